Source: an optimization exercise on an open RTL-to-GDS flow (aim: small area). Production flows keep margins and buffers that such runs may drop.
Where RTL was checked, it was by simulation tests only, not by an equivalence proof against the original.
Order is by start time. A run may have started before the one above it ended, and the first run may already hold edits.
Not every run is shown, and edits may drop behaviour that the tests do not exercise.
The RTL of runs 3, 4, 10, 11, 14, 16, 18 and 23 was laid out without a check of its function.
Power and IR drop assume default switching activity.

File: design/flow/design.v
module clock_cell_dffr(
	input wire ck,
	input wire rn,
	input wire d,
	output wire out
);
reg out_reg;
assign out = out_reg;
always @(posedge ck or negedge rn)
begin
	if(!rn)
		out_reg <= 1'b0;
	else
		out_reg <= d;
end
endmodule
module clock_logic_cross_sync_0(
	input  wire clock,
	input  wire resetn,
	input  wire data_in,
	output wire data_out
);
wire data_metastable;
clock_cell_dffr clock_domain_cross_sync(
	.ck(clock),
	.rn(resetn),
	.d(data_in),
	.out(data_metastable)
);
clock_cell_dffr meta_stable_remover(
	.ck(clock),
	.rn(resetn),
	.d(data_metastable),
	.out(data_out)
);
endmodule
module clock_logic_delay_chain_0(
	input  wire clock,
	input  wire resetn,
	input  wire data_in,
	output wire data_delay_1,
	output wire data_delay_2,
	output wire data_delay_3,
	output wire data_delay_4
);
reg [4:1] delay;
assign data_delay_1 = delay[1];
assign data_delay_2 = delay[2];
assign data_delay_3 = delay[3];
assign data_delay_4 = delay[4];
always @(posedge clock or negedge resetn)
begin
	if(~resetn)
		delay <= 4'b0;
	else
		delay <= {delay[3:1], data_in};
end
endmodule
module clock_route_control_div(
	input  wire clock,
	input  wire async_resetn,
	input  wire async_enable,
	output  reg async_enable_ack,
	input  wire async_update,
	output wire async_update_ack,
	input  wire [7:0] mfi,
	input  wire [7:0] mfn,
	input  wire [7:0] mfd,
	output wire control_path_data0_or_gate,
	output wire control_path_data1_and_gate
);
wire	[7:0] podf_in_active;
reg	[7:0] ratio_samp;
reg	[7:0] count;
reg	counter_in_1;
wire	[7:0] short;
wire	[7:0] long;
reg	pre_data0_clk;
reg	data1_clk;
reg	[7:0] remainder;
reg	remainder_overflow;
wire	enable;
clock_logic_cross_sync_0  enable_sync(
	.clock(clock),
	.resetn(async_resetn),
	.data_in(async_enable),
	.data_out(enable)
);
always @(posedge clock or negedge async_resetn)
begin
	if(~async_resetn)
		async_enable_ack <= 1'b0;
	else if(counter_in_1)
		async_enable_ack <= enable;
end
wire update;
wire update_prev;
wire update_edge = ~update_prev & update;
clock_logic_cross_sync_0  update_sync(
	.clock(clock),
	.resetn(async_resetn),
	.data_in(async_update),
	.data_out(update)
);
clock_logic_delay_chain_0 update_delay(
	.clock(clock),
	.resetn(async_resetn),
	.data_in(update),
	.data_delay_1(update_prev)
);
assign async_update_ack = update_prev;
reg	[7:0] mfi_int;
reg	[7:0] mfd_int;
reg	[7:0] mfn_int;
always @(posedge clock or negedge async_resetn)
begin
	if(~async_resetn)
	begin
		mfi_int <= 8'h0;
		mfn_int <= 8'b0;
		mfd_int <= 8'b0;
	end
	else if(update_edge)
	begin
		mfi_int <= mfi;
		mfn_int <= mfn;
		mfd_int <= mfd;
	end
end
always @(posedge clock or negedge async_resetn)
begin
	if(~async_resetn)
		remainder <= 8'b0;
	else if(update_edge)
		remainder <= 8'b0;
	else if(counter_in_1)
		remainder <= (remainder + mfn_int) > mfd_int ? (remainder + mfn_int - mfd_int) : (remainder + mfn_int);
end
always @(posedge clock or negedge async_resetn)
begin
	if(~async_resetn)
		remainder_overflow <= 1'b0;
	else if(counter_in_1)
		remainder_overflow <= (remainder + mfn_int) > mfd_int ? 1 : 0;
end
assign podf_in_active = mfi_int + (remainder_overflow ? 1 : 0);
always @(posedge clock or negedge async_resetn)
begin
    if(~async_resetn)
        counter_in_1 <= 1'b1;
    else 
        counter_in_1 <= ((podf_in_active == 1) | (count == 2)) | (~async_enable_ack);
end
always @(posedge clock or negedge async_resetn)
begin
    if (~async_resetn) 
        count <= 8'b0;
    else if (podf_in_active == 1)
        count <= 8'b1;
    else if (~async_enable_ack)
        count <= 8'b0;
    else if (counter_in_1 & enable)
        count <= podf_in_active;
    else
        count <= count - 1'b1;
end
always @(posedge clock or negedge async_resetn)
begin
    if(~async_resetn)
        ratio_samp <= 8'b0;
    else if (counter_in_1)
        ratio_samp <= podf_in_active;
end
assign short = (ratio_samp) / 2;
assign long =  (ratio_samp + 1) / 2;
always @(posedge clock or negedge async_resetn)
begin
    if(~async_resetn)
        data1_clk <= 1'b0;
    else
        data1_clk <=  (count > short);
end
always @(posedge clock or negedge async_resetn)
begin
    if(~async_resetn)
        pre_data0_clk <= 1'b0;
    else
        pre_data0_clk <=  (count > long);
end
assign control_path_data0_or_gate = pre_data0_clk;
assign control_path_data1_and_gate = data1_clk;
endmodule
File: design/flow/run.sh
#!/bin/bash
# synth_recipe.tcl (not shown) runs the flow's synth.tcl, then flattens the netlist and writes it again
# the make line also repeats each setting of config.mk as NAME=value (left out here)
make -C /OpenROAD-flow-scripts/flow DESIGN_CONFIG=/design/flow/config.mk WORK_HOME=/design/flow/orfs CLKGATE_MAP_FILE= SYNTH_SCRIPT=/design/flow/synth_recipe.tcl finish
File: design/flow/config.mk
export PLATFORM = sky130hd
export DESIGN_NAME = clock_route_control_div
export DESIGN_NICKNAME = clock_route_control_div
export VERILOG_FILES = /design/flow/design.v
export SDC_FILE = /design/flow/constraint.sdc
export NUM_CORES = 4
export LEC_CHECK = 0
export CAP_MARGIN = 20
export CORE_MARGIN = 2
export CORE_UTILIZATION = 40
export SLEW_MARGIN = 20
File: design/flow/constraint.sdc
create_clock -name core_clock -period 5.0 [get_ports {clock}]
set_input_delay 1.0000 -clock core_clock [delete_from_list [all_inputs] [get_ports {clock}]]
set_output_delay 1.0000 -clock core_clock [all_outputs]
set_load 0.01 [all_outputs]
==> run notes, run 1 <==
Final min period=between 3000 and 4000 ps; worst-margin pin slew=around 750 ps; DRT iter0 DRCs=roughly 90; worst setup path class=reg2reg; Final Cycle Share=0.7027; first-pass GRT wire length=about 13000 um; die footprint=0.009757 mm2; Inserted Diodes=0; outcome=finished clean; Setup TNS Final=0 ps; Syn Std Cell Area=roughly 0.0036 mm2; Async S/R FF share, synth=1.000; Post-Layout Cell Count=508; CP max FO=13; Post-synth EDFFs=0; Std-Cell Rows=34; gr usage total=0.1672; Clock Skews=7.216 ps; crit path DAT=between 3000 and 4000 ps; Slew headroom=0.5003; drt total wl=approximately 7500 um; vias=around 2800; TritonCTS buffer count=9; global routing's busiest layer=met2; final hold violations=0; CTS tree=built; Clock Pin Slew Worst Setup and Hold Paths=about 60 ps; Slew Limit Fails=0; GPL Wtd Cong=roughly 0.83; PD cells=692.5 mW/mm2; YS warnings=3; main flop type after synthesis=dfrtp_1; initial antenna violation count=0; die extent in y=roughly 99 um; largest net degree at the start of global routing=about 60; R2R setup slack=1490 ps; fin area=around 0.0042 mm2; Max Cap Viol=0; fmax=284.6 MHz; Netlist cell types=49; vias per cell=around 5.5; DR DRC count=0; crit path from=remainder[0]$_DFFE_PN0P_; Worst setup EP type=register; PortBufs=31; WL/cell=between 10 and 15 um; cts-stage hold buffer count=0; Initial Util=0.4121; worst-case reg-to-reg path depth=11; Chip Width=98.78 um; Ports=32; leakage power=around 1.8 nW; CTS Sinks=58; Syn-to-layout area delta=16.64%; Worst Hold Class=reg2reg; worst-skew pair later-pin latency=between 300 and 400 ps; VDD IR-drop max=slightly below 0.0005 V; Syn Area/Cell=9.954 um2; #FFs+latches synth=58; WHS=350.5 ps; Design Power=2.903 mW; Detail Route Antenna Nets=0; root buffer cell=clkbuf_8; Worst R2R End=remainder[0]$_DFFE_PN0P_; unrepaired setup endpoints after global routing=false; Core Area=~0.0087 mm2; Global Route met2 Usage=0.2827; M3 GR Usage=0.04752; number of global-route vias before repair=around 2800; placed wire-length estimate=5420 um; Hold Startpoint=enable_sync.clock_domain_cross_sync.out_reg$_DFF_PN0_; count of final setup violators=0; post-place instance area=around 0.004 mm2; Detailed Routing Iterations Pass 1=4; post-CTS setup buffers=0; DP Cell Count=492; Setup crit start kind=register; H-Tree Depth=3; critical path required time=5240 ps; clk buf depth=2; nets=460; Net Count, Synth=426; cts repair resizes=0; Seq/Total Area, Yosys=0.4042; layout cells sized above 1=0.1150; Critical Path Sink=remainder[0]$_DFFE_PN0P_; FF-to-FF Start=remainder[0]$_DFFE_PN0P_; post-synthesis cell count=around 360; grt ovf=0; met1 Track Usage GR=0.1960
[placed cells by master (no fill, tap or decap), types with 9 or more instances in the layout]
master,count
inv_1,23
o21ai_0,23
ha_1,35
nand2_1,23
nand3_1,9
xor2_1,11
mux2_2,21
a211oi_1,16
clkbuf_8,12
a21oi_1,17
clkdlybuf4s50_1,30
dfrtp_1,57
nor2_1,34
xnor2_1,16
[synth_stat cells (2+ instances only)]
| master | n | share of area |
|---|---|---|
| dfrtp_1 | 57 | 0.40 |
| ha_1 | 35 | 0.12 |
| nor2_1 | 34 | 0.036 |
| inv_1 | 23 | 0.024 |
| nand2_1 | 23 | 0.024 |
| o21ai_0 | 23 | 0.032 |
| mux2_2 | 21 | 0.066 |
| a21oi_1 | 17 | 0.024 |
| a211oi_1 | 16 | 0.033 |
| xnor2_1 | 16 | 0.039 |
| xor2_1 | 11 | 0.027 |
| nand3_1 | 9 | 0.013 |
| nand4_1 | 6 | 0.010 |
| nor3_1 | 6 | 0.0084 |
| o21a_1 | 6 | 0.013 |
| clkbuf_1 | 5 | 0.0052 |
| nand2b_1 | 5 | 0.0087 |
| nor2b_1 | 4 | 0.0070 |
| a21o_1 | 3 | 0.0063 |
| buf_1 | 3 | 0.0031 |
| mux2i_1 | 3 | 0.0084 |
| o21bai_1 | 3 | 0.0063 |
| fa_1 | 2 | 0.011 |
| nor4b_1 | 2 | 0.0049 |
| o211ai_1 | 2 | 0.0042 |
| o22ai_1 | 2 | 0.0035 |
| or4_1 | 2 | 0.0042 |
[report_power, final]
part	total (mW)	switching [mW]	internal, mW
clock network	0.402	0.183	0.219
registers	0.796	0.175	0.621
logic	1.70	0.903	0.802
total	2.90	1.26	1.64
[cells by family (layout without fill, tap and decap cells)]
group | Yosys count | after routing | synth area share
AOI/OAI and AO/OA | 84 | 84 | 0.1560
and+or+nand+nor | 98 | 98 | 0.1309
muxes | 24 | 24 | 0.07417
DFF | 58 | 58 | 0.4042
buffers and inverters | 33 | 72 | 0.03586
adders and majority gates | 37 | 37 | 0.1330
xor gates and xnor gates | 27 | 27 | 0.06581
[final cells by class]
| class | instances | area (um2) |
|---|---|---|
| clock buffer | 14 | 172.7 |
| clock inverter | 2 | 10.01 |
| inverter | 23 | 86.33 |
| tap | 108 | 135.1 |
| fill | 809 | 4529 |
| timing repair buffer | 33 | 320.3 |
| sequential | 58 | 1453 |
| multi-input combinational | 270 | 2014 |
[worst max-delay path, stage by stage (launching register included)]
cell and delay (ps):
dfrtp_1 380, ha_1 240, fa_1 430, a211oi_1 330, or4b_4 200, o2111ai_2 120
ha_1 360, nand4_1 130, a211oi_1 210, o22a_2 380, mux2_2 370, a211oi_1 250
[per-stage QoR]
step,worst slack (ps),utilization
after floorplan,2022,-
after global placement,1689,0.4597
after detailed placement,1546,0.4597
after CTS,1491,0.4806
after global routing,1206,0.4806
final,1487,0.4806
[worst min-delay path by stage]
stage | slack (ps) | end | cells after the start
after floorplan | 330 | enable_sync.meta_stable_remover.out_reg$_DFF_PN0_ | 0
after global placement | 330 | update_sync.meta_stable_remover.out_reg$_DFF_PN0_ | 0
after detailed placement | 340 | update_sync.meta_stable_remover.out_reg$_DFF_PN0_ | 0
after CTS | 350 | enable_sync.meta_stable_remover.out_reg$_DFF_PN0_ | 0
after global routing | 360 | enable_sync.meta_stable_remover.out_reg$_DFF_PN0_ | 0
final | 350 | enable_sync.meta_stable_remover.out_reg$_DFF_PN0_ | 0
[layer usage]
layer	up-vias	share of wire
li1	1359	-
met1	1341	0.43
met2	49	0.51
met3	23	0.033
met4	0	0.031
met5	-	0
==> run 2: changes to the inputs <==
--- a/design/flow/config.mk
+++ b/design/flow/config.mk
@@ -8,4 +8,5 @@
 export CAP_MARGIN = 20
 export CORE_MARGIN = 2
 export CORE_UTILIZATION = 40
+export CTS_BUF_LIST = sky130_fd_sc_hd__clkbuf_4
 export SLEW_MARGIN = 20
==> run 2 against run 1 <==
Final cell count unchanged. Utilization down 0.90 points. Worst setup slack worse by 11 ps. Clock-buffer cell count down 3. Flip-flop and latch count unchanged. Via count down 1.0%. Sequential share of layout area up 0.66 points. First-iteration DRC count down 10%. Still clean. Synthesized area unchanged. Wire length up 0.13%. Non-clock buffer count unchanged. Sequential power about the same.
==> run notes, run 2 <==
WL/cell=about 15 um; TritonCTS buffer count=9; post-place instance area=0.004009 mm2; Max Cap Viol=0; sw frac=0.4485; Top delay family on crit path=compound AO/OA/AOI/OAI gates; final hold violations=0; DP Cell Count=492; area leader, netlist=dfrtp_1; DRT iter0 DRCs=80; Synth top cells by count=dfrtp_1, ha_1, nor2_1; Clock Skews=between 10 and 15 ps; nets=460; Post-synth EDFFs=0; Std-Cell Rows=34; Syn-to-layout area delta=14.45%; Worst Hold Class=reg2reg; GPL Wtd Cong=approximately 0.83; PD cells=674.0 mW/mm2; Chip Width=~99 um; worst-path cell chain=ha_1 -> fa_1 -> a211oi_1 -> or4b_4 -> o2111ai_2 -> ha_1 -> nand4_1 -> a211oi_1 -> o22a_2 -> mux2_2 -> a211oi_1; commonest cells after routing, fill and taps aside=dfrtp_1, ha_1, nor2_1; Seq/Total Area, Yosys=0.4042; Inserted Diodes=0; Slowest-stage cell, CP=fa_1; cts-stage hold buffer count=0; initial antenna violation count=0; final core utilization=0.4716; die footprint=approximately 0.0098 mm2; total number of cells along the worst setup path=11; critical path required time=between 5000 and 6000 ps; gr usage total=0.1662; number of global-route vias before repair=approximately 2800; Setup crit start kind=register; crit path DAT=approximately 3800 ps; Core Area=a little under 0.009 mm2; Logic pwr share=0.613; CTS tree=built; Int Pwr=1.529 mW; largest cells by area after synthesis=dfrtp_1, ha_1, mux2_2, xnor2_1, nor2_1; Netlist cell types=49; Syn Std Cell Area=0.003593 mm2; crit path from=remainder[0]$_DFFE_PN0P_; post-CTS setup buffers=0; Crit path largest cell delay=between 400 and 500 ps; CP Buf/Inv Count=0; layout cells sized above 1=0.1125; root buffer cell=clkbuf_4; hold path depth=0; fin area=about 0.0041 mm2; #FFs+latches synth=a little under 60; fin worst setup slack=around 1500 ps; placed wire-length estimate=between 5000 and 6000 um; leakage power=roughly 1.8 nW; H-Tree Depth=3; cts repair resizes=0; first-pass GRT wire length=~13000 um; DR DRC count=0; worst-margin pin slew=about 750 ps; Sequential Power Share=0.287; Worst R2R End=remainder[0]$_DFFE_PN0P_; DP Worst Slack=about 1500 ps; Net Count, Synth=426; Clock Pin Slew Worst Setup and Hold Paths=100 ps; Syn Area/Cell=between 9 and 10 um2; Async S/R FF share, synth=1.000; cell with the most instances after synthesis=dfrtp_1; R2R setup slack=~1500 ps; unrepaired setup endpoints after global routing=false; CP dominant cell by count=a211oi_1; post-synthesis cell count=roughly 360; worst-case reg-to-reg path depth=11; drt total wl=~7500 um; vias per cell=5.400; Clock power frac=0.100; most common cell after layout, fill and taps aside=dfrtp_1; Critical Path Sink=remainder[0]$_DFFE_PN0P_; CTS Sinks=58; fmax=between 200 and 300 MHz; vias=around 2700; clk buf depth=2; count of final setup violators=0; die extent in y=roughly 100 um; worst setup path class=reg2reg; VDD IR-drop max=slightly below 0.0005 V; main flop type after synthesis=dfrtp_1; FF-to-FF Start=remainder[0]$_DFFE_PN0P_; outcome=finished clean; Slew Limit Fails=0; Setup TNS Final=0 ps; top cell type's share of synthesized area=0.3969; Ports=32; Sw Pwr=1.243 mW; Detailed Routing Iterations Pass 1=4; Final min period=about 3500 ps; Final Cycle Share=0.7049; YS warnings=3; Slew headroom=0.5023; Initial Util=0.4121; Detail Route Antenna Nets=0; worst-skew pair later-pin latency=approximately 400 ps; Post-Layout Cell Count=508; grt ovf=0; PortBufs=31; CP max FO=13; largest net degree at the start of global routing=between 50 and 60; Worst setup EP type=register
run 2: cell counts after synthesis:
No cell type changed its count.
run 2: how the worst min path moves through the flow:
stage,start,end,slack [ps]
global placement,update_sync.clock_domain_cross_sync.out_reg$_DFF_PN0_,update_sync.meta_stable_remover.out_reg$_DFF_PN0_,330
CTS,enable_sync.clock_domain_cross_sync.out_reg$_DFF_PN0_,enable_sync.meta_stable_remover.out_reg$_DFF_PN0_,360
finish,enable_sync.clock_domain_cross_sync.out_reg$_DFF_PN0_,enable_sync.meta_stable_remover.out_reg$_DFF_PN0_,350
floorplan,enable_sync.clock_domain_cross_sync.out_reg$_DFF_PN0_,enable_sync.meta_stable_remover.out_reg$_DFF_PN0_,330
detailed placement,update_sync.clock_domain_cross_sync.out_reg$_DFF_PN0_,update_sync.meta_stable_remover.out_reg$_DFF_PN0_,340
global route,enable_sync.clock_domain_cross_sync.out_reg$_DFF_PN0_,enable_sync.meta_stable_remover.out_reg$_DFF_PN0_,350
run 2: logic make-up (layout without fill, tap and decap cells):
| group | after synthesis | after routing | share of synthesized area |
|---|---|---|---|
| flops | 58 | 58 | 0.4042 |
| simple gates | 98 | 98 | 0.1309 |
| buf+inv | 33 | 72 | 0.03586 |
| xor+xnor | 27 | 27 | 0.06581 |
| compound gates | 84 | 84 | 0.1560 |
| fa+ha+maj | 37 | 37 | 0.1330 |
| mux | 24 | 24 | 0.07417 |
run 2: final cells by class:
class	instances	area [um2]
Clock buffer	11	82.58
Clock inverter	5	21.27
Fill cell	830	4608
Inverter	23	86.33
Multi-Input combinational cell	270	2014
Sequential cell	58	1453
Tap cell	108	135.1
Timing Repair Buffer	33	320.3
run 2: power groups by stage:
stage	Clock (mW)	Sequential [mW]	Combinational [mW]
3_5_place_dp	0	0.804	1.70
3_3_place_gp	0	0.800	1.67
4_1_cts	0.293	0.796	1.71
2_1_floorplan	0	0.729	1.39
6_report	0.278	0.794	1.70
5_1_grt	0.311	0.822	1.93
run 2: through the flow:
stage	hold slack, ps	power [mW]
final	351.5	2.772
after global routing	353.3	3.067
after CTS	355.5	2.800
after detailed placement	338.7	2.501
after global placement	333.8	2.467
after floorplan	331.2	2.123
run 2: routing by layer:
| metal | part of all wire | up-vias | global-route usage | routed length, um |
|---|---|---|---|---|
| met3 | 0.026 | 13 | 0.04326 | 199 |
| met4 | 0.022 | 0 | 0.06006 | 162 |
| met2 | 0.52 | 38 | 0.2926 | 3882 |
| li1 | - | 1361 | - | - |
| met1 | 0.44 | 1331 | 0.1947 | 3279 |
| met5 | 0 | - | 0 | 0 |
==> run 3: changes to the inputs <==
==> design/flow/design.v (replaced) <==
module clock_cell_dffr(
	input wire ck,
	input wire rn,
	input wire d,
	output wire out
);
reg out_reg;
assign out = out_reg;
always @(posedge ck or negedge rn)
begin
	if(!rn)
		out_reg <= 1'b0;
	else
		out_reg <= d;
end
endmodule
module clock_logic_cross_sync_0(
	input  wire clock,
	input  wire resetn,
	input  wire data_in,
	output wire data_out
);
wire data_metastable;
clock_cell_dffr clock_domain_cross_sync(
	.ck(clock),
	.rn(resetn),
	.d(data_in),
	.out(data_metastable)
);
clock_cell_dffr meta_stable_remover(
	.ck(clock),
	.rn(resetn),
	.d(data_metastable),
	.out(data_out)
);
endmodule
module clock_logic_delay_chain_0(
	input  wire clock,
	input  wire resetn,
	input  wire data_in,
	output wire data_delay_1,
	output wire data_delay_2,
	output wire data_delay_3,
	output wire data_delay_4
);
reg [4:1] delay;
assign data_delay_1 = delay[1];
assign data_delay_2 = delay[2];
assign data_delay_3 = delay[3];
assign data_delay_4 = delay[4];
always @(posedge clock or negedge resetn)
begin
	if(~resetn)
		delay <= 4'b0;
	else
		delay <= {delay[3:1], data_in};
end
endmodule
module clock_route_control_div(
	input  wire clock,
	input  wire async_resetn,
	input  wire async_enable,
	output  reg async_enable_ack,
	input  wire async_update,
	output wire async_update_ack,
	input  wire [7:0] mfi,
	input  wire [7:0] mfn,
	input  wire [7:0] mfd,
	output wire control_path_data0_or_gate,
	output wire control_path_data1_and_gate
);
reg en_s1, enable, up_s1, update, update_prev;
reg [7:0] mfi_int, mfn_int, mfd_int;
reg [7:0] remainder;
reg remainder_overflow;
reg counter_in_1;
reg [7:0] count;
reg [7:0] ratio_samp;
reg data1_clk, pre_data0_clk;
wire update_edge = update & ~update_prev;
assign async_update_ack = update_prev;
wire [7:0] addend = mfn_int & {8{counter_in_1}};
wire [8:0] ca;
wire [7:0] sum;
assign ca[0] = 1'b0;
wire [8:0] cs;
wire [7:0] diff;
assign cs[0] = 1'b1;
genvar i;
generate for (i = 0; i < 8; i = i + 1) begin : g_acc
	assign sum[i] = remainder[i] ^ addend[i] ^ ca[i];
	assign ca[i+1] = (remainder[i] & addend[i]) | (ca[i] & (remainder[i] ^ addend[i]));
	assign diff[i] = sum[i] ^ ~mfd_int[i] ^ cs[i];
	assign cs[i+1] = (sum[i] & ~mfd_int[i]) | (cs[i] & (sum[i] ^ ~mfd_int[i]));
end endgenerate
wire gt = cs[8] & (|diff);
wire take = counter_in_1 & gt;
wire [8:0] ci;
wire [7:0] podf;
assign ci[0] = remainder_overflow;
generate for (i = 0; i < 8; i = i + 1) begin : g_podf
	assign podf[i] = mfi_int[i] ^ ci[i];
	assign ci[i+1] = mfi_int[i] & ci[i];
end endgenerate
wire podf_is_1 = (mfi_int[7:1] == 7'd0) & (mfi_int[0] ^ remainder_overflow);
wire [8:0] bd;
wire [7:0] cm1;
assign bd[0] = 1'b1;
generate for (i = 0; i < 8; i = i + 1) begin : g_dec
	assign cm1[i] = count[i] ^ bd[i];
	assign bd[i+1] = ~count[i] & bd[i];
end endgenerate
wire [7:0] shortx = {1'b0, ratio_samp[7:1]};
wire [8:0] g1, g2;
assign g1[0] = 1'b0;
assign g2[0] = 1'b0;
generate for (i = 0; i < 8; i = i + 1) begin : g_cmp
	assign g1[i+1] = (count[i] & ~shortx[i]) | (g1[i] & (count[i] | ~shortx[i]));
	assign g2[i+1] = (cm1[i] & ~shortx[i]) | (g2[i] & (cm1[i] | ~shortx[i]));
end endgenerate
wire d1_next = g1[8];
wire d0_next = ratio_samp[0] ? (g2[8] & ~bd[8]) : g1[8];
always @(posedge clock or negedge async_resetn)
begin
	if (~async_resetn) begin
		en_s1 <= 1'b0; enable <= 1'b0;
		up_s1 <= 1'b0; update <= 1'b0; update_prev <= 1'b0;
		mfi_int <= 8'd0; mfn_int <= 8'd0; mfd_int <= 8'd0;
		remainder <= 8'd0; remainder_overflow <= 1'b0;
		async_enable_ack <= 1'b0;
		counter_in_1 <= 1'b1;
		count <= 8'd0;
		ratio_samp <= 8'd0;
		data1_clk <= 1'b0; pre_data0_clk <= 1'b0;
	end else begin
		en_s1 <= async_enable; enable <= en_s1;
		up_s1 <= async_update; update <= up_s1; update_prev <= update;
		if (update_edge) begin
			mfi_int <= mfi; mfn_int <= mfn; mfd_int <= mfd;
		end
		remainder <= update_edge ? 8'd0 : (take ? diff : sum);
		if (counter_in_1) begin
			remainder_overflow <= gt;
			async_enable_ack <= enable;
			ratio_samp <= podf;
		end
		counter_in_1 <= podf_is_1 | (count == 8'd2) | ~async_enable_ack;
		if (podf_is_1) count <= 8'd1;
		else if (~async_enable_ack) count <= 8'd0;
		else if (counter_in_1 & enable) count <= podf;
		else count <= cm1;
		data1_clk <= d1_next;
		pre_data0_clk <= d0_next;
	end
end
assign control_path_data0_or_gate = pre_data0_clk;
assign control_path_data1_and_gate = data1_clk;
endmodule
--- a/design/flow/config.mk
+++ b/design/flow/config.mk
@@ -7,6 +7,8 @@
 export LEC_CHECK = 0
 export CAP_MARGIN = 20
 export CORE_MARGIN = 2
-export CORE_UTILIZATION = 40
+export CORE_UTILIZATION = 70
 export CTS_BUF_LIST = sky130_fd_sc_hd__clkbuf_4
+export CTS_CLUSTER_DIAMETER = 60
+export CTS_CLUSTER_SIZE = 20
 export SLEW_MARGIN = 20
==> run 3 against run 2 <==
Via count is 23% lower. Clock power grew about 40%. Utilization rose by 42 points. Flip-flop and latch count unchanged. Synthesized cell count is 34% lower. Clock-buffer cell count fell by 1. Wire length is 10% lower. Still clean on timing, DRC and antenna. Power fell by 0.29%. Die area fell by 51%.
==> run notes, run 3 <==
Initial Util=0.7332; final hold violations=0; count of final setup violators=0; cell with the most instances after synthesis=dfrtp_1; Std-Cell Rows=23; top cell type's share of synthesized area=0.4828; die extent in y=68.96 um; fin worst setup slack=~53 ps; outcome=finished clean; cts-stage hold buffer count=0; gr usage total=0.3012; Syn Std Cell Area=a little under 0.003 mm2; clk buf depth=2; layout cells sized above 1=0.2877; Slew Limit Fails=0; worst setup path class=reg2reg; Design Power=2.764 mW; worst-margin pin slew=717.0 ps; nets=338; grt ovf=0; final core utilization=0.8891; Final Cycle Share=0.9894; Netlist cell types=35; TritonCTS buffer count=9; post-synthesis cell count=240; number of global-route vias before repair=between 2000 and 2500; Final min period=around 5000 ps; main flop type after synthesis=dfrtp_1; Clock Pin Slew Worst Setup and Hold Paths=100 ps; PortBufs=31; Chip Width=slightly below 70 um; Seq/Total Area, Yosys=0.4917; Slew headroom=0.5220; worst-case reg-to-reg path depth=16; Worst Hold Class=reg2reg; first-pass GRT wire length=between 9000 and 10000 um; YS warnings=1; Synth top cells by count=dfrtp_1, mux2_2, inv_1, ha_1, nand2_1; Post-synth EDFFs=0; Async S/R FF share, synth=1.000; Syn Area/Cell=between 10 and 15 um2; DRT iter0 DRCs=approximately 240; Syn-to-layout area delta=21.26%; drt total wl=between 6000 and 7000 um; hold path depth=0; vias=2104; VDD IR-drop max=between 0.0005 and 0.0006 V; H-Tree Depth=3; die footprint=approximately 0.0048 mm2; initial antenna violation count=0; Worst setup EP type=register; Setup crit start kind=register; CTS tree=built; leakage power=about 1.6 nW; most common cell after layout, fill and taps aside=dfrtp_1; Net Count, Synth=around 300; PD cells=roughly 770 mW/mm2; Inserted Diodes=0; Detailed Routing Iterations Pass 1=4; Detail Route Antenna Nets=0; GPL Wtd Cong=between 0.8 and 0.9; largest net degree at the start of global routing=between 50 and 60; Core Area=0.004029 mm2; #FFs+latches synth=58; Ports=32; crit path DAT=5240 ps; placed wire-length estimate=slightly above 4000 um; largest cells by area after synthesis=dfrtp_1, mux2_2, fa_1, ha_1, a211oi_1; worst-skew pair later-pin latency=between 400 and 500 ps; DR DRC count=0; Clock Skews=roughly 14 ps; commonest cells after routing, fill and taps aside=dfrtp_1, clkdlybuf4s50_1, mux2_2; area leader, netlist=dfrtp_1; Max Cap Viol=0; CP max FO=7; critical path required time=between 5000 and 6000 ps; Post-Layout Cell Count=around 340; DP Cell Count=~320; CTS Sinks=a little under 60; vias per cell=between 6 and 7; WL/cell=roughly 20 um; Setup TNS Final=0 ps; root buffer cell=clkbuf_4; fmax=between 200 and 250 MHz; DP Worst Slack=-78.53 ps
==> run 3: path summary, 6_finish.rpt <==
kind	slack, ps	startpoint	endpoint
worst max-delay path	50	counter_in_1$_DFF_PN1_	remainder[4]$_DFF_PN0_
worst min-delay path	360	up_s1$_DFF_PN0_	update$_DFF_PN0_
worst max register to register	50	counter_in_1$_DFF_PN1_	remainder[4]$_DFF_PN0_
worst min register to register	360	up_s1$_DFF_PN0_	update$_DFF_PN0_
max in group asynchronous	3800	async_resetn	count[1]$_DFF_PN0_
min in group asynchronous	710	async_resetn	pre_data0_clk$_DFF_PN0_
==> run 3: area by class of cell <==
cell class | count | area, um2
repair buffers | 36 | 342.8
fillers | 176 | 446.7
clock buffers | 10 | 75.07
inverters | 24 | 90.09
clock inverters | 6 | 81.33
flip-flops and latches | 58 | 1453
multi-input cells | 151 | 1478
well taps | 50 | 62.56
==> run 3: where the power goes <==
group	total [mW]	switching [mW]	internal, mW	leakage (nW)
Combinational	1.63	0.853	0.782	0.773
Sequential	0.740	0.117	0.623	0.695
Clock	0.389	0.184	0.205	0.0838
==> run 3: critical path: stages (launching register included) <==
cell and delay [ps]:
dfstp_2 550, and2_1 120, ha_1 130, inv_1 50
fa_2 350, fa_2 360, fa_2 360, fa_2 470
fa_2 400, fa_2 380, fa_2 390, fa_1 570
nand4_1 80, buf_4 170, o21ai_4 210, and2_1 190
a211oi_2 50
==> run 3: cells by family (layout without fill, tap and decap cells) <==
logic type	Yosys count	after routing	synth area share
flip-flops	58	58	0.4917
AND/OR/NAND/NOR	47	47	0.07624
AO/OA/AOI/OAI	38	39	0.09530
adder cells (fa/ha/maj)	33	33	0.1715
buffers and inverters	32	76	0.04574
multiplexers	29	29	0.1105
XOR/XNOR	3	3	0.008896
==> run 3: what timing repair did <==
item | 4_1_cts | 5_1_grt
setup endpoints to repair | 9 | 9
pin swaps | 4 | 8
gates cloned | 1 | 0
setup buffers | 0 | 2
resized for setup | 13 | 14
==> run 3: metal layers <==
metal / GRT usage / wire [um]
met1: 0.3812 / 2672
met2: 0.4748 / 3425
met3: 0.08442 / 432
met4: 0.1544 / 240
met5: 0 / 0
==> run 3: per-stage QoR <==
step | hold WS, ps | cell area [um2]
floorplan | 331.2 | 2963
global placement | 336.0 | 3307
detailed placement | 341.3 | 3307
CTS | 364.1 | 3511
global route | 370.5 | 3582
finish | 363.7 | 3582
==> run 4: changes to the inputs <==
--- a/design/flow/config.mk
+++ b/design/flow/config.mk
@@ -7,7 +7,7 @@
 export LEC_CHECK = 0
 export CAP_MARGIN = 20
 export CORE_MARGIN = 2
-export CORE_UTILIZATION = 70
+export CORE_UTILIZATION = 40
 export CTS_BUF_LIST = sky130_fd_sc_hd__clkbuf_4
 export CTS_CLUSTER_DIAMETER = 60
 export CTS_CLUSTER_SIZE = 20
==> run 4 against run 3 <==
Cell area up 1.6%. Clock skew is 2.0 ps lower. Critical endpoint is now remainder[2]$_DFF_PN0_. Still clean. Synthesized area did not move. Largest power group unchanged. Critical path type unchanged.
==> run notes, run 4 <==
Inserted Diodes=0; sw frac=0.3822; cts-stage hold buffer count=0; WL/cell=between 10 and 15 um; initial antenna violation count=0; worst setup path class=reg2reg; leakage power=1.557 nW; R2R setup slack=~120 ps; M3 GR Usage=0.02934; vias=between 1500 and 2000; Final min period=about 5000 ps; H-Tree Depth=3; vias per cell=4.924; worst-margin pin slew=around 730 ps; worst-path cell chain=and2_4 -> ha_4 -> inv_2 -> fa_2 -> fa_2 -> fa_2 -> fa_2 -> fa_2 -> fa_2 -> fa_2 -> fa_1 -> nand4_1 -> o21ai_1 -> buf_4 -> and2_1 -> a211oi_2; fin worst setup slack=approximately 120 ps; Worst Hold Class=reg2reg; largest net degree at the start of global routing=between 50 and 60; Syn Std Cell Area=roughly 0.0030 mm2; Slowest-stage cell, CP=dfstp_2; Sequential Power Share=0.286; post-place instance area=0.003376 mm2; Syn Area/Cell=12.31 um2; layout cells sized above 1=0.2842; CP dominant cell by count=fa_2; Netlist cell types=35; YS warnings=1; CTS tree=built; root buffer cell=clkbuf_4; CP Buf/Inv Count=2; critical path required time=about 5300 ps; FF-to-FF Start=counter_in_1$_DFF_PN1_; unrepaired setup endpoints after global routing=true; nets=between 300 and 400; commonest cells after routing, fill and taps aside=dfrtp_1, clkdlybuf4s50_1, mux2_2; final hold violations=0; main flop type after synthesis=dfrtp_1; Logic pwr share=0.550; Clock Pin Slew Worst Setup and Hold Paths=110 ps; VDD IR-drop max=roughly 0.00024 V; worst-skew pair later-pin latency=roughly 400 ps; Hold Startpoint=en_s1$_DFF_PN0_; Global Route met2 Usage=0.2210; DR DRC count=0; Detail Route Antenna Nets=0; CP max FO=7; Ports=32; DP Cell Count=approximately 370; met1 Track Usage GR=0.2065; DP Worst Slack=-16.63 ps; Slew headroom=0.5148; Detailed Routing Iterations Pass 1=4; Max Cap Viol=0; cell with the most instances after synthesis=dfrtp_1; Clock Skews=~12 ps; global routing's busiest layer=met2; Int Pwr=1.577 mW; DRT iter0 DRCs=88; #FFs+latches synth=between 50 and 60; crit path DAT=approximately 5200 ps; fin area=around 0.0036 mm2; Crit path largest cell delay=about 560 ps; TritonCTS buffer count=9; largest cells by area after synthesis=dfrtp_1, mux2_2, fa_1, ha_1, a211oi_1; Clock power frac=0.164; area leader, netlist=dfrtp_1; gr usage total=0.1488; count of final setup violators=0; most common cell after layout, fill and taps aside=dfrtp_1; Post-Layout Cell Count=384; Setup crit start kind=register; Final Cycle Share=0.9759; Post-synth EDFFs=0; number of global-route vias before repair=1989; Net Count, Synth=slightly below 300; post-synthesis cell count=240; PD cells=approximately 700 mW/mm2; Layout fillers=~670; Initial Util=0.4095; GPL Wtd Cong=~0.8; hold path depth=0; outcome=finished clean; Std-Cell Rows=31; placed wire-length estimate=~4000 um; drt total wl=5571 um; clk buf depth=2; area of the multi-input gates=0.001449 mm2; CTS Sinks=58; Chip Width=around 90 um; final core utilization=0.5047; top cell type's share of synthesized area=0.4828; worst-case reg-to-reg path depth=16; Core Area=just over 0.007 mm2; Async S/R FF share, synth=1.000; Worst setup EP type=register; fmax=about 200 MHz; Worst R2R End=remainder[2]$_DFF_PN0_; grt ovf=0; die footprint=roughly 0.008 mm2; Top delay family on crit path=adder cells; die extent in y=~90 um; PortBufs=31; Sw Pwr=0.9753 mW; register area=between 0.001 and 0.0015 mm2; Seq/Total Area, Yosys=0.4917; first-pass GRT wire length=approximately 9500 um; Slew Limit Fails=0; Syn-to-layout area delta=23.25%; Synth top cells by count=dfrtp_1, mux2_2, inv_1, ha_1, nand2_1; Hold Path End=enable$_DFF_PN0_
[run 4: cell counts after synthesis]
Identical to the previous run, type by type.
[run 4: worst max-delay path by stage]
stage	depth (start not counted)	endpoint	startpoint
finish	16	remainder[2]$_DFF_PN0_	counter_in_1$_DFF_PN1_
floorplan	16	remainder[0]$_DFF_PN0_	counter_in_1$_DFF_PN1_
detailed placement	14	remainder[6]$_DFF_PN0_	counter_in_1$_DFF_PN1_
CTS	14	remainder[6]$_DFF_PN0_	counter_in_1$_DFF_PN1_
global placement	14	remainder[2]$_DFF_PN0_	counter_in_1$_DFF_PN1_
global route	18	remainder[6]$_DFF_PN0_	counter_in_1$_DFF_PN1_
[run 4: final cells by class]
cell class,count,area share
Timing Repair Buffer,37,0.09622
Tap cell,99,0.03402
Multi-Input combinational cell,150,0.3979
Clock inverter,7,0.02955
Clock buffer,9,0.01856
Inverter,24,0.02474
Sequential cell,58,0.3990
[run 4: metal layers]
metal  share of wire  vias up
met1            0.48      923
met2            0.46       43
met5               0        -
met3           0.044       12
li1                -      913
met4           0.023        0
[run 4: power by group through the flow]
stage | clock network (mW) | registers (mW) | logic, mW
finish | 0.418 | 0.730 | 1.40
floorplan | 0 | 0.711 | 0.931
detailed placement | 0 | 0.737 | 1.21
global placement | 0 | 0.734 | 1.19
global route | 0.450 | 0.748 | 1.59
CTS | 0.431 | 0.728 | 1.23
[run 4: worst reg2reg max path, stage by stage, from the launching register on]
cell and delay [ps]:
dfstp_2 560, and2_4 140, ha_4 120, inv_2 30
fa_2 350, fa_2 380, fa_2 510, fa_2 390
fa_2 370, fa_2 340, fa_2 350, fa_1 560
nand4_1 120, o21ai_1 170, buf_4 170, and2_1 160
a211oi_2 50
[run 4: what timing repair did]
item | in CTS | in global routing
setup endpoints to repair | 1 | 9
gates resized for setup | 1 | 25
pin swaps | 0 | 13
setup buffers | 0 | 2
[run 4: logic make-up after synthesis]
logic type	synth area share
AO/OA/AOI/OAI	0.09530
XOR/XNOR	0.008896
adder cells (fa/ha/maj)	0.1715
buffers and inverters	0.04574
flip-flops	0.4917
multiplexers	0.1105
AND/OR/NAND/NOR	0.07624
[run 4: metrics by stage]
| step | power [mW] | hold slack (ps) | setup TNS (ps) |
|---|---|---|---|
| 2_1_floorplan | 1.642 | 331.2 | 0 |
| 3_3_place_gp | 1.924 | 334.1 | 0 |
| 3_5_place_dp | 1.951 | 337.9 | -16.63 |
| 4_1_cts | 2.385 | 359.9 | 0 |
| 5_1_grt | 2.786 | 380.2 | -365.5 |
| 6_report | 2.552 | 356.5 | 0 |
==> run 5: changes to the inputs <==
--- a/design/flow/design.v
+++ b/design/flow/design.v
@@ -102,7 +102,9 @@
 	assign podf[i] = mfi_int[i] ^ ci[i];
 	assign ci[i+1] = mfi_int[i] & ci[i];
 end endgenerate
-wire podf_is_1 = (mfi_int[7:1] == 7'd0) & (mfi_int[0] ^ remainder_overflow);
+wire podf_is_1;
+wire load = podf_is_1 | (async_enable_ack & counter_in_1 & enable);
+assign podf_is_1 = (mfi_int[7:1] == 7'd0) & (mfi_int[0] ^ remainder_overflow);
 wire [8:0] bd;
 wire [7:0] cm1;
 assign bd[0] = 1'b1;
@@ -145,10 +147,7 @@
 			ratio_samp <= podf;
 		end
 		counter_in_1 <= podf_is_1 | (count == 8'd2) | ~async_enable_ack;
-		if (podf_is_1) count <= 8'd1;
-		else if (~async_enable_ack) count <= 8'd0;
-		else if (counter_in_1 & enable) count <= podf;
-		else count <= cm1;
+		count <= load ? podf : (cm1 & {8{async_enable_ack}});
 		data1_clk <= d1_next;
 		pre_data0_clk <= d0_next;
 	end
--- a/design/flow/config.mk
+++ b/design/flow/config.mk
@@ -8,7 +8,7 @@
 export CAP_MARGIN = 20
 export CORE_MARGIN = 2
 export CORE_UTILIZATION = 40
-export CTS_BUF_LIST = sky130_fd_sc_hd__clkbuf_4
-export CTS_CLUSTER_DIAMETER = 60
-export CTS_CLUSTER_SIZE = 20
+export CTS_BUF_LIST = sky130_fd_sc_hd__clkbuf_16
+export CTS_CLUSTER_DIAMETER = 500
+export CTS_CLUSTER_SIZE = 100
 export SLEW_MARGIN = 20
==> run 5 against run 4 <==
Clock power up about 40%. Via count fell by 1.6%. Global-route usage increased by 1.1 points. Synthesized cell count grew 0.42%. Cell area rose by 1.0%. Critical path depth unchanged. Combinational power down 6%. Worst setup slack better by 31 ps. Power is 3.5% higher. Utilization rose by 1.1 points. Critical endpoint is now remainder[1]$_DFF_PN0_.
==> run notes, run 5 <==
Netlist cell types=35; die extent in y=89.32 um; Worst setup EP type=register; GPL Wtd Cong=approximately 0.84; first-pass GRT wire length=9494 um; worst setup path class=reg2reg; fmax=between 200 and 250 MHz; Inserted Diodes=0; main flop type after synthesis=dfrtp_1; die footprint=0.007977 mm2; most common cell after layout, fill and taps aside=dfrtp_1; Syn-to-layout area delta=26.34%; post-CTS setup buffers=0; Net Count, Synth=roughly 300; Hold Startpoint=up_s1$_DFF_PN0_; Clock Skews=7.074 ps; FF-to-FF Start=counter_in_1$_DFF_PN1_; PortBufs=31; Chip Width=89.32 um; vias per cell=4.844; drt total wl=5560 um; CTS Sinks=58; final hold violations=0; fin area=between 0.003 and 0.004 mm2; DP Worst Slack=-34.94 ps; Slew headroom=0.5143; Hold Path End=update$_DFF_PN0_; top cell type's share of synthesized area=0.4899; worst-margin pin slew=between 700 and 800 ps; fin worst setup slack=~150 ps; number of global-route vias before repair=1915; Synth Area in Adders=0.1659; Clock Pin Slew Worst Setup and Hold Paths=50 ps; Detailed Routing Iterations Pass 1=4; Initial Util=0.4080; Max Cap Viol=0; grt ovf=0; WL/cell=about 14 um; area leader, netlist=dfrtp_1; Std-Cell Rows=31; PD cells=718.1 mW/mm2; critical path required time=about 5200 ps; Async S/R FF share, synth=1.000; Setup crit start kind=register; post-synthesis mux area share=0.1122; Design Power=roughly 2.6 mW; Ports=32; count of final setup violators=0; R2R setup slack=around 150 ps; worst-skew pair later-pin latency=roughly 330 ps; outcome=finished clean; largest family of logic cells by synthesized area=adder cells; hold path depth=0; Synth top cells by count=dfrtp_1, mux2_2, inv_1, nand2_1, ha_1; CP max FO=7; commonest cells after routing, fill and taps aside=dfrtp_1, clkdlybuf4s50_1, mux2_2; Worst Hold Class=reg2reg; DR DRC count=0; #FFs+latches synth=58; leakage power=around 1.6 nW; DRT iter0 DRCs=roughly 80; xor/xnor share of the synthesized area=0.009024; placed wire-length estimate=~3800 um; cell with the most instances after synthesis=dfrtp_1; worst-case reg-to-reg path depth=16; Worst R2R End=remainder[1]$_DFF_PN0_; Post-synth EDFFs=0; YS warnings=1; clk buf depth=2; nets=between 300 and 400; unrepaired setup endpoints after global routing=false; Detail Route Antenna Nets=0; root buffer cell=clkbuf_16; Final min period=about 4800 ps; Core Area=around 0.007 mm2; post-synthesis compound-gate area fraction=0.09411; Syn Std Cell Area=0.002912 mm2; initial antenna violation count=0; Slew Limit Fails=0; layout cells sized above 1=0.2281; Final Cycle Share=0.9697; largest cells by area after synthesis=dfrtp_1, mux2_2, fa_1, ha_1, inv_1; H-Tree Depth=3; gr usage total=0.1600; post-synthesis cell count=241; TritonCTS buffer count=9; largest net degree at the start of global routing=59; Setup TNS Final=0 ps; Synth Area in Simple Gates=0.07950; crit path DAT=roughly 5100 ps; final core utilization=0.5154; Syn Area/Cell=12.08 um2; Seq/Total Area, Yosys=0.4989; Layout fillers=between 600 and 700; vias=approximately 1900; VDD IR-drop max=0.0002444 V; post-place instance area=around 0.0033 mm2; CTS tree=built
==> run 5: changes by cell type in the layout (fill, tap and decap cells not counted), moves of 5 or more <==
cell and change:
a211oi_1 -6, clkbuf_16 +9, clkbuf_4 -9, nand2_1 +5, nor2_1 -6, o21ai_0 +6
==> run 5: worst max-delay path, cell delays in order (launching register included) <==
cell and delay (ps):
dfstp_2 540, and2_1 120, ha_1 130, inv_1 50, fa_2 330, fa_2 340, fa_2 350, fa_1 510
fa_2 390, fa_2 370, fa_1 400, fa_1 480, nand4_1 140, o21ai_1 70, buf_4 160, and2_1 160
a211oi_2 210
==> run 5: what timing repair did <==
action,4_1_cts,5_1_grt
setup endpoints to repair,8,8
gates resized for setup,5,7
hold buffers,0,0
pin swaps,0,1
==> run 5: metrics by stage <==
step | cells | hold slack (ps)
finish | 384 | 357.9
floorplan | 241 | 331.2
global route | 384 | 362.5
detailed placement | 368 | 347.1
global placement | 368 | 339.4
CTS | 384 | 358.7
==> run 5: cell type report <==
class                           count  area, um2  share of cell area
Clock inverter                      7      61.31             0.01667
Clock buffer                        9      225.2             0.06122
Timing Repair Buffer               35      335.3             0.09116
Sequential cell                    58       1453              0.3949
Multi-Input combinational cell    153       1394              0.3789
Tap cell                           99      123.9             0.03367
Inverter                           23      86.33             0.02347
==> run 5: worst max path at each step <==
stage,startpoint,to,slack [ps]
3_3_place_gp,counter_in_1$_DFF_PN1_,remainder[3]$_DFF_PN0_,120
6_report,counter_in_1$_DFF_PN1_,remainder[1]$_DFF_PN0_,150
3_5_place_dp,counter_in_1$_DFF_PN1_,remainder[2]$_DFF_PN0_,-30
5_1_grt,counter_in_1$_DFF_PN1_,remainder[1]$_DFF_PN0_,7
4_1_cts,counter_in_1$_DFF_PN1_,remainder[2]$_DFF_PN0_,20
2_1_floorplan,counter_in_1$_DFF_PN1_,remainder[1]$_DFF_PN0_,40
==> run 5: power breakdown <==
group | total (mW) | internal (mW) | switching, mW
clock | 0.587 | 0.379 | 0.207
combinational | 1.32 | 0.643 | 0.677
sequential | 0.735 | 0.624 | 0.111
==> run 5: cell families after synthesis <==
logic type / count (synthesis)
buf+inv: 30
flops: 58
mux: 29
simple gates: 48
xor+xnor: 3
compound gates: 42
fa+ha+maj: 31
==> run 5: layer usage <==
metal  up-vias  GRT usage  share of wire
met2        30     0.2337           0.46
met1       909     0.2283           0.48
met3         6    0.04340          0.040
met4         0    0.06106          0.014
li1        915          -              -
met5         -          0              0
==> run 6: changes to the inputs <==
--- a/design/flow/config.mk
+++ b/design/flow/config.mk
@@ -8,7 +8,7 @@
 export CAP_MARGIN = 20
 export CORE_MARGIN = 2
 export CORE_UTILIZATION = 40
-export CTS_BUF_LIST = sky130_fd_sc_hd__clkbuf_16
-export CTS_CLUSTER_DIAMETER = 500
-export CTS_CLUSTER_SIZE = 100
+export CTS_BUF_LIST = sky130_fd_sc_hd__clkbuf_8
+export CTS_CLUSTER_DIAMETER = 200
+export CTS_CLUSTER_SIZE = 30
 export SLEW_MARGIN = 20
==> run 6 against run 5 <==
Via count increased by 1.4%. Synthesized area unchanged. Flip-flop and latch count unchanged. Largest power group unchanged.
==> run notes, run 6 <==
outcome=finished clean; leakage power=1.545 nW; die extent in y=just under 90 um; WL/cell=14.32 um; Chip Width=between 80 and 90 um; Initial Util=0.4080; Final Cycle Share=0.9652; VDD IR-drop max=~0.00027 V; commonest cells after routing, fill and taps aside=dfrtp_1, clkdlybuf4s50_1, mux2_2; largest cells by area after synthesis=dfrtp_1, mux2_2, fa_1, ha_1, inv_1; Sw Pwr=0.9920 mW; Max Cap Viol=0; Async S/R FF share, synth=1.000; critical path required time=around 5200 ps; H-Tree Depth=3; Ports=32; top cell type's share of synthesized area=0.4899; fin worst setup slack=about 170 ps; DRT iter0 DRCs=105; worst setup path class=reg2reg; grt ovf=0; DR DRC count=0; GPL Wtd Cong=~0.84; Net Count, Synth=between 200 and 300; Worst Hold Class=reg2reg; placed wire-length estimate=3800 um; sw frac=0.3879; post-place instance area=0.003347 mm2; #FFs+latches synth=between 50 and 60; drt total wl=between 5000 and 6000 um; final core utilization=0.5075; main flop type after synthesis=dfrtp_1; Worst setup EP type=register; Netlist cell types=35; die footprint=between 0.007 and 0.008 mm2; crit path DAT=5030 ps; PD cells=706.1 mW/mm2; Slew headroom=0.5074; CTS Sinks=58; number of global-route vias before repair=about 1900; Int Pwr=1.565 mW; Synth top cells by count=dfrtp_1, mux2_2, inv_1, nand2_1, ha_1; first-pass GRT wire length=9335 um; final hold violations=0; Setup crit start kind=register; Clock power frac=0.161; Slew Limit Fails=0; gr usage total=0.1580; fmax=207.2 MHz; vias per cell=between 4 and 5; Post-Layout Cell Count=~390; Detailed Routing Iterations Pass 1=4; Post-synth EDFFs=0; largest net degree at the start of global routing=about 60; DP Cell Count=around 370; TritonCTS buffer count=9; root buffer cell=clkbuf_8; WHS=roughly 360 ps; nets=340; post-synthesis cell count=around 240; initial antenna violation count=0; clk buf depth=2; Std-Cell Rows=31; worst-skew pair later-pin latency=around 340 ps; count of final setup violators=0; area leader, netlist=dfrtp_1; Clock Skews=approximately 6.6 ps; Detail Route Antenna Nets=0; vias=~1900; Core Area=about 0.0071 mm2; fin area=roughly 0.0036 mm2; Syn-to-layout area delta=24.41%; DP Worst Slack=-34.94 ps; Syn Std Cell Area=around 0.0029 mm2; CP max FO=7; Final min period=roughly 4800 ps; Syn Area/Cell=~12 um2; cts-stage hold buffer count=0; worst-margin pin slew=~740 ps; CTS tree=built; PortBufs=31; YS warnings=1; Clock Pin Slew Worst Setup and Hold Paths=roughly 70 ps; Logic pwr share=0.552; cell with the most instances after synthesis=dfrtp_1; Inserted Diodes=0; Sequential Power Share=0.287; most common cell after layout, fill and taps aside=dfrtp_1; Seq/Total Area, Yosys=0.4989; layout cells sized above 1=0.2648
run 6: per-stage QoR:
step / total power, mW / setup TNS (ps)
2_1_floorplan: 1.605 / 0
3_3_place_gp: 1.921 / 0
3_5_place_dp: 1.934 / -102.8
4_1_cts: 2.392 / 0
5_1_grt: 2.793 / -0.3078
6_report: 2.557 / 0
run 6: logic make-up (layout without fill, tap and decap cells):
kind of cell,count (synthesis),in the layout,share of synthesized area
muxes,29,29,0.1122
xor gates and xnor gates,3,3,0.009026
AOI/OAI and AO/OA,42,42,0.09411
adders and majority gates,31,31,0.1659
DFF,58,58,0.4989
buffers and inverters,30,76,0.04039
and+or+nand+nor,48,48,0.07950
run 6: worst paths after layout:
kind,startpoint,end,slack [ps],cells after the start
worst max-delay path,counter_in_1$_DFF_PN1_,remainder[7]$_DFF_PN0_,170,16
worst min-delay path,en_s1$_DFF_PN0_,enable$_DFF_PN0_,360,0
worst max register to register,counter_in_1$_DFF_PN1_,remainder[7]$_DFF_PN0_,170,16
worst min register to register,en_s1$_DFF_PN0_,enable$_DFF_PN0_,360,0
max in group asynchronous,async_resetn,remainder[7]$_DFF_PN0_,3700,2
min in group asynchronous,async_resetn,count[1]$_DFF_PN0_,800,2
run 6: what timing repair did:
| action | in CTS | in global routing |
|---|---|---|
| endpoints found under the setup margin | 8 | 9 |
| pin swaps | 0 | 10 |
| buffers inserted | 0 | 2 |
| gates resized for setup | 4 | 18 |
run 6: per-layer routing:
layer,vias to the layer above,GRT usage,share of wire
li1,917,-,-
met1,930,0.2283,0.49
met2,30,0.2249,0.46
met3,9,0.03232,0.030
met4,0,0.08141,0.019
met5,-,0,0
run 6: area by class of cell:
| class | instances | area, um2 |
|---|---|---|
| Clock buffer | 9 | 123.9 |
| Clock inverter | 7 | 61.31 |
| Fill cell | 670 | 3515 |
| Inverter | 23 | 86.33 |
| Multi-Input combinational cell | 153 | 1424 |
| Sequential cell | 58 | 1453 |
| Tap cell | 99 | 123.9 |
| Timing Repair Buffer | 37 | 350.3 |
run 6: power groups by stage:
| stage | logic (mW) | registers [mW] | clock network, mW |
|---|---|---|---|
| 2_1_floorplan | 0.893 | 0.713 | 0 |
| 3_3_place_gp | 1.19 | 0.736 | 0 |
| 3_5_place_dp | 1.20 | 0.736 | 0 |
| 4_1_cts | 1.24 | 0.732 | 0.422 |
| 5_1_grt | 1.59 | 0.753 | 0.449 |
| 6_report | 1.41 | 0.733 | 0.411 |
run 6: critical path, cell delays in order, from the launching register on:
cell and delay (ps):
dfstp_2 540, and2_4 140, ha_4 120, inv_2 30
fa_2 450, fa_2 360, fa_2 380, fa_2 380
fa_2 370, fa_2 350, fa_2 350, fa_1 580
nand4_1 140, o21ai_1 150, buf_4 160, and2_4 140
a211oi_2 40
==> run 7: changes to the inputs <==
==> design/flow/flow/run.sh (new file) <==
#!/bin/bash
# Standard synthesis and layout; port buffers use the smallest buffer and
# the clock tree is built without dummy loads.
set -e
export BUFFER_PORTS_ARGS="-buffer_cell sky130_fd_sc_hd__buf_1"
export CTS_ARGS="-sink_clustering_enable -repair_clock_nets -dont_use_dummy_load -buf_list sky130_fd_sc_hd__clkbuf_4"
bash standard.sh > standard.log 2>&1
==> design/flow/standard.sh (new file) <==
#!/bin/bash
# synth_recipe.tcl (not shown) runs the flow's synth.tcl, then flattens the netlist and writes it again
# the make line also repeats each setting of config.mk as NAME=value (left out here)
make -C /OpenROAD-flow-scripts/flow DESIGN_CONFIG=/design/flow/config.mk WORK_HOME=/design/flow/orfs CLKGATE_MAP_FILE= SYNTH_SCRIPT=/design/flow/synth_recipe.tcl "${@:-finish}"
--- a/design/flow/config.mk
+++ b/design/flow/config.mk
@@ -8,7 +8,4 @@
 export CAP_MARGIN = 20
 export CORE_MARGIN = 2
 export CORE_UTILIZATION = 40
-export CTS_BUF_LIST = sky130_fd_sc_hd__clkbuf_8
-export CTS_CLUSTER_DIAMETER = 200
-export CTS_CLUSTER_SIZE = 30
 export SLEW_MARGIN = 20
removed: design/flow/run.sh
==> run 7 against run 6 <==
Still clean. Critical path depth decreased by 1. Power decreased by 4.9%. Combinational power increased by 4%. Critical path type unchanged. Largest cell class unchanged.
==> run notes, run 7 <==
area leader, netlist=dfrtp_1; CTS tree=built; placed wire-length estimate=approximately 3800 um; CTS Sinks=58; Chip Width=89.32 um; Inserted Diodes=0; Max Cap Viol=0; outcome=finished clean; most common cell after layout, fill and taps aside=dfrtp_1; cts-stage hold buffer count=0; DR DRC count=0; Ports=32; post-place instance area=around 0.0032 mm2; Setup crit start kind=register; vias per cell=4.984; R2R setup slack=roughly 130 ps; Crit path largest cell delay=between 500 and 600 ps; worst setup path class=reg2reg; Slew headroom=0.5126; Top delay family on crit path=adder cells; TritonCTS buffer count=9; Core Area=about 0.0071 mm2; worst-skew pair later-pin latency=roughly 400 ps; DP Cell Count=~370; layout cells sized above 1=0.2624; gr usage total=0.1599; Setup TNS Final=0 ps; count of final setup violators=0; Seq/Total Area, Yosys=0.4989; nets=between 300 and 400; cell with the most instances after synthesis=dfrtp_1; die extent in y=89.32 um; worst-margin pin slew=731.1 ps; Worst setup EP type=register; Net Count, Synth=roughly 300; number of global-route vias before repair=1927; Met2 Wirelength=approximately 2500 um; drt total wl=around 5500 um; Syn Std Cell Area=~0.0029 mm2; Worst Hold Class=reg2reg; worst-path cell chain=and2_1 -> ha_2 -> inv_1 -> fa_2 -> fa_2 -> fa_2 -> fa_1 -> fa_2 -> fa_2 -> fa_2 -> fa_1 -> nand4_1 -> o21ai_4 -> and2_4 -> a211oi_2; highest metal used=met4; WL/cell=around 14 um; crit path DAT=roughly 5000 ps; Initial Util=0.4080; Post-Layout Cell Count=about 380; fin worst setup slack=between 100 and 150 ps; Slowest-stage cell, CP=dfstp_2; vias=1899; Final Cycle Share=0.9739; VDD IR-drop max=slightly above 0.0003 V; Syn-to-layout area delta=15.17%; top cell type's share of synthesized area=0.4899; largest net degree at the start of global routing=a little under 60; initial antenna violation count=0; Clock Skews=~24 ps; post-synthesis cell count=between 200 and 250; largest cells by area after synthesis=dfrtp_1, mux2_2, fa_1, ha_1, inv_1; H-Tree Depth=3; critical path required time=5240 ps; PortBufs=31; Detailed Routing Iterations Pass 1=4; #FFs+latches synth=58; YS warnings=1; commonest cells after routing, fill and taps aside=dfrtp_1, buf_1, mux2_2; fmax=between 200 and 250 MHz; leakage power=1.414 nW; DRT iter0 DRCs=114; Clock Pin Slew Worst Setup and Hold Paths=about 90 ps; Syn Area/Cell=around 12 um2; Synth top cells by count=dfrtp_1, mux2_2, inv_1, nand2_1, ha_1; first-pass GRT wire length=9390 um; main flop type after synthesis=dfrtp_1; met3 routed WL=approximately 150 um; DP Worst Slack=-93.40 ps; Detail Route Antenna Nets=0; Post-synth EDFFs=0; fin area=roughly 0.0034 mm2; M1 WL=between 2000 and 3000 um; CP dominant cell by count=fa_2; final hold violations=0; root buffer cell=clkbuf_4; grt ovf=0; Async S/R FF share, synth=1.000; clk buf depth=2; final core utilization=0.4698; WHS=358.6 ps; GPL Wtd Cong=0.8322; CP max FO=7; Final min period=approximately 4900 ps; PD cells=725.6 mW/mm2; Design Power=roughly 2.4 mW; Netlist cell types=35; CP Buf/Inv Count=1; Std-Cell Rows=31; die footprint=~0.0080 mm2; Slew Limit Fails=0
==> run 7: final timing paths <==
| kind | startpoint | end | cells past startpoint |
|---|---|---|---|
| min reg2reg | en_s1$_DFF_PN0_ | enable$_DFF_PN0_ | 0 |
| max reg2reg | counter_in_1$_DFF_PN1_ | remainder[7]$_DFF_PN0_ | 15 |
| min | en_s1$_DFF_PN0_ | enable$_DFF_PN0_ | 0 |
| min in group asynchronous | async_resetn | remainder[6]$_DFF_PN0_ | 2 |
| max | counter_in_1$_DFF_PN1_ | remainder[7]$_DFF_PN0_ | 15 |
| max in group asynchronous | async_resetn | ratio_samp[5]$_DFFE_PN0P_ | 2 |
==> run 7: cell families (layout without fill, tap and decap cells) <==
| kind of cell | after synthesis | after routing | synth area share |
|---|---|---|---|
| adder cells (fa/ha/maj) | 31 | 31 | 0.1659 |
| buffers and inverters | 30 | 70 | 0.04039 |
| multiplexers | 29 | 29 | 0.1122 |
| XOR/XNOR | 3 | 3 | 0.009026 |
| flip-flops | 58 | 58 | 0.4989 |
| AO/OA/AOI/OAI | 42 | 43 | 0.09411 |
| AND/OR/NAND/NOR | 48 | 48 | 0.07950 |
==> run 7: power by group <==
part	internal (mW)	total [mW]	leakage [nW]	switching, mW
clock	0.0835	0.230	0.0414	0.146
sequential	0.622	0.729	0.696	0.107
combinational	0.729	1.47	0.676	0.745
==> run 7: what timing repair did <==
action / CTS / global route
gates resized for setup: 17 / 8
pin swaps: 12 / 11
setup endpoints to repair: 9 / 9
setup buffers: 3 / 1
gates cloned: 1 / 0
==> run 7: area by class of cell <==
cell class              instances  area [um2]
inverters                      23       86.33
flip-flops and latches         58        1453
repair buffers                 38       170.2
fillers                       702        3784
well taps                      99       123.9
clock buffers                   9       67.56
multi-input cells             154        1453
==> run 7: layer usage <==
| layer | vias to the layer above | GRT usage |
|---|---|---|
| li1 | 916 | - |
| met1 | 946 | 0.2294 |
| met2 | 29 | 0.2229 |
| met3 | 8 | 0.04063 |
| met4 | 0 | 0.08412 |
| met5 | - | 0 |
==> run 7: worst reg2reg max path: cells and delay by family (launching register included) <==
kind | cells | cell delay, ps
buf+inv | 1 | 50
simple gates | 3 | 550
fa+ha+maj | 9 | 3220
flops | 1 | 530
compound gates | 2 | 360
==> run 8: changes to the inputs <==
--- a/design/flow/design.v
+++ b/design/flow/design.v
@@ -71,30 +71,33 @@
 );
 reg en_s1, enable, up_s1, update, update_prev;
 reg [7:0] mfi_int, mfn_int, mfd_int;
-reg [7:0] remainder;
+reg [7:0] rem_s;   
 reg remainder_overflow;
 reg counter_in_1;
-reg [7:0] count;
+reg data1_clk, pre_data0_clk;
 reg [7:0] ratio_samp;
-reg data1_clk, pre_data0_clk;
+genvar i;
 wire update_edge = update & ~update_prev;
 assign async_update_ack = update_prev;
+reg [7:0] count;
+wire [7:0] cnt = count;
 wire [7:0] addend = mfn_int & {8{counter_in_1}};
 wire [8:0] ca;
 wire [7:0] sum;
-assign ca[0] = 1'b0;
+assign ca[0] = remainder_overflow & counter_in_1;
 wire [8:0] cs;
-wire [7:0] diff;
-assign cs[0] = 1'b1;
-genvar i;
+wire [7:0] dm1;
+assign cs[0] = 1'b0;
 generate for (i = 0; i < 8; i = i + 1) begin : g_acc
-	assign sum[i] = remainder[i] ^ addend[i] ^ ca[i];
-	assign ca[i+1] = (remainder[i] & addend[i]) | (ca[i] & (remainder[i] ^ addend[i]));
-	assign diff[i] = sum[i] ^ ~mfd_int[i] ^ cs[i];
+	assign sum[i] = rem_s[i] ^ addend[i] ^ ca[i];
+	assign ca[i+1] = (rem_s[i] & addend[i]) | (ca[i] & (rem_s[i] ^ addend[i]));
+	assign dm1[i] = sum[i] ^ ~mfd_int[i] ^ cs[i];
 	assign cs[i+1] = (sum[i] & ~mfd_int[i]) | (cs[i] & (sum[i] ^ ~mfd_int[i]));
 end endgenerate
-wire gt = cs[8] & (|diff);
+wire gt = cs[8];
 wire take = counter_in_1 & gt;
+wire [7:0] rem_next = take ? dm1 : sum;
+wire ovf_next = counter_in_1 ? gt : remainder_overflow;
 wire [8:0] ci;
 wire [7:0] podf;
 assign ci[0] = remainder_overflow;
@@ -102,9 +105,8 @@
 	assign podf[i] = mfi_int[i] ^ ci[i];
 	assign ci[i+1] = mfi_int[i] & ci[i];
 end endgenerate
-wire podf_is_1;
+wire podf_is_1 = (mfi_int[7:1] == 7'd0) & (mfi_int[0] ^ remainder_overflow);
 wire load = podf_is_1 | (async_enable_ack & counter_in_1 & enable);
-assign podf_is_1 = (mfi_int[7:1] == 7'd0) & (mfi_int[0] ^ remainder_overflow);
 wire [8:0] bd;
 wire [7:0] cm1;
 assign bd[0] = 1'b1;
@@ -112,23 +114,27 @@
 	assign cm1[i] = count[i] ^ bd[i];
 	assign bd[i+1] = ~count[i] & bd[i];
 end endgenerate
+wire cnt_zero = bd[8];
 wire [7:0] shortx = {1'b0, ratio_samp[7:1]};
-wire [8:0] g1, g2;
+wire [8:0] g1;
 assign g1[0] = 1'b0;
+generate for (i = 0; i < 8; i = i + 1) begin : g_cmp1
+	assign g1[i+1] = (cnt[i] & ~shortx[i]) | (g1[i] & (cnt[i] | ~shortx[i]));
+end endgenerate
+wire d1_next = g1[8];
+wire [8:0] g2;
 assign g2[0] = 1'b0;
-generate for (i = 0; i < 8; i = i + 1) begin : g_cmp
-	assign g1[i+1] = (count[i] & ~shortx[i]) | (g1[i] & (count[i] | ~shortx[i]));
+generate for (i = 0; i < 8; i = i + 1) begin : g_cmp2
 	assign g2[i+1] = (cm1[i] & ~shortx[i]) | (g2[i] & (cm1[i] | ~shortx[i]));
 end endgenerate
-wire d1_next = g1[8];
-wire d0_next = ratio_samp[0] ? (g2[8] & ~bd[8]) : g1[8];
+wire d0_next = ratio_samp[0] ? (g2[8] & ~cnt_zero) : g1[8];
 always @(posedge clock or negedge async_resetn)
 begin
 	if (~async_resetn) begin
 		en_s1 <= 1'b0; enable <= 1'b0;
 		up_s1 <= 1'b0; update <= 1'b0; update_prev <= 1'b0;
 		mfi_int <= 8'd0; mfn_int <= 8'd0; mfd_int <= 8'd0;
-		remainder <= 8'd0; remainder_overflow <= 1'b0;
+		rem_s <= 8'd0; remainder_overflow <= 1'b0;
 		async_enable_ack <= 1'b0;
 		counter_in_1 <= 1'b1;
 		count <= 8'd0;
@@ -140,7 +146,7 @@
 		if (update_edge) begin
 			mfi_int <= mfi; mfn_int <= mfn; mfd_int <= mfd;
 		end
-		remainder <= update_edge ? 8'd0 : (take ? diff : sum);
+		rem_s <= update_edge ? {8{ovf_next}} : rem_next;
 		if (counter_in_1) begin
 			remainder_overflow <= gt;
 			async_enable_ack <= enable;
--- a/design/flow/config.mk
+++ b/design/flow/config.mk
@@ -7,5 +7,5 @@
 export LEC_CHECK = 0
 export CAP_MARGIN = 20
 export CORE_MARGIN = 2
-export CORE_UTILIZATION = 40
+export CORE_UTILIZATION = 55
 export SLEW_MARGIN = 20
==> run 8 against run 7 <==
Synthesized cell count grew 27%. Register-to-register slack improved by 70 ps. Die area decreased by 25%. Flip-flop and latch count unchanged. Non-clock buffer count unchanged. Sequential power is 2% lower. Clock-buffer cell count stayed put. Critical path depth stayed put. Clock power barely moved. Global-route usage grew 5.9 points. Critical endpoint is now rem_s[6]$_DFF_PN0_. Largest cell class unchanged.
==> run notes, run 8 <==
outcome=finished clean; crit path DAT=about 5000 ps; fmax=208.3 MHz; vias=about 2100; Seq/Total Area, Yosys=0.4932; Worst R2R End=rem_s[6]$_DFF_PN0_; Net Count, Synth=approximately 360; first-pass GRT wire length=about 10000 um; Hold Startpoint=up_s1$_DFF_PN0_; Max Cap Viol=0; commonest cells after routing, fill and taps aside=nand2_1, dfrtp_1, inv_1; VDD IR-drop max=0.0003206 V; Synth top cells by count=nand2_1, dfrtp_1, inv_1, o21ai_0, ha_1; top cell type's share of synthesized area=0.4843; Clock Pin Slew Worst Setup and Hold Paths=roughly 80 ps; nets=402; DRT iter0 DRCs=137; placed wire-length estimate=around 4200 um; Setup TNS Final=0 ps; YS warnings=1; largest family of logic cells by synthesized area=adder cells; grt ovf=0; Syn Area/Cell=slightly below 10 um2; Inserted Diodes=0; Slew headroom=0.3067; initial antenna violation count=0; post-synthesis mux area share=0.01827; CP max FO=6; root buffer cell=clkbuf_4; DR DRC count=0; CTS tree=built; Worst Hold Class=reg2reg; R2R setup slack=a little under 200 ps; PortBufs=31; most common cell after layout, fill and taps aside=nand2_1; final hold violations=0; Synth Area in Adders=0.1631; register area=0.001453 mm2; WL/cell=between 10 and 15 um; Hold Path End=update$_DFF_PN0_; critical path required time=~5200 ps; Crit path largest cell delay=around 550 ps; Final min period=4801 ps; area leader, netlist=dfrtp_1; largest net degree at the start of global routing=43; worst setup path class=reg2reg; #FFs+latches synth=between 50 and 60; worst-skew pair later-pin latency=between 300 and 400 ps; main flop type after synthesis=dfrtp_1; Slowest-stage cell, CP=dfstp_2; layout cells sized above 1=0.1053; Initial Util=0.5730; Netlist cell types=37; TritonCTS buffer count=9; crit path from=counter_in_1$_DFF_PN1_; Synth Area in Simple Gates=0.1474; Final Cycle Share=0.9603; Clock Skews=approximately 21 ps; xor/xnor share of the synthesized area=0.008921; Detail Route Antenna Nets=0; drt total wl=about 5800 um; Core Area=0.005140 mm2; Slew Limit Fails=0; die extent in y=around 77 um; cell with the most instances after synthesis=nand2_1; PD cells=roughly 680 mW/mm2; worst-path cell chain=nand2_1 -> fa_2 -> fa_2 -> fa_2 -> fa_2 -> fa_2 -> fa_1 -> inv_1 -> fa_2 -> fa_2 -> fa_1 -> nand2_2 -> buf_6 -> mux2i_1 -> a21oi_1; leakage power=1.571 nW; largest cells by area after synthesis=dfrtp_1, nand2_1, fa_1, ha_1, inv_1; Ports=32; clk buf depth=2; number of global-route vias before repair=~2200; Async S/R FF share, synth=1.000; post-synthesis compound-gate area fraction=0.1054; area of the multi-input gates=0.001349 mm2; Syn Std Cell Area=just under 0.003 mm2; worst-margin pin slew=1040 ps; Setup crit start kind=register; Std-Cell Rows=26; Syn-to-layout area delta=11.30%; vias per cell=about 5; unrepaired setup endpoints after global routing=false; hold path depth=0; Layout fillers=approximately 480; WHS=roughly 360 ps; FF-to-FF Start=counter_in_1$_DFF_PN1_; Worst setup EP type=register; Detailed Routing Iterations Pass 1=6; Design Power=about 2.2 mW; post-synthesis cell count=305; Post-synth EDFFs=0; GPL Wtd Cong=0.8301; H-Tree Depth=3; gr usage total=0.2188; worst-case reg-to-reg path depth=15; CP dominant cell by count=fa_2; Chip Width=between 70 and 80 um; count of final setup violators=0; CTS Sinks=58; die footprint=~0.0060 mm2
==> run 8: cell types whose count changed in the layout (fill, tap and decap cells not counted), moves of 5 or more <==
cell | before | now
nand2_1 | 22 | 88
mux2_2 | 28 | 3
inv_1 | 22 | 39
o21ai_0 | 15 | 25
a211oi_2 | 8 | 0
a21oi_1 | 2 | 9
and2_1 | 6 | 1
==> run 8: what timing repair did <==
item / in CTS / in global routing
setup endpoints to repair: 0 / 8
hold buffers: 0 / 0
gates resized for setup: 0 / 10
setup buffers: 0 / 2
==> run 8: logic make-up after synthesis <==
kind of cell,Yosys count
mux,5
flops,58
buf+inv,50
fa+ha+maj,30
compound gates,52
simple gates,107
xor+xnor,3
==> run 8: layout make-up <==
class | instances | share of cell area
Sequential cell | 58 | 0.4431
Multi-Input combinational cell | 197 | 0.4114
Clock buffer | 9 | 0.02061
Inverter | 40 | 0.04580
Timing Repair Buffer | 38 | 0.05229
Tap cell | 70 | 0.02672
==> run 8: critical path, delay by kind of cell, from the launching register on <==
| kind | cells | cell delay (ps) |
|---|---|---|
| flip-flops | 1 | 550 |
| AND/OR/NAND/NOR | 2 | 230 |
| adder cells (fa/ha/maj) | 9 | 3370 |
| AO/OA/AOI/OAI | 1 | 80 |
| multiplexers | 1 | 190 |
| buffers and inverters | 2 | 210 |
==> run 8: per-stage QoR <==
stage	instances	util	area [um2]	worst slack, ps
finish	412	0.6378	3278	198.6
global route	412	0.6378	3278	4.786
CTS	409	0.6271	3223	30.71
detailed placement	400	0.6139	3156	50.05
global placement	400	0.6139	3156	152.4
floorplan	305	-	2977	14.42
==> run 8: layer usage <==
layer  global-route usage  up-vias  part of all wire  wire length, um
met1               0.3209      996              0.51             2937
met5                    0        -                 0                0
met3              0.03529       14             0.038              220
li1                     -     1061                 -                -
met4               0.1054        0             0.022              126
met2               0.3191       43              0.43             2480
==> run 8: how the worst max path moves through the flow <==
stage	end	slack, ps	cells past startpoint
global route	rem_s[6]$_DFF_PN0_	5	15
finish	rem_s[6]$_DFF_PN0_	200	15
detailed placement	rem_s[6]$_DFF_PN0_	50	15
CTS	rem_s[6]$_DFF_PN0_	30	15
floorplan	rem_s[5]$_DFF_PN0_	10	16
global placement	rem_s[1]$_DFF_PN0_	150	15
==> run 8: report_power, final <==
| group | internal (mW) | total [mW] | switching (mW) |
|---|---|---|---|
| registers | 0.617 | 0.711 | 0.0944 |
| clock network | 0.0834 | 0.227 | 0.143 |
| logic | 0.599 | 1.30 | 0.705 |
| total | 1.30 | 2.24 | 0.943 |
==> run 9: changes to the inputs <==
--- a/design/flow/config.mk
+++ b/design/flow/config.mk
@@ -7,5 +7,5 @@
 export LEC_CHECK = 0
 export CAP_MARGIN = 20
 export CORE_MARGIN = 2
-export CORE_UTILIZATION = 55
+export CORE_UTILIZATION = 40
 export SLEW_MARGIN = 20
==> run 9 against run 8 <==
Highest routed layer unchanged. Largest cell class unchanged. Largest power group unchanged. Flip-flop and latch count unchanged. Critical path depth unchanged. Synthesized cell count unchanged.
==> run notes, run 9 <==
outcome=finished clean; main flop type after synthesis=dfrtp_1; Syn-to-layout area delta=12.02%; fin area=roughly 0.0033 mm2; post-synthesis mux area share=0.01827; first-pass GRT wire length=roughly 10000 um; Sw Pwr=0.9199 mW; die footprint=0.008066 mm2; unrepaired setup endpoints after global routing=false; YS warnings=1; count of final setup violators=0; Netlist cell types=37; Final min period=between 4000 and 5000 ps; Clock Skews=roughly 35 ps; final hold violations=0; Sequential Power Share=0.323; Logic pwr share=0.574; worst-margin pin slew=around 1000 ps; most common cell after layout, fill and taps aside=nand2_1; PortBufs=31; Core Area=roughly 0.0072 mm2; worst setup path class=reg2reg; register area=0.001453 mm2; largest cells by area after synthesis=dfrtp_1, nand2_1, fa_1, ha_1, inv_1; critical path required time=between 5000 and 6000 ps; Final Cycle Share=0.9653; Detail Route Antenna Nets=0; GPL Wtd Cong=just under 0.8; DR DRC count=0; vias=~2100; Detailed Routing Iterations Pass 1=4; #FFs+latches synth=between 50 and 60; Ports=32; die extent in y=about 90 um; Crit path largest cell delay=560 ps; vias per cell=4.727; Setup TNS Final=0 ps; CP max FO=6; sw frac=0.4202; Setup crit start kind=register; grt ovf=0; gr usage total=0.1543; cts-stage hold buffer count=0; Seq/Total Area, Yosys=0.4932; CP Buf/Inv Count=2; post-place instance area=about 0.0032 mm2; worst-skew pair later-pin latency=~400 ps; Clock Pin Slew Worst Setup and Hold Paths=about 100 ps; largest net degree at the start of global routing=45; Slowest-stage cell, CP=dfstp_2; Slew headroom=0.3010; Layout fillers=between 700 and 800; Max Cap Viol=0; CTS Sinks=58; Post-synth EDFFs=0; commonest cells after routing, fill and taps aside=nand2_1, dfrtp_1, inv_1; Synth Area in Simple Gates=0.1474; Slew Limit Fails=0; number of global-route vias before repair=between 2000 and 2500; Initial Util=0.4105; Net Count, Synth=between 300 and 400; TritonCTS buffer count=9; root buffer cell=clkbuf_4; Inserted Diodes=0; worst-path cell chain=nand2_1 -> fa_2 -> fa_2 -> fa_2 -> fa_1 -> fa_2 -> fa_1 -> inv_1 -> fa_1 -> fa_2 -> fa_1 -> nand2_2 -> buf_6 -> mux2i_1 -> a21oi_1; placed wire-length estimate=4258 um; PD cells=663.5 mW/mm2; cell with the most instances after synthesis=nand2_1; WL/cell=between 10 and 15 um; Async S/R FF share, synth=1.000; xor/xnor share of the synthesized area=0.008921; nets=between 400 and 500; initial antenna violation count=0; H-Tree Depth=3; top cell type's share of synthesized area=0.4843; drt total wl=approximately 5700 um; Syn Area/Cell=around 9.7 um2; area of the multi-input gates=about 0.0013 mm2; leakage power=~1.6 nW; Int Pwr=~1.3 mW; Clock power frac=0.104; Syn Std Cell Area=approximately 0.003 mm2; crit path DAT=between 5000 and 6000 ps; CP dominant cell by count=fa_2; VDD IR-drop max=slightly below 0.0003 V; Top delay family on crit path=adder cells; Worst setup EP type=register; DRT iter0 DRCs=74; layout cells sized above 1=0.09384; Chip Width=~90 um; post-synthesis cell count=305; post-synthesis compound-gate area fraction=0.1054; Std-Cell Rows=31; fmax=~210 MHz; largest family of logic cells by synthesized area=adder cells; CTS tree=built; clk buf depth=2; Synth Area in Adders=0.1631; area leader, netlist=dfrtp_1; Synth top cells by count=nand2_1, dfrtp_1, inv_1, o21ai_0, ha_1; Worst Hold Class=reg2reg
-- run 9: layout make-up --
type | instances | share of cell area
Inverter | 40 | 0.04551
Timing Repair Buffer | 37 | 0.04968
Sequential cell | 58 | 0.4403
Multi-Input combinational cell | 197 | 0.4065
Clock buffer | 9 | 0.02048
Tap cell | 99 | 0.03754
-- run 9: worst paths after layout --
path	startpoint	end	slack, ps	cells past startpoint
worst max-delay path	counter_in_1$_DFF_PN1_	rem_s[6]$_DFF_PN0_	170	15
worst min-delay path	up_s1$_DFF_PN0_	update$_DFF_PN0_	360	0
worst max register to register	counter_in_1$_DFF_PN1_	rem_s[6]$_DFF_PN0_	170	15
worst min register to register	up_s1$_DFF_PN0_	update$_DFF_PN0_	360	0
max in group asynchronous	async_resetn	rem_s[6]$_DFF_PN0_	3560	2
min in group asynchronous	async_resetn	pre_data0_clk$_DFF_PN0_	530	1
-- run 9: through the flow --
| step | setup slack [ps] | hold slack (ps) | power [mW] | utilization | cells |
|---|---|---|---|---|---|
| 4_1_cts | 21.16 | 361.8 | 2.161 | 0.4542 | 438 |
| 3_3_place_gp | 161.7 | 332.1 | 1.901 | 0.4448 | 429 |
| 6_report | 173.7 | 359.0 | 2.189 | 0.4598 | 440 |
| 2_1_floorplan | 14.42 | 331.2 | 1.616 | - | 305 |
| 3_5_place_dp | 5.401 | 336.5 | 1.917 | 0.4448 | 429 |
| 5_1_grt | 39.11 | 369.6 | 2.421 | 0.4598 | 440 |
-- run 9: metal layers --
metal  up-vias  GRT usage  part of all wire
met5         -          0                 0
met4         0    0.07692             0.018
met3        10    0.02850             0.028
met2        27     0.2424              0.47
met1       989     0.2070              0.48
li1       1054          -                 -
-- run 9: what timing repair did --
action / CTS / global route
resized for setup: 0 / 7
setup buffers: 0 / 1
hold endpoints to repair: 0 / 0
setup endpoints to repair: 0 / 8
-- run 9: logic make-up after synthesis --
logic type / count (synthesis)
buffers and inverters: 50
muxes: 5
AOI/OAI and AO/OA: 52
DFF: 58
xor gates and xnor gates: 3
and+or+nand+nor: 107
adders and majority gates: 30
-- run 9: worst register-to-register path: stages (launching register included) --
cell and delay (ps):
dfstp_2 560, nand2_1 80, fa_2 360, fa_2 350, fa_2 350, fa_1 410, fa_2 350, fa_1 360
inv_1 70, fa_1 450, fa_2 370, fa_1 390, nand2_2 140, buf_6 140, mux2i_1 190, a21oi_1 80
-- run 9: power by group through the flow --
stage               registers [mW]  logic, mW  clock network [mW]
floorplan                    0.695      0.921                   0
global placement             0.713       1.19                   0
detailed placement           0.714       1.20                   0
CTS                          0.706       1.22               0.236
global route                 0.725       1.44               0.257
finish                       0.706       1.26               0.227
==> run 10: changes to the inputs <==
--- a/design/flow/design.v
+++ b/design/flow/design.v
@@ -79,8 +79,8 @@
 genvar i;
 wire update_edge = update & ~update_prev;
 assign async_update_ack = update_prev;
-reg [7:0] count;
-wire [7:0] cnt = count;
+reg [7:0] count_n;   
+wire [7:0] cnt = ~count_n;
 wire [7:0] addend = mfn_int & {8{counter_in_1}};
 wire [8:0] ca;
 wire [7:0] sum;
@@ -108,12 +108,13 @@
 wire podf_is_1 = (mfi_int[7:1] == 7'd0) & (mfi_int[0] ^ remainder_overflow);
 wire load = podf_is_1 | (async_enable_ack & counter_in_1 & enable);
 wire [8:0] bd;
-wire [7:0] cm1;
+wire [7:0] cm1_n;    
 assign bd[0] = 1'b1;
 generate for (i = 0; i < 8; i = i + 1) begin : g_dec
-	assign cm1[i] = count[i] ^ bd[i];
-	assign bd[i+1] = ~count[i] & bd[i];
+	assign cm1_n[i] = count_n[i] ^ bd[i];
+	assign bd[i+1] = count_n[i] & bd[i];
 end endgenerate
+wire [7:0] cm1 = ~cm1_n;
 wire cnt_zero = bd[8];
 wire [7:0] shortx = {1'b0, ratio_samp[7:1]};
 wire [8:0] g1;
@@ -137,7 +138,7 @@
 		rem_s <= 8'd0; remainder_overflow <= 1'b0;
 		async_enable_ack <= 1'b0;
 		counter_in_1 <= 1'b1;
-		count <= 8'd0;
+		count_n <= 8'hff;
 		ratio_samp <= 8'd0;
 		data1_clk <= 1'b0; pre_data0_clk <= 1'b0;
 	end else begin
@@ -152,8 +153,8 @@
 			async_enable_ack <= enable;
 			ratio_samp <= podf;
 		end
-		counter_in_1 <= podf_is_1 | (count == 8'd2) | ~async_enable_ack;
-		count <= load ? podf : (cm1 & {8{async_enable_ack}});
+		counter_in_1 <= podf_is_1 | (count_n == 8'hfd) | ~async_enable_ack;
+		count_n <= load ? ~podf : (cm1_n | {8{~async_enable_ack}});
 		data1_clk <= d1_next;
 		pre_data0_clk <= d0_next;
 	end
==> run 10 against run 9 <==
Clock skew down 4.3 ps. Cell area up 2.3%. Sequential power up 5.4%. Fmax down 0.13%. Combinational power up 4%. Global-route usage up 0.31 points. Non-clock buffer count up 1. Worst setup slack worse by 6.4 ps. Wire length up 1.1%. Register-to-register slack about the same. First-iteration DRC count down 16%. Critical path type unchanged. Largest cell class unchanged. Largest power group unchanged. Highest routed layer unchanged.
==> run notes, run 10 <==
register area=around 0.0015 mm2; top cell type's share of synthesized area=0.4071; DR DRC count=0; post-synthesis compound-gate area fraction=0.1093; Core Area=0.007253 mm2; H-Tree Depth=3; Seq/Total Area, Yosys=0.4857; Syn Std Cell Area=0.003012 mm2; TritonCTS buffer count=9; gr usage total=0.1575; placed wire-length estimate=~4100 um; DP Cell Count=between 400 and 500; area of the multi-input gates=roughly 0.0014 mm2; Clock Pin Slew Worst Setup and Hold Paths=about 90 ps; #FFs+latches synth=a little under 60; root buffer cell=clkbuf_4; count of final setup violators=0; Std-Cell Rows=31; VDD IR-drop max=around 0.00023 V; critical path required time=roughly 5200 ps; Synth Area in Simple Gates=0.1479; Worst setup EP type=register; Worst Hold Class=reg2reg; post-synthesis cell count=between 200 and 300; Clock Skews=about 31 ps; commonest cells after routing, fill and taps aside=nand2_1, dfrtp_1, buf_1; vias per cell=~4.9; Inserted Diodes=0; largest net degree at the start of global routing=just under 60; DRT iter0 DRCs=62; grt ovf=0; Final min period=between 4000 and 5000 ps; Max Cap Viol=0; Clock power frac=0.101; CTS tree=built; Ports=32; xor/xnor share of the synthesized area=0.008725; layout cells sized above 1=0.1915; nets=approximately 390; Post-synth EDFFs=0; Netlist cell types=39; Int Pwr=~1.3 mW; worst-margin pin slew=a little over 1000 ps; worst-skew pair later-pin latency=~420 ps; Design Power=2.281 mW; Detail Route Antenna Nets=0; Async S/R FF share, synth=1.000; unrepaired setup endpoints after global routing=false; worst setup path class=reg2reg; Setup TNS Final=0 ps; fmax=approximately 210 MHz; Chip Width=90.77 um; leakage power=1.573 nW; Syn Area/Cell=10.31 um2; sw frac=0.4156; Initial Util=0.4152; crit path DAT=5060 ps; first-pass GRT wire length=10140 um; Sw Pwr=between 0.9 and 1 mW; Synth top cells by count=nand2_1, dfrtp_1, inv_1, o21ai_0, ha_1; PD cells=~680 mW/mm2; final core utilization=0.4652; cts-stage hold buffer count=0; largest family of logic cells by synthesized area=adder cells; number of global-route vias before repair=2073; YS warnings=1; Syn-to-layout area delta=12.05%; outcome=finished clean; final hold violations=0; vias=between 2000 and 2500; Net Count, Synth=350; Sequential Power Share=0.326; Slew headroom=0.3214; WL/cell=approximately 13 um; CP max FO=5; largest cells by area after synthesis=dfrtp_1, nand2_1, fa_1, dfstp_2, ha_1; area leader, netlist=dfrtp_1; drt total wl=between 5000 and 6000 um; Final Cycle Share=0.9666; post-synthesis mux area share=0.04030; die footprint=between 0.008 and 0.009 mm2; main flop type after synthesis=dfrtp_1; cell with the most instances after synthesis=nand2_1; Logic pwr share=0.573; Detailed Routing Iterations Pass 1=4; CTS Sinks=58; initial antenna violation count=0; clk buf depth=2; Layout fillers=712; Post-Layout Cell Count=roughly 430; Synth Area in Adders=0.1595; Setup crit start kind=register; GPL Wtd Cong=around 0.84; die extent in y=around 91 um; most common cell after layout, fill and taps aside=nand2_1; Slew Limit Fails=0; PortBufs=31
==> run 10: cell count changes in the layout (fill, tap and decap cells not counted), moves of 4 or more <==
| cell | change |
|---|---|
| nand2_1 | -6 |
| a21oi_2 | +6 |
| inv_1 | -14 |
| fa_1 | -4 |
| nand3_1 | -4 |
| nor2_1 | +6 |
| dfrtp_1 | -8 |
| dfstp_2 | +8 |
| o21ai_0 | -7 |
| fa_2 | +4 |
| mux2_2 | +6 |
==> run 10: cell type report <==
type	count	share of cell area
multi-input cells	198	0.4294
flip-flops and latches	58	0.4334
clock buffers	9	0.02002
well taps	99	0.03671
inverters	26	0.02892
repair buffers	38	0.05154
==> run 10: power groups by stage <==
stage	logic [mW]	clock network (mW)	registers (mW)
global route	1.49	0.264	0.770
global placement	1.19	0	0.750
detailed placement	1.22	0	0.750
finish	1.31	0.231	0.744
floorplan	0.957	0	0.728
CTS	1.23	0.242	0.744
==> run 10: through the flow <==
step                hold WS, ps  cell area [um2]  setup slack [ps]
global route              364.1             3374             10.65
global placement          332.5             3262             108.3
CTS                       355.1             3329             8.530
floorplan                 331.2             3040             3.147
finish                    353.5             3374             167.2
detailed placement        336.3             3262             17.28
==> run 10: path summary, 6_finish.rpt <==
path | start | end | slack [ps] | depth (start not counted)
min in group asynchronous | async_resetn | mfd_int[3]$_DFFE_PN0P_ | 700 | 2
max reg2reg | counter_in_1$_DFF_PN1_ | rem_s[6]$_DFF_PN0_ | 170 | 15
min reg2reg | en_s1$_DFF_PN0_ | enable$_DFF_PN0_ | 350 | 0
min | en_s1$_DFF_PN0_ | enable$_DFF_PN0_ | 350 | 0
max in group asynchronous | async_resetn | ratio_samp[6]$_DFFE_PN0P_ | 3770 | 2
max | counter_in_1$_DFF_PN1_ | rem_s[6]$_DFF_PN0_ | 170 | 15
==> run 10: cell families (layout without fill, tap and decap cells) <==
kind of cell,Yosys count,after routing
XOR/XNOR,3,3
adder cells (fa/ha/maj),30,30
flip-flops,58,58
multiplexers,11,11
buffers and inverters,36,73
AND/OR/NAND/NOR,105,105
AO/OA/AOI/OAI,49,49
==> run 10: per-layer routing <==
metal / share of wire / GRT usage
met3: 0.041 / 0.04257
met2: 0.44 / 0.2270
met5: 0 / 0
met4: 0.020 / 0.06818
met1: 0.50 / 0.2232
==> run 10: repair_timing <==
action,4_1_cts,5_1_grt
endpoints found under the hold margin,0,0
endpoints found under the setup margin,0,8
gates resized for setup,0,9
setup buffers,0,2
==> run 10: worst max-delay path, cell delays in order, from the launching register on <==
cell	delay (ps)
dfstp_2	560
nand2_1	80
fa_2	360
fa_1	390
fa_2	350
fa_2	360
fa_2	360
fa_1	360
inv_1	80
fa_1	460
fa_2	390
fa_2	380
nand2_4	120
buf_4	120
mux2i_1	210
a21oi_1	90
==> run 11: changes to the inputs <==
--- a/design/flow/design.v
+++ b/design/flow/design.v
@@ -73,14 +73,15 @@
 reg [7:0] mfi_int, mfn_int, mfd_int;
 reg [7:0] rem_s;   
 reg remainder_overflow;
-reg counter_in_1;
+reg counter_in_1_n;   
+wire counter_in_1 = ~counter_in_1_n;
 reg data1_clk, pre_data0_clk;
 reg [7:0] ratio_samp;
 genvar i;
 wire update_edge = update & ~update_prev;
 assign async_update_ack = update_prev;
-reg [7:0] count_n;   
-wire [7:0] cnt = ~count_n;
+reg [7:0] count;
+wire [7:0] cnt = count;
 wire [7:0] addend = mfn_int & {8{counter_in_1}};
 wire [8:0] ca;
 wire [7:0] sum;
@@ -108,13 +109,12 @@
 wire podf_is_1 = (mfi_int[7:1] == 7'd0) & (mfi_int[0] ^ remainder_overflow);
 wire load = podf_is_1 | (async_enable_ack & counter_in_1 & enable);
 wire [8:0] bd;
-wire [7:0] cm1_n;    
+wire [7:0] cm1;
 assign bd[0] = 1'b1;
 generate for (i = 0; i < 8; i = i + 1) begin : g_dec
-	assign cm1_n[i] = count_n[i] ^ bd[i];
-	assign bd[i+1] = count_n[i] & bd[i];
+	assign cm1[i] = count[i] ^ bd[i];
+	assign bd[i+1] = ~count[i] & bd[i];
 end endgenerate
-wire [7:0] cm1 = ~cm1_n;
 wire cnt_zero = bd[8];
 wire [7:0] shortx = {1'b0, ratio_samp[7:1]};
 wire [8:0] g1;
@@ -137,8 +137,8 @@
 		mfi_int <= 8'd0; mfn_int <= 8'd0; mfd_int <= 8'd0;
 		rem_s <= 8'd0; remainder_overflow <= 1'b0;
 		async_enable_ack <= 1'b0;
-		counter_in_1 <= 1'b1;
-		count_n <= 8'hff;
+		counter_in_1_n <= 1'b0;
+		count <= 8'd0;
 		ratio_samp <= 8'd0;
 		data1_clk <= 1'b0; pre_data0_clk <= 1'b0;
 	end else begin
@@ -153,8 +153,8 @@
 			async_enable_ack <= enable;
 			ratio_samp <= podf;
 		end
-		counter_in_1 <= podf_is_1 | (count_n == 8'hfd) | ~async_enable_ack;
-		count_n <= load ? ~podf : (cm1_n | {8{~async_enable_ack}});
+		counter_in_1_n <= ~(podf_is_1 | (count == 8'd2) | ~async_enable_ack);
+		count <= load ? podf : (cm1 & {8{async_enable_ack}});
 		data1_clk <= d1_next;
 		pre_data0_clk <= d0_next;
 	end
==> run 11 against run 10 <==
Critical path depth up 2. Die area shrank 0.32%. Flip-flop and latch count unchanged. First-iteration DRC count increased by 58%. Via count decreased by 0.96%. Highest routed layer unchanged. Still clean on timing, DRC and antenna. Cell area decreased by 0.82%. Non-clock buffer count down 3. Power down 4.1%. Clock power hardly changed.
==> run notes, run 11 <==
Detailed Routing Iterations Pass 1=4; Seq/Total Area, Yosys=0.4835; count of final setup violators=0; Slew headroom=0.2967; Core Area=a little over 0.007 mm2; Syn-to-layout area delta=11.50%; largest net degree at the start of global routing=59; post-synthesis cell count=around 300; main flop type after synthesis=dfrtp_1; Synth top cells by count=nand2_1, dfrtp_1, inv_1, o21ai_0, nand2b_1; Setup crit start kind=register; crit path DAT=about 5000 ps; first-pass GRT wire length=slightly above 10000 um; YS warnings=1; top cell type's share of synthesized area=0.4835; Final Cycle Share=0.9512; Std-Cell Rows=31; CTS tree=built; Worst setup EP type=register; WHS=356.0 ps; placed wire-length estimate=4094 um; Max Cap Viol=0; Async S/R FF share, synth=1.000; drt total wl=roughly 5700 um; cts-stage hold buffer count=0; Clock Pin Slew Worst Setup and Hold Paths=90 ps; die extent in y=roughly 91 um; area leader, netlist=dfrtp_1; most common cell after layout, fill and taps aside=nand2_1; vias per cell=roughly 4.7; Netlist cell types=34; worst setup path class=reg2reg; cell with the most instances after synthesis=nand2_1; VDD IR-drop max=between 0.0002 and 0.0003 V; H-Tree Depth=3; layout cells sized above 1=0.09821; Post-synth EDFFs=0; Initial Util=0.4138; Syn Area/Cell=a little under 10 um2; Setup TNS Final=0 ps; largest cells by area after synthesis=dfrtp_1, nand2_1, fa_1, ha_1, inv_1; DR DRC count=0; critical path required time=roughly 5200 ps; CTS Sinks=between 50 and 60; die footprint=slightly above 0.008 mm2; WL/cell=about 13 um; clk buf depth=2; worst-skew pair later-pin latency=390 ps; leakage power=between 1.5 and 2 nW; Worst Hold Class=reg2reg; Inserted Diodes=0; outcome=finished clean; CP max FO=11; Clock Skews=approximately 18 ps; PortBufs=31; fmax=210.3 MHz; Slew Limit Fails=0; grt ovf=0; GPL Wtd Cong=between 0.8 and 0.9; Detail Route Antenna Nets=0; #FFs+latches synth=58; commonest cells after routing, fill and taps aside=nand2_1, dfrtp_1, inv_1; Chip Width=90.63 um; Final min period=approximately 4800 ps; DRT iter0 DRCs=98; number of global-route vias before repair=2176; PD cells=roughly 650 mW/mm2; nets=396; vias=about 2100; unrepaired setup endpoints after global routing=false; initial antenna violation count=0; worst-margin pin slew=between 1000 and 1500 ps; Net Count, Synth=360; root buffer cell=clkbuf_4; Syn Std Cell Area=approximately 0.003 mm2; Ports=32; gr usage total=0.1573; final hold violations=0; TritonCTS buffer count=9
==> run 11: area by class of cell <==
type	count	area (um2)
Sequential cell	58	1451
Inverter	32	120.1
Timing Repair Buffer	35	151.4
Tap cell	99	123.9
Multi-Input combinational cell	202	1433
Clock buffer	9	67.56
Fill cell	735	3906
==> run 11: path summary, 6_finish.rpt <==
kind / depth (start not counted) / startpoint / end / slack (ps)
setup / recovery: 17 / counter_in_1_n$_DFF_PN0_ / rem_s[6]$_DFF_PN0_ / 240
hold / removal: 0 / en_s1$_DFF_PN0_ / enable$_DFF_PN0_ / 360
setup reg to reg: 17 / counter_in_1_n$_DFF_PN0_ / rem_s[6]$_DFF_PN0_ / 240
hold reg to reg: 0 / en_s1$_DFF_PN0_ / enable$_DFF_PN0_ / 360
max in group asynchronous: 2 / async_resetn / mfn_int[1]$_DFFE_PN0P_ / 3740
min in group asynchronous: 2 / async_resetn / async_enable_ack$_DFFE_PN0N_ / 730
==> run 11: power by group <==
group | internal [mW] | switching [mW] | leakage [nW] | total (mW)
clock network | 0.0834 | 0.145 | 0.0414 | 0.228
registers | 0.614 | 0.100 | 0.706 | 0.714
logic | 0.596 | 0.650 | 0.835 | 1.25
==> run 11: what timing repair did <==
action,4_1_cts,5_1_grt
buffers inserted,0,0
endpoints found under the setup margin,0,8
gates resized for setup,0,4
==> run 11: logic make-up (layout without fill, tap and decap cells) <==
group / after synthesis / count (layout) / synth area share
adder cells (fa/ha/maj): 32 / 32 / 0.1667
buffers and inverters: 42 / 76 / 0.05252
AO/OA/AOI/OAI: 47 / 47 / 0.09129
multiplexers: 10 / 10 / 0.03668
flip-flops: 58 / 58 / 0.4835
AND/OR/NAND/NOR: 110 / 110 / 0.1605
XOR/XNOR: 3 / 3 / 0.008755
==> run 11: metal layers <==
metal  vias to the layer above  track usage  wire (um)
li1                       1036            -          -
met1                       973       0.2129       2844
met2                        37       0.2357       2525
met3                        11      0.06093        266
met4                         0      0.04487         86
met5                         -            0          0
==> run 11: critical path: stages, from the launching register on <==
cell,delay [ps]
dfrtp_1,410
nand2b_1,170
fa_1,410
fa_2,550
inv_1,50
fa_1,400
fa_1,410
fa_2,360
fa_1,360
inv_1,70
fa_1,160
inv_1,50
fa_2,330
fa_2,360
nand2b_4,110
buf_6,140
mux2i_1,180
a21oi_1,80
==> run 11: per-stage QoR <==
step / power [mW] / utilization / cell area [um2] / cells / setup slack (ps)
6_report: 2.188 / 0.4614 / 3347 / 435 / 244.0
5_1_grt: 2.455 / 0.4614 / 3347 / 435 / 9.035
4_1_cts: 2.182 / 0.4582 / 3323 / 435 / 94.48
3_5_place_dp: 1.943 / 0.4489 / 3256 / 426 / 110.6
3_3_place_gp: 1.923 / 0.4489 / 3256 / 426 / 188.6
2_1_floorplan: 1.647 / - / 3042 / 302 / 19.69
==> run 12: changes to the inputs <==
--- a/design/flow/design.v
+++ b/design/flow/design.v
@@ -73,8 +73,7 @@
 reg [7:0] mfi_int, mfn_int, mfd_int;
 reg [7:0] rem_s;   
 reg remainder_overflow;
-reg counter_in_1_n;   
-wire counter_in_1 = ~counter_in_1_n;
+reg counter_in_1;
 reg data1_clk, pre_data0_clk;
 reg [7:0] ratio_samp;
 genvar i;
@@ -137,7 +136,7 @@
 		mfi_int <= 8'd0; mfn_int <= 8'd0; mfd_int <= 8'd0;
 		rem_s <= 8'd0; remainder_overflow <= 1'b0;
 		async_enable_ack <= 1'b0;
-		counter_in_1_n <= 1'b0;
+		counter_in_1 <= 1'b1;
 		count <= 8'd0;
 		ratio_samp <= 8'd0;
 		data1_clk <= 1'b0; pre_data0_clk <= 1'b0;
@@ -153,7 +152,7 @@
 			async_enable_ack <= enable;
 			ratio_samp <= podf;
 		end
-		counter_in_1_n <= ~(podf_is_1 | (count == 8'd2) | ~async_enable_ack);
+		counter_in_1 <= podf_is_1 | (count == 8'd2) | ~async_enable_ack;
 		count <= load ? podf : (cm1 & {8{async_enable_ack}});
 		data1_clk <= d1_next;
 		pre_data0_clk <= d0_next;
--- a/design/flow/config.mk
+++ b/design/flow/config.mk
@@ -5,7 +5,7 @@
 export SDC_FILE = /design/flow/constraint.sdc
 export NUM_CORES = 4
 export LEC_CHECK = 0
-export CAP_MARGIN = 20
+export CAP_MARGIN = 0
 export CORE_MARGIN = 2
 export CORE_UTILIZATION = 40
-export SLEW_MARGIN = 20
+export SLEW_MARGIN = 0
==> run 12 against run 11 <==
Fmax is 1.1% lower. Wire length down 0.86%. Non-clock buffer count grew 2. Cell area is 1.6% lower. Via count increased by 2.1%. Sequential power shrank 1%. Utilization is 0.23 points lower. Die area fell by 1.8%. Worst setup slack worse by 52 ps.
==> run notes, run 12 <==
YS warnings=1; GPL Wtd Cong=about 0.79; worst-margin pin slew=1063 ps; Syn Std Cell Area=0.002945 mm2; worst-case reg-to-reg path depth=15; grt ovf=0; cell with the most instances after synthesis=nand2_1; die extent in y=~90 um; commonest cells after routing, fill and taps aside=nand2_1, dfrtp_1, inv_1; Slew headroom=0.2878; Synth Area in Simple Gates=0.1474; Syn-to-layout area delta=11.85%; DRT iter0 DRCs=between 80 and 90; Ports=32; worst-skew pair later-pin latency=390 ps; outcome=finished clean; FF-to-FF Start=counter_in_1$_DFF_PN1_; Worst R2R End=rem_s[6]$_DFF_PN0_; root buffer cell=clkbuf_4; DP Cell Count=roughly 430; Seq/Total Area, Yosys=0.4932; Clock Skews=roughly 35 ps; Met2 Wirelength=2694 um; main flop type after synthesis=dfrtp_1; Inserted Diodes=0; leakage power=1.565 nW; final core utilization=0.4591; fmax=around 210 MHz; post-synthesis compound-gate area fraction=0.1054; Synth top cells by count=nand2_1, dfrtp_1, inv_1, o21ai_0, ha_1; PortBufs=31; Initial Util=0.4105; first-pass GRT wire length=just under 10000 um; Slew Limit Fails=0; Post-Layout Cell Count=440; Max Cap Viol=0; gr usage total=0.1543; Design Power=about 2.2 mW; post-synthesis cell count=between 300 and 400; Setup crit start kind=register; Chip Width=89.81 um; Post-synth EDFFs=0; vias=2100; Netlist cell types=37; Final min period=roughly 4800 ps; Critical Path Sink=rem_s[6]$_DFF_PN0_; Synth Area in Adders=0.1631; TritonCTS buffer count=9; vias per cell=4.773; highest metal used=met4; area leader, netlist=dfrtp_1; post-synthesis mux area share=0.01827; WL/cell=12.89 um; CTS Sinks=58; nets=approximately 400; number of global-route vias before repair=around 2100; unrepaired setup endpoints after global routing=false; VDD IR-drop max=between 0.0002 and 0.0003 V; Clock Pin Slew Worst Setup and Hold Paths=about 110 ps; Net Count, Synth=363; crit path DAT=~5000 ps; final hold violations=0; PD cells=664.5 mW/mm2; count of final setup violators=0; critical path required time=about 5200 ps; H-Tree Depth=3; initial antenna violation count=0; Syn Area/Cell=9.657 um2; Worst setup EP type=register; Async S/R FF share, synth=1.000; M1 WL=~2700 um; met3 routed WL=125 um; CP max FO=6; clk buf depth=2; drt total wl=between 5000 and 6000 um; largest net degree at the start of global routing=45; Std-Cell Rows=31; worst setup path class=reg2reg; Worst Hold Class=reg2reg; Final Cycle Share=0.9616; die footprint=slightly above 0.008 mm2; #FFs+latches synth=between 50 and 60; placed wire-length estimate=about 4300 um; largest family of logic cells by synthesized area=adder cells; most common cell after layout, fill and taps aside=nand2_1; R2R setup slack=190 ps; CTS tree=built; Detailed Routing Iterations Pass 1=4; Core Area=0.007176 mm2; crit path from=counter_in_1$_DFF_PN1_; Detail Route Antenna Nets=0; largest cells by area after synthesis=dfrtp_1, nand2_1, fa_1, ha_1, inv_1; xor/xnor share of the synthesized area=0.008921; DR DRC count=0; top cell type's share of synthesized area=0.4843; Setup TNS Final=0 ps; layout cells sized above 1=0.09384
run 12: cell count changes after synthesis, moves of 3 or more:
cell,previous run,this run
o21ai_0,22,26
nand2b_1,17,2
nor2b_1,4,1
mux2_2,8,3
nand2_1,78,89
inv_1,32,39
nand3_1,1,5
a21oi_1,13,9
run 12: metrics by stage:
step | setup WS (ps) | cell area [um2] | hold slack, ps
finish | 191.8 | 3294 | 359.6
global route | 39.67 | 3294 | 369.6
CTS | 21.16 | 3259 | 361.8
detailed placement | 5.401 | 3192 | 336.5
global placement | 161.7 | 3192 | 332.1
floorplan | 14.42 | 2977 | 331.2
run 12: where the power goes:
part / internal (mW) / switching [mW]
combinational: 0.568 / 0.688
clock: 0.0835 / 0.143
sequential: 0.617 / 0.0895
run 12: worst max-delay path, cell delays in order (launching register included):
cell and delay [ps]:
dfstp_2 560, nand2_1 70, fa_2 360, fa_2 350, fa_2 350, fa_1 410
fa_2 350, fa_1 360, inv_1 70, fa_1 450, fa_2 370, fa_1 390
nand2_2 140, buf_6 140, mux2i_1 180, a21oi_1 80
run 12: cells by family (layout without fill, tap and decap cells):
| kind of cell | count (synthesis) | in the layout |
|---|---|---|
| and+or+nand+nor | 107 | 107 |
| AOI/OAI and AO/OA | 52 | 52 |
| buffers and inverters | 50 | 86 |
| xor gates and xnor gates | 3 | 3 |
| adders and majority gates | 30 | 30 |
| muxes | 5 | 5 |
| DFF | 58 | 58 |
run 12: how the worst min path moves through the flow:
| stage | from | end | slack, ps | depth (start not counted) |
|---|---|---|---|---|
| 2_1_floorplan | en_s1$_DFF_PN0_ | enable$_DFF_PN0_ | 330 | 0 |
| 3_3_place_gp | up_s1$_DFF_PN0_ | update$_DFF_PN0_ | 330 | 0 |
| 3_5_place_dp | up_s1$_DFF_PN0_ | update$_DFF_PN0_ | 340 | 0 |
| 4_1_cts | up_s1$_DFF_PN0_ | update$_DFF_PN0_ | 360 | 0 |
| 5_1_grt | up_s1$_DFF_PN0_ | update$_DFF_PN0_ | 370 | 0 |
| 6_report | up_s1$_DFF_PN0_ | update$_DFF_PN0_ | 360 | 0 |
run 12: cell type report:
cell class / count / area (um2)
flip-flops and latches: 58 / 1453
fillers: 709 / 3881
repair buffers: 37 / 163.9
clock buffers: 9 / 67.56
multi-input cells: 197 / 1336
inverters: 40 / 150.1
well taps: 99 / 123.9
run 12: what timing repair did:
item                       CTS  global route
resized for setup            0             7
setup endpoints to repair    0             8
buffers inserted             0             1
hold buffers                 0             0
run 12: metal layers:
metal  track usage  up-vias
li1              -     1054
met2        0.2424       28
met3       0.02850        9
met4       0.07692        0
met1        0.2070     1009
met5             0        -
==> run 13: changes to the inputs <==
--- a/design/flow/config.mk
+++ b/design/flow/config.mk
@@ -8,4 +8,5 @@
 export CAP_MARGIN = 0
 export CORE_MARGIN = 2
 export CORE_UTILIZATION = 40
+export PLACE_DENSITY = 0.75
 export SLEW_MARGIN = 0
==> run 13 against run 12 <==
Flip-flop and latch count did not move. Clock skew fell by 7.1 ps. Highest routed layer unchanged. Via count rose by 3.2%. Largest cell class unchanged. Register-to-register slack got worse by 40 ps.
==> run notes, run 13 <==
outcome=finished clean; fmax=206.2 MHz; Post-synth EDFFs=0; worst setup path class=reg2reg; worst-path cell chain=nand2_1 -> fa_2 -> fa_1 -> fa_2 -> fa_2 -> fa_2 -> fa_1 -> inv_1 -> fa_1 -> fa_2 -> fa_2 -> nand2_4 -> mux2_2 -> a21oi_1; most common cell after layout, fill and taps aside=nand2_1; clk buf depth=2; Inserted Diodes=0; largest net degree at the start of global routing=59; Worst Hold Class=reg2reg; GPL Wtd Cong=around 0.88; WL/cell=between 10 and 15 um; CP dominant cell by count=fa_2; Netlist cell types=37; largest cells by area after synthesis=dfrtp_1, nand2_1, fa_1, ha_1, inv_1; TritonCTS buffer count=9; layout cells sized above 1=0.09440; H-Tree Depth=3; Clock Pin Slew Worst Setup and Hold Paths=~90 ps; unrepaired setup endpoints after global routing=false; placed wire-length estimate=4269 um; cell with the most instances after synthesis=nand2_1; Final min period=between 4000 and 5000 ps; crit path DAT=5130 ps; hold path depth=0; number of global-route vias before repair=2203; Setup crit start kind=register; Async S/R FF share, synth=1.000; initial antenna violation count=0; Syn Area/Cell=9.657 um2; Syn-to-layout area delta=11.77%; Core Area=0.007176 mm2; gr usage total=0.1545; DP Cell Count=429; commonest cells after routing, fill and taps aside=nand2_1, dfrtp_1, inv_1; area leader, netlist=dfrtp_1; Slew headroom=0.2439; nets=399; Max Cap Viol=0; YS warnings=1; final hold violations=0; vias per cell=between 4 and 5; top cell type's share of synthesized area=0.4843; Net Count, Synth=between 300 and 400; Post-Layout Cell Count=~440; worst-case reg-to-reg path depth=14; drt total wl=5874 um; CTS Sinks=slightly below 60; critical path required time=5280 ps; Chip Width=~90 um; leakage power=about 1.6 nW; FF-to-FF Start=counter_in_1$_DFF_PN1_; final core utilization=0.4588; Ports=32; DRT iter0 DRCs=~110; worst-skew pair later-pin latency=just under 400 ps; die footprint=a little over 0.008 mm2; Worst R2R End=rem_s[5]$_DFF_PN0_; Synth top cells by count=nand2_1, dfrtp_1, inv_1, o21ai_0, ha_1; Hold Path End=enable$_DFF_PN0_; Initial Util=0.4105; Setup TNS Final=0 ps; vias=approximately 2200; worst-margin pin slew=~1100 ps; Std-Cell Rows=31; #FFs+latches synth=between 50 and 60; PD cells=approximately 670 mW/mm2; Slew Limit Fails=0; count of final setup violators=0; Hold Startpoint=en_s1$_DFF_PN0_; Slowest-stage cell, CP=dfstp_2; Detail Route Antenna Nets=0; Crit path largest cell delay=between 500 and 600 ps; Seq/Total Area, Yosys=0.4932; Clock Skews=27.99 ps; WHS=roughly 340 ps; main flop type after synthesis=dfrtp_1; PortBufs=31; R2R setup slack=about 150 ps; Detailed Routing Iterations Pass 1=5; die extent in y=around 90 um; grt ovf=0; first-pass GRT wire length=9970 um; VDD IR-drop max=around 0.00028 V; Final Cycle Share=0.9697; root buffer cell=clkbuf_4; DR DRC count=0; CTS tree=built; Syn Std Cell Area=between 0.002 and 0.003 mm2; Worst setup EP type=register; cts-stage hold buffer count=0; Design Power=2.203 mW; CP max FO=5; post-synthesis cell count=305; post-CTS setup buffers=0
run 13: changes by cell type in the layout (fill, tap and decap cells not counted):
| cell | previous run | this run |
|---|---|---|
| buf_4 | 4 | 3 |
| fa_2 | 6 | 8 |
| buf_2 | 1 | 0 |
| nand2_2 | 1 | 0 |
| nand2_4 | 0 | 1 |
| fa_1 | 8 | 6 |
run 13: worst max-delay path by stage:
| stage | to | slack, ps | start |
|---|---|---|---|
| after global routing | rem_s[5]$_DFF_PN0_ | 7 | counter_in_1$_DFF_PN1_ |
| after global placement | rem_s[0]$_DFF_PN0_ | 160 | counter_in_1$_DFF_PN1_ |
| after detailed placement | rem_s[5]$_DFF_PN0_ | -40 | counter_in_1$_DFF_PN1_ |
| after floorplan | rem_s[5]$_DFF_PN0_ | 10 | counter_in_1$_DFF_PN1_ |
| after CTS | rem_s[5]$_DFF_PN0_ | 5 | counter_in_1$_DFF_PN1_ |
| final | rem_s[5]$_DFF_PN0_ | 150 | counter_in_1$_DFF_PN1_ |
run 13: critical path, delay by kind of cell (launching register included):
family          cells  cell delay [ps]
simple gates        2              190
flops               1              560
mux                 1              340
compound gates      1              150
buf+inv             1               90
fa+ha+maj           9             3430
run 13: logic make-up after synthesis:
logic type / Yosys count / synth area share
flops: 58 / 0.4932
mux: 5 / 0.01827
simple gates: 107 / 0.1474
compound gates: 52 / 0.1054
fa+ha+maj: 30 / 0.1631
xor+xnor: 3 / 0.008923
buf+inv: 50 / 0.06372
run 13: power by group:
part | internal, mW | switching, mW
logic | 0.569 | 0.697
clock network | 0.0835 | 0.143
registers | 0.617 | 0.0945
total | 1.27 | 0.934
run 13: final cells by class:
| type | instances | area, um2 |
|---|---|---|
| tap | 99 | 123.9 |
| sequential | 58 | 1453 |
| fill | 688 | 3884 |
| timing repair buffer | 35 | 151.4 |
| inverter | 40 | 150.1 |
| multi-input combinational | 197 | 1346 |
| clock buffer | 9 | 67.56 |
run 13: routing by layer:
layer | part of all wire | routed length [um] | GRT usage | vias to the layer above
li1 | - | - | - | 1056
met1 | 0.45 | 2642 | 0.2046 | 1050
met2 | 0.50 | 2922 | 0.2525 | 50
met3 | 0.031 | 180 | 0.02179 | 11
met4 | 0.022 | 130 | 0.07308 | 0
met5 | 0 | 0 | 0 | -
run 13: repair_timing:
action,4_1_cts,5_1_grt
resized for setup,1,9
cloned,0,0
endpoints found under the setup margin,8,8
pin swaps,0,2
run 13: stage by stage:
stage	worst slack (ps)	cell area [um2]
global route	6.736	3292
detailed placement	-35.47	3192
finish	151.4	3292
global placement	159.7	3192
floorplan	14.42	2977
CTS	5.328	3264
==> run 14: changes to the inputs <==
--- a/design/flow/design.v
+++ b/design/flow/design.v
@@ -123,11 +123,11 @@
 end endgenerate
 wire d1_next = g1[8];
 wire [8:0] g2;
-assign g2[0] = 1'b0;
+assign g2[0] = ratio_samp[0];
 generate for (i = 0; i < 8; i = i + 1) begin : g_cmp2
-	assign g2[i+1] = (cm1[i] & ~shortx[i]) | (g2[i] & (cm1[i] | ~shortx[i]));
+	assign g2[i+1] = (shortx[i] & ~cm1[i]) | (g2[i] & (shortx[i] | ~cm1[i]));
 end endgenerate
-wire d0_next = ratio_samp[0] ? (g2[8] & ~cnt_zero) : g1[8];
+wire d0_next = ~g2[8] & ~cnt_zero;
 always @(posedge clock or negedge async_resetn)
 begin
 	if (~async_resetn) begin
--- a/design/flow/config.mk
+++ b/design/flow/config.mk
@@ -5,8 +5,7 @@
 export SDC_FILE = /design/flow/constraint.sdc
 export NUM_CORES = 4
 export LEC_CHECK = 0
-export CAP_MARGIN = 0
+export CAP_MARGIN = 20
 export CORE_MARGIN = 2
 export CORE_UTILIZATION = 40
-export PLACE_DENSITY = 0.75
-export SLEW_MARGIN = 0
+export SLEW_MARGIN = 20
==> run 14 against run 13 <==
Cell area grew 1.1%. Clock power increased by 3%. Worst setup slack improved by 120 ps. Die area is 0.20% higher. Fmax rose by 2.5%. Combinational power is essentially flat. Wire length fell by 4.0%. Register-to-register slack better by 120 ps. Utilization grew 0.27 points. Largest power group unchanged. Highest routed layer unchanged.
==> run notes, run 14 <==
Layout fillers=roughly 730; Async S/R FF share, synth=1.000; Detailed Routing Iterations Pass 1=4; number of global-route vias before repair=2135; final hold violations=0; Slew headroom=0.2720; clk buf depth=2; Syn-to-layout area delta=12.80%; DRT iter0 DRCs=~130; CP dominant cell by count=fa_2; post-synthesis compound-gate area fraction=0.09411; Crit path largest cell delay=560 ps; first-pass GRT wire length=roughly 10000 um; top cell type's share of synthesized area=0.4833; Worst setup EP type=register; die extent in y=around 90 um; CP Buf/Inv Count=1; Seq/Total Area, Yosys=0.4922; Clock Pin Slew Worst Setup and Hold Paths=about 90 ps; Synth Area in Adders=0.1700; YS warnings=1; commonest cells after routing, fill and taps aside=nand2_1, dfrtp_1, inv_1; leakage power=~1.6 nW; Final Cycle Share=0.9458; layout cells sized above 1=0.1201; Post-Layout Cell Count=roughly 430; Worst Hold Class=reg2reg; Top delay family on crit path=adder cells; #FFs+latches synth=58; Synth top cells by count=nand2_1, dfrtp_1, inv_1, o21ai_0, ha_1; Netlist cell types=40; root buffer cell=clkbuf_4; worst setup path class=reg2reg; Chip Width=89.90 um; post-synthesis cell count=296; largest cells by area after synthesis=dfrtp_1, nand2_1, fa_1, ha_1, inv_1; WL/cell=between 10 and 15 um; area leader, netlist=dfrtp_1; H-Tree Depth=3; Slew Limit Fails=0; initial antenna violation count=0; Inserted Diodes=0; Hold Startpoint=en_s1$_DFF_PN0_; Syn Area/Cell=between 9 and 10 um2; die footprint=0.008082 mm2; drt total wl=~5600 um; main flop type after synthesis=dfrtp_1; CTS tree=built; grt ovf=0; GPL Wtd Cong=0.8496; Ports=32; vias=slightly above 2000; crit path DAT=around 5000 ps; critical path required time=5300 ps; outcome=finished clean; PD cells=roughly 670 mW/mm2; Max Cap Viol=0; Clock Skews=between 20 and 30 ps; worst-skew pair later-pin latency=roughly 400 ps; DR DRC count=0; WHS=approximately 360 ps; cell with the most instances after synthesis=nand2_1; Synth Area in Simple Gates=0.1475; most common cell after layout, fill and taps aside=nand2_1; largest family of logic cells by synthesized area=adder cells; TritonCTS buffer count=9; Detail Route Antenna Nets=0; crit path from=counter_in_1$_DFF_PN1_; FF-to-FF Start=counter_in_1$_DFF_PN1_; count of final setup violators=0; VDD IR-drop max=between 0.0003 and 0.0004 V; Net Count, Synth=between 300 and 400; fmax=between 200 and 250 MHz; post-synthesis mux area share=0.03349; Core Area=slightly above 0.007 mm2; Std-Cell Rows=31; DP Cell Count=421; Slowest-stage cell, CP=dfstp_2; gr usage total=0.1544; Setup crit start kind=register; Setup TNS Final=0 ps; CP max FO=5; largest net degree at the start of global routing=52; PortBufs=31; worst-margin pin slew=roughly 1100 ps; Initial Util=0.4091; placed wire-length estimate=4043 um; cts-stage hold buffer count=0; CTS Sinks=between 50 and 60; worst-path cell chain=nand2_1 -> fa_1 -> fa_2 -> fa_2 -> fa_2 -> fa_2 -> fa_1 -> inv_1 -> fa_1 -> fa_2 -> fa_2 -> nand2_4 -> mux2_2 -> a21oi_2; Post-synth EDFFs=0; nets=393; xor/xnor share of the synthesized area=0.008902; unrepaired setup endpoints after global routing=false; Syn Std Cell Area=0.002952 mm2; Final min period=4729 ps; vias per cell=4.787
## run 14: cell count changes after synthesis, moves of 2 or more
cell	before	now
clkbuf_1	10	7
inv_1	39	33
mux2_2	3	7
nand2_1	89	84
nand3_1	5	2
nor2_1	4	6
nor3b_1	0	2
o211ai_1	3	1
o21ai_0	26	22
## run 14: path summary, 6_finish.rpt
kind	slack (ps)	endpoint	cells after the start
worst max-delay path	270	rem_s[5]$_DFF_PN0_	14
worst min-delay path	360	enable$_DFF_PN0_	0
worst max register to register	270	rem_s[5]$_DFF_PN0_	14
worst min register to register	360	enable$_DFF_PN0_	0
max in group asynchronous	3640	count[2]$_DFF_PN0_	2
min in group asynchronous	420	mfn_int[4]$_DFFE_PN0P_	1
## run 14: kinds of logic after synthesis
group / count (synthesis)
adder cells (fa/ha/maj): 32
multiplexers: 9
buffers and inverters: 42
AND/OR/NAND/NOR: 105
AO/OA/AOI/OAI: 47
XOR/XNOR: 3
flip-flops: 58
## run 14: final cells by class
cell class                      instances  area [um2]  area share
Timing Repair Buffer                   37       163.9     0.04923
Tap cell                               99       123.9     0.03720
Inverter                               33       123.9     0.03720
Multi-Input combinational cell        196        1398      0.4198
Clock buffer                            9       67.56     0.02029
Sequential cell                        58        1453      0.4363
## run 14: timing repair
action                                  in CTS  in global routing
buffers inserted                             0                  1
hold endpoints to repair                     0                  0
gates resized for setup                      0                 11
endpoints found under the setup margin       0                  8
## run 14: per-layer routing
layer,wire [um],track usage,up-vias
met5,0,0,-
met4,109,0.07692,0
met3,201,0.03269,10
met2,2512,0.2336,36
met1,2816,0.2118,988
li1,-,-,1034
## run 14: report_power, final
group          internal [mW]  switching, mW  leakage [nW]
Combinational          0.604          0.674         0.816
Sequential             0.617         0.0970         0.705
Clock                 0.0836          0.149        0.0414
## run 14: through the flow
step                      power, mW  utilization  worst slack, ps  area, um2
after floorplan               1.623            -            17.15       2979
after global placement        1.880       0.4440            117.5       3203
after detailed placement      1.896       0.4440            44.15       3203
after CTS                     2.145       0.4533            45.82       3271
after global routing          2.498       0.4615            32.54       3329
final                         2.225       0.4615            271.1       3329
==> run 15: changes to the inputs <==
--- a/design/flow/design.v
+++ b/design/flow/design.v
@@ -71,7 +71,7 @@
 );
 reg en_s1, enable, up_s1, update, update_prev;
 reg [7:0] mfi_int, mfn_int, mfd_int;
-reg [7:0] rem_s;   
+reg [7:0] rem_n;   
 reg remainder_overflow;
 reg counter_in_1;
 reg data1_clk, pre_data0_clk;
@@ -79,24 +79,24 @@
 genvar i;
 wire update_edge = update & ~update_prev;
 assign async_update_ack = update_prev;
-reg [7:0] count;
-wire [7:0] cnt = count;
-wire [7:0] addend = mfn_int & {8{counter_in_1}};
+reg [7:0] count_n;   
+wire [7:0] cnt = ~count_n;
+wire [7:0] addend_n = ~(mfn_int & {8{counter_in_1}});
 wire [8:0] ca;
-wire [7:0] sum;
-assign ca[0] = remainder_overflow & counter_in_1;
+wire [7:0] nsum;
+assign ca[0] = ~(remainder_overflow & counter_in_1);
 wire [8:0] cs;
-wire [7:0] dm1;
-assign cs[0] = 1'b0;
+wire [7:0] ndm1;
+assign cs[0] = 1'b1;
 generate for (i = 0; i < 8; i = i + 1) begin : g_acc
-	assign sum[i] = rem_s[i] ^ addend[i] ^ ca[i];
-	assign ca[i+1] = (rem_s[i] & addend[i]) | (ca[i] & (rem_s[i] ^ addend[i]));
-	assign dm1[i] = sum[i] ^ ~mfd_int[i] ^ cs[i];
-	assign cs[i+1] = (sum[i] & ~mfd_int[i]) | (cs[i] & (sum[i] ^ ~mfd_int[i]));
+	assign nsum[i] = rem_n[i] ^ addend_n[i] ^ ca[i];
+	assign ca[i+1] = (rem_n[i] & addend_n[i]) | (ca[i] & (rem_n[i] ^ addend_n[i]));
+	assign ndm1[i] = nsum[i] ^ mfd_int[i] ^ cs[i];
+	assign cs[i+1] = (nsum[i] & mfd_int[i]) | (cs[i] & (nsum[i] ^ mfd_int[i]));
 end endgenerate
-wire gt = cs[8];
+wire gt = ~cs[8];
 wire take = counter_in_1 & gt;
-wire [7:0] rem_next = take ? dm1 : sum;
+wire [7:0] rem_next = take ? ndm1 : nsum;
 wire ovf_next = counter_in_1 ? gt : remainder_overflow;
 wire [8:0] ci;
 wire [7:0] podf;
@@ -108,12 +108,13 @@
 wire podf_is_1 = (mfi_int[7:1] == 7'd0) & (mfi_int[0] ^ remainder_overflow);
 wire load = podf_is_1 | (async_enable_ack & counter_in_1 & enable);
 wire [8:0] bd;
-wire [7:0] cm1;
+wire [7:0] cm1_n;    
 assign bd[0] = 1'b1;
 generate for (i = 0; i < 8; i = i + 1) begin : g_dec
-	assign cm1[i] = count[i] ^ bd[i];
-	assign bd[i+1] = ~count[i] & bd[i];
+	assign cm1_n[i] = count_n[i] ^ bd[i];
+	assign bd[i+1] = count_n[i] & bd[i];
 end endgenerate
+wire [7:0] cm1 = ~cm1_n;
 wire cnt_zero = bd[8];
 wire [7:0] shortx = {1'b0, ratio_samp[7:1]};
 wire [8:0] g1;
@@ -123,21 +124,21 @@
 end endgenerate
 wire d1_next = g1[8];
 wire [8:0] g2;
-assign g2[0] = ratio_samp[0];
+assign g2[0] = 1'b0;
 generate for (i = 0; i < 8; i = i + 1) begin : g_cmp2
-	assign g2[i+1] = (shortx[i] & ~cm1[i]) | (g2[i] & (shortx[i] | ~cm1[i]));
+	assign g2[i+1] = (cm1[i] & ~shortx[i]) | (g2[i] & (cm1[i] | ~shortx[i]));
 end endgenerate
-wire d0_next = ~g2[8] & ~cnt_zero;
+wire d0_next = ratio_samp[0] ? (g2[8] & ~cnt_zero) : g1[8];
 always @(posedge clock or negedge async_resetn)
 begin
 	if (~async_resetn) begin
 		en_s1 <= 1'b0; enable <= 1'b0;
 		up_s1 <= 1'b0; update <= 1'b0; update_prev <= 1'b0;
 		mfi_int <= 8'd0; mfn_int <= 8'd0; mfd_int <= 8'd0;
-		rem_s <= 8'd0; remainder_overflow <= 1'b0;
+		rem_n <= 8'hff; remainder_overflow <= 1'b0;
 		async_enable_ack <= 1'b0;
 		counter_in_1 <= 1'b1;
-		count <= 8'd0;
+		count_n <= 8'hff;
 		ratio_samp <= 8'd0;
 		data1_clk <= 1'b0; pre_data0_clk <= 1'b0;
 	end else begin
@@ -146,14 +147,14 @@
 		if (update_edge) begin
 			mfi_int <= mfi; mfn_int <= mfn; mfd_int <= mfd;
 		end
-		rem_s <= update_edge ? {8{ovf_next}} : rem_next;
+		rem_n <= update_edge ? {8{~ovf_next}} : rem_next;
 		if (counter_in_1) begin
 			remainder_overflow <= gt;
 			async_enable_ack <= enable;
 			ratio_samp <= podf;
 		end
-		counter_in_1 <= podf_is_1 | (count == 8'd2) | ~async_enable_ack;
-		count <= load ? podf : (cm1 & {8{async_enable_ack}});
+		counter_in_1 <= podf_is_1 | (count_n == 8'hfd) | ~async_enable_ack;
+		count_n <= load ? ~podf : (cm1_n | {8{~async_enable_ack}});
 		data1_clk <= d1_next;
 		pre_data0_clk <= d0_next;
 	end
==> run 15 against run 14 <==
Still clean. Non-clock buffer count did not move. Sequential share of layout area rose by 1.4 points. Final cell count fell by 11%. Wire length fell by 5.6%. Cell area fell by 1.8%. Register-to-register slack barely moved. Fmax rose by 0.22%. Power rose by 2.8%. Largest power group unchanged.
==> run notes, run 15 <==
root buffer cell=clkbuf_4; layout cells sized above 1=0.2273; CP max FO=12; post-place instance area=around 0.0032 mm2; worst-path cell chain=and2_1 -> fa_1 -> inv_1 -> fa_1 -> fa_1 -> fa_1 -> fa_1 -> inv_1 -> fa_1 -> inv_1 -> fa_1 -> xnor2_1 -> xnor2_1 -> fa_1 -> nand2b_2 -> buf_4 -> nor2_1 -> a21oi_1 -> o21ai_0; Max Cap Viol=0; area of the multi-input gates=between 0.001 and 0.0015 mm2; #FFs+latches synth=slightly below 60; Final Cycle Share=0.9437; Synth top cells by count=dfrtp_1, mux2_2, inv_1, nand2_1, o21ai_0; first-pass GRT wire length=around 9400 um; Post-Layout Cell Count=385; Detailed Routing Iterations Pass 1=4; Final min period=~4700 ps; Chip Width=around 90 um; worst-margin pin slew=just over 700 ps; Net Count, Synth=306; Setup TNS Final=0 ps; register area=0.001473 mm2; CTS tree=built; FF-to-FF Start=counter_in_1$_DFF_PN1_; Ports=32; post-synthesis cell count=approximately 250; Crit path largest cell delay=560 ps; fin area=between 0.003 and 0.004 mm2; die footprint=0.008062 mm2; Std-Cell Rows=31; nets=about 350; hold path depth=0; PD cells=around 700 mW/mm2; Clock Pin Slew Worst Setup and Hold Paths=~100 ps; DP Cell Count=between 300 and 400; gr usage total=0.1488; WL/cell=~14 um; drt total wl=5321 um; Slowest-stage cell, CP=dfstp_2; Inserted Diodes=0; Syn Std Cell Area=around 0.0029 mm2; Layout fillers=between 600 and 700; most common cell after layout, fill and taps aside=dfrtp_1; H-Tree Depth=3; outcome=finished clean; placed wire-length estimate=approximately 3800 um; Syn-to-layout area delta=11.05%; CP Buf/Inv Count=4; Syn Area/Cell=between 10 and 15 um2; Setup crit start kind=register; Slew headroom=0.5183; YS warnings=1; CP dominant cell by count=fa_1; grt ovf=0; Clock Skews=between 20 and 25 ps; Design Power=around 2.3 mW; final hold violations=0; Core Area=approximately 0.007 mm2; area leader, netlist=dfrtp_1; count of final setup violators=0; VDD IR-drop max=between 0.0002 and 0.0003 V; worst-skew pair later-pin latency=just under 400 ps; worst-case reg-to-reg path depth=19; vias=1863; cell with the most instances after synthesis=dfrtp_1; Worst R2R End=rem_n[6]$_DFF_PN1_; die extent in y=89.79 um; TritonCTS buffer count=9; fmax=between 200 and 250 MHz; initial antenna violation count=0; Netlist cell types=36; Async S/R FF share, synth=1.000; largest net degree at the start of global routing=slightly below 60; Hold Startpoint=en_s1$_DFF_PN0_; crit path DAT=~5000 ps; leakage power=about 1.4 nW; worst setup path class=reg2reg; vias per cell=4.839; CTS Sinks=58; clk buf depth=2; GPL Wtd Cong=around 0.81; cts-stage hold buffer count=0; R2R setup slack=approximately 280 ps; Slew Limit Fails=0; critical path required time=about 5300 ps; Detail Route Antenna Nets=0; Top delay family on crit path=adder cells; Hold Path End=enable$_DFF_PN0_; Seq/Total Area, Yosys=0.5002; Worst setup EP type=register; Post-synth EDFFs=0; Initial Util=0.4103; number of global-route vias before repair=roughly 1900; DR DRC count=0; Worst Hold Class=reg2reg; largest cells by area after synthesis=dfrtp_1, dfstp_2, mux2_2, fa_1, ha_1; DRT iter0 DRCs=100; final core utilization=0.4556; commonest cells after routing, fill and taps aside=dfrtp_1, buf_1, mux2_2; main flop type after synthesis=dfrtp_1; PortBufs=31; top cell type's share of synthesized area=0.3485
run 15: cell count changes after synthesis, moves of 4 or more:
cell and change:
nand2_1 -64, mux2_2 +20, dfrtp_1 -16, dfstp_2 +16, inv_1 -8, nor2_1 +7, o21ai_0 -4
run 15: layout make-up:
| type | instances | share of cell area |
|---|---|---|
| well taps | 99 | 0.03789 |
| repair buffers | 37 | 0.04975 |
| clock buffers | 9 | 0.02067 |
| flip-flops and latches | 58 | 0.4504 |
| inverters | 25 | 0.02870 |
| multi-input cells | 157 | 0.4126 |
run 15: worst max-delay path by stage:
stage / slack, ps / endpoint / startpoint / depth (start not counted)
final: 280 / rem_n[6]$_DFF_PN1_ / counter_in_1$_DFF_PN1_ / 19
after global routing: -6 / rem_n[6]$_DFF_PN1_ / counter_in_1$_DFF_PN1_ / 20
after CTS: 210 / rem_n[6]$_DFF_PN1_ / counter_in_1$_DFF_PN1_ / 20
after detailed placement: 230 / rem_n[6]$_DFF_PN1_ / counter_in_1$_DFF_PN1_ / 20
after global placement: 340 / rem_n[7]$_DFF_PN1_ / counter_in_1$_DFF_PN1_ / 17
after floorplan: 0.03 / rem_n[0]$_DFF_PN1_ / counter_in_1$_DFF_PN1_ / 22
run 15: per-layer routing:
layer  GRT usage  share of wire  up-vias
met2      0.2064           0.45       32
met5           0              0        -
li1            -              -      921
met3     0.03101          0.030        8
met1      0.2140           0.50      902
met4     0.08974          0.023        0
run 15: timing repair:
item                                    4_1_cts  5_1_grt
setup buffers                                 0        1
gates resized for setup                       0        3
endpoints found under the setup margin        0        8
run 15: stage by stage:
stage                     worst slack (ps)  hold WS [ps]
after global placement               341.1         333.3
after floorplan                    0.03464         331.2
after global routing                -6.132         370.0
final                                281.6         355.6
after CTS                            210.8         357.6
after detailed placement             231.1         340.2
run 15: power breakdown:
| part | switching (mW) | internal (mW) |
|---|---|---|
| Combinational | 0.675 | 0.599 |
| Clock | 0.147 | 0.0836 |
| Sequential | 0.115 | 0.668 |
| Total | 0.937 | 1.35 |
run 15: kinds of logic after synthesis:
family	after synthesis	share of synthesized area
buffers and inverters	33	0.04334
muxes	28	0.1067
xor gates and xnor gates	3	0.008926
AOI/OAI and AO/OA	49	0.1024
DFF	58	0.5002
and+or+nand+nor	45	0.06758
adders and majority gates	32	0.1708
==> run 16: changes to the inputs <==
--- a/design/flow/design.v
+++ b/design/flow/design.v
@@ -79,8 +79,8 @@
 genvar i;
 wire update_edge = update & ~update_prev;
 assign async_update_ack = update_prev;
-reg [7:0] count_n;   
-wire [7:0] cnt = ~count_n;
+reg [7:0] count;
+wire [7:0] cnt = count;
 wire [7:0] addend_n = ~(mfn_int & {8{counter_in_1}});
 wire [8:0] ca;
 wire [7:0] nsum;
@@ -108,13 +108,12 @@
 wire podf_is_1 = (mfi_int[7:1] == 7'd0) & (mfi_int[0] ^ remainder_overflow);
 wire load = podf_is_1 | (async_enable_ack & counter_in_1 & enable);
 wire [8:0] bd;
-wire [7:0] cm1_n;    
+wire [7:0] cm1;
 assign bd[0] = 1'b1;
 generate for (i = 0; i < 8; i = i + 1) begin : g_dec
-	assign cm1_n[i] = count_n[i] ^ bd[i];
-	assign bd[i+1] = count_n[i] & bd[i];
+	assign cm1[i] = count[i] ^ bd[i];
+	assign bd[i+1] = ~count[i] & bd[i];
 end endgenerate
-wire [7:0] cm1 = ~cm1_n;
 wire cnt_zero = bd[8];
 wire [7:0] shortx = {1'b0, ratio_samp[7:1]};
 wire [8:0] g1;
@@ -138,7 +137,7 @@
 		rem_n <= 8'hff; remainder_overflow <= 1'b0;
 		async_enable_ack <= 1'b0;
 		counter_in_1 <= 1'b1;
-		count_n <= 8'hff;
+		count <= 8'd0;
 		ratio_samp <= 8'd0;
 		data1_clk <= 1'b0; pre_data0_clk <= 1'b0;
 	end else begin
@@ -153,8 +152,8 @@
 			async_enable_ack <= enable;
 			ratio_samp <= podf;
 		end
-		counter_in_1 <= podf_is_1 | (count_n == 8'hfd) | ~async_enable_ack;
-		count_n <= load ? ~podf : (cm1_n | {8{~async_enable_ack}});
+		counter_in_1 <= podf_is_1 | (count == 8'd2) | ~async_enable_ack;
+		count <= load ? podf : (cm1 & {8{async_enable_ack}});
 		data1_clk <= d1_next;
 		pre_data0_clk <= d0_next;
 	end
==> run 16 against run 15 <==
Still clean on timing, DRC and antenna. Worst hold slack better by 16 ps. Synthesized area grew 0.98%. Clock-buffer cell count is the same. Combinational power about the same. Sequential share of layout area decreased by 0.37 points. Global-route usage is 0.25 points higher. Clock power about the same. Non-clock buffer count fell by 2. Critical path type unchanged.
==> run notes, run 16 <==
Inserted Diodes=0; Synth top cells by count=dfrtp_1, inv_1, mux2_2, o21ai_0, nand2_1; drt total wl=roughly 5300 um; fin worst setup slack=~330 ps; placed wire-length estimate=between 3000 and 4000 um; largest family of logic cells by synthesized area=adder cells; post-synthesis cell count=around 260; vias=slightly below 2000; Detail Route Antenna Nets=0; crit path from=counter_in_1$_DFF_PN1_; DRT iter0 DRCs=between 90 and 100; Max Cap Viol=0; initial antenna violation count=0; gr usage total=0.1513; Synth Area in Adders=0.1721; Async S/R FF share, synth=1.000; Setup crit start kind=register; nets=351; clk buf depth=2; Initial Util=0.4121; Slew headroom=0.4760; Clock Skews=approximately 21 ps; TritonCTS buffer count=9; Syn Area/Cell=11.61 um2; main flop type after synthesis=dfrtp_1; CTS Sinks=58; count of final setup violators=0; cell with the most instances after synthesis=dfrtp_1; worst-case reg-to-reg path depth=18; DP Worst Slack=316.5 ps; PortBufs=31; leakage power=~1.4 nW; CTS tree=built; Netlist cell types=38; Int Pwr=1.295 mW; cts-stage hold buffer count=0; largest net degree at the start of global routing=between 50 and 60; worst setup path class=reg2reg; H-Tree Depth=3; root buffer cell=clkbuf_4; Sequential Power Share=0.339; die footprint=just over 0.008 mm2; GPL Wtd Cong=about 0.78; Clock Pin Slew Worst Setup and Hold Paths=around 90 ps; Logic pwr share=0.558; hold path depth=0; area leader, netlist=dfrtp_1; commonest cells after routing, fill and taps aside=dfrtp_1, inv_1, buf_1; Worst Hold Class=reg2reg; Worst R2R End=rem_n[0]$_DFF_PN1_; Net Count, Synth=314; Sw Pwr=roughly 0.93 mW; die extent in y=90.21 um; worst-margin pin slew=between 700 and 800 ps; grt ovf=0; worst-skew pair later-pin latency=400 ps; final hold violations=0; Syn-to-layout area delta=10.14%; Slew Limit Fails=0; Hold Path End=update_prev$_DFF_PN0_; Design Power=2.228 mW; number of global-route vias before repair=2026; fmax=214.1 MHz; post-CTS setup buffers=0; R2R setup slack=between 300 and 400 ps; CP max FO=5; YS warnings=1; DR DRC count=0; WL/cell=between 10 and 15 um; Ports=32; crit path DAT=about 5000 ps; cts repair resizes=0; most common cell after layout, fill and taps aside=dfrtp_1; first-pass GRT wire length=around 9700 um; Clock power frac=0.103; Seq/Total Area, Yosys=0.4920; Std-Cell Rows=31; post-synthesis compound-gate area fraction=0.1061; Core Area=between 0.007 and 0.008 mm2; PD cells=~680 mW/mm2; FF-to-FF Start=counter_in_1$_DFF_PN1_; unrepaired setup endpoints after global routing=false; outcome=finished clean; Final min period=roughly 4700 ps; xor/xnor share of the synthesized area=0.008838; final core utilization=0.4539; Post-synth EDFFs=0; VDD IR-drop max=0.0002193 V; vias per cell=between 4 and 5; Chip Width=90.21 um; layout cells sized above 1=0.1649; Syn Std Cell Area=between 0.002 and 0.003 mm2; largest cells by area after synthesis=dfrtp_1, fa_1, mux2_2, dfstp_2, ha_1; Final Cycle Share=0.9342; #FFs+latches synth=58; Setup TNS Final=0 ps; top cell type's share of synthesized area=0.4125; post-synthesis mux area share=0.09386; Hold Startpoint=update$_DFF_PN0_; Detailed Routing Iterations Pass 1=4; Synth Area in Simple Gates=0.07071; critical path required time=roughly 5300 ps; Worst setup EP type=register; sw frac=0.4189
## run 16: how the worst max path moves through the flow
| stage | cells after the start | endpoint | slack (ps) |
|---|---|---|---|
| 3_3_place_gp | 18 | rem_n[5]$_DFF_PN1_ | 370 |
| 3_5_place_dp | 18 | rem_n[0]$_DFF_PN1_ | 320 |
| 4_1_cts | 20 | rem_n[6]$_DFF_PN1_ | 290 |
| 5_1_grt | 19 | rem_n[7]$_DFF_PN1_ | 20 |
| 6_report | 18 | rem_n[0]$_DFF_PN1_ | 330 |
| 2_1_floorplan | 21 | rem_n[0]$_DFF_PN1_ | 40 |
## run 16: per-layer routing
metal | up-vias | part of all wire | global-route usage
li1 | 934 | - | -
met1 | 954 | 0.49 | 0.2092
met2 | 37 | 0.43 | 0.2206
met3 | 8 | 0.048 | 0.04107
met4 | 0 | 0.023 | 0.07308
met5 | - | 0 | 0
## run 16: power groups by stage
stage / Sequential, mW / Combinational [mW] / Clock, mW
6_report: 0.756 / 1.24 / 0.230
3_3_place_gp: 0.763 / 1.24 / 0
2_1_floorplan: 0.734 / 0.978 / 0
5_1_grt: 0.780 / 1.48 / 0.263
4_1_cts: 0.756 / 1.27 / 0.241
3_5_place_dp: 0.763 / 1.26 / 0
## run 16: metrics by stage
| step | cell area, um2 | instances | hold slack, ps |
|---|---|---|---|
| 4_1_cts | 3274 | 390 | 371.1 |
| 3_3_place_gp | 3207 | 381 | 338.5 |
| 6_report | 3274 | 390 | 371.6 |
| 3_5_place_dp | 3207 | 381 | 347.7 |
| 2_1_floorplan | 2973 | 256 | 331.2 |
| 5_1_grt | 3274 | 390 | 383.6 |
## run 16: kinds of logic (layout without fill, tap and decap cells)
group | after synthesis | count (layout)
compound gates | 49 | 49
fa+ha+maj | 33 | 33
mux | 25 | 25
flops | 58 | 58
simple gates | 45 | 45
buf+inv | 43 | 78
xor+xnor | 3 | 3
## run 16: worst max-delay path, cell delays in order (launching register included)
cell and delay [ps]:
dfstp_2 560, and2_1 140, fa_1 160, inv_1 50, fa_1 370, fa_1 390, fa_1 390, fa_1 390
inv_1 80, fa_1 170, inv_1 50, fa_1 500, inv_1 60, fa_1 380, inv_1 70, fa_1 150
nand2b_1 170, mux2_2 350, o21ai_0 170
## run 16: layout make-up
| type | instances | area [um2] |
|---|---|---|
| flip-flops and latches | 58 | 1463 |
| inverters | 34 | 127.6 |
| multi-input cells | 155 | 1345 |
| fillers | 705 | 3940 |
| clock buffers | 9 | 67.56 |
| repair buffers | 35 | 147.6 |
| well taps | 99 | 123.9 |
==> run 17: changes to the inputs <==
--- a/design/flow/design.v
+++ b/design/flow/design.v
@@ -79,8 +79,8 @@
 genvar i;
 wire update_edge = update & ~update_prev;
 assign async_update_ack = update_prev;
-reg [7:0] count;
-wire [7:0] cnt = count;
+reg [7:0] count_n;   
+wire [7:0] cnt = ~count_n;
 wire [7:0] addend_n = ~(mfn_int & {8{counter_in_1}});
 wire [8:0] ca;
 wire [7:0] nsum;
@@ -108,12 +108,13 @@
 wire podf_is_1 = (mfi_int[7:1] == 7'd0) & (mfi_int[0] ^ remainder_overflow);
 wire load = podf_is_1 | (async_enable_ack & counter_in_1 & enable);
 wire [8:0] bd;
-wire [7:0] cm1;
+wire [7:0] cm1_n;    
 assign bd[0] = 1'b1;
 generate for (i = 0; i < 8; i = i + 1) begin : g_dec
-	assign cm1[i] = count[i] ^ bd[i];
-	assign bd[i+1] = ~count[i] & bd[i];
+	assign cm1_n[i] = count_n[i] ^ bd[i];
+	assign bd[i+1] = count_n[i] & bd[i];
 end endgenerate
+wire [7:0] cm1 = ~cm1_n;
 wire cnt_zero = bd[8];
 wire [7:0] shortx = {1'b0, ratio_samp[7:1]};
 wire [8:0] g1;
@@ -137,7 +138,7 @@
 		rem_n <= 8'hff; remainder_overflow <= 1'b0;
 		async_enable_ack <= 1'b0;
 		counter_in_1 <= 1'b1;
-		count <= 8'd0;
+		count_n <= 8'hff;
 		ratio_samp <= 8'd0;
 		data1_clk <= 1'b0; pre_data0_clk <= 1'b0;
 	end else begin
@@ -152,8 +153,8 @@
 			async_enable_ack <= enable;
 			ratio_samp <= podf;
 		end
-		counter_in_1 <= podf_is_1 | (count == 8'd2) | ~async_enable_ack;
-		count <= load ? podf : (cm1 & {8{async_enable_ack}});
+		counter_in_1 <= podf_is_1 | (count_n == 8'hfd) | ~async_enable_ack;
+		count_n <= load ? ~podf : (cm1_n | {8{~async_enable_ack}});
 		data1_clk <= d1_next;
 		pre_data0_clk <= d0_next;
 	end
==> design/flow/flow/run.sh (replaced) <==
#!/bin/bash
# Standard synthesis and layout, with three changes to how the layout is made:
# the combinational logic is re-mapped for area before floorplanning
# (flow/restructure.tcl), port buffers use the smallest buffer, and the
# clock tree is built without dummy loads.
set -e
mkdir -p rmp_work
export PRE_FLOORPLAN_TCL=$PWD/flow/restructure.tcl
export BUFFER_PORTS_ARGS="-buffer_cell sky130_fd_sc_hd__buf_1"
export CTS_ARGS="-sink_clustering_enable -repair_clock_nets -dont_use_dummy_load -buf_list sky130_fd_sc_hd__clkbuf_4"
bash standard.sh > standard.log 2>&1
==> design/flow/flow/restructure.tcl (new file) <==
# PRE_FLOORPLAN hook: re-map the combinational logic of the standard
# synthesis netlist for area with OpenROAD's restructure (ABC). Registers,
# their names and cell types are left as synthesis made them.
set work [file dirname $::env(FLOW_OUT)]
set lib [lindex $::env(LIB_FILES) 0]
set_dont_use $::env(DONT_USE_CELLS)
report_design_area
restructure -target area -liberty_file $lib \
  -tielo_port sky130_fd_sc_hd__conb_1/LO -tiehi_port sky130_fd_sc_hd__conb_1/HI \
  -work_dir $work/rmp_work -abc_logfile $work/rmp_abc.log
report_design_area
==> run 17 against run 16 <==
Fmax rose by 6.3%. Critical endpoint is now rem_n[1]$_DFF_PN1_. Die area fell by 4.8%. Power fell by 3.8%.
==> run notes, run 17 <==
first-pass GRT wire length=10770 um; VDD IR-drop max=approximately 0.00027 V; YS warnings=1; count of final setup violators=0; crit path from=counter_in_1$_DFF_PN1_; vias per cell=approximately 5.4; Hold Startpoint=up_s1$_DFF_PN0_; FF-to-FF Start=counter_in_1$_DFF_PN1_; die extent in y=slightly below 90 um; final hold violations=0; Clock Pin Slew Worst Setup and Hold Paths=roughly 100 ps; drt total wl=~6300 um; worst-margin pin slew=1011 ps; nets=379; Initial Util=0.4134; outcome=finished clean; root buffer cell=clkbuf_4; Clock Skews=roughly 23 ps; Syn Area/Cell=9.320 um2; Detail Route Antenna Nets=0; worst setup path class=reg2reg; TritonCTS buffer count=9; Core Area=0.006832 mm2; H-Tree Depth=3; initial antenna violation count=0; placed wire-length estimate=4333 um; Crit path largest cell delay=slightly below 600 ps; Setup TNS Final=0 ps; Worst setup EP type=register; DRT iter0 DRCs=120; CP Buf/Inv Count=2; Final Cycle Share=0.8788; worst-skew pair later-pin latency=roughly 400 ps; number of global-route vias before repair=2241; WL/cell=roughly 14 um; CP dominant cell by count=nor2_1; WHS=around 360 ps; PD cells=668.9 mW/mm2; cts-stage hold buffer count=0; Slew headroom=0.3186; DP Worst Slack=378.0 ps; total number of cells along the worst setup path=26; most common cell after layout, fill and taps aside=dfrtp_1; CP max FO=8; fin worst setup slack=just over 600 ps; clk buf depth=2; Chip Width=between 80 and 90 um; Setup crit start kind=register; post-synthesis cell count=approximately 300; Hold Path End=update$_DFF_PN0_; Max Cap Viol=0; Slew Limit Fails=0; Syn Std Cell Area=0.002824 mm2; grt ovf=0; Final min period=4394 ps; Slowest-stage cell, CP=dfstp_2; largest net degree at the start of global routing=59; hold path depth=0; Syn-to-layout area delta=13.42%; PortBufs=31; R2R setup slack=roughly 610 ps; die footprint=about 0.0077 mm2; layout cells sized above 1=0.1175; Worst R2R End=rem_n[1]$_DFF_PN1_; gr usage total=0.1827; fmax=between 200 and 250 MHz; CTS Sinks=58; Worst Hold Class=reg2reg; CTS tree=built; critical path required time=5290 ps; post-CTS setup buffers=0; Std-Cell Rows=30; crit path DAT=around 4700 ps; GPL Wtd Cong=around 0.8; Top delay family on crit path=compound AO/OA/AOI/OAI gates; worst-case reg-to-reg path depth=26; vias=2403; DR DRC count=0; leakage power=1.290 nW; Ports=32; Design Power=2.143 mW; Net Count, Synth=331; commonest cells after routing, fill and taps aside=dfrtp_1, o21ai_0, nor2_1; Detailed Routing Iterations Pass 1=5; Inserted Diodes=0
[run 17: through the flow]
stage                       util  instance area, um2  instances
after floorplan                -                2824        303
after global placement    0.4551                3109        436
after detailed placement  0.4551                3109        436
after CTS                 0.4650                3177        445
after global routing      0.4689                3203        445
final                     0.4689                3203        445
[run 17: repair_timing]
action	CTS	global route
gates resized for setup	0	15
setup endpoints to repair	0	8
hold endpoints to repair	0	0
[run 17: worst max path at each step]
stage	end	slack [ps]
2_1_floorplan	rem_n[0]$_DFF_PN1_	200
3_3_place_gp	rem_n[4]$_DFF_PN1_	580
3_5_place_dp	rem_n[4]$_DFF_PN1_	380
4_1_cts	rem_n[1]$_DFF_PN1_	320
5_1_grt	rem_n[1]$_DFF_PN1_	-30
6_report	rem_n[1]$_DFF_PN1_	610
[run 17: worst register-to-register path: stages (launching register included)]
cell and delay [ps]:
dfstp_2 580, a22oi_1 100, nor2_1 90, nor2_1 50, nor3_1 170, o21ai_0 130
nor3_1 250, o21ai_1 120, nor3_2 260, o21ai_2 120, o21ai_0 170, o21ai_1 110
o21a_1 130, nor2_1 90, nor2_1 60, nor3_1 160, nand2b_1 180, nor2_1 60
a21oi_2 190, nor2_1 90, o21ai_1 160, o21ai_0 140, a21oi_1 200, clkinv_1 110
buf_4 180, o22a_1 210, o21ai_0 180
[run 17: power breakdown]
part	switching (mW)	internal [mW]
registers	0.120	0.652
clock network	0.149	0.0836
logic	0.667	0.471
[run 17: final cells by class]
| type | instances | area, um2 |
|---|---|---|
| fill | 700 | 3628 |
| sequential | 58 | 1473 |
| multi-input combinational | 214 | 1264 |
| inverter | 31 | 116.4 |
| clock buffer | 9 | 67.56 |
| tap | 96 | 120.1 |
| timing repair buffer | 37 | 162.7 |
[run 17: per-layer routing]
layer	up-vias	track usage	routed length [um]
met2	47	0.2906	3000
met1	1122	0.2472	2979
met4	0	0.07438	128
met3	13	0.03393	200
li1	1221	-	-
met5	-	0	0
==> run 18: changes to the inputs <==
--- a/design/flow/design.v
+++ b/design/flow/design.v
@@ -71,7 +71,7 @@
 );
 reg en_s1, enable, up_s1, update, update_prev;
 reg [7:0] mfi_int, mfn_int, mfd_int;
-reg [7:0] rem_n;   
+reg [7:0] remainder;
 reg remainder_overflow;
 reg counter_in_1;
 reg data1_clk, pre_data0_clk;
@@ -79,25 +79,24 @@
 genvar i;
 wire update_edge = update & ~update_prev;
 assign async_update_ack = update_prev;
-reg [7:0] count_n;   
-wire [7:0] cnt = ~count_n;
-wire [7:0] addend_n = ~(mfn_int & {8{counter_in_1}});
+reg [7:0] count;
+wire [7:0] cnt = count;
+wire [7:0] addend = mfn_int & {8{counter_in_1}};
 wire [8:0] ca;
-wire [7:0] nsum;
-assign ca[0] = ~(remainder_overflow & counter_in_1);
+wire [7:0] sum;
+assign ca[0] = 1'b0;
 wire [8:0] cs;
-wire [7:0] ndm1;
+wire [7:0] diff;
 assign cs[0] = 1'b1;
 generate for (i = 0; i < 8; i = i + 1) begin : g_acc
-	assign nsum[i] = rem_n[i] ^ addend_n[i] ^ ca[i];
-	assign ca[i+1] = (rem_n[i] & addend_n[i]) | (ca[i] & (rem_n[i] ^ addend_n[i]));
-	assign ndm1[i] = nsum[i] ^ mfd_int[i] ^ cs[i];
-	assign cs[i+1] = (nsum[i] & mfd_int[i]) | (cs[i] & (nsum[i] ^ mfd_int[i]));
+	assign sum[i] = remainder[i] ^ addend[i] ^ ca[i];
+	assign ca[i+1] = (remainder[i] & addend[i]) | (ca[i] & (remainder[i] ^ addend[i]));
+	assign diff[i] = sum[i] ^ ~mfd_int[i] ^ cs[i];
+	assign cs[i+1] = (sum[i] & ~mfd_int[i]) | (cs[i] & (sum[i] ^ ~mfd_int[i]));
 end endgenerate
-wire gt = ~cs[8];
+wire gt = cs[8] & (|diff);
 wire take = counter_in_1 & gt;
-wire [7:0] rem_next = take ? ndm1 : nsum;
-wire ovf_next = counter_in_1 ? gt : remainder_overflow;
+wire [7:0] rem_next = take ? diff : sum;
 wire [8:0] ci;
 wire [7:0] podf;
 assign ci[0] = remainder_overflow;
@@ -108,13 +107,12 @@
 wire podf_is_1 = (mfi_int[7:1] == 7'd0) & (mfi_int[0] ^ remainder_overflow);
 wire load = podf_is_1 | (async_enable_ack & counter_in_1 & enable);
 wire [8:0] bd;
-wire [7:0] cm1_n;    
+wire [7:0] cm1;
 assign bd[0] = 1'b1;
 generate for (i = 0; i < 8; i = i + 1) begin : g_dec
-	assign cm1_n[i] = count_n[i] ^ bd[i];
-	assign bd[i+1] = count_n[i] & bd[i];
+	assign cm1[i] = count[i] ^ bd[i];
+	assign bd[i+1] = ~count[i] & bd[i];
 end endgenerate
-wire [7:0] cm1 = ~cm1_n;
 wire cnt_zero = bd[8];
 wire [7:0] shortx = {1'b0, ratio_samp[7:1]};
 wire [8:0] g1;
@@ -135,10 +133,10 @@
 		en_s1 <= 1'b0; enable <= 1'b0;
 		up_s1 <= 1'b0; update <= 1'b0; update_prev <= 1'b0;
 		mfi_int <= 8'd0; mfn_int <= 8'd0; mfd_int <= 8'd0;
-		rem_n <= 8'hff; remainder_overflow <= 1'b0;
+		remainder <= 8'd0; remainder_overflow <= 1'b0;
 		async_enable_ack <= 1'b0;
 		counter_in_1 <= 1'b1;
-		count_n <= 8'hff;
+		count <= 8'd0;
 		ratio_samp <= 8'd0;
 		data1_clk <= 1'b0; pre_data0_clk <= 1'b0;
 	end else begin
@@ -147,14 +145,14 @@
 		if (update_edge) begin
 			mfi_int <= mfi; mfn_int <= mfn; mfd_int <= mfd;
 		end
-		rem_n <= update_edge ? {8{~ovf_next}} : rem_next;
+		remainder <= update_edge ? 8'd0 : rem_next;
 		if (counter_in_1) begin
 			remainder_overflow <= gt;
 			async_enable_ack <= enable;
 			ratio_samp <= podf;
 		end
-		counter_in_1 <= podf_is_1 | (count_n == 8'hfd) | ~async_enable_ack;
-		count_n <= load ? ~podf : (cm1_n | {8{~async_enable_ack}});
+		counter_in_1 <= podf_is_1 | (count == 8'd2) | ~async_enable_ack;
+		count <= load ? podf : (cm1 & {8{async_enable_ack}});
 		data1_clk <= d1_next;
 		pre_data0_clk <= d0_next;
 	end
==> run 18 against run 17 <==
Synthesized area fell by 1.4%. Sequential power shrank 7.6%. Critical path depth down 3. Die area fell by 1.4%. Combinational power down 4%. Wire length down 8.0%. Register-to-register slack worse by 140 ps. Clock-buffer cell count is the same. Worst setup slack got worse by 140 ps. Clock skew decreased by 5.9 ps. Critical path type unchanged. Largest power group unchanged.
==> run notes, run 18 <==
outcome=finished clean; PD cells=~640 mW/mm2; die footprint=between 0.007 and 0.008 mm2; Worst setup EP type=register; Detailed Routing Iterations Pass 1=4; DR DRC count=0; CTS Sinks=58; nets=about 380; hold path depth=0; post-synthesis cell count=297; Net Count, Synth=between 300 and 400; Slew Limit Fails=0; Clock Pin Slew Worst Setup and Hold Paths=90 ps; DRT iter0 DRCs=between 90 and 100; crit path from=counter_in_1$_DFF_PN1_; Hold Path End=update$_DFF_PN0_; gr usage total=0.1757; first-pass GRT wire length=between 10000 and 15000 um; Core Area=0.006756 mm2; final hold violations=0; FF-to-FF Start=counter_in_1$_DFF_PN1_; Chip Width=87.43 um; Syn Std Cell Area=between 0.002 and 0.003 mm2; DP Cell Count=between 400 and 500; Detail Route Antenna Nets=0; WL/cell=13.59 um; YS warnings=1; vias=around 2300; CP max FO=4; GPL Wtd Cong=between 0.7 and 0.8; Post-Layout Cell Count=between 400 and 500; placed wire-length estimate=about 4100 um; die extent in y=87.43 um; Syn Area/Cell=9.373 um2; Syn-to-layout area delta=14.07%; fin worst setup slack=between 400 and 500 ps; Max Cap Viol=0; final core utilization=0.4700; critical path required time=5280 ps; Ports=32; root buffer cell=clkbuf_4; commonest cells after routing, fill and taps aside=dfrtp_1, o21ai_0, clkinv_1; most common cell after layout, fill and taps aside=dfrtp_1; TritonCTS buffer count=9; CTS tree=built; Worst Hold Class=reg2reg; Worst R2R End=remainder[2]$_DFF_PN0_; Clock Skews=between 15 and 20 ps; number of global-route vias before repair=roughly 2300; fin area=around 0.0032 mm2; post-place instance area=around 0.003 mm2; Slew headroom=0.3485; Final min period=approximately 4500 ps; Initial Util=0.4120; initial antenna violation count=0; H-Tree Depth=3; Std-Cell Rows=30; Hold Startpoint=up_s1$_DFF_PN0_; Setup crit start kind=register; R2R setup slack=~460 ps; clk buf depth=2; Inserted Diodes=0; fmax=around 220 MHz; Final Cycle Share=0.9072; crit path DAT=slightly below 5000 ps; worst-case reg-to-reg path depth=23; VDD IR-drop max=between 0.0002 and 0.0003 V; worst-margin pin slew=~970 ps; grt ovf=0; Layout fillers=674; worst setup path class=reg2reg; worst-skew pair later-pin latency=~390 ps; vias per cell=5.389; PortBufs=31; count of final setup violators=0; layout cells sized above 1=0.07781; DP Worst Slack=approximately 300 ps; largest net degree at the start of global routing=roughly 60; drt total wl=5805 um; leakage power=between 1 and 1.5 nW
-- run 18: worst max path at each step --
stage	slack, ps	end	cells past startpoint
5_1_grt	-40	remainder[4]$_DFF_PN0_	24
3_3_place_gp	480	remainder[2]$_DFF_PN0_	23
2_1_floorplan	380	remainder[1]$_DFF_PN0_	21
3_5_place_dp	310	remainder[2]$_DFF_PN0_	23
6_report	460	remainder[2]$_DFF_PN0_	23
4_1_cts	280	remainder[2]$_DFF_PN0_	23
-- run 18: timing repair --
action / in CTS / in global routing
setup endpoints to repair: 0 / 9
buffers inserted: 0 / 4
gates resized for setup: 0 / 10
hold buffers: 0 / 0
-- run 18: report_power, final --
| group | switching, mW | internal, mW | total [mW] |
|---|---|---|---|
| registers | 0.102 | 0.612 | 0.714 |
| clock network | 0.140 | 0.0835 | 0.223 |
| logic | 0.651 | 0.447 | 1.10 |
-- run 18: final cells by class --
| cell class | instances | area [um2] | area share |
|---|---|---|---|
| tap | 80 | 100.1 | 0.03152 |
| timing repair buffer | 41 | 192.7 | 0.06068 |
| multi-input combinational | 202 | 1224 | 0.3853 |
| clock buffer | 9 | 67.56 | 0.02128 |
| inverter | 37 | 138.9 | 0.04374 |
| sequential | 58 | 1453 | 0.4574 |
-- run 18: per-layer routing --
layer,routed length (um),vias to the layer above,part of all wire,track usage
li1,-,1188,-,-
met1,2722,1069,0.47,0.2213
met2,2825,38,0.49,0.2837
met3,206,6,0.035,0.05118
met4,50,0,0.0086,0.06993
met5,0,-,0,0
-- run 18: worst max-delay path, stage by stage (launching register included) --
cell and delay, ps:
dfstp_2 560, nand3_1 100, a21boi_0 150, o21bai_1 190
nor3_2 140, o21ai_0 140, nor3_2 160, o21ai_0 120
nor3_1 240, o21ai_0 130, nor3_1 230, o21ai_1 110
nor3_1 220, nand2b_1 180, xor2_2 220, nor2_1 90
o21ai_2 150, nand2_1 80, o21ai_0 110, o21ai_0 130
or4_1 410, o2111ai_1 140, clkinv_1 180, o221a_1 260
-- run 18: through the flow --
stage | power (mW) | TNS, ps | hold slack (ps)
floorplan | 1.485 | 0 | 331.2
detailed placement | 1.736 | 0 | 340.5
global placement | 1.721 | 0 | 331.5
finish | 2.036 | 0 | 356.8
global route | 2.281 | -190.9 | 374.9
CTS | 1.975 | 0 | 361.2
==> run 19: changes to the inputs <==
--- a/design/flow/design.v
+++ b/design/flow/design.v
@@ -71,7 +71,7 @@
 );
 reg en_s1, enable, up_s1, update, update_prev;
 reg [7:0] mfi_int, mfn_int, mfd_int;
-reg [7:0] remainder;
+reg [7:0] rem_s;   
 reg remainder_overflow;
 reg counter_in_1;
 reg data1_clk, pre_data0_clk;
@@ -84,19 +84,20 @@
 wire [7:0] addend = mfn_int & {8{counter_in_1}};
 wire [8:0] ca;
 wire [7:0] sum;
-assign ca[0] = 1'b0;
+assign ca[0] = remainder_overflow & counter_in_1;
 wire [8:0] cs;
-wire [7:0] diff;
-assign cs[0] = 1'b1;
+wire [7:0] dm1;
+assign cs[0] = 1'b0;
 generate for (i = 0; i < 8; i = i + 1) begin : g_acc
-	assign sum[i] = remainder[i] ^ addend[i] ^ ca[i];
-	assign ca[i+1] = (remainder[i] & addend[i]) | (ca[i] & (remainder[i] ^ addend[i]));
-	assign diff[i] = sum[i] ^ ~mfd_int[i] ^ cs[i];
-	assign cs[i+1] = (sum[i] & ~mfd_int[i]) | (cs[i] & (sum[i] ^ ~mfd_int[i]));
+	assign sum[i] = rem_s[i] ^ addend[i] ^ ca[i];
+	assign ca[i+1] = (rem_s[i] & addend[i]) | (rem_s[i] & ca[i]) | (addend[i] & ca[i]);
+	assign dm1[i] = sum[i] ^ ~mfd_int[i] ^ cs[i];
+	assign cs[i+1] = (sum[i] & ~mfd_int[i]) | (sum[i] & cs[i]) | (~mfd_int[i] & cs[i]);
 end endgenerate
-wire gt = cs[8] & (|diff);
+wire gt = cs[8];
 wire take = counter_in_1 & gt;
-wire [7:0] rem_next = take ? diff : sum;
+wire [7:0] rem_next = take ? dm1 : sum;
+wire ovf_next = counter_in_1 ? gt : remainder_overflow;
 wire [8:0] ci;
 wire [7:0] podf;
 assign ci[0] = remainder_overflow;
@@ -133,7 +134,7 @@
 		en_s1 <= 1'b0; enable <= 1'b0;
 		up_s1 <= 1'b0; update <= 1'b0; update_prev <= 1'b0;
 		mfi_int <= 8'd0; mfn_int <= 8'd0; mfd_int <= 8'd0;
-		remainder <= 8'd0; remainder_overflow <= 1'b0;
+		rem_s <= 8'd0; remainder_overflow <= 1'b0;
 		async_enable_ack <= 1'b0;
 		counter_in_1 <= 1'b1;
 		count <= 8'd0;
@@ -145,7 +146,7 @@
 		if (update_edge) begin
 			mfi_int <= mfi; mfn_int <= mfn; mfd_int <= mfd;
 		end
-		remainder <= update_edge ? 8'd0 : rem_next;
+		rem_s <= update_edge ? {8{ovf_next}} : rem_next;
 		if (counter_in_1) begin
 			remainder_overflow <= gt;
 			async_enable_ack <= enable;
==> design/flow/flow/filter_lib.py (new file) <==
#!/usr/bin/env python3
"""Write a copy of a liberty file without the cells that match the given
don't-use patterns (shell-style), so that ABC inside restructure cannot pick them."""
import fnmatch, re, sys

src, dst = sys.argv[1], sys.argv[2]
patterns = sys.argv[3].split()
text = open(src).read()
out = []
pos = 0
dropped = []
for m in re.finditer(r'\n(\s*)cell\s*\(\s*"?([\w]+)"?\s*\)\s*\{', text):
    if m.start() < pos:
        continue
    name = m.group(2)
    if not any(fnmatch.fnmatchcase(name, p) for p in patterns):
        continue
    # find the matching closing brace
    depth = 0
    i = m.end() - 1
    while True:
        c = text[i]
        if c == '{':
            depth += 1
        elif c == '}':
            depth -= 1
            if depth == 0:
                break
        i += 1
    out.append(text[pos:m.start()])
    pos = i + 1
    dropped.append(name)
out.append(text[pos:])
open(dst, 'w').write(''.join(out))
print("filter_lib: dropped %d cells: %s" % (len(dropped), ' '.join(dropped)))
==> design/flow/flow/restructure.tcl (replaced) <==
# PRE_FLOORPLAN hook: re-map the combinational logic of the standard
# synthesis netlist for area with OpenROAD's restructure (ABC). Registers,
# their names and cell types are left as synthesis made them. ABC gets a
# copy of the library without the platform's don't-use cells.
set work [file dirname $::env(FLOW_OUT)]
set lib [lindex $::env(LIB_FILES) 0]
set rlib $work/rmp_lib.lib
exec python3 $work/flow/filter_lib.py $lib $rlib $::env(DONT_USE_CELLS) >@ stdout
set_dont_use $::env(DONT_USE_CELLS)
report_design_area
restructure -target area -liberty_file $rlib \
  -tielo_port sky130_fd_sc_hd__conb_1/LO -tiehi_port sky130_fd_sc_hd__conb_1/HI \
  -work_dir $work/rmp_work -abc_logfile $work/rmp_abc.log
report_design_area
==> run 19 against run 18 <==
Utilization shrank 0.59 points. Critical path depth grew 1. Power shrank 0.43%. Clock-buffer cell count is the same. Highest routed layer unchanged. Synthesized cell count shrank 2.4%.
==> run notes, run 19 <==
initial antenna violation count=0; layout cells sized above 1=0.07396; Sw Pwr=about 0.90 mW; grt ovf=0; Detailed Routing Iterations Pass 1=4; Syn-to-layout area delta=13.29%; fmax=approximately 230 MHz; critical path required time=approximately 5200 ps; root buffer cell=clkbuf_4; number of global-route vias before repair=~2300; H-Tree Depth=3; WL/cell=between 10 and 15 um; Layout fillers=around 700; Net Count, Synth=roughly 320; Int Pwr=around 1.1 mW; PD cells=approximately 650 mW/mm2; Slew headroom=0.2988; Clock Skews=21.93 ps; GPL Wtd Cong=0.8112; post-synthesis cell count=between 200 and 300; first-pass GRT wire length=10600 um; nets=~370; DP Worst Slack=roughly 210 ps; CP max FO=8; register area=0.001453 mm2; CTS Sinks=58; Clock power frac=0.113; largest net degree at the start of global routing=59; Worst setup EP type=register; final core utilization=0.4641; crit path from=counter_in_1$_DFF_PN1_; final hold violations=0; worst-margin pin slew=1041 ps; Clock Pin Slew Worst Setup and Hold Paths=around 90 ps; Hold Startpoint=en_s1$_DFF_PN0_; Sequential Power Share=0.361; area of the multi-input gates=roughly 0.0012 mm2; PortBufs=31; vias=between 2000 and 2500; VDD IR-drop max=between 0.0002 and 0.0003 V; Detail Route Antenna Nets=0; count of final setup violators=0; Ports=32; DRT iter0 DRCs=between 100 and 150; placed wire-length estimate=roughly 4200 um; Worst Hold Class=reg2reg; outcome=finished clean; commonest cells after routing, fill and taps aside=dfrtp_1, clkinv_1, buf_1, o21ai_0, o22a_1; most common cell after layout, fill and taps aside=dfrtp_1; clk buf depth=2; Final Cycle Share=0.8717; CTS tree=built; crit path DAT=about 4600 ps; Final min period=approximately 4400 ps; WHS=~350 ps; Chip Width=around 87 um; Global Route met2 Usage=0.2616; DR DRC count=0; global routing's busiest layer=met1; drt total wl=just over 6000 um; Post-Layout Cell Count=418; Slew Limit Fails=0; TritonCTS buffer count=9; leakage power=roughly 1.3 nW; vias per cell=5.519; die footprint=0.007600 mm2; Inserted Diodes=0; gr usage total=0.1812; M3 GR Usage=0.04739; Syn Std Cell Area=0.002768 mm2; Max Cap Viol=0; worst-skew pair later-pin latency=approximately 390 ps; fin area=0.003136 mm2; Syn Area/Cell=9.544 um2; Logic pwr share=0.527; Setup crit start kind=register; Initial Util=0.4096; sw frac=0.4424; fin worst setup slack=approximately 640 ps; Std-Cell Rows=30; YS warnings=1; die extent in y=87.18 um; DP Cell Count=406; post-place instance area=about 0.0030 mm2; FF-to-FF Start=counter_in_1$_DFF_PN1_; worst setup path class=reg2reg; met1 Track Usage GR=0.2625; Core Area=roughly 0.0068 mm2; Setup TNS Final=0 ps; Design Power=about 2.0 mW
-- run 19: layout make-up --
type,instances,area share
Clock buffer,9,0.02155
Inverter,32,0.03831
Multi-Input combinational cell,200,0.3883
Sequential cell,58,0.4633
Tap cell,80,0.03192
Timing Repair Buffer,39,0.05666
-- run 19: per-layer routing --
layer	up-vias	routed length, um
met5	-	0
met4	0	55
met3	4	210
met2	43	2627
met1	1082	3218
li1	1178	-
-- run 19: timing repair --
| item | CTS | global route |
|---|---|---|
| endpoints found under the setup margin | 0 | 9 |
| hold buffers | 0 | 0 |
| gates resized for setup | 0 | 11 |
| setup buffers | 0 | 3 |
-- run 19: critical path, stage by stage, from the launching register on --
cell,delay [ps]
dfstp_2,600
nand2_1,100
nor2_1,140
o21ai_0,100
nor3_1,220
o21ai_1,100
nor3_1,230
o21ai_1,120
nor3_2,200
o21ai_1,110
nor3_2,190
o21ai_0,130
nor3_1,210
o21ai_0,120
nor3_1,170
o21ai_0,130
a2bb2oi_1,190
clkinv_1,100
o21ai_0,70
a21boi_2,210
nor2_1,90
o21ai_2,200
o21ai_0,160
nand2_2,190
o221ai_1,130
-- run 19: path summary, 6_finish.rpt --
path / to / slack, ps / cells after the start
worst max-delay path: rem_s[4]$_DFF_PN0_ / 640 / 24
worst min-delay path: enable$_DFF_PN0_ / 350 / 0
worst max register to register: rem_s[4]$_DFF_PN0_ / 640 / 24
worst min register to register: enable$_DFF_PN0_ / 350 / 0
max in group asynchronous: mfd_int[5]$_DFFE_PN0P_ / 3740 / 2
min in group asynchronous: count[7]$_DFF_PN0_ / 740 / 2
-- run 19: power by group through the flow --
stage / clock network (mW) / registers [mW] / logic, mW
floorplan: 0 / 0.720 / 0.792
global placement: 0 / 0.745 / 0.983
detailed placement: 0 / 0.747 / 1.01
CTS: 0.243 / 0.739 / 1.01
global route: 0.259 / 0.751 / 1.22
finish: 0.228 / 0.731 / 1.07
==> run 20: changes to the inputs <==
--- a/design/flow/config.mk
+++ b/design/flow/config.mk
@@ -5,7 +5,7 @@
 export SDC_FILE = /design/flow/constraint.sdc
 export NUM_CORES = 4
 export LEC_CHECK = 0
-export CAP_MARGIN = 20
+export CAP_MARGIN = 0
 export CORE_MARGIN = 2
 export CORE_UTILIZATION = 40
-export SLEW_MARGIN = 20
+export SLEW_MARGIN = 0
==> run 20 against run 19 <==
Flip-flop and latch count stayed put. Critical endpoint unchanged. Critical path type unchanged. Final cell count unchanged. Largest cell class unchanged. Still clean on timing, DRC and antenna. Non-clock buffer count unchanged. Synthesized cell count is the same.
==> run notes, run 20 <==
post-place instance area=~0.003 mm2; largest net degree at the start of global routing=between 50 and 60; initial antenna violation count=0; clk buf depth=2; sw frac=0.4424; Detailed Routing Iterations Pass 1=4; die extent in y=a little under 90 um; first-pass GRT wire length=~11000 um; FF-to-FF Start=counter_in_1$_DFF_PN1_; Chip Width=~87 um; GPL Wtd Cong=between 0.8 and 0.9; Core Area=0.006756 mm2; Clock Skews=21.93 ps; VDD IR-drop max=about 0.00027 V; Detail Route Antenna Nets=0; final hold violations=0; post-synthesis cell count=290; area of the multi-input gates=0.001217 mm2; TritonCTS buffer count=9; Sequential Power Share=0.361; die footprint=~0.0076 mm2; Std-Cell Rows=30; Clock power frac=0.113; grt ovf=0; count of final setup violators=0; Initial Util=0.4096; Slew Limit Fails=0; PD cells=646.5 mW/mm2; commonest cells after routing, fill and taps aside=dfrtp_1, clkinv_1, buf_1, o21ai_0, o22a_1; worst-path cell chain=nand2_1 -> nor2_1 -> o21ai_0 -> nor3_1 -> o21ai_1 -> nor3_1 -> o21ai_1 -> nor3_2 -> o21ai_1 -> nor3_2 -> o21ai_0 -> nor3_1 -> o21ai_0 -> nor3_1 -> o21ai_0 -> a2bb2oi_1 -> clkinv_1 -> o21ai_0 -> a21boi_2 -> nor2_1 -> o21ai_2 -> o21ai_0 -> nand2_2 -> o221ai_1; worst setup path class=reg2reg; critical path required time=approximately 5200 ps; crit path DAT=roughly 4600 ps; Critical Path Sink=rem_s[4]$_DFF_PN0_; Ports=32; leakage power=around 1.3 nW; number of global-route vias before repair=between 2000 and 2500; Syn-to-layout area delta=13.29%; Layout fillers=697; CTS tree=built; Max Cap Viol=0; Sw Pwr=roughly 0.90 mW; worst-case reg-to-reg path depth=24; Design Power=just over 2 mW; PortBufs=31; worst-skew pair later-pin latency=just under 400 ps; CP max FO=8; cts-stage hold buffer count=0; Syn Area/Cell=between 9 and 10 um2; Worst R2R End=rem_s[4]$_DFF_PN0_; YS warnings=1; Syn Std Cell Area=roughly 0.0028 mm2; Crit path largest cell delay=roughly 600 ps; drt total wl=6110 um; R2R setup slack=around 640 ps; register area=between 0.001 and 0.0015 mm2; Clock Pin Slew Worst Setup and Hold Paths=90 ps; final core utilization=0.4641; gr usage total=0.1812; Inserted Diodes=0; root buffer cell=clkbuf_4; CTS Sinks=58; Slowest-stage cell, CP=dfstp_2; vias per cell=roughly 5.5; Worst setup EP type=register; Final Cycle Share=0.8717; outcome=finished clean; Slew headroom=0.2988; CP dominant cell by count=o21ai_0; Worst Hold Class=reg2reg; Final min period=4358 ps; Net Count, Synth=about 320; Setup crit start kind=register; most common cell after layout, fill and taps aside=dfrtp_1; nets=between 300 and 400; placed wire-length estimate=~4200 um; vias=around 2300; layout cells sized above 1=0.07396; crit path from=counter_in_1$_DFF_PN1_; WL/cell=14.62 um; worst-margin pin slew=around 1000 ps; DR DRC count=0; fmax=around 230 MHz; DRT iter0 DRCs=around 140; Logic pwr share=0.527; hold path depth=0; Int Pwr=1.130 mW; fin area=approximately 0.0031 mm2; H-Tree Depth=3
[run 20: cell counts in the layout (fill, tap and decap cells not counted)]
No cell type changed its count.
[run 20: what timing repair did]
action / in CTS / in global routing
endpoints found under the setup margin: 0 / 9
gates resized for setup: 0 / 11
setup buffers: 0 / 3
[run 20: worst min path at each step]
stage                                        to  slack, ps             start
after floorplan                enable$_DFF_PN0_        330   en_s1$_DFF_PN0_
after global placement         update$_DFF_PN0_        340   up_s1$_DFF_PN0_
after detailed placement       enable$_DFF_PN0_        330   en_s1$_DFF_PN0_
after CTS                 update_prev$_DFF_PN0_        350  update$_DFF_PN0_
after global routing      update_prev$_DFF_PN0_        360  update$_DFF_PN0_
final                          enable$_DFF_PN0_        350   en_s1$_DFF_PN0_
[run 20: area by class of cell]
type,count,area share
flip-flops and latches,58,0.4633
multi-input cells,200,0.3883
repair buffers,39,0.05666
inverters,32,0.03831
well taps,80,0.03192
clock buffers,9,0.02155
[run 20: metal layers]
layer / GRT usage / vias to the layer above / part of all wire
met5: 0 / - / 0
met1: 0.2625 / 1082 / 0.53
met4: 0.06573 / 0 / 0.0090
li1: - / 1178 / -
met3: 0.04739 / 4 / 0.034
met2: 0.2616 / 43 / 0.43
[run 20: metrics by stage]
| step | setup WS [ps] | TNS, ps | hold WS [ps] | instances |
|---|---|---|---|---|
| 4_1_cts | 167.3 | 0 | 346.8 | 415 |
| 5_1_grt | -2.453 | -2.453 | 364.2 | 418 |
| 2_1_floorplan | 684.3 | 0 | 331.2 | 290 |
| 6_report | 641.7 | 0 | 348.5 | 418 |
| 3_5_place_dp | 208.1 | 0 | 334.7 | 406 |
| 3_3_place_gp | 452.3 | 0 | 337.6 | 406 |
[run 20: power groups by stage]
| stage | clock network [mW] | logic, mW | registers [mW] |
|---|---|---|---|
| 2_1_floorplan | 0 | 0.792 | 0.720 |
| 3_3_place_gp | 0 | 0.983 | 0.745 |
| 3_5_place_dp | 0 | 1.01 | 0.747 |
| 4_1_cts | 0.243 | 1.01 | 0.739 |
| 5_1_grt | 0.259 | 1.22 | 0.751 |
| 6_report | 0.228 | 1.07 | 0.731 |
[run 20: critical path: cells and delay by family (launching register included)]
kind            cells  cell delay [ps]
compound gates     13             1770
buf+inv             1              100
simple gates       10             1740
flops               1              600
==> run 21: changes to the inputs <==
--- a/design/flow/config.mk
+++ b/design/flow/config.mk
@@ -5,7 +5,8 @@
 export SDC_FILE = /design/flow/constraint.sdc
 export NUM_CORES = 4
 export LEC_CHECK = 0
-export CAP_MARGIN = 0
+export CAP_MARGIN = 20
 export CORE_MARGIN = 2
 export CORE_UTILIZATION = 40
-export SLEW_MARGIN = 0
+export SETUP_SLACK_MARGIN = -0.3
+export SLEW_MARGIN = 20
==> run 21 against run 20 <==
Synthesized area is the same. Critical path depth is the same. Via count shrank 0.56%. Clock-buffer cell count is the same. Worst hold slack lost 0.55 ps. Critical endpoint unchanged.
==> run notes, run 21 <==
outcome=finished clean; die footprint=around 0.0076 mm2; layout cells sized above 1=0.05655; commonest cells after routing, fill and taps aside=dfrtp_1, o21ai_0, clkinv_1; TritonCTS buffer count=9; Hold Startpoint=en_s1$_DFF_PN0_; Detailed Routing Iterations Pass 1=4; Initial Util=0.4096; worst-path cell chain=nand2_1 -> nor2_1 -> o21ai_0 -> nor3_1 -> o21ai_0 -> nor3_1 -> o21ai_0 -> nor3_1 -> o21ai_0 -> nor3_1 -> o21ai_0 -> nor3_1 -> o21ai_0 -> nor3_1 -> o21ai_0 -> a2bb2oi_1 -> clkinv_1 -> o21ai_0 -> a21boi_1 -> nor2_1 -> o21ai_1 -> o21ai_0 -> nand2_2 -> o221ai_1; Syn Std Cell Area=0.002768 mm2; Clock Skews=between 20 and 25 ps; drt total wl=~6000 um; Final min period=~4400 ps; Setup TNS Final=0 ps; PD cells=around 640 mW/mm2; FF-to-FF Start=counter_in_1$_DFF_PN1_; post-place instance area=0.003025 mm2; post-synthesis cell count=290; Chip Width=about 87 um; H-Tree Depth=3; area of the multi-input gates=approximately 0.0012 mm2; leakage power=~1.3 nW; CP max FO=8; worst setup path class=reg2reg; Post-Layout Cell Count=~420; Worst R2R End=rem_s[4]$_DFF_PN0_; Inserted Diodes=0; Top delay family on crit path=compound AO/OA/AOI/OAI gates; CTS tree=built; Final Cycle Share=0.8821; Worst Hold Class=reg2reg; Hold Path End=enable$_DFF_PN0_; Std-Cell Rows=30; hold path depth=0; worst-skew pair later-pin latency=between 300 and 400 ps; Layout fillers=700; number of global-route vias before repair=between 2000 and 2500; register area=0.001453 mm2; DP Cell Count=~410; Worst setup EP type=register; grt ovf=0; largest net degree at the start of global routing=59; R2R setup slack=about 590 ps; PortBufs=31; CP dominant cell by count=o21ai_0; final hold violations=0; Slew headroom=0.3073; Detail Route Antenna Nets=0; total number of cells along the worst setup path=24; Setup crit start kind=register; Clock Pin Slew Worst Setup and Hold Paths=roughly 90 ps; WHS=approximately 350 ps; CP Buf/Inv Count=1; most common cell after layout, fill and taps aside=dfrtp_1; Slowest-stage cell, CP=dfstp_2; clk buf depth=2; DRT iter0 DRCs=~150; root buffer cell=clkbuf_4; first-pass GRT wire length=between 10000 and 15000 um; Slew Limit Fails=0; Syn Area/Cell=approximately 9.5 um2; Net Count, Synth=318; placed wire-length estimate=around 4200 um; VDD IR-drop max=roughly 0.00027 V; crit path DAT=between 4000 and 5000 ps; CTS Sinks=58; GPL Wtd Cong=just over 0.8; vias=about 2300; DR DRC count=0; fmax=between 200 and 250 MHz; WL/cell=approximately 15 um; initial antenna violation count=0; Syn-to-layout area delta=12.12%; Design Power=1.996 mW; count of final setup violators=0; nets=366; die extent in y=around 87 um; worst-margin pin slew=around 1000 ps; critical path required time=roughly 5200 ps; worst-case reg-to-reg path depth=24; Ports=32; Crit path largest cell delay=610 ps; vias per cell=between 5 and 6; Max Cap Viol=0; fin area=0.003103 mm2; gr usage total=0.1812; cts-stage hold buffer count=0; YS warnings=1; Core Area=0.006756 mm2
-- run 21: final cells by class --
type	count	area share
timing repair buffer	37	0.05242
tap	80	0.03226
clock buffer	9	0.02177
multi-input combinational	200	0.3867
inverter	32	0.03871
sequential	58	0.4681
-- run 21: how the worst max path moves through the flow --
stage,from,endpoint,slack [ps]
floorplan,counter_in_1$_DFF_PN1_,rem_s[6]$_DFF_PN0_,680
global placement,counter_in_1$_DFF_PN1_,rem_s[6]$_DFF_PN0_,450
detailed placement,counter_in_1$_DFF_PN1_,rem_s[6]$_DFF_PN0_,210
CTS,counter_in_1$_DFF_PN1_,rem_s[4]$_DFF_PN0_,170
global route,counter_in_1$_DFF_PN1_,rem_s[2]$_DFF_PN0_,-230
finish,counter_in_1$_DFF_PN1_,rem_s[4]$_DFF_PN0_,590
-- run 21: metal layers --
metal	track usage	share of wire	wire, um
met1	0.2625	0.52	3178
met2	0.2616	0.42	2576
met3	0.04739	0.039	235
met4	0.06573	0.014	85
met5	0	0	0
-- run 21: through the flow --
stage	worst slack [ps]	util
after global routing	-231.0	0.4593
after floorplan	684.3	-
after global placement	452.3	0.4478
final	589.4	0.4593
after CTS	167.3	0.4578
after detailed placement	208.1	0.4478
-- run 21: what timing repair did --
action | 4_1_cts | 5_1_grt
endpoints found under the setup margin | 0 | 8
gates resized for setup | 0 | 4
buffers inserted | 0 | 1
-- run 21: power by group --
part / internal [mW] / switching [mW]
clock: 0.0835 / 0.145
sequential: 0.615 / 0.117
combinational: 0.414 / 0.621
total: 1.11 / 0.883
-- run 21: worst register-to-register path: stages (launching register included) --
cell and delay [ps]:
dfstp_2 610, nand2_1 110, nor2_1 140, o21ai_0 110, nor3_1 170, o21ai_0 130
nor3_1 180, o21ai_0 120, nor3_1 190, o21ai_0 140, nor3_1 180, o21ai_0 140
nor3_1 180, o21ai_0 120, nor3_1 180, o21ai_0 130, a2bb2oi_1 190, clkinv_1 110
o21ai_0 70, a21boi_1 250, nor2_1 80, o21ai_1 240, o21ai_0 190, nand2_2 190
o221ai_1 130
==> run 22: changes to the inputs <==
--- a/design/flow/flow/run.sh
+++ b/design/flow/flow/run.sh
@@ -7,5 +7,5 @@
 mkdir -p rmp_work
 export PRE_FLOORPLAN_TCL=$PWD/flow/restructure.tcl
 export BUFFER_PORTS_ARGS="-buffer_cell sky130_fd_sc_hd__buf_1"
-export CTS_ARGS="-sink_clustering_enable -repair_clock_nets -dont_use_dummy_load -buf_list sky130_fd_sc_hd__clkbuf_4"
+export CTS_ARGS="-sink_clustering_enable -repair_clock_nets -dont_use_dummy_load -buf_list {sky130_fd_sc_hd__clkbuf_2 sky130_fd_sc_hd__clkbuf_4}"
 bash standard.sh > standard.log 2>&1
==> run 22 against run 21 <==
Still clean. Global-route usage unchanged. Worst setup slack unchanged. Wire length unchanged. Critical path depth unchanged. Cell area unchanged. Largest cell class unchanged.
==> run notes, run 22 <==
outcome=finished clean; Sw Pwr=roughly 0.9 mW; die extent in y=87.18 um; Final min period=4411 ps; Std-Cell Rows=30; grt ovf=0; gr usage total=0.1812; count of final setup violators=0; worst-skew pair later-pin latency=around 400 ps; DRT iter0 DRCs=between 150 and 200; Logic pwr share=0.519; Post-Layout Cell Count=~420; vias=about 2300; PD cells=roughly 640 mW/mm2; commonest cells after routing, fill and taps aside=dfrtp_1, o21ai_0, clkinv_1; worst-margin pin slew=roughly 1000 ps; critical path required time=5240 ps; Net Count, Synth=about 320; fin area=0.003103 mm2; number of global-route vias before repair=around 2300; most common cell after layout, fill and taps aside=dfrtp_1; die footprint=roughly 0.0076 mm2; initial antenna violation count=0; Final Cycle Share=0.8821; CTS Sinks=58; WL/cell=roughly 15 um; TritonCTS buffer count=9; Worst Hold Class=reg2reg; Sequential Power Share=0.367; cts-stage hold buffer count=0; DP Cell Count=between 400 and 500; fmax=between 200 and 250 MHz; Worst setup EP type=register; Ports=32; sw frac=0.4423; post-place instance area=0.003025 mm2; first-pass GRT wire length=10600 um; Chip Width=slightly below 90 um; Detail Route Antenna Nets=0; Clock Pin Slew Worst Setup and Hold Paths=around 90 ps; CTS tree=built; worst setup path class=reg2reg; YS warnings=1; Detailed Routing Iterations Pass 1=4; root buffer cell=clkbuf_4; layout cells sized above 1=0.05655; Syn Area/Cell=9.544 um2; Int Pwr=1.113 mW; Clock power frac=0.115; Initial Util=0.4096; post-synthesis cell count=290; Core Area=0.006756 mm2; Max Cap Viol=0; Syn Std Cell Area=0.002768 mm2; final hold violations=0; crit path DAT=about 4700 ps; Design Power=1.996 mW; Inserted Diodes=0; CP max FO=8; DR DRC count=0; nets=approximately 370; Clock Skews=between 20 and 25 ps; Slew Limit Fails=0; leakage power=~1.3 nW; drt total wl=6075 um; Slew headroom=0.3073; GPL Wtd Cong=around 0.8; vias per cell=about 5.5; Setup crit start kind=register; PortBufs=31; Syn-to-layout area delta=12.12%; H-Tree Depth=3; placed wire-length estimate=between 4000 and 5000 um; VDD IR-drop max=approximately 0.00027 V; clk buf depth=2; WHS=around 350 ps; largest net degree at the start of global routing=just under 60
==> run 22: final timing paths <==
check	endpoint	slack [ps]	start	cells past startpoint
setup / recovery	rem_s[4]$_DFF_PN0_	590	counter_in_1$_DFF_PN1_	24
setup reg to reg	rem_s[4]$_DFF_PN0_	590	counter_in_1$_DFF_PN1_	24
hold / removal	enable$_DFF_PN0_	350	en_s1$_DFF_PN0_	0
min in group asynchronous	count[7]$_DFF_PN0_	730	async_resetn	2
hold reg to reg	enable$_DFF_PN0_	350	en_s1$_DFF_PN0_	0
max in group asynchronous	update$_DFF_PN0_	3740	async_resetn	2
==> run 22: area by class of cell <==
cell class | count | area, um2
Fill cell | 700 | 3654
Sequential cell | 58 | 1453
Multi-Input combinational cell | 200 | 1200
Timing Repair Buffer | 37 | 162.7
Inverter | 32 | 120.1
Tap cell | 80 | 100.1
Clock buffer | 9 | 67.56
==> run 22: timing repair <==
action	4_1_cts	5_1_grt
setup endpoints to repair	0	8
gates resized for setup	0	4
buffers inserted	0	1
==> run 22: power groups by stage <==
stage | sequential, mW | clock, mW | combinational (mW)
2_1_floorplan | 0.720 | 0 | 0.792
3_3_place_gp | 0.745 | 0 | 0.983
3_5_place_dp | 0.747 | 0 | 1.01
4_1_cts | 0.739 | 0.243 | 1.01
5_1_grt | 0.753 | 0.259 | 1.19
6_report | 0.732 | 0.229 | 1.04
==> run 22: critical path, cell delays in order (launching register included) <==
cell and delay, ps:
dfstp_2 610, nand2_1 110, nor2_1 140, o21ai_0 110, nor3_1 170, o21ai_0 130
nor3_1 180, o21ai_0 120, nor3_1 190, o21ai_0 140, nor3_1 180, o21ai_0 140
nor3_1 180, o21ai_0 120, nor3_1 180, o21ai_0 130, a2bb2oi_1 190, clkinv_1 100
o21ai_0 70, a21boi_1 250, nor2_1 80, o21ai_1 240, o21ai_0 190, nand2_2 190
o221ai_1 130
==> run 22: metrics by stage <==
step                  util  setup TNS (ps)  setup WS [ps]
floorplan                -               0          684.3
global placement    0.4478               0          452.3
detailed placement  0.4478               0          208.1
CTS                 0.4578               0          167.3
global route        0.4593           -1605         -231.0
finish              0.4593               0          589.4
==> run 22: metal layers <==
metal | part of all wire | track usage
met1 | 0.52 | 0.2625
met3 | 0.039 | 0.04739
met2 | 0.42 | 0.2616
met4 | 0.014 | 0.06573
met5 | 0 | 0
==> run 23: changes to the inputs <==
--- a/design/flow/design.v
+++ b/design/flow/design.v
@@ -70,7 +70,8 @@
 	output wire control_path_data1_and_gate
 );
 reg en_s1, enable, up_s1, update, update_prev;
-reg [7:0] mfi_int, mfn_int, mfd_int;
+reg [7:0] mfi_int, mfn_int_n, mfd_int;   
+wire [7:0] mfn_int = ~mfn_int_n;
 reg [7:0] rem_s;   
 reg remainder_overflow;
 reg counter_in_1;
@@ -133,7 +134,7 @@
 	if (~async_resetn) begin
 		en_s1 <= 1'b0; enable <= 1'b0;
 		up_s1 <= 1'b0; update <= 1'b0; update_prev <= 1'b0;
-		mfi_int <= 8'd0; mfn_int <= 8'd0; mfd_int <= 8'd0;
+		mfi_int <= 8'd0; mfn_int_n <= 8'hff; mfd_int <= 8'd0;
 		rem_s <= 8'd0; remainder_overflow <= 1'b0;
 		async_enable_ack <= 1'b0;
 		counter_in_1 <= 1'b1;
@@ -144,7 +145,7 @@
 		en_s1 <= async_enable; enable <= en_s1;
 		up_s1 <= async_update; update <= up_s1; update_prev <= update;
 		if (update_edge) begin
-			mfi_int <= mfi; mfn_int <= mfn; mfd_int <= mfd;
+			mfi_int <= mfi; mfn_int_n <= ~mfn; mfd_int <= mfd;
 		end
 		rem_s <= update_edge ? {8{ovf_next}} : rem_next;
 		if (counter_in_1) begin
--- a/design/flow/flow/run.sh
+++ b/design/flow/flow/run.sh
@@ -7,5 +7,5 @@
 mkdir -p rmp_work
 export PRE_FLOORPLAN_TCL=$PWD/flow/restructure.tcl
 export BUFFER_PORTS_ARGS="-buffer_cell sky130_fd_sc_hd__buf_1"
-export CTS_ARGS="-sink_clustering_enable -repair_clock_nets -dont_use_dummy_load -buf_list {sky130_fd_sc_hd__clkbuf_2 sky130_fd_sc_hd__clkbuf_4}"
+export CTS_ARGS="-sink_clustering_enable -repair_clock_nets -dont_use_dummy_load -buf_list sky130_fd_sc_hd__clkbuf_4"
 bash standard.sh > standard.log 2>&1
==> run 23 against run 22 <==
Largest cell class unchanged. Utilization is 0.56 points higher. Critical path type unchanged. Still clean. Clock-buffer cell count stayed put. Largest power group unchanged. Wire length is 3.5% lower. Synthesized cell count is 1.7% lower. Die area is 0.13% lower.
==> run notes, run 23 <==
CP Buf/Inv Count=3; commonest cells after routing, fill and taps aside=dfrtp_1, o21ai_0, clkinv_1; YS warnings=1; gr usage total=0.1702; most common cell after layout, fill and taps aside=dfrtp_1; DR DRC count=0; Final min period=roughly 4700 ps; Detail Route Antenna Nets=0; Worst setup EP type=register; Chip Width=87.13 um; DRT iter0 DRCs=71; vias per cell=5.583; cts-stage hold buffer count=0; grt ovf=0; initial antenna violation count=0; layout cells sized above 1=0.1054; count of final setup violators=0; DP Cell Count=about 400; hold path depth=0; WHS=approximately 350 ps; Setup crit start kind=register; Worst Hold Class=reg2reg; Clock Pin Slew Worst Setup and Hold Paths=90 ps; worst setup path class=reg2reg; H-Tree Depth=3; critical path required time=approximately 5300 ps; vias=between 2000 and 2500; Post-Layout Cell Count=412; fin worst setup slack=~300 ps; VDD IR-drop max=0.0002513 V; placed wire-length estimate=4213 um; fin area=approximately 0.0031 mm2; Crit path largest cell delay=620 ps; first-pass GRT wire length=between 9000 and 10000 um; die footprint=between 0.007 and 0.008 mm2; CTS tree=built; area of the multi-input gates=0.001224 mm2; outcome=finished clean; nets=about 360; WL/cell=~14 um; CP dominant cell by count=o21ai_0; Top delay family on crit path=compound AO/OA/AOI/OAI gates; Worst R2R End=rem_s[4]$_DFF_PN0_; CTS Sinks=slightly below 60; Final Cycle Share=0.9417; Core Area=roughly 0.0068 mm2; Sw Pwr=0.8338 mW; leakage power=~1.3 nW; Slowest-stage cell, CP=dfstp_2; Hold Path End=update$_DFF_PN0_; root buffer cell=clkbuf_4; final hold violations=0; Slew Limit Fails=0; crit path DAT=approximately 5000 ps; largest net degree at the start of global routing=approximately 60; Inserted Diodes=0; PortBufs=31; post-place instance area=0.003022 mm2; Detailed Routing Iterations Pass 1=5; Layout fillers=approximately 670; Net Count, Synth=between 300 and 400; PD cells=between 600 and 700 mW/mm2; post-synthesis cell count=approximately 290; number of global-route vias before repair=approximately 2200; sw frac=0.4295; fmax=around 210 MHz; FF-to-FF Start=counter_in_1$_DFF_PN1_; Syn-to-layout area delta=13.63%; Logic pwr share=0.505; GPL Wtd Cong=~0.84; worst-margin pin slew=just over 900 ps; Syn Std Cell Area=approximately 0.0028 mm2; Std-Cell Rows=30; Clock Skews=9.520 ps; TritonCTS buffer count=9; Clock power frac=0.118; register area=about 0.0015 mm2; final core utilization=0.4648; Sequential Power Share=0.378; Syn Area/Cell=between 9 and 10 um2; die extent in y=between 80 and 90 um; Max Cap Viol=0; drt total wl=roughly 6000 um; worst-path cell chain=clkinv_1 -> nor2_1 -> clkinv_1 -> nor2_1 -> o22ai_1 -> nor3_1 -> o21ai_0 -> nor3_1 -> o21ai_1 -> nor3_1 -> o21ai_0 -> nor3_2 -> o21ai_1 -> nor3_1 -> o21ai_0 -> o21ai_0 -> o21a_1 -> a2bb2oi_2 -> o21ai_0 -> nor2_1 -> o21ai_1 -> buf_4 -> nand2_2 -> o221ai_1; CP max FO=8; worst-case reg-to-reg path depth=24; Initial Util=0.4091; DP Worst Slack=~55 ps; Int Pwr=1.107 mW; R2R setup slack=around 300 ps; Ports=32; Slew headroom=0.3786; clk buf depth=2; Hold Startpoint=up_s1$_DFF_PN0_; worst-skew pair later-pin latency=roughly 390 ps
[run 23: changes by cell type in the layout (fill, tap and decap cells not counted), sizes merged, moves of 3 or more]
cell | previous run | this run
a21oi | 16 | 7
a2bb2oi | 1 | 9
dfrtp | 57 | 49
dfstp | 1 | 9
o22a | 27 | 19
o21ai | 34 | 39
o22ai | 20 | 23
[run 23: how the worst max path moves through the flow]
stage                                 startpoint            endpoint  slack (ps)  cells after the start
after global placement    counter_in_1$_DFF_PN1_  rem_s[2]$_DFF_PN0_         280                     25
after floorplan           counter_in_1$_DFF_PN1_  rem_s[0]$_DFF_PN0_         -20                     23
after CTS                 counter_in_1$_DFF_PN1_  rem_s[2]$_DFF_PN0_           2                     25
after global routing      counter_in_1$_DFF_PN1_  rem_s[5]$_DFF_PN0_        -290                     24
final                     counter_in_1$_DFF_PN1_  rem_s[4]$_DFF_PN0_         290                     24
after detailed placement  counter_in_1$_DFF_PN1_  rem_s[2]$_DFF_PN0_          60                     25
[run 23: power groups by stage]
stage	registers (mW)	logic [mW]	clock network [mW]
global route	0.751	1.12	0.263
floorplan	0.719	0.712	0
global placement	0.742	0.914	0
detailed placement	0.743	0.921	0
finish	0.733	0.979	0.229
CTS	0.734	0.926	0.239
[run 23: per-stage QoR]
step | power [mW] | setup TNS (ps)
detailed placement | 1.664 | 0
CTS | 1.899 | 0
floorplan | 1.431 | -168.1
global placement | 1.656 | 0
global route | 2.135 | -2244
finish | 1.941 | 0
[run 23: area by class of cell]
type	instances	share of cell area
Multi-Input combinational cell	196	0.3896
Inverter	31	0.03705
Tap cell	80	0.03187
Timing Repair Buffer	38	0.05418
Clock buffer	9	0.02151
Sequential cell	58	0.4657
[run 23: repair_timing]
item,4_1_cts,5_1_grt
buffers inserted,0,2
endpoints found under the setup margin,0,9
gates resized for setup,0,14
[run 23: routing by layer]
metal | GRT usage | vias to the layer above | wire length, um
met1 | 0.2198 | 1095 | 2734
met3 | 0.03981 | 6 | 192
met2 | 0.2700 | 34 | 2858
met5 | 0 | - | 0
li1 | - | 1165 | -
met4 | 0.08252 | 0 | 78
==> run 24: changes to the inputs <==
--- a/design/flow/design.v
+++ b/design/flow/design.v
@@ -70,8 +70,7 @@
 	output wire control_path_data1_and_gate
 );
 reg en_s1, enable, up_s1, update, update_prev;
-reg [7:0] mfi_int, mfn_int_n, mfd_int;   
-wire [7:0] mfn_int = ~mfn_int_n;
+reg [7:0] mfi_int, mfn_int, mfd_int;
 reg [7:0] rem_s;   
 reg remainder_overflow;
 reg counter_in_1;
@@ -134,7 +133,7 @@
 	if (~async_resetn) begin
 		en_s1 <= 1'b0; enable <= 1'b0;
 		up_s1 <= 1'b0; update <= 1'b0; update_prev <= 1'b0;
-		mfi_int <= 8'd0; mfn_int_n <= 8'hff; mfd_int <= 8'd0;
+		mfi_int <= 8'd0; mfn_int <= 8'd0; mfd_int <= 8'd0;
 		rem_s <= 8'd0; remainder_overflow <= 1'b0;
 		async_enable_ack <= 1'b0;
 		counter_in_1 <= 1'b1;
@@ -145,7 +144,7 @@
 		en_s1 <= async_enable; enable <= en_s1;
 		up_s1 <= async_update; update <= up_s1; update_prev <= update;
 		if (update_edge) begin
-			mfi_int <= mfi; mfn_int_n <= ~mfn; mfd_int <= mfd;
+			mfi_int <= mfi; mfn_int <= mfn; mfd_int <= mfd;
 		end
 		rem_s <= update_edge ? {8{ovf_next}} : rem_next;
 		if (counter_in_1) begin
--- a/design/flow/config.mk
+++ b/design/flow/config.mk
@@ -7,6 +7,6 @@
 export LEC_CHECK = 0
 export CAP_MARGIN = 20
 export CORE_MARGIN = 2
-export CORE_UTILIZATION = 40
+export CORE_UTILIZATION = 55
 export SETUP_SLACK_MARGIN = -0.3
 export SLEW_MARGIN = 20
==> run 24 against run 23 <==
Highest routed layer unchanged. Largest power group unchanged. Sequential power about the same. Clock power about the same. Critical endpoint unchanged. Clock-buffer cell count unchanged. Global-route usage grew 7.4 points. Synthesized cell count up 1.8%. Cell area is 1.7% lower. Register-to-register slack improved by 270 ps.
==> run notes, run 24 <==
worst setup path class=reg2reg; die extent in y=74.94 um; die footprint=0.005615 mm2; root buffer cell=clkbuf_4; post-synthesis cell count=290; Syn Std Cell Area=roughly 0.0028 mm2; gr usage total=0.2446; worst-skew pair later-pin latency=about 410 ps; Clock Skews=between 30 and 40 ps; Syn Area/Cell=9.544 um2; CP max FO=9; met1 Track Usage GR=0.3666; initial antenna violation count=0; Setup TNS Final=0 ps; WHS=between 300 and 400 ps; DP Worst Slack=around 230 ps; Slew Limit Fails=0; clk buf depth=2; fmax=225.5 MHz; drt total wl=5976 um; grt ovf=0; GPL Wtd Cong=0.8851; Global Route met2 Usage=0.3294; Setup crit start kind=register; Final min period=~4400 ps; Inserted Diodes=0; DR DRC count=0; Worst Hold Class=reg2reg; cts-stage hold buffer count=0; count of final setup violators=0; final core utilization=0.6450; fin area=between 0.003 and 0.004 mm2; VDD IR-drop max=about 0.00030 V; post-place instance area=between 0.003 and 0.004 mm2; critical path required time=5250 ps; fin worst setup slack=roughly 570 ps; vias=2396; Design Power=between 2 and 2.5 mW; PortBufs=31; nets=approximately 370; vias per cell=between 5 and 6; CTS Sinks=a little under 60; worst-margin pin slew=~1000 ps; Net Count, Synth=between 300 and 400; Slew headroom=0.3211; PD cells=about 650 mW/mm2; crit path DAT=4680 ps; CTS tree=built; Core Area=approximately 0.0048 mm2; global routing's busiest layer=met1; largest net degree at the start of global routing=59; layout cells sized above 1=0.05655; Post-Layout Cell Count=roughly 400; H-Tree Depth=3; first-pass GRT wire length=10070 um; M3 GR Usage=0.07631; Final Cycle Share=0.8868; leakage power=between 1 and 1.5 nW; TritonCTS buffer count=9; number of global-route vias before repair=2196; Clock Pin Slew Worst Setup and Hold Paths=roughly 90 ps; most common cell after layout, fill and taps aside=dfrtp_1; worst-case reg-to-reg path depth=24; hold path depth=0; Chip Width=about 75 um; placed wire-length estimate=4197 um; DP Cell Count=between 300 and 400; commonest cells after routing, fill and taps aside=dfrtp_1, o21ai_0, clkinv_1; Detailed Routing Iterations Pass 1=4; outcome=finished clean; Worst setup EP type=register; Max Cap Viol=0; YS warnings=1; DRT iter0 DRCs=231; Detail Route Antenna Nets=0; final hold violations=0; Syn-to-layout area delta=11.53%; Ports=32; Initial Util=0.5783; WL/cell=~15 um; Std-Cell Rows=25
## run 24: final cells by class
class / count / area [um2]
fillers: 441 / 1699
clock buffers: 9 / 67.56
well taps: 67 / 83.83
flip-flops and latches: 58 / 1453
multi-input cells: 200 / 1200
repair buffers: 37 / 162.7
inverters: 32 / 120.1
## run 24: report_power, final
group / total, mW / internal [mW] / switching (mW)
Combinational: 1.05 / 0.419 / 0.636
Clock: 0.229 / 0.0833 / 0.145
Sequential: 0.733 / 0.615 / 0.118
Total: 2.02 / 1.12 / 0.899
## run 24: worst paths after layout
kind / startpoint / to / slack, ps
min in group asynchronous: async_resetn / mfi_int[6]$_DFFE_PN0P_ / 730
worst min register to register: en_s1$_DFF_PN0_ / enable$_DFF_PN0_ / 360
worst max register to register: counter_in_1$_DFF_PN1_ / rem_s[4]$_DFF_PN0_ / 570
worst max-delay path: counter_in_1$_DFF_PN1_ / rem_s[4]$_DFF_PN0_ / 570
worst min-delay path: en_s1$_DFF_PN0_ / enable$_DFF_PN0_ / 360
max in group asynchronous: async_resetn / mfn_int[5]$_DFFE_PN0P_ / 3770
## run 24: critical path: stages, from the launching register on
cell and delay [ps]:
dfstp_2 620, nand2_1 110, nor2_1 150, o21ai_0 120, nor3_1 170, o21ai_0 120, nor3_1 160, o21ai_0 120
nor3_1 190, o21ai_0 150, nor3_1 180, o21ai_0 130, nor3_1 180, o21ai_0 120, nor3_1 190, o21ai_0 130
a2bb2oi_1 190, clkinv_1 100, o21ai_0 70, a21boi_1 250, nor2_1 90, o21ai_1 240, o21ai_0 180, nand2_2 190
o221ai_1 130
## run 24: timing repair
action | in CTS | in global routing
gates resized for setup | 0 | 4
setup endpoints to repair | 0 | 8
setup buffers | 0 | 2
## run 24: metal layers
metal	wire length, um	vias up
met2	2613	75
met3	355	8
met5	0	-
met4	90	0
li1	-	1175
met1	2916	1138
==> run 25: changes to the inputs <==
--- a/design/flow/config.mk
+++ b/design/flow/config.mk
@@ -7,6 +7,6 @@
 export LEC_CHECK = 0
 export CAP_MARGIN = 20
 export CORE_MARGIN = 2
-export CORE_UTILIZATION = 55
+export CORE_UTILIZATION = 65
 export SETUP_SLACK_MARGIN = -0.3
 export SLEW_MARGIN = 20
==> run 25 against run 24 <==
Worst setup slack got worse by 230 ps. Global-route usage increased by 2.1 points. Register-to-register slack got worse by 230 ps. Critical endpoint is now rem_s[3]$_DFF_PN0_. Largest cell class unchanged.
==> run notes, run 25 <==
Chip Width=69.25 um; final hold violations=0; Setup crit start kind=register; CP dominant cell by count=o21ai_0; Net Count, Synth=~320; H-Tree Depth=3; PD cells=~660 mW/mm2; nets=364; DP Worst Slack=57.19 ps; placed wire-length estimate=4178 um; Final min period=between 4000 and 5000 ps; layout cells sized above 1=0.05689; R2R setup slack=about 340 ps; Post-Layout Cell Count=between 300 and 400; Syn Std Cell Area=about 0.0028 mm2; gr usage total=0.2657; first-pass GRT wire length=9998 um; Setup TNS Final=0 ps; post-synthesis cell count=290; clk buf depth=2; Detailed Routing Iterations Pass 1=5; Worst setup EP type=register; fmax=214.5 MHz; CTS tree=built; number of global-route vias before repair=between 2000 and 2500; worst-skew pair later-pin latency=around 390 ps; critical path required time=about 5300 ps; Clock Pin Slew Worst Setup and Hold Paths=around 80 ps; Initial Util=0.6821; Core Area=around 0.0041 mm2; CTS Sinks=58; worst-margin pin slew=around 1000 ps; Slew headroom=0.3269; Syn-to-layout area delta=10.62%; crit path DAT=between 4000 and 5000 ps; Ports=32; Detail Route Antenna Nets=0; vias per cell=between 6 and 7; DR DRC count=0; Final Cycle Share=0.9323; fin area=just over 0.003 mm2; Design Power=2.026 mW; die footprint=approximately 0.0048 mm2; leakage power=about 1.2 nW; Slew Limit Fails=0; commonest cells after routing, fill and taps aside=dfrtp_1, o21ai_0, clkinv_1; most common cell after layout, fill and taps aside=dfrtp_1; Std-Cell Rows=23; count of final setup violators=0; Clock Skews=around 13 ps; die extent in y=69.25 um; DP Cell Count=about 380; Crit path largest cell delay=just over 700 ps; initial antenna violation count=0; Inserted Diodes=0; worst setup path class=reg2reg; TritonCTS buffer count=9; WL/cell=approximately 15 um; CP max FO=14; DRT iter0 DRCs=around 240; cts-stage hold buffer count=0; PortBufs=31; Slowest-stage cell, CP=dfstp_4; worst-path cell chain=nand2_1 -> nor2_1 -> o21ai_0 -> nor3_1 -> o21ai_0 -> nor3_1 -> o21ai_0 -> nor3_1 -> o21ai_0 -> nor3_1 -> o21ai_0 -> nor3_1 -> o21ai_0 -> nor3_1 -> o21ai_0 -> a2bb2oi_1 -> clkinv_1 -> nor2_1 -> a21boi_2 -> nor2_1 -> o21ai_2 -> or2_1 -> o221ai_1; Max Cap Viol=0; GPL Wtd Cong=between 0.8 and 0.9; grt ovf=0; CP Buf/Inv Count=1; root buffer cell=clkbuf_4; VDD IR-drop max=around 0.00032 V; Top delay family on crit path=simple AND/OR/NAND/NOR gates; fin worst setup slack=approximately 340 ps; outcome=finished clean; Syn Area/Cell=9.544 um2; post-place instance area=0.002980 mm2; Worst Hold Class=reg2reg; YS warnings=1; drt total wl=just under 6000 um; largest net degree at the start of global routing=slightly below 60; vias=2373
## run 25: metrics by stage
step / util / hold slack, ps
floorplan: - / 331.2
global placement: 0.7345 / 332.5
detailed placement: 0.7345 / 334.7
CTS: 0.7512 / 353.4
global route: 0.7545 / 356.7
finish: 0.7545 / 352.7
## run 25: layer usage
| metal | GRT usage | wire [um] | vias up | share of wire |
|---|---|---|---|---|
| met3 | 0.05233 | 321 | 16 | 0.054 |
| li1 | - | - | 1168 | - |
| met4 | 0.1351 | 141 | 0 | 0.024 |
| met2 | 0.4006 | 2649 | 79 | 0.45 |
| met1 | 0.3689 | 2793 | 1110 | 0.47 |
| met5 | 0 | 0 | - | 0 |
## run 25: final timing paths
kind                                      end              startpoint  cells after the start
max                        rem_s[3]$_DFF_PN0_  counter_in_1$_DFF_PN1_                     23
min in group asynchronous  count[7]$_DFF_PN0_            async_resetn                      2
max reg2reg                rem_s[3]$_DFF_PN0_  counter_in_1$_DFF_PN1_                     23
min reg2reg                  enable$_DFF_PN0_         en_s1$_DFF_PN0_                      0
min                          enable$_DFF_PN0_         en_s1$_DFF_PN0_                      0
max in group asynchronous  count[2]$_DFF_PN0_            async_resetn                      2
## run 25: worst register-to-register path, cell delays in order (launching register included)
cell	delay, ps
dfstp_4	720
nand2_1	110
nor2_1	150
o21ai_0	120
nor3_1	220
o21ai_0	150
nor3_1	190
o21ai_0	140
nor3_1	190
o21ai_0	150
nor3_1	180
o21ai_0	120
nor3_1	170
o21ai_0	120
nor3_1	180
o21ai_0	150
a2bb2oi_1	250
clkinv_1	120
nor2_1	190
a21boi_2	100
nor2_1	190
o21ai_2	120
or2_1	310
o221ai_1	230
## run 25: timing repair
item | in CTS | in global routing
gates resized for setup | 0 | 7
buffers inserted | 0 | 0
endpoints found under the setup margin | 0 | 9
## run 25: power by group
group	leakage, nW	switching (mW)	internal, mW
Clock	0.0414	0.143	0.0834
Combinational	0.523	0.640	0.414
Sequential	0.678	0.127	0.618
## run 25: layout make-up
class | instances | area, um2
Multi-Input combinational cell | 200 | 1207
Inverter | 32 | 120.1
Fill cell | 312 | 996.0
Clock buffer | 9 | 67.56
Tap cell | 50 | 62.56
Sequential cell | 58 | 1456
Timing Repair Buffer | 35 | 147.6

## what the ideal ports hide
The results above use ideal ports. As a check the final layouts listed here were re-extracted and re-timed, cells and wires unchanged. Step 1 assumes that a clkbuf_16 drives the clock port and a buf_2 every other input. Step 2 moves the port delays by t, midway between the first and last clock arrival at a register: inputs arrive t later, outputs are due t later. That takes back most of the time a late clock gives input paths. a / b / c = ideal / step 1 / step 2; a / b = the first two.
run | t, ns | setup slack, ns | hold WS [ns]
run 1 | 0.360 | 1.487 / 1.487 / 1.487 | 0.351 / 0.351 / 0.351
run 2 | 0.418 | 1.475 / 1.475 / 1.475 | 0.352 / 0.352 / 0.352
run 3 | 0.430 | 0.053 / 0.053 / 0.053 | 0.364 / 0.364 / 0.364
run 4 | 0.417 | 0.121 / 0.121 / 0.121 | 0.357 / 0.357 / 0.357
run 5 | 0.355 | 0.152 / 0.152 / 0.152 | 0.358 / 0.358 / 0.358
run 6 | 0.362 | 0.174 / 0.174 / 0.174 | 0.360 / 0.360 / 0.360
run 7 | 0.405 | 0.131 / 0.131 / 0.131 | 0.359 / 0.359 / 0.359
run 8 | 0.407 | 0.199 / 0.199 / 0.199 | 0.357 / 0.357 / 0.357
run 9 | 0.408 | 0.174 / 0.174 / 0.174 | 0.359 / 0.359 / 0.359
run 10 | 0.427 | 0.167 / 0.167 / 0.167 | 0.354 / 0.354 / 0.354
run 11 | 0.409 | 0.244 / 0.244 / 0.244 | 0.356 / 0.356 / 0.356
run 12 | 0.404 | 0.192 / 0.192 / 0.192 | 0.360 / 0.360 / 0.360
run 13 | 0.398 | 0.151 / 0.151 / 0.151 | 0.341 / 0.341 / 0.341
run 14 | 0.410 | 0.271 / 0.271 / 0.271 | 0.358 / 0.358 / 0.358
run 15 | 0.401 | 0.282 / 0.282 / 0.282 | 0.356 / 0.356 / 0.356
run 16 | 0.419 | 0.329 / 0.329 / 0.329 | 0.372 / 0.372 / 0.372
run 17 | 0.406 | 0.606 / 0.606 / 0.606 | 0.359 / 0.359 / 0.359
run 18 | 0.403 | 0.464 / 0.464 / 0.464 | 0.357 / 0.357 / 0.357
run 19 | 0.401 | 0.642 / 0.642 / 0.642 | 0.349 / 0.349 / 0.349
run 20 | 0.401 | 0.642 / 0.642 / 0.642 | 0.349 / 0.349 / 0.349
run 21 | 0.408 | 0.589 / 0.589 / 0.589 | 0.348 / 0.348 / 0.348
run 22 | 0.408 | 0.589 / 0.589 / 0.589 | 0.348 / 0.348 / 0.348
run 23 | 0.410 | 0.292 / 0.292 / 0.292 | 0.353 / 0.353 / 0.353
run 24 | 0.418 | 0.566 / 0.566 / 0.566 | 0.364 / 0.364 / 0.364
run 25 | 0.410 | 0.338 / 0.338 / 0.338 | 0.353 / 0.353 / 0.353
After both steps every run listed still meets setup and hold.
